This is an optimization exercise on Yosys and OpenROAD, whose aim is small area and a short achievable clock period, not a production implementation.
Where RTL was checked, it was by simulation tests only, not by an equivalence proof against the original.
Runs are listed by start time; runs that overlapped did not see each other's results, and the first one shown may already differ from the original design.
The series may have gaps, and a smaller design here may also do less where the tests do not look.
No functional check of the RTL was part of runs 3 to 6, 8, 9, 12, 14, 22 and 25.

--- design/flow/design.v ---
`timescale 1ns / 1ps
module conv3x3 #(
    parameter int PIXEL_WIDTH = 8,   
    parameter int IMAGE_WIDTH = 8,   
    parameter int COEFF_WIDTH = 8,   
    parameter int OUTPUT_WIDTH = 8,   
    parameter logic signed [COEFF_WIDTH-1:0] K00 = 1,
    K01 = 1,
    K02 = 1,
    parameter logic signed [COEFF_WIDTH-1:0] K10 = 1,
    K11 = 1,
    K12 = 1,
    parameter logic signed [COEFF_WIDTH-1:0] K20 = 1,
    K21 = 1,
    K22 = 1,
    parameter int SCALE_SHIFT = 0   
) (
    input  logic                           clk,
    input  logic                           rst_n,
    input  logic        [ PIXEL_WIDTH-1:0] pixel_in,
    input  logic                           valid_in,
    output logic signed [OUTPUT_WIDTH-1:0] pixel_out,
    output logic                           valid_out
);
  logic [PIXEL_WIDTH-1:0] line_buf0[0:IMAGE_WIDTH-1];
  logic [PIXEL_WIDTH-1:0] line_buf1[0:IMAGE_WIDTH-1];
  int col_count;
  always_ff @(posedge clk or negedge rst_n) begin
    if (!rst_n) begin
      for (int i = 0; i <= IMAGE_WIDTH - 1; i++) begin
        line_buf0[i] <= '0;
        line_buf1[i] <= '0;
      end
      col_count <= 0;
    end else if (valid_in) begin
      for (int i = IMAGE_WIDTH - 1; i >= 0; i--) begin
        line_buf0[i] <= line_buf0[i-1];
        line_buf1[i] <= line_buf1[i-1];
      end
      line_buf0[0] <= pixel_in;
      line_buf1[0] <= line_buf0[IMAGE_WIDTH-1];
      if (col_count == IMAGE_WIDTH - 1) col_count <= 0;
      else col_count <= col_count + 1;
    end
  end
  localparam int WINDOW_SIZE = 3;
  logic [PIXEL_WIDTH-1:0] window_reg[WINDOW_SIZE-1:0][WINDOW_SIZE-1:0];
  always_ff @(posedge clk or negedge rst_n) begin
    if (!rst_n) begin
      for (int i = 0; i < WINDOW_SIZE; i++) begin
        for (int j = 0; j < WINDOW_SIZE; j++) begin
          window_reg[i][j] <= '0;
        end
      end
    end else if (valid_in) begin
      if (col_count == 0) begin
        window_reg[0][0] <= '0;
        window_reg[0][1] <= '0;
      end else if (col_count == 1) begin
        window_reg[0][0] <= '0;
        window_reg[0][1] <= window_reg[0][2];
      end else begin
        window_reg[0][0] <= window_reg[0][1];
        window_reg[0][1] <= window_reg[0][2];
      end
      window_reg[0][2] <= line_buf1[IMAGE_WIDTH-1];
      if (col_count == 0) begin
        window_reg[1][0] <= '0;
        window_reg[1][1] <= '0;
      end else if (col_count == 1) begin
        window_reg[1][0] <= '0;
        window_reg[1][1] <= window_reg[1][2];
      end else begin
        window_reg[1][0] <= window_reg[1][1];
        window_reg[1][1] <= window_reg[1][2];
      end
      window_reg[1][2] <= line_buf0[IMAGE_WIDTH-1];
      if (col_count == 0) begin
        window_reg[2][0] <= '0;
        window_reg[2][1] <= '0;
      end else if (col_count == 1) begin
        window_reg[2][0] <= '0;
        window_reg[2][1] <= window_reg[2][2];
      end else begin
        window_reg[2][0] <= window_reg[2][1];
        window_reg[2][1] <= window_reg[2][2];
      end
      window_reg[2][2] <= pixel_in;
    end
  end
  localparam int CONV_WIDTH = PIXEL_WIDTH + COEFF_WIDTH + 4;
  logic signed [CONV_WIDTH-1:0] sum;
  assign sum = $signed(
      {1'b0, window_reg[0][0]}
  ) * K00 + $signed(
      {1'b0, window_reg[0][1]}
  ) * K01 + $signed(
      {1'b0, window_reg[0][2]}
  ) * K02 + $signed(
      {1'b0, window_reg[1][0]}
  ) * K10 + $signed(
      {1'b0, window_reg[1][1]}
  ) * K11 + $signed(
      {1'b0, window_reg[1][2]}
  ) * K12 + $signed(
      {1'b0, window_reg[2][0]}
  ) * K20 + $signed(
      {1'b0, window_reg[2][1]}
  ) * K21 + $signed(
      {1'b0, window_reg[2][2]}
  ) * K22;
  logic signed [CONV_WIDTH-1:0] scaled;
  assign scaled = sum >>> SCALE_SHIFT;
  localparam int MAX_PIXEL = (1 << (OUTPUT_WIDTH - 1)) - 1;   
  localparam int MIN_PIXEL = -(1 << (OUTPUT_WIDTH - 1));   
  always_comb begin
    if (scaled > CONV_WIDTH'($signed(MAX_PIXEL))) pixel_out = MAX_PIXEL[OUTPUT_WIDTH-1:0];
    else if (scaled < CONV_WIDTH'($signed(MIN_PIXEL))) pixel_out = MIN_PIXEL[OUTPUT_WIDTH-1:0];
    else pixel_out = scaled[OUTPUT_WIDTH-1:0];
  end
  localparam int WARMUP_CYCLES = 2 * IMAGE_WIDTH + 3;
  int pixel_count;
  always_ff @(posedge clk or negedge rst_n) begin
    if (!rst_n) begin
      pixel_count <= '0;
    end else if (valid_in) begin
      if (pixel_count < WARMUP_CYCLES) pixel_count <= pixel_count + 1;
    end
  end
  assign valid_out = valid_in && (pixel_count >= WARMUP_CYCLES);
endmodule
`timescale 1ns / 1ps
module sobel_filter #(
    parameter int PIXEL_WIDTH = 8,
    parameter int IMAGE_WIDTH = 64
) (
    input  logic                   clk,
    input  logic                   rst_n,
    input  logic [PIXEL_WIDTH-1:0] pixel_in,
    input  logic                   valid_in,
    output logic [PIXEL_WIDTH-1:0] edge_out,
    output logic                   valid_out
);
  localparam int CONV_OUTPUT_WIDTH = 12;
  logic signed [CONV_OUTPUT_WIDTH-1:0] gx_out;
  logic valid_gx_out;
  conv3x3 #(
      .PIXEL_WIDTH(PIXEL_WIDTH),
      .IMAGE_WIDTH(IMAGE_WIDTH),
      .COEFF_WIDTH(8),
      .OUTPUT_WIDTH(CONV_OUTPUT_WIDTH),
      .K00(-8'sd1),
      .K01(8'sd0),
      .K02(8'sd1),
      .K10(-8'sd2),
      .K11(8'sd0),
      .K12(8'sd2),
      .K20(-8'sd1),
      .K21(8'sd0),
      .K22(8'sd1),
      .SCALE_SHIFT(0)
  ) gx (
      .clk(clk),
      .rst_n(rst_n),
      .pixel_in(pixel_in),
      .valid_in(valid_in),
      .pixel_out(gx_out),
      .valid_out(valid_gx_out)
  );
  logic signed [CONV_OUTPUT_WIDTH-1:0] gy_out;
  logic valid_gy_out;
  conv3x3 #(
      .PIXEL_WIDTH(PIXEL_WIDTH),
      .IMAGE_WIDTH(IMAGE_WIDTH),
      .COEFF_WIDTH(8),
      .OUTPUT_WIDTH(CONV_OUTPUT_WIDTH),
      .K00(-8'sd1),
      .K01(-8'sd2),
      .K02(-8'sd1),
      .K10(8'sd0),
      .K11(8'sd0),
      .K12(8'sd0),
      .K20(8'sd1),
      .K21(8'sd2),
      .K22(8'sd1),
      .SCALE_SHIFT(0)
  ) gy (
      .clk(clk),
      .rst_n(rst_n),
      .pixel_in(pixel_in),
      .valid_in(valid_in),
      .pixel_out(gy_out),
      .valid_out(valid_gy_out)
  );
  logic [  CONV_OUTPUT_WIDTH:0] gradient;
  logic [CONV_OUTPUT_WIDTH-1:0] gx_abs;
  logic [CONV_OUTPUT_WIDTH-1:0] gy_abs;
  always_comb begin
    gx_abs   = (gx_out < 0) ? -gx_out : gx_out;
    gy_abs   = (gy_out < 0) ? -gy_out : gy_out;
    gradient = gx_abs + gy_abs;
  end
  assign edge_out  = (gradient > 255) ? 8'd255 : gradient[PIXEL_WIDTH-1:0];
  assign valid_out = valid_gx_out & valid_gy_out;
endmodule
--- design/flow/run.sh ---
#!/bin/bash
# synth_recipe.tcl (not shown) runs the flow's synth.tcl, then flattens the netlist and writes it again
# the make line also repeats each setting of config.mk as NAME=value (left out here)
make -C /OpenROAD-flow-scripts/flow DESIGN_CONFIG=/design/flow/config.mk WORK_HOME=/design/flow/orfs CLKGATE_MAP_FILE= SYNTH_SCRIPT=/design/flow/synth_recipe.tcl finish
--- design/flow/config.mk ---
export PLATFORM = sky130hd
export DESIGN_NAME = sobel_filter
export DESIGN_NICKNAME = sobel_filter
export VERILOG_FILES = /design/flow/design.v
export SDC_FILE = /design/flow/constraint.sdc
export NUM_CORES = 4
export LEC_CHECK = 0
export CAP_MARGIN = 20
export CORE_MARGIN = 2
export CORE_UTILIZATION = 40
export SLEW_MARGIN = 20
--- design/flow/constraint.sdc ---
create_clock -name core_clock -period 12.0 [get_ports {clk}]
set_input_delay 2.4000 -clock core_clock [delete_from_list [all_inputs] [get_ports {clk}]]
set_output_delay 2.4000 -clock core_clock [all_outputs]
set_load 0.01 [all_outputs]
==> impl_metrics.yaml, run 1 <==
critical_path:
  end_kind: "primary output"
  crit_required_ps: 9600
  reg2reg_depth: 9
  max_stage_delay_ps: 650
  r2r_start: "gx.pixel_count[0]"
  r2r-end: "gx.pixel_count[30]"
  worstSetupPathType: "reg2out"
  crit_path_max_fanout: 11
  worstPathArrival_ps: 8960
  start_kind: "flop"
  crit_slowest_cell: "or4b_4"
  r2r_setup_slack_ps: 8700
timing:
  slew_violations: 0
  fin_crit_ps: 11360
  tightest_slew_ps: 1210
  timing.final.crit_share: 0.947
  maxSlewHeadroom: 0.192
  finalSetupViolCount: 0
  fmax_mhz: 88.0
  hold_viol_final: 0
  finClkSkew_ps: 25.0
  fin_tns_setup_ps: 0
  grt_setup_unrepaired: "false"
yosys:
  synth.distinct_cells: 92
  yosysWarnings: 9
  synth_common_cells: "1240 x dfrtp_1, 1004 x mux2_2, 192 x inv_1"
  syn_area_um2: 52300
  yosys_register_bits: 1240
  synthMostInstantiatedCell: "dfrtp_1"
  yosysTopAreaCellShare: 0.593
  yosysTopAreaCell: "dfrtp_1"
  netlist_instances: 3739
  synth_flop_cell: "dfrtp_1"
  ys_top_cells_by_area: "dfrtp_1 59%, mux2_2 22%, fa_1 2.4%, ha_1 2.1%, xnor2_1 1.9%"
  async_flop_share: 1.00
  avgSynthCellArea_um2: 14.0
  seq_area_frac_synth: 0.593
  synth_edf_count: 0
drt:
  dr.pass1.iters: 5
  drc: 0
  drt_iter0_markers: 1648
  dr_total_vias: 27600
  antenna_left: 0
  viasPerCell: 4.92
  routed_wl_um: 82100
  wl_per_cell_um: 14.6
status:
  status: "timing/DRC/antenna clean"
finish:
  multi_input_area_um2: 20100
  largest_reg_flops: 352
  reg_top3: "gy.line_buf1 (352), gx.line_buf0 (280), gy.line_buf0 (224)"
  fillCellCount: 11500
  area_growth_pct: 12.5
  regMostFlops: "gy.line_buf1"
  layout.nets: 3930
  drive_above_1_share: 0.332
  stdcell_count: 5608
  postLayoutCoreUtil: 0.454
  antenna_cells: 0
  seqCellArea_um2: 31000
grt:
  grt_pass1_vias: 28300
  grt_pass1_wl_um: 144000
  gr-total-overflow: 0
  grt_start_max_net_pins: 201
  antenna_found_initial: 0
  grt.total_usage: 0.128
floorplanning:
  num_io_pins: 20
  die_w_um: 366
  rows: 132
  die_area_um2: 134000
  die_h_um: 366
  start_util: 0.404
  placeableCoreArea_um2: 130000
placed_design:
  place_inst: 5370
  globalplace.congestion: 0.833
  portBuffers: 19
  dp_hpwl_um: 49900
min_path:
  hold_class: "reg2reg"
  hold_start: "gy.window_reg[1][3]"
  hold-path-cell-count: 2
  hold_end: "gy.window_reg[2][3]"
cts:
  clk_pin_slew_worst_paths_ps: 70
  clock_path_buffers: 3
  cts_max_level: 4
  cts_hold_buf: 0
  worstSkewPairLatency_ps: 740
  numCtsBuffers: 135
  cts_sinks: 1240
  cts_tree: "built"
  clock-root-buffer: "clkbuf_16"
job:
  cap_violations: 0
==> kinds of logic after synthesis <==
| kind of cell | Yosys count | synth area share |
|---|---|---|
| flops | 1240 | 0.593 |
| mux | 1011 | 0.218 |
| simple gates | 523 | 0.0517 |
| buf+inv | 350 | 0.0256 |
| compound gates | 307 | 0.0407 |
| xor+xnor | 159 | 0.0269 |
| fa+ha+maj | 149 | 0.0447 |
==> how the worst max path moves through the flow <==
| stage | start | to | slack (ps) | depth (start not counted) |
|---|---|---|---|---|
| final | gx.window_reg[5][0] | edge_out[1] | 640 | 32 |
| after global placement | gx.window_reg[5][0] | edge_out[0] | 940 | 32 |
| after global routing | gx.window_reg[5][0] | edge_out[1] | 20 | 32 |
| after detailed placement | gx.window_reg[5][0] | edge_out[1] | 700 | 32 |
| after floorplan | gx.window_reg[5][0] | edge_out[0] | 1900 | 33 |
| after CTS | gx.window_reg[5][0] | edge_out[1] | 70 | 31 |
==> cell type report <==
class,instances,area share
Clock buffer,205,0.0679
Clock inverter,28,0.00540
Inverter,193,0.0123
Multi-Input combinational cell,2149,0.341
Sequential cell,1240,0.527
Tap cell,1742,0.0370
Timing Repair Buffer,51,0.00903
==> repair_timing <==
action | CTS | global route
setup endpoints to repair | 3 | 8
setup buffers | 0 | 5
pin swaps | 0 | 8
cloned | 0 | 0
resized for setup | 1 | 24
==> worst max-delay path: cells and delay by family, from the launching register on <==
kind | cells | cell delay [ps]
AOI/OAI and AO/OA | 6 | 1120
adders and majority gates | 7 | 2890
buffers and inverters | 6 | 810
DFF | 1 | 430
muxes | 1 | 250
and+or+nand+nor | 12 | 2740
==> per-layer routing <==
| layer | GRT usage | up-vias | wire length [um] |
|---|---|---|---|
| met1 | 0.189 | 13900 | 41700 |
| met5 | 0 | - | 0 |
| met3 | 0.0269 | 149 | 2870 |
| li1 | - | 13300 | - |
| met2 | 0.185 | 301 | 35400 |
| met4 | 0.0454 | 0 | 2090 |
==> metrics by stage <==
step	hold slack (ps)	cell area, um^2	setup slack (ps)
after floorplan	443	52300	1900
final	471	58900	640
after global placement	458	54400	938
after detailed placement	464	54400	700
after global routing	494	58900	18.2
after CTS	470	58700	69.3
==> placed cells by master (no fill, tap or decap), types with 27 or more instances in the layout <==
cell type  instances
o21ai_0           69
o2bb2ai_1         35
mux2_2          1004
inv_1            190
nand2_1          163
a22o_1            27
nand3_1           60
clkbuf_16        141
nor3_1            30
nor4_1            31
dfrtp_1         1240
ha_1              82
xnor2_1          113
a21oi_1           57
and3_1            28
nand4_1           39
clkbuf_1          41
xor2_1            44
fa_1              63
nor2_1            69
Power of run 1 is not shown: the default activity estimate is doubtful for this run.
==> run 2, diff against run 1 <==
==> design/flow/design.v (replaced) <==
`timescale 1ns / 1ps
module conv3x3 #(
    parameter int PIXEL_WIDTH = 8,
    parameter int IMAGE_WIDTH = 64
) (
    input  logic                   clk,
    input  logic                   rst_n,
    input  logic [PIXEL_WIDTH-1:0] pixel_in,
    input  logic                   valid_in,
    output logic [PIXEL_WIDTH-1:0] edge_out,
    output logic                   valid_out
);
  localparam int W = IMAGE_WIDTH;
  localparam int PW = PIXEL_WIDTH;
  localparam int DEPTH = 2 * W + 2;   
  localparam int CW = 6;   
  logic [PW-1:0] lb[DEPTH];
  always_ff @(posedge clk) begin
    if (valid_in) begin
      lb[0] <= pixel_in;
      for (int i = 1; i < DEPTH; i++) lb[i] <= lb[i-1];
    end
  end
  logic [CW-1:0] col;
  logic [1:0] line;
  logic warm;
  always_ff @(posedge clk or negedge rst_n) begin
    if (!rst_n) begin
      col  <= '0;
      line <= '0;
      warm <= 1'b0;
    end else if (valid_in) begin
      col <= col + 1'b1;
      if (&col && !line[1]) line <= line + 1'b1;
      if (line[1] && col == CW'(2)) warm <= 1'b1;
    end
  end
  assign valid_out = valid_in & warm;
  logic m1, m0;   
  assign m1 = (col != '0);
  assign m0 = (col[CW-1:1] != '0);
  logic [PW-1:0] w02, w12, w21, w11, w01, w20, w10, w00;
  assign w12 = lb[W-1];
  assign w02 = lb[2*W-1];
  assign w21 = lb[0];
  assign w11 = lb[W];
  assign w01 = lb[2*W];
  assign w20 = lb[1];
  assign w10 = lb[W+1];
  assign w00 = lb[2*W+1];
  logic signed [11:0] e, f, g, u, z;
  assign e = m1 ? (12'(w21) - 12'(w01)) : '0;
  assign f = m0 ? (12'(w10) + 12'(w20)) : '0;
  assign g = m0 ? (12'(w00) + 12'(w10)) : '0;
  assign u = 12'(w02) + 12'(w12) - f - e;
  assign z = 12'(w12) - g + e;
  logic usat;
  logic [6:0] ua;
  assign usat = (u >= 12'sd128) || (u <= -12'sd128);
  assign ua = u[11] ? 7'(-u) : u[6:0];
  logic signed [11:0] v;
  logic vsat;
  logic [6:0] va;
  assign v = z + 12'(pixel_in);
  assign vsat = (v >= 12'sd128) || (v <= -12'sd128);
  assign va = v[11] ? 7'(-v) : v[6:0];
  logic [PW-1:0] edge_nxt;
  assign edge_nxt = (usat || vsat) ? 8'd255 : {(va > ua ? va : ua), 1'b0};
  always_ff @(posedge clk) begin
    if (valid_in) edge_out <= edge_nxt;
  end
endmodule
`timescale 1ns / 1ps
module sobel_filter #(
    parameter int PIXEL_WIDTH = 8,
    parameter int IMAGE_WIDTH = 64
) (
    input  logic                   clk,
    input  logic                   rst_n,
    input  logic [PIXEL_WIDTH-1:0] pixel_in,
    input  logic                   valid_in,
    output logic [PIXEL_WIDTH-1:0] edge_out,
    output logic                   valid_out
);
  conv3x3 #(
      .PIXEL_WIDTH(PIXEL_WIDTH),
      .IMAGE_WIDTH(IMAGE_WIDTH)
  ) u_core (
      .clk      (clk),
      .rst_n    (rst_n),
      .pixel_in (pixel_in),
      .valid_in (valid_in),
      .edge_out (edge_out),
      .valid_out(valid_out)
  );
endmodule
==> impl_metrics.yaml, run 2 <==
status:
  status: "timing/DRC/antenna clean"
grt:
  gr-total-overflow: 0
  grt_pass1_wl_um: 74600
  grt_pass1_vias: 13300
  antenna_found_initial: 1
  grt_start_max_net_pins: 229
  grt.total_usage: 0.105
job:
  cap_violations: 0
timing:
  slew_violations: 0
  timing.final.crit_share: 0.632
  tightest_slew_ps: 1010
  finClkSkew_ps: 50.4
  fin_crit_ps: 7590
  grt_setup_unrepaired: "false"
  fmax_mhz: 132
  maxSlewHeadroom: 0.324
  fin_tns_setup_ps: 0
  hold_viol_final: 0
  finalSetupViolCount: 0
yosys:
  async_flop_share: 0.00851
  yosysTopAreaCell: "edfxtp_1"
  seq_area_frac_synth: 0.895
  synth.distinct_cells: 63
  syn_area_um2: 35400
  synth_edf_count: 1048
  yosysWarnings: 2
  yosys_register_bits: 1057
  avgSynthCellArea_um2: 23.1
  yosysTopAreaCellShare: 0.889
  ys_top_cells_by_area: "edfxtp_1 89%, ha_1 2.4%, fa_1 1.6%, inv_1 0.86%, xnor2_1 0.72%"
  synth_flop_cell: "edfxtp_1"
  synth_common_cells: "1048 x edfxtp_1, 81 x inv_1, 67 x ha_1"
  synthMostInstantiatedCell: "edfxtp_1"
  netlist_instances: 1535
finish:
  reg_top3: "u_core.lb (1040), u_core.edge_out (8), u_core.col (6)"
  drive_above_1_share: 0.0985
  largest_reg_flops: 1040
  regMostFlops: "u_core.lb"
  final_cell_mix: "1048 x edfxtp_1, 99 x clkbuf_16, 81 x inv_1, 67 x ha_1, 34 x nand2_1"
  layout_commonest_cell: "edfxtp_1"
  layout.nets: 1769
  antenna_cells: 0
  area_growth_pct: 14.0
drt:
  dr_total_vias: 13500
  drt_iter0_markers: 1142
  routed_wl_um: 47300
  detail_route.wirelength.met1_um: 24700
  drc: 0
  antenna_left: 0
  wl_per_cell_um: 16.2
  top_layer: "met4"
  wl_met3_um: 2220
  viasPerCell: 4.63
  met2_length_um: 18800
  dr.pass1.iters: 5
floorplanning:
  rows: 109
  num_io_pins: 20
  die_area_um2: 90900
  start_util: 0.402
  die_w_um: 302
  placeableCoreArea_um2: 88100
  die_h_um: 302
min_path:
  hold_class: "reg2reg"
  hold_start: "u_core.lb[120][6]"
critical_path:
  r2r_start: "u_core.lb[65][1]"
  crit_start: "pixel_in[1]"
  worstSetupPathType: "in2reg"
  r2r_setup_slack_ps: 5040
  worstPathArrival_ps: 8080
  crit_required_ps: 12500
  crit_path_max_fanout: 7
  start_kind: "input port"
  end_kind: "flop"
placed_design:
  dp_hpwl_um: 25000
  portBuffers: 19
  globalplace.congestion: 0.789
cts:
  numCtsBuffers: 98
  clock_path_buffers: 3
  cts_setup_buffers: 0
  cts_max_level: 3
  cts_tree: "built"
  cts_hold_buf: 0
  worstSkewPairLatency_ps: 670
  cts-resized-gates: 0
  cts_sinks: 1057
  clock-root-buffer: "clkbuf_16"
  clk_pin_slew_worst_paths_ps: 60
run 2: worst paths after layout:
| check | end | cells after the start |
|---|---|---|
| worst max register to register | u_core.edge_out[6] | 29 |
| min in group asynchronous | u_core.col[1] | 1 |
| worst min-delay path | u_core.lb[121][6] | 0 |
| worst min register to register | u_core.lb[121][6] | 0 |
| max in group asynchronous | u_core.col[5] | 1 |
| worst max-delay path | u_core.edge_out[6] | 23 |
run 2: worst max-delay path: stages:
cell,delay [ps]
clkdlybuf4s50_1,500
fa_1,570
inv_1,60
fa_1,460
inv_1,60
ha_1,170
inv_1,70
fa_1,410
nor2b_1,200
o2111ai_2,140
a31oi_1,280
and2_1,310
nand2b_1,200
mux2_2,390
ha_1,330
nor2b_1,140
o21ai_0,140
nand2b_1,90
a221oi_1,470
a41oi_1,190
and3_1,260
a21o_1,160
nand3_2,70
run 2: metal layers:
layer / global-route usage / vias to the layer above
met2: 0.133 / 245
met3: 0.0256 / 113
met1: 0.167 / 6900
met5: 0 / -
li1: - / 6237
met4: 0.0471 / 0
run 2: stage by stage:
step / setup WS, ps / util / hold WS (ps) / instances / cell area [um^2]
after global routing: 4000 / 0.458 / 390 / 2912 / 40400
after detailed placement: 3790 / 0.422 / 405 / 2725 / 37100
after global placement: 3950 / 0.422 / 401 / 2725 / 37100
after CTS: 4490 / 0.458 / 384 / 2910 / 40300
after floorplan: 4890 / - / 400 / 1535 / 35400
final: 4410 / 0.458 / 390 / 2912 / 40400
run 2: cell type report:
type	instances	area, um^2
clock buffer	116	2540
clock inverter	69	631
fill	7351	47700
inverter	81	304
multi-input combinational	393	3390
sequential	1057	31700
tap	1165	1460
timing repair buffer	31	350
run 2: kinds of logic (layout without fill, tap and decap cells):
| group | after synthesis | after routing | synth area share |
|---|---|---|---|
| adder cells (fa/ha/maj) | 96 | 96 | 0.0401 |
| flip-flops | 1057 | 1057 | 0.895 |
| XOR/XNOR | 45 | 45 | 0.0111 |
| AO/OA/AOI/OAI | 118 | 118 | 0.0244 |
| multiplexers | 2 | 2 | 0.000601 |
| AND/OR/NAND/NOR | 132 | 132 | 0.0195 |
| buffers and inverters | 85 | 297 | 0.00905 |
Power of run 2 is not shown: the default activity estimate is doubtful for this run.
==> run 3, diff against run 2 <==
--- a/design/flow/design.v
+++ b/design/flow/design.v
@@ -41,31 +41,34 @@
   assign m0 = (col[CW-1:1] != '0);
-  logic [PW-1:0] w02, w12, w21, w11, w01, w20, w10, w00;
-  assign w12 = lb[W-1];
-  assign w02 = lb[2*W-1];
-  assign w21 = lb[0];
-  assign w11 = lb[W];
-  assign w01 = lb[2*W];
-  assign w20 = lb[1];
-  assign w10 = lb[W+1];
-  assign w00 = lb[2*W+1];
-  logic signed [11:0] e, f, g, u, z;
-  assign e = m1 ? (12'(w21) - 12'(w01)) : '0;
-  assign f = m0 ? (12'(w10) + 12'(w20)) : '0;
-  assign g = m0 ? (12'(w00) + 12'(w10)) : '0;
-  assign u = 12'(w02) + 12'(w12) - f - e;
-  assign z = 12'(w12) - g + e;
+  logic signed [11:0] w02, w12, w21, w01, w20, w10, w00;
+  assign w12 = 12'(lb[W-1]);
+  assign w02 = 12'(lb[2*W-1]);
+  assign w21 = m1 ? 12'(lb[0]) : '0;
+  assign w01 = m1 ? 12'(lb[2*W]) : '0;
+  assign w20 = m0 ? 12'(lb[1]) : '0;
+  assign w10 = m0 ? 12'(lb[W+1]) : '0;
+  assign w00 = m0 ? 12'(lb[2*W+1]) : '0;
+  logic signed [11:0] bx, ay, z, u, nu, k;
+  assign bx = 2 * w12 + w02 - w00 - 2 * w10 - w20;
+  assign ay = 2 * w21 - 2 * w01 - w02 + w20 - w00;
+  assign z  = w12 - w00 - w10 + w21 - w01;
+  assign u  = w12 + w02 - w10 - w20 - w21 + w01;
+  assign nu = w10 + w20 + w21 - w01 - w12 - w02;   
+  assign k  = 12'sd1 + w00 + w10 - w21 + w01 - w12;   
   logic usat;
-  logic [6:0] ua;
   assign usat = (u >= 12'sd128) || (u <= -12'sd128);
-  assign ua = u[11] ? 7'(-u) : u[6:0];
-  logic signed [11:0] v;
-  logic vsat;
-  logic [6:0] va;
-  assign v = z + 12'(pixel_in);
-  assign vsat = (v >= 12'sd128) || (v <= -12'sd128);
-  assign va = v[11] ? 7'(-v) : v[6:0];
-  logic [PW-1:0] edge_nxt;
-  assign edge_nxt = (usat || vsat) ? 8'd255 : {(va > ua ? va : ua), 1'b0};
+  logic signed [11:0] p, v, gx, gy;
+  logic [6:0] nv;
+  assign p  = 12'(pixel_in);
+  assign v  = p + z;
+  assign nv = 7'(~pixel_in) + k[6:0];   
+  assign gx = p + bx;
+  assign gy = p + ay;
+  logic sx, sy, sat;
+  logic [6:0] half;
+  assign sx  = gx[11];
+  assign sy  = gy[11];
+  assign sat = usat || (v >= 12'sd128) || (v <= -12'sd128);
+  assign half = (sx == sy) ? (sx ? nv : v[6:0]) : (sx ? nu[6:0] : u[6:0]);
   always_ff @(posedge clk) begin
-    if (valid_in) edge_out <= edge_nxt;
+    if (valid_in) edge_out <= sat ? 8'd255 : {half, 1'b0};
   end
--- a/design/flow/config.mk
+++ b/design/flow/config.mk
@@ -10,2 +10,5 @@
 export CORE_UTILIZATION = 40
+export CTS_BUF_LIST = sky130_fd_sc_hd__clkbuf_4 sky130_fd_sc_hd__clkbuf_8
+export CTS_CLUSTER_SIZE = 30
+export SETUP_SLACK_MARGIN = 5
 export SLEW_MARGIN = 20
==> impl_metrics.yaml, run 3 <==
yosys:
  yosysTopAreaCellShare: 0.808
  async_flop_share: 0.00851
  synth_compound_gate_area_share: 0.0236
  yosysWarnings: 2
  synth_adder_area_share: 0.105
  synth_flop_cell: "edfxtp_1"
  synth_edf_count: 1048
  avgSynthCellArea_um2: 20.7
  synth.distinct_cells: 57
  seq_area_frac_synth: 0.813
  netlist_instances: 1881
  synth-xor-area-share: 0.0144
  synth.area.mux_share: 0.00417
  synth_common_cells: "1048 x edfxtp_1, 229 x inv_1, 140 x fa_1"
  yosys.area_share.simple: 0.0163
  ys_top_cells_by_area: "edfxtp_1 81%, fa_1 7.2%, ha_1 3.3%, inv_1 2.2%, xnor2_1 0.94%"
  syn_area_um2: 39000
  yosysTopAreaCell: "edfxtp_1"
  synthMostInstantiatedCell: "edfxtp_1"
  yosys_register_bits: 1057
  synth_top_family_by_area: "adder cells"
drt:
  detail_route.wirelength.met1_um: 29800
  dr.pass1.iters: 4
  drt_iter0_markers: 1339
  drc: 0
  wl_met3_um: 2610
  top_layer: "met5"
  viasPerCell: 4.55
  routed_wl_um: 59200
  antenna_left: 0
  wl_per_cell_um: 17.0
  dr_total_vias: 15800
  met2_length_um: 25300
critical_path:
  crit_slowest_cell: "clkdlybuf4s50_1"
  end_kind: "flop"
  worstSetupPathType: "in2reg"
  worstPathArrival_ps: 7160
  max_stage_delay_ps: 630
  crit_family: "adder cells"
  path_common_cell: "fa_1"
  crit_path_max_fanout: 8
  cp.buffers_inverters: 4
  worstPathCellList: "clkdlybuf4s50_1, fa_1, inv_1, fa_1, inv_1, fa_1, inv_1, fa_1, nor2b_4, o21ai_0, a21oi_2, nor3_1, a2111o_1, nor4_1, a2bb2oi_4, o21ai_1"
  start_kind: "input port"
  crit_required_ps: 12510
cts:
  cts_tree: "built"
  clock-root-buffer: "clkbuf_8"
  worstSkewPairLatency_ps: 800
  cts_sinks: 1057
  cts_max_level: 4
  cts_hold_buf: 0
  clk_pin_slew_worst_paths_ps: 60
  numCtsBuffers: 157
  clock_path_buffers: 3
floorplanning:
  rows: 114
  die_w_um: 316
  die_h_um: 316
  num_io_pins: 20
  die_area_um2: 99900
  start_util: 0.404
  placeableCoreArea_um2: 96600
grt:
  grt_pass1_wl_um: 93500
  gr-total-overflow: 0
  grt_start_max_net_pins: 221
  antenna_found_initial: 6
  grt_pass1_vias: 16500
  grt.total_usage: 0.122
finish:
  regMostFlops: "u_core.lb"
  drive_above_1_share: 0.127
  fin_area_um2: 44100
  final_cell_mix: "1048 x edfxtp_1, 227 x inv_1, 159 x clkbuf_8, 140 x fa_1, 104 x ha_1"
  reg_top3: "u_core.lb (1040), u_core.edge_out (8), u_core.col (6)"
  layout.nets: 2322
  layout_commonest_cell: "edfxtp_1"
  largest_reg_flops: 1040
  area_growth_pct: 13.2
  postLayoutCoreUtil: 0.457
timing:
  fin_tns_setup_ps: 0
  maxSlewHeadroom: 0.307
  grt_setup_unrepaired: "false"
  timing.final.crit_share: 0.554
  slew_violations: 0
  finClkSkew_ps: 32.7
  fin_crit_ps: 6650
  fmax_mhz: 150
  hold_viol_final: 0
  finalSetupViolCount: 0
  tightest_slew_ps: 1040
placed_design:
  dp_hpwl_um: 34200
  portBuffers: 19
  globalplace.congestion: 0.836
  postPlaceCellArea_um2: 40900
min_path:
  hold_class: "reg2reg"
job:
  cap_violations: 0
status:
  status: "timing/DRC/antenna clean"
## run 3: cell types whose count changed after synthesis, sizes merged, moves of 6 or more
cell,before,now
a21o,15,21
a21oi,29,46
nor3,13,6
ha,67,104
fa,29,140
nand2,34,55
xnor2,29,42
mux2i,1,14
inv,81,229
## run 3: cells by family (layout without fill, tap and decap cells)
family,after synthesis,after routing
AOI/OAI and AO/OA,137,137
xor gates and xnor gates,61,61
adders and majority gates,244,244
buffers and inverters,236,551
DFF,1057,1057
muxes,16,16
other,0,3
and+or+nand+nor,130,130
## run 3: final cells by class
cell class,instances,area [um^2]
clock buffers,199,2490
well taps,1276,1600
flip-flops and latches,1057,31700
clock inverters,89,621
repair buffers,34,385
multi-input cells,588,6450
diodes,3,7.51
inverters,229,860
fillers,8163,52500
## run 3: worst paths after layout
kind | start | to | slack [ps] | cells past startpoint
max | pixel_in[2] | u_core.edge_out[1] | 5350 | 16
max in group asynchronous | rst_n | u_core.col[4] | 9780 | 1
max reg2reg | u_core.col[3] | u_core.edge_out[1] | 5370 | 27
min | u_core.lb[126][1] | u_core.lb[127][1] | 400 | 0
min reg2reg | u_core.lb[126][1] | u_core.lb[127][1] | 400 | 0
min in group asynchronous | rst_n | u_core.line[0] | 1910 | 1
## run 3: layer usage
metal / GRT usage / vias up
met3: 0.0334 / 122
met5: 0 / -
met4: 0.0514 / 6
met1: 0.184 / 8069
met2: 0.167 / 266
li1: - / 7336
## run 3: metrics by stage
stage / cells / setup WS, ps / hold WS, ps
6_report: 3475 / 5350 / 400
5_1_grt: 3474 / 4960 / 403
4_1_cts: 3467 / 5030 / 395
3_5_place_dp: 3179 / 4570 / 405
3_3_place_gp: 3179 / 4550 / 402
2_1_floorplan: 1881 / 5620 / 400
## run 3: what timing repair did
action,CTS,global route
resized for setup,7,17
setup buffers,0,4
pin swaps,2,6
endpoints found under the hold margin,0,0
setup endpoints to repair,8,8
## run 3: worst register-to-register path: stages, from the launching register on
cell       delay [ps]
dfrtp_1           450
nor4_4            370
nand2_1           130
buf_8             200
nand2_2           140
inv_2             100
fa_1              510
inv_1              50
ha_1              280
a21o_1            180
a21oi_2           170
o21ai_1           140
a21oi_2           210
nor2b_1            80
o21ai_1           130
nand2b_1          110
xnor2_1           200
fa_1              460
fa_1              510
inv_1              40
ha_1              210
or3_1             410
o32ai_4           260
and3b_1           210
o2111ai_1         160
o21bai_1          230
a2bb2oi_4         290
o21ai_1           110
Power of run 3 is not shown: the default activity estimate is doubtful for this run.
==> run 4, diff against run 3 <==
--- a/design/flow/config.mk
+++ b/design/flow/config.mk
@@ -10,5 +10,2 @@
 export CORE_UTILIZATION = 40
-export CTS_BUF_LIST = sky130_fd_sc_hd__clkbuf_4 sky130_fd_sc_hd__clkbuf_8
-export CTS_CLUSTER_SIZE = 30
-export SETUP_SLACK_MARGIN = 5
 export SLEW_MARGIN = 20
==> impl_metrics.yaml, run 4 <==
timing:
  finalSetupViolCount: 0
  grt_setup_unrepaired: "false"
  finClkSkew_ps: 14.3
  fin_tns_setup_ps: 0
  slew_violations: 0
  fmax_mhz: 136
  fin_crit_ps: 7330
  timing.final.crit_share: 0.611
  hold_viol_final: 0
  tightest_slew_ps: 1030
  maxSlewHeadroom: 0.312
yosys:
  ys_top_cells_by_area: "edfxtp_1 81%, fa_1 7.2%, ha_1 3.3%, inv_1 2.2%, xnor2_1 0.94%"
  avgSynthCellArea_um2: 20.7
  async_flop_share: 0.00851
  netlist_instances: 1881
  syn_area_um2: 39000
  synth_edf_count: 1048
  yosys_register_bits: 1057
  synth_common_cells: "1048 x edfxtp_1, 229 x inv_1, 140 x fa_1"
  synth_flop_cell: "edfxtp_1"
  synth.distinct_cells: 57
  yosysTopAreaCellShare: 0.808
  seq_area_frac_synth: 0.813
  synthMostInstantiatedCell: "edfxtp_1"
  yosysWarnings: 2
  yosysTopAreaCell: "edfxtp_1"
grt:
  use_met1: 0.181
  gr-total-overflow: 0
  grt_pass1_wl_um: 90700
  antenna_found_initial: 4
  met3_usage: 0.0245
  grt_pass1_vias: 15700
  grt_use_met2: 0.164
  grt.total_usage: 0.117
  grt-busiest-layer: "met1"
  grt_start_max_net_pins: 221
drt:
  dr.pass1.iters: 4
  viasPerCell: 4.57
  wl_per_cell_um: 17.2
  drt_iter0_markers: 1420
  dr_total_vias: 15400
  antenna_left: 0
  routed_wl_um: 57600
  drc: 0
status:
  status: "timing/DRC/antenna clean"
floorplanning:
  rows: 114
  die_area_um2: 99900
  placeableCoreArea_um2: 96600
  start_util: 0.404
  die_w_um: 316
  die_h_um: 316
  num_io_pins: 20
cts:
  cts_sinks: 1057
  clock-root-buffer: "clkbuf_16"
  cts-resized-gates: 0
  clock_path_buffers: 3
  cts_max_level: 3
  cts_setup_buffers: 0
  numCtsBuffers: 97
  cts_tree: "built"
  worstSkewPairLatency_ps: 640
  cts_hold_buf: 0
  clk_pin_slew_worst_paths_ps: 60
min_path:
  hold-path-cell-count: 0
  hold_class: "reg2reg"
  hold_start: "u_core.lb[126][7]"
critical_path:
  crit_required_ps: 12350
  reg2reg_depth: 27
  end_kind: "flop"
  crit_start: "u_core.col[2]"
  crit_path_max_fanout: 24
  worstSetupPathType: "reg2reg"
  start_kind: "flop"
  r2r_start: "u_core.col[2]"
  worstPathArrival_ps: 7680
placed_design:
  globalplace.congestion: 0.836
  portBuffers: 19
  dp_hpwl_um: 34200
finish:
  reg_top3: "u_core.lb (1040), u_core.edge_out (8), u_core.col (6)"
  regMostFlops: "u_core.lb"
  area_growth_pct: 12.8
  layout.nets: 2258
  layout_commonest_cell: "edfxtp_1"
  final_cell_mix: "1048 x edfxtp_1, 229 x inv_1, 140 x fa_1, 104 x ha_1, 99 x clkbuf_16"
  drive_above_1_share: 0.0793
  largest_reg_flops: 1040
job:
  cap_violations: 0
==> run 4: cell counts after synthesis <==
No cell type changed its count.
==> run 4: routing by layer <==
| layer | wire length, um | share of wire |
|---|---|---|
| met3 | 2240 | 0.039 |
| met5 | 42 | 0.00073 |
| met2 | 24600 | 0.43 |
| met1 | 29300 | 0.51 |
| met4 | 1460 | 0.025 |
==> run 4: path summary, 6_finish.rpt <==
path                                       to  slack, ps
min                         u_core.lb[127][7]        410
max in group asynchronous         u_core.warm       9660
max                        u_core.edge_out[3]       4670
min in group asynchronous       u_core.col[4]       2050
max reg2reg                u_core.edge_out[3]       4670
min reg2reg                 u_core.lb[127][7]        410
==> run 4: layout make-up <==
class / count / area (um^2)
well taps: 1276 / 1600
inverters: 229 / 860
diodes: 2 / 5.00
flip-flops and latches: 1057 / 31700
repair buffers: 30 / 348
multi-input cells: 588 / 6380
fillers: 8083 / 52600
clock inverters: 65 / 554
clock buffers: 111 / 2520
==> run 4: worst max-delay path, cell delays in order, from the launching register on <==
cell and delay, ps:
dfrtp_1 430, nor4_2 450, nand2_1 100, buf_4 260, nand2_1 160, inv_1 180
fa_1 630, inv_1 60, ha_1 280, a21o_1 160, a21oi_1 260, o21ai_0 190
a21oi_1 290, nor2b_1 90, o21ai_0 180, nand2b_1 130, xnor2_1 180, fa_1 460
fa_1 510, inv_1 40, ha_1 290, o21ai_0 110, a21boi_0 340, o32ai_4 160
mux2i_1 140, or3_1 410, a2bb2oi_2 390, o211ai_2 140
==> run 4: per-stage QoR <==
stage	hold slack, ps	setup WS, ps	std cells	area, um^2	util
2_1_floorplan	400	5620	1881	39000	-
3_3_place_gp	402	4550	3179	40900	0.423
3_5_place_dp	405	4570	3179	40900	0.423
4_1_cts	408	4640	3355	43900	0.455
5_1_grt	414	4120	3356	44000	0.455
6_report	410	4670	3358	44000	0.455
==> run 4: cells by family (layout without fill, tap and decap cells) <==
group                      count (synthesis)  count (layout)  share of synthesized area
muxes                                     16              16                    0.00417
DFF                                     1057            1057                      0.813
xor gates and xnor gates                  61              61                     0.0144
AOI/OAI and AO/OA                        137             137                     0.0236
buffers and inverters                    236             435                     0.0227
and+or+nand+nor                          130             130                     0.0163
other                                      0               2                          0
adders and majority gates                244             244                      0.105
Power of run 4 is not shown: the default activity estimate is doubtful for this run.
==> run 5, diff against run 4 <==
--- a/design/flow/design.v
+++ b/design/flow/design.v
@@ -41,35 +41,91 @@
   assign m0 = (col[CW-1:1] != '0);
-  logic signed [11:0] w02, w12, w21, w01, w20, w10, w00;
-  assign w12 = 12'(lb[W-1]);
-  assign w02 = 12'(lb[2*W-1]);
-  assign w21 = m1 ? 12'(lb[0]) : '0;
-  assign w01 = m1 ? 12'(lb[2*W]) : '0;
-  assign w20 = m0 ? 12'(lb[1]) : '0;
-  assign w10 = m0 ? 12'(lb[W+1]) : '0;
-  assign w00 = m0 ? 12'(lb[2*W+1]) : '0;
-  logic signed [11:0] bx, ay, z, u, nu, k;
-  assign bx = 2 * w12 + w02 - w00 - 2 * w10 - w20;
-  assign ay = 2 * w21 - 2 * w01 - w02 + w20 - w00;
-  assign z  = w12 - w00 - w10 + w21 - w01;
-  assign u  = w12 + w02 - w10 - w20 - w21 + w01;
-  assign nu = w10 + w20 + w21 - w01 - w12 - w02;   
-  assign k  = 12'sd1 + w00 + w10 - w21 + w01 - w12;   
+  logic signed [11:0] z, bx, ay;
+  logic [6:0] zm1, ua;
   logic usat;
+  sobel_pre u_pre (
+      .w02(lb[2*W-1]),
+      .w12(lb[W-1]),
+      .w21(lb[0]),
+      .w01(lb[2*W]),
+      .w20(lb[1]),
+      .w10(lb[W+1]),
+      .w00(lb[2*W+1]),
+      .m1 (m1),
+      .m0 (m0),
+      .z  (z),
+      .zm1(zm1),
+      .bx (bx),
+      .ay (ay),
+      .ua (ua),
+      .usat(usat)
+  );
+  logic [PW-1:0] edge_nxt;
+  sobel_mag u_mag (
+      .p   (pixel_in),
+      .z   (z),
+      .zm1 (zm1),
+      .bx  (bx),
+      .ay  (ay),
+      .ua  (ua),
+      .usat(usat),
+      .edge_nxt(edge_nxt)
+  );
+  always_ff @(posedge clk) begin
+    if (valid_in) edge_out <= edge_nxt;
+  end
+endmodule
+module sobel_pre (
+    input  logic        [7:0] w02,
+    input  logic        [7:0] w12,
+    input  logic        [7:0] w21,
+    input  logic        [7:0] w01,
+    input  logic        [7:0] w20,
+    input  logic        [7:0] w10,
+    input  logic        [7:0] w00,
+    input  logic              m1,
+    input  logic              m0,
+    output logic signed [11:0] z,
+    output logic        [6:0] zm1,
+    output logic signed [11:0] bx,
+    output logic signed [11:0] ay,
+    output logic        [6:0] ua,
+    output logic              usat
+);
+  logic signed [11:0] a, b, t1, s0, s1, u;
+  assign a  = 12'(w02);
+  assign b  = 12'(w12);
+  assign t1 = m1 ? 12'(w21) - 12'(w01) : '0;   
+  assign s0 = m0 ? 12'(w00) + 12'(w10) : '0;   
+  assign s1 = m0 ? 12'(w10) + 12'(w20) : '0;   
+  assign z  = b + t1 - s0;
+  assign u  = b + a - t1 - s1;
+  assign zm1 = 7'(z[6:0] - 7'd1);
+  assign bx = z + u;
+  assign ay = z - u;
+  assign ua = u[11] ? 7'(-u) : u[6:0];
   assign usat = (u >= 12'sd128) || (u <= -12'sd128);
-  logic signed [11:0] p, v, gx, gy;
-  logic [6:0] nv;
-  assign p  = 12'(pixel_in);
-  assign v  = p + z;
-  assign nv = 7'(~pixel_in) + k[6:0];   
-  assign gx = p + bx;
-  assign gy = p + ay;
+endmodule
+module sobel_mag (
+    input  logic        [7:0] p,
+    input  logic signed [11:0] z,
+    input  logic        [6:0] zm1,
+    input  logic signed [11:0] bx,
+    input  logic signed [11:0] ay,
+    input  logic        [6:0] ua,
+    input  logic              usat,
+    output logic        [7:0] edge_nxt
+);
+  logic signed [11:0] v, gx, gy;
+  logic [6:0] vm1;
+  assign v   = 12'(p) + z;
+  assign vm1 = p[6:0] + zm1;   
+  assign gx  = 12'(p) + bx;
+  assign gy  = 12'(p) + ay;
   logic sx, sy, sat;
   logic [6:0] half;
-  assign sx  = gx[11];
-  assign sy  = gy[11];
-  assign sat = usat || (v >= 12'sd128) || (v <= -12'sd128);
-  assign half = (sx == sy) ? (sx ? nv : v[6:0]) : (sx ? nu[6:0] : u[6:0]);
-  always_ff @(posedge clk) begin
-    if (valid_in) edge_out <= sat ? 8'd255 : {half, 1'b0};
-  end
+  assign sx   = gx[11];
+  assign sy   = gy[11];
+  assign sat  = usat || (v >= 12'sd128) || (v <= -12'sd128);
+  assign half = (sx == sy) ? (sx ? ~vm1 : v[6:0]) : ua;
+  assign edge_nxt = sat ? 8'd255 : {half, 1'b0};
 endmodule
--- a/design/flow/config.mk
+++ b/design/flow/config.mk
@@ -10,2 +10,7 @@
 export CORE_UTILIZATION = 40
+export CTS_BUF_LIST = sky130_fd_sc_hd__clkbuf_4 sky130_fd_sc_hd__clkbuf_8
+export CTS_CLUSTER_SIZE = 30
+export SETUP_SLACK_MARGIN = 5
 export SLEW_MARGIN = 20
+export SYNTH_HIERARCHICAL = 1
+export SYNTH_MINIMUM_KEEP_SIZE = 0
==> impl_metrics.yaml, run 5 <==
drt:
  wl_per_cell_um: 16.9
  dr.pass1.iters: 4
  routed_wl_um: 54400
  drc: 0
  viasPerCell: 4.70
  dr_total_vias: 15200
  antenna_left: 0
  drt_iter0_markers: 1122
finish:
  final_cell_mix: "1048 x edfxtp_1, 166 x clkbuf_8, 103 x ha_1, 88 x inv_1, 54 x clkbuf_4"
  reg_top3: "u_core.lb (1040), u_core.edge_out (8), u_core.col (6)"
  largest_reg_flops: 1040
  postLayoutCoreUtil: 0.459
  drive_above_1_share: 0.155
  layout_commonest_cell: "edfxtp_1"
  fillCellCount: 7601
  layout.nets: 2052
  area_growth_pct: 13.9
  regMostFlops: "u_core.lb"
yosys:
  yosysTopAreaCellShare: 0.855
  synth_edf_count: 1048
  yosysTopAreaCell: "edfxtp_1"
  yosys_register_bits: 1057
  synth.distinct_cells: 71
  netlist_instances: 1718
  seq_area_frac_synth: 0.861
  avgSynthCellArea_um2: 21.4
  ys_top_cells_by_area: "edfxtp_1 85%, ha_1 3.6%, fa_1 1.4%, xnor2_1 1.3%, inv_1 0.90%"
  synth_common_cells: "1048 x edfxtp_1, 107 x ha_1, 88 x inv_1"
  synth_flop_cell: "edfxtp_1"
  syn_area_um2: 36800
  async_flop_share: 0.00851
  synthMostInstantiatedCell: "edfxtp_1"
  yosysWarnings: 9
timing:
  fin_crit_ps: 6640
  hold_viol_final: 0
  grt_setup_unrepaired: "false"
  fmax_mhz: 151
  timing.final.crit_share: 0.553
  finClkSkew_ps: 29.5
  slew_violations: 0
  fin_ws_ps: 5360
  finalSetupViolCount: 0
  hold_ws_ps: 386
  tightest_slew_ps: 1040
  fin_tns_setup_ps: 0
  maxSlewHeadroom: 0.305
critical_path:
  r2r_start: "u_core.lb[127][0]"
  r2r-end: "u_core.edge_out[7]"
  start_kind: "flop"
  crit_path_max_fanout: 6
  reg2reg_depth: 24
  r2r_setup_slack_ps: 5360
  worstPathArrival_ps: 7140
  end_kind: "flop"
  worstSetupPathType: "reg2reg"
  crit_required_ps: 12500
min_path:
  hold_class: "reg2reg"
  hold-path-cell-count: 0
  hold_start: "u_core.lb[44][5]"
  hold_end: "u_core.lb[45][5]"
cts:
  worstSkewPairLatency_ps: 770
  clk_pin_slew_worst_paths_ps: 60
  cts_tree: "built"
  cts_max_level: 4
  cts_sinks: 1057
  clock_path_buffers: 3
  clock-root-buffer: "clkbuf_8"
  numCtsBuffers: 163
  cts_hold_buf: 0
floorplanning:
  num_io_pins: 20
  placeableCoreArea_um2: 91400
  die_area_um2: 94500
  die_h_um: 307
  rows: 111
  die_w_um: 307
  start_util: 0.403
grt:
  grt.total_usage: 0.116
  grt_start_max_net_pins: 187
  grt_pass1_vias: 15500
  gr-total-overflow: 0
  antenna_found_initial: 1
  grt_pass1_wl_um: 86400
placed_design:
  portBuffers: 19
  place_ws_ps: 4590
  globalplace.congestion: 0.847
  dp_hpwl_um: 28300
status:
  status: "timing/DRC/antenna clean"
job:
  cap_violations: 0
-- run 5: layer usage --
metal / routed length [um] / share of wire / vias to the layer above / global-route usage
li1: - / - / 7074 / -
met1: 28000 / 0.52 / 7730 / 0.176
met2: 22800 / 0.42 / 276 / 0.157
met3: 2270 / 0.042 / 103 / 0.0325
met4: 1280 / 0.024 / 0 / 0.0482
met5: 0 / 0 / - / 0
-- run 5: area by class of cell --
| class | instances | area (um^2) | area share |
|---|---|---|---|
| antenna | 1 | 2.50 | 0.0000597 |
| clock inverter | 76 | 463 | 0.0110 |
| timing repair buffer | 35 | 348 | 0.00829 |
| multi-input combinational | 563 | 4920 | 0.117 |
| sequential | 1057 | 31700 | 0.756 |
| tap | 1186 | 1480 | 0.0354 |
| inverter | 89 | 334 | 0.00797 |
| clock buffer | 220 | 2690 | 0.0641 |
-- run 5: metrics by stage --
step,instance area (um^2),cells
after floorplan,36800,1718
after global placement,38500,2925
after detailed placement,38500,2925
after CTS,41700,3222
after global routing,41900,3227
final,41900,3227
-- run 5: worst max path at each step --
stage,startpoint,endpoint,slack (ps),depth (start not counted)
floorplan,u_core.lb[0][0],u_core.edge_out[4],5780,28
global placement,u_core.lb[1][0],u_core.edge_out[5],4770,25
detailed placement,u_core.lb[1][0],u_core.edge_out[6],4590,25
CTS,u_core.lb[65][0],u_core.edge_out[5],5030,27
global route,u_core.lb[0][0],u_core.edge_out[3],4990,28
finish,u_core.lb[127][0],u_core.edge_out[7],5360,24
-- run 5: worst max-delay path: stages (launching register included) --
cell,delay (ps)
edfxtp_1,400
ha_1,270
fa_1,420
a21o_1,180
a21oi_1,240
o21bai_1,110
a21oi_1,230
xnor2_1,200
fa_1,480
ha_2,350
a21o_1,210
o221a_2,280
o31a_1,350
a31oi_4,230
inv_1,70
ha_1,370
inv_1,100
a21o_1,210
a221o_1,350
a311o_1,310
o2111ai_1,160
xor2_2,180
or2_2,370
o22ai_1,190
o21ai_1,100
-- run 5: repair_timing --
item / 4_1_cts / 5_1_grt
setup buffers: 1 / 3
pin swaps: 2 / 9
endpoints found under the setup margin: 7 / 7
gates resized for setup: 7 / 29
-- run 5: kinds of logic after synthesis --
kind of cell,count (synthesis),synth area share
simple gates,152,0.0208
buf+inv,98,0.0103
fa+ha+maj,135,0.0508
mux,3,0.000850
compound gates,185,0.0351
xor+xnor,88,0.0211
flops,1057,0.861
-- run 5: modules after synthesis (local to each module, per instance), excerpt --
module,flops+latches,times used
sobel_mag,0,1
sobel_pre,0,1
Power of run 5 is left out: the tool's default activity adds up to more than one toggle a clock period on the data nets, which glitch-free logic cannot reach.
==> run 6, diff against run 5 <==
==> design/flow/flow/run.sh (new file) <==
#!/bin/bash
set -euo pipefail
bash standard.sh SETUP_SLACK_MARGIN=7 finish > standard_flow.log 2>&1
==> design/flow/standard.sh (new file) <==
#!/bin/bash
# synth_recipe.tcl (not shown) runs the flow's synth.tcl, then flattens the netlist and writes it again
# the make line also repeats each setting of config.mk as NAME=value (left out here)
make -C /OpenROAD-flow-scripts/flow DESIGN_CONFIG=/design/flow/config.mk WORK_HOME=/design/flow/orfs CLKGATE_MAP_FILE= SYNTH_SCRIPT=/design/flow/synth_recipe.tcl "${@:-finish}"
removed: design/flow/run.sh
==> impl_metrics.yaml, run 6 <==
finish:
  layout_commonest_cell: "edfxtp_1"
  drive_above_1_share: 0.214
  reg_top3: "u_core.lb (1040), u_core.edge_out (8), u_core.col (6)"
  fillCellCount: 7454
  layout.nets: 2097
  largest_reg_flops: 1040
  area_growth_pct: 17.1
  regMostFlops: "u_core.lb"
  final_cell_mix: "1048 x edfxtp_1, 167 x clkbuf_8, 87 x ha_1, 80 x inv_1, 47 x buf_4"
timing:
  maxSlewHeadroom: 0.317
  fin_crit_ps: 6180
  finClkSkew_ps: 34.5
  grt_setup_unrepaired: "true"
  timing.final.crit_share: 0.515
  finalSetupViolCount: 0
  fin_tns_setup_ps: 0
  slew_violations: 0
  tightest_slew_ps: 1020
  hold_viol_final: 0
  fmax_mhz: 162
critical_path:
  crit_path_max_fanout: 6
  start_kind: "flop"
  worstPathArrival_ps: 6720
  crit_required_ps: 12530
  r2r_setup_slack_ps: 5820
  end_kind: "flop"
  crit_start: "u_core.lb[0][0]"
  worstSetupPathType: "reg2reg"
  r2r_start: "u_core.lb[0][0]"
  crit_slowest_cell: "fa_1"
  max_stage_delay_ps: 560
cts:
  cts_hold_buf: 0
  cts_sinks: 1057
  clk_pin_slew_worst_paths_ps: 60
  worstSkewPairLatency_ps: 800
  clock_path_buffers: 3
  numCtsBuffers: 162
  clock-root-buffer: "clkbuf_8"
  cts_max_level: 4
  cts_tree: "built"
placed_design:
  portBuffers: 19
  globalplace.congestion: 0.805
  dp_hpwl_um: 30700
grt:
  gr-total-overflow: 0
  grt_pass1_wl_um: 89300
  antenna_found_initial: 2
  grt_start_max_net_pins: 200
  grt_use_met2: 0.170
  use_met1: 0.185
  grt_pass1_vias: 15800
  grt-busiest-layer: "met1"
  met3_usage: 0.0328
  grt.total_usage: 0.122
yosys:
  synth_common_cells: "1048 x edfxtp_1, 107 x ha_1, 88 x inv_1"
  synth.distinct_cells: 71
  ys_top_cells_by_area: "edfxtp_1 85%, ha_1 3.6%, fa_1 1.4%, xnor2_1 1.3%, inv_1 0.90%"
  synth_flop_cell: "edfxtp_1"
  seq_area_frac_synth: 0.861
  synth_edf_count: 1048
  async_flop_share: 0.00851
  netlist_instances: 1718
  yosysWarnings: 9
  yosys_register_bits: 1057
  yosysTopAreaCellShare: 0.855
  avgSynthCellArea_um2: 21.4
  synthMostInstantiatedCell: "edfxtp_1"
  syn_area_um2: 36800
  yosysTopAreaCell: "edfxtp_1"
drt:
  drc: 0
  routed_wl_um: 57100
  dr.pass1.iters: 4
  drt_iter0_markers: 1314
  viasPerCell: 4.73
  dr_total_vias: 15500
  antenna_left: 0
  wl_per_cell_um: 17.5
status:
  status: "timing/DRC/antenna clean"
floorplanning:
  num_io_pins: 20
  die_h_um: 307
  placeableCoreArea_um2: 91400
  rows: 111
  die_w_um: 307
  die_area_um2: 94500
  start_util: 0.403
min_path:
  hold_class: "reg2reg"
  hold_start: "u_core.lb[108][2]"
job:
  cap_violations: 0
[run 6: cell counts after synthesis]
Identical to the previous run, type by type.
[run 6: critical path, delay by kind of cell (launching register included)]
family                     cells  cell delay (ps)
AOI/OAI and AO/OA             10             1500
xor gates and xnor gates       4              790
adders and majority gates      6             1940
buffers and inverters          5              410
DFF                            1              380
and+or+nand+nor                3              920
[run 6: final cells by class]
cell class,count,area [um^2],area share
inverters,89,337,0.00781
multi-input cells,563,5610,0.130
repair buffers,81,817,0.0190
flip-flops and latches,1057,31700,0.735
well taps,1186,1480,0.0344
diodes,1,2.50,0.0000581
clock inverters,83,536,0.0124
clock buffers,210,2620,0.0608
[run 6: routing by layer]
layer,vias up,wire [um]
li1,7170,-
met1,7914,29100
met2,287,24500
met3,94,2390
met4,0,1140
met5,-,0
[run 6: worst paths after layout]
check,endpoint,cells after the start
worst min-delay path,u_core.lb[109][2],0
min in group asynchronous,u_core.col[1],1
worst max-delay path,u_core.edge_out[6],28
worst min register to register,u_core.lb[109][2],0
worst max register to register,u_core.edge_out[6],28
max in group asynchronous,u_core.col[0],1
[run 6: stage by stage]
| step | util | instance area, um^2 | cells | hold WS [ps] | setup WS (ps) |
|---|---|---|---|---|---|
| after global routing | 0.472 | 43100 | 3270 | 406 | 5500 |
| after global placement | 0.425 | 38800 | 2927 | 402 | 5050 |
| after CTS | 0.469 | 42800 | 3259 | 401 | 5770 |
| final | 0.472 | 43100 | 3270 | 400 | 5820 |
| after floorplan | - | 37100 | 1718 | 400 | 6270 |
| after detailed placement | 0.425 | 38800 | 2927 | 405 | 4980 |
[run 6: kinds of logic after synthesis]
family          synth area share
mux                     0.000850
compound gates            0.0351
xor+xnor                  0.0211
fa+ha+maj                 0.0508
flops                      0.861
simple gates              0.0208
buf+inv                   0.0103
[run 6: Yosys stat by module, one instance, submodules excluded, excerpt]
module | cells inside | flip-flops and latches | cell area [um^2]
sobel_pre | 479 | 0 | 3710
sobel_mag | 153 | 0 | 1200
[run 6: timing repair]
action / 4_1_cts / 5_1_grt
gates resized for setup: 91 / 33
pin swaps: 58 / 25
gates cloned: 2 / 0
setup endpoints to repair: 9 / 9
setup buffers: 37 / 9
Power of run 6 is left out for the same reason.
==> run 7, diff against run 6 <==
--- a/design/flow/design.v
+++ b/design/flow/design.v
@@ -14,3 +14,3 @@
   localparam int PW = PIXEL_WIDTH;
-  localparam int DEPTH = 2 * W + 2;   
+  localparam int DEPTH = 2 * W + 1;   
   localparam int CW = 6;   
@@ -38,23 +38,41 @@
   assign valid_out = valid_in & warm;
-  logic m1, m0;   
-  assign m1 = (col != '0);
-  assign m0 = (col[CW-1:1] != '0);
-  logic signed [11:0] z, bx, ay;
+  logic n1, n0;
+  assign n1 = ~&col;
+  assign n0 = n1 & (col != '0);
+  logic signed [10:0] bx, ay;   
+  logic signed [10:0] bx_nxt, ayq, ay_nxt;
+  sobel_bx u_bx (
+      .w12(lb[W-2]),
+      .w02(lb[2*W-2]),
+      .w00(lb[2*W]),
+      .w10(lb[W]),
+      .w20(lb[0]),
+      .n0 (n0),
+      .bx (bx_nxt)
+  );
+  sobel_ayq u_ayq (
+      .w01(lb[2*W-1]),
+      .w02(lb[2*W-2]),
+      .w20(lb[0]),
+      .w00(lb[2*W]),
+      .n1 (n1),
+      .n0 (n0),
+      .ayq(ayq)
+  );
+  assign ay_nxt = ayq + (n1 ? {2'b00, pixel_in, 1'b0} : 11'sd0);
+  always_ff @(posedge clk) begin
+    if (valid_in) begin
+      bx <= bx_nxt;
+      ay <= ay_nxt;
+    end
+  end
+  logic signed [10:0] z;
   logic [6:0] zm1, ua;
   logic usat;
-  sobel_pre u_pre (
-      .w02(lb[2*W-1]),
-      .w12(lb[W-1]),
-      .w21(lb[0]),
-      .w01(lb[2*W]),
-      .w20(lb[1]),
-      .w10(lb[W+1]),
-      .w00(lb[2*W+1]),
-      .m1 (m1),
-      .m0 (m0),
-      .z  (z),
-      .zm1(zm1),
-      .bx (bx),
-      .ay (ay),
-      .ua (ua),
+  sobel_zu u_zu (
+      .bx  (bx),
+      .ay  (ay),
+      .z   (z),
+      .zm1 (zm1),
+      .ua  (ua),
       .usat(usat)
@@ -63,9 +81,9 @@
   sobel_mag u_mag (
-      .p   (pixel_in),
-      .z   (z),
-      .zm1 (zm1),
-      .bx  (bx),
-      .ay  (ay),
-      .ua  (ua),
-      .usat(usat),
+      .p       (pixel_in),
+      .z       (z),
+      .zm1     (zm1),
+      .bx      (bx),
+      .ay      (ay),
+      .ua      (ua),
+      .usat    (usat),
       .edge_nxt(edge_nxt)
@@ -76,16 +94,34 @@
 endmodule
-module sobel_pre (
+module sobel_bx (
+    input  logic        [7:0] w12,
     input  logic        [7:0] w02,
-    input  logic        [7:0] w12,
-    input  logic        [7:0] w21,
+    input  logic        [7:0] w00,
+    input  logic        [7:0] w10,
+    input  logic        [7:0] w20,
+    input  logic              n0,
+    output logic signed [10:0] bx
+);
+  logic signed [10:0] s0;
+  assign s0 = n0 ? 11'(w00) + 11'(2 * w10) + 11'(w20) : 11'sd0;
+  assign bx = 11'(2 * w12) + 11'(w02) - s0;
+endmodule
+module sobel_ayq (
     input  logic        [7:0] w01,
+    input  logic        [7:0] w02,
     input  logic        [7:0] w20,
-    input  logic        [7:0] w10,
     input  logic        [7:0] w00,
-    input  logic              m1,
-    input  logic              m0,
-    output logic signed [11:0] z,
+    input  logic              n1,
+    input  logic              n0,
+    output logic signed [10:0] ayq
+);
+  logic signed [10:0] t1, d0;
+  assign t1  = n1 ? 11'(2 * w01) : 11'sd0;
+  assign d0  = n0 ? 11'(w20) - 11'(w00) : 11'sd0;
+  assign ayq = d0 - t1 - 11'(w02);
+endmodule
+module sobel_zu (
+    input  logic signed [10:0] bx,
+    input  logic signed [10:0] ay,
+    output logic signed [10:0] z,
     output logic        [6:0] zm1,
-    output logic signed [11:0] bx,
-    output logic signed [11:0] ay,
     output logic        [6:0] ua,
@@ -93,15 +129,11 @@
 );
-  logic signed [11:0] a, b, t1, s0, s1, u;
-  assign a  = 12'(w02);
-  assign b  = 12'(w12);
-  assign t1 = m1 ? 12'(w21) - 12'(w01) : '0;   
-  assign s0 = m0 ? 12'(w00) + 12'(w10) : '0;   
-  assign s1 = m0 ? 12'(w10) + 12'(w20) : '0;   
-  assign z  = b + t1 - s0;
-  assign u  = b + a - t1 - s1;
+  logic signed [11:0] s, d;
+  logic signed [10:0] u;
+  assign s = 12'(bx) + 12'(ay);
+  assign d = 12'(bx) - 12'(ay);
+  assign z = s[11:1];
+  assign u = d[11:1];
   assign zm1 = 7'(z[6:0] - 7'd1);
-  assign bx = z + u;
-  assign ay = z - u;
-  assign ua = u[11] ? 7'(-u) : u[6:0];
-  assign usat = (u >= 12'sd128) || (u <= -12'sd128);
+  assign ua = u[10] ? 7'(-u) : u[6:0];
+  assign usat = (u >= 11'sd128) || (u <= -11'sd128);
 endmodule
@@ -109,6 +141,6 @@
     input  logic        [7:0] p,
-    input  logic signed [11:0] z,
+    input  logic signed [10:0] z,
     input  logic        [6:0] zm1,
-    input  logic signed [11:0] bx,
-    input  logic signed [11:0] ay,
+    input  logic signed [10:0] bx,
+    input  logic signed [10:0] ay,
     input  logic        [6:0] ua,
@@ -119,6 +151,6 @@
   logic [6:0] vm1;
-  assign v   = 12'(p) + z;
+  assign v   = 12'(p) + 12'(z);
   assign vm1 = p[6:0] + zm1;   
-  assign gx  = 12'(p) + bx;
-  assign gy  = 12'(p) + ay;
+  assign gx  = 12'(p) + 12'(bx);
+  assign gy  = 12'(p) + 12'(ay);
   logic sx, sy, sat;
==> design/flow/run.sh (new file) <==
#!/bin/bash
# synth_recipe.tcl (not shown) runs the flow's synth.tcl, then flattens the netlist and writes it again
# the make line also repeats each setting of config.mk as NAME=value (left out here)
make -C /OpenROAD-flow-scripts/flow DESIGN_CONFIG=/design/flow/config.mk WORK_HOME=/design/flow/orfs CLKGATE_MAP_FILE= SYNTH_SCRIPT=/design/flow/synth_recipe.tcl finish
removed: design/flow/flow/run.sh
removed: design/flow/standard.sh
==> impl_metrics.yaml, run 7 <==
status:
  status: "timing/DRC/antenna clean"
floorplanning:
  die_area_um2: 96200
  die_w_um: 310
  start_util: 0.403
  placeableCoreArea_um2: 93000
  die_h_um: 310
  rows: 112
  num_io_pins: 20
critical_path:
  crit_path_max_fanout: 48
  reg2reg_depth: 21
  worstSetupPathType: "in2out"
  cp.buffers_inverters: 2
  end_kind: "primary output"
  worstPathCellList: "buf_8, and2_1, clkdlybuf4s50_1"
  start_kind: "input port"
  worstPathArrival_ps: 3550
  crit_family: "buffers and inverters"
  r2r_start: "u_core.col[0]"
  max_stage_delay_ps: 550
  r2r_setup_slack_ps: 6900
  crit_required_ps: 9600
  crit_cells: 3
  r2r-end: "u_core.ay[10]"
  crit_slowest_cell: "clkdlybuf4s50_1"
timing:
  fin_tns_setup_ps: 0
  finClkSkew_ps: 37.6
  tightest_slew_ps: 1020
  fin_crit_ps: 5950
  slew_violations: 0
  grt_setup_unrepaired: "false"
  maxSlewHeadroom: 0.320
  timing.final.crit_share: 0.496
  finalSetupViolCount: 0
  hold_viol_final: 0
  fmax_mhz: 168
drt:
  dr_total_vias: 15800
  routed_wl_um: 55800
  antenna_left: 0
  viasPerCell: 4.73
  drc: 0
  wl_per_cell_um: 16.7
  drt_iter0_markers: 1301
  dr.pass1.iters: 5
cts:
  cts-resized-gates: 0
  clk_pin_slew_worst_paths_ps: 60
  cts_hold_buf: 0
  worstSkewPairLatency_ps: 800
  cts_tree: "built"
  numCtsBuffers: 163
  clock-root-buffer: "clkbuf_8"
  clock_path_buffers: 3
  cts_setup_buffers: 0
  cts_sinks: 1071
  cts_max_level: 4
yosys:
  synth_flop_cell: "edfxtp_1"
  synth_edf_count: 1062
  yosysWarnings: 9
  synth_common_cells: "1062 x edfxtp_1, 106 x ha_1, 75 x inv_1"
  avgSynthCellArea_um2: 21.1
  yosys_register_bits: 1071
  yosysTopAreaCell: "edfxtp_1"
  ys_top_cells_by_area: "edfxtp_1 85%, ha_1 3.5%, fa_1 1.2%, xnor2_1 1.1%, inv_1 0.75%"
  async_flop_share: 0.00840
  netlist_instances: 1779
  synth.distinct_cells: 75
  syn_area_um2: 37500
  seq_area_frac_synth: 0.857
  synthMostInstantiatedCell: "edfxtp_1"
  yosysTopAreaCellShare: 0.851
finish:
  regMostFlops: "u_core.lb"
  layout_commonest_cell: "edfxtp_1"
  area_growth_pct: 13.1
  layout.nets: 2101
  final_cell_mix: "1062 x edfxtp_1, 163 x clkbuf_8, 106 x ha_1, 75 x inv_1, 53 x nand2_1"
  drive_above_1_share: 0.142
  reg_top3: "u_core.lb (1032), u_core.ay (11), u_core.bx (11)"
  largest_reg_flops: 1032
grt:
  gr-total-overflow: 0
  grt_pass1_wl_um: 86700
  grt_start_max_net_pins: 191
  grt_pass1_vias: 15800
  antenna_found_initial: 1
  grt.total_usage: 0.117
placed_design:
  globalplace.congestion: 0.888
  portBuffers: 19
  dp_hpwl_um: 30600
job:
  cap_violations: 0
min_path:
  hold_start: "u_core.lb[108][0]"
  hold_end: "u_core.lb[109][0]"
  hold_class: "reg2reg"
  hold-path-cell-count: 0
[run 7: cell count changes after synthesis, sizes merged, moves of 7 or more]
cell / delta
inv: -14
nand2: +23
o21ai: +7
nand3: +14
o211ai: +10
nor2: -12
a21oi: +11
edfxtp: +14
a21o: -8
[run 7: per-module statistics from Yosys, one instance, submodules excluded, a selection]
| module | flip-flops and latches | cells | area [um^2] |
|---|---|---|---|
| sobel_ayq | 0 | 129 | 978 |
| sobel_bx | 0 | 147 | 1190 |
| sobel_mag | 0 | 169 | 1300 |
| sobel_zu | 0 | 178 | 1270 |
[run 7: cell families after synthesis]
logic type / after synthesis / share of synthesized area
XOR/XNOR: 77 / 0.0182
flip-flops: 1071 / 0.857
adder cells (fa/ha/maj): 129 / 0.0477
buffers and inverters: 89 / 0.00978
multiplexers: 4 / 0.00107
AND/OR/NAND/NOR: 212 / 0.0299
AO/OA/AOI/OAI: 197 / 0.0367
[run 7: area by class of cell]
cell class | instances | area (um^2)
flip-flops and latches | 1071 | 32100
multi-input cells | 619 | 5010
clock inverters | 70 | 474
diodes | 1 | 2.50
well taps | 1254 | 1570
inverters | 75 | 282
fillers | 7894 | 50600
clock buffers | 214 | 2630
repair buffers | 31 | 335
[run 7: how the worst max path moves through the flow]
stage | from | endpoint | slack [ps]
2_1_floorplan | valid_in | valid_out | 6870
3_3_place_gp | valid_in | u_core.lb[45][7] | 5960
3_5_place_dp | valid_in | u_core.lb[45][7] | 5800
4_1_cts | valid_in | valid_out | 6010
5_1_grt | valid_in | valid_out | 5990
6_report | valid_in | valid_out | 6050
[run 7: stage by stage]
stage / hold WS [ps] / util / setup slack, ps / instance area, um^2 / cells
4_1_cts: 398 / 0.456 / 6010 / 42400 / 3333
3_5_place_dp: 405 / 0.422 / 5800 / 39300 / 3049
3_3_place_gp: 400 / 0.422 / 5960 / 39300 / 3049
5_1_grt: 397 / 0.456 / 5990 / 42400 / 3334
2_1_floorplan: 400 / - / 6870 / 37500 / 1779
6_report: 400 / 0.456 / 6050 / 42400 / 3335
[run 7: layer usage]
layer	track usage	vias up	share of wire
met1	0.174	7981	0.50
met5	0	-	0
met4	0.0645	0	0.037
met3	0.0283	120	0.044
li1	-	7333	-
met2	0.158	328	0.41
Power of run 7 is not shown: the default activity estimate is doubtful for this run.
==> run 8, diff against run 7 <==
==> design/flow/design.v (replaced) <==
`timescale 1ns / 1ps
module conv3x3 #(
    parameter int PIXEL_WIDTH = 8,
    parameter int IMAGE_WIDTH = 64
) (
    input  logic                   clk,
    input  logic                   rst_n,
    input  logic [PIXEL_WIDTH-1:0] pixel_in,
    input  logic                   valid_in,
    output logic [PIXEL_WIDTH-1:0] edge_out,
    output logic                   valid_out
);
  localparam int W = IMAGE_WIDTH;
  localparam int PW = PIXEL_WIDTH;
  localparam int DEPTH = 2 * W + 1;   
  localparam int CW = 6;   
  logic [DEPTH*PW-1:0] lb;
  always_ff @(posedge clk) begin
    if (valid_in) lb <= {lb[(DEPTH-1)*PW-1:0], pixel_in};
  end
  logic [CW-1:0] col;
  logic [1:0] line;
  logic warm;
  always_ff @(posedge clk or negedge rst_n) begin
    if (!rst_n) begin
      col  <= '0;
      line <= '0;
      warm <= 1'b0;
    end else if (valid_in) begin
      col <= col + 1'b1;
      if (&col && !line[1]) line <= line + 1'b1;
      if (line[1] && col == CW'(2)) warm <= 1'b1;
    end
  end
  assign valid_out = valid_in & warm;
  logic n1, n0;
  assign n1 = ~&col;
  assign n0 = n1 & (col != '0);
  logic [7:0] w12, w02, w01, w20, w10, w00, w21;
  assign w12 = lb[(W-2)*PW+:PW];
  assign w02 = lb[(2*W-2)*PW+:PW];
  assign w01 = n1 ? lb[(2*W-1)*PW+:PW] : '0;
  assign w20 = n0 ? lb[(0)*PW+:PW] : '0;
  assign w10 = n0 ? lb[(W)*PW+:PW] : '0;
  assign w00 = n0 ? lb[(2*W)*PW+:PW] : '0;
  assign w21 = n1 ? pixel_in : '0;
  logic [7:0] zs1, zc1;
  logic [8:0] zs2, zc2, zs3, zc3;
  assign zs1 = w12 ^ ~w00 ^ ~w10;
  assign zc1 = (w12 & ~w00) | (w12 & ~w10) | (~w00 & ~w10);
  sobel_csa #(9) u_z2 (
      .a({1'b0, zs1}),
      .b({zc1, 1'b1}),
      .c({1'b0, ~w01}),
      .s(zs2),
      .co(zc2)
  );
  sobel_csa #(9) u_z3 (
      .a(zs2),
      .b({zc2[7:0], 1'b1}),
      .c({1'b0, w21}),
      .s(zs3),
      .co(zc3)
  );
  logic [10:0] z_nxt;
  assign z_nxt = 11'(zs3) + {1'b0, zc3, 1'b1};
  logic [7:0] us1, uc1, us2, uc2;
  logic [8:0] us3, uc3;
  logic [9:0] us4, uc4;
  assign us1 = w12 ^ w02 ^ w01;
  assign uc1 = (w12 & w02) | (w12 & w01) | (w02 & w01);
  assign us2 = ~w10 ^ ~w20 ^ us1;
  assign uc2 = (~w10 & ~w20) | (~w10 & us1) | (~w20 & us1);
  sobel_csa #(9) u_u3 (
      .a({1'b0, us2}),
      .b({uc1, 1'b1}),
      .c({uc2, 1'b1}),
      .s(us3),
      .co(uc3)
  );
  sobel_csa #(10) u_u4 (
      .a({1'b0, us3}),
      .b({uc3, 1'b0}),
      .c({2'b00, ~w21}),
      .s(us4),
      .co(uc4)
  );
  logic [10:0] u_nxt;
  assign u_nxt = 11'(us4) + {uc4, 1'b1};
  logic [6:0] ua_nxt;
  logic usat_nxt;
  sobel_abs u_abs (
      .x   (u_nxt),
      .xa  (ua_nxt),
      .xsat(usat_nxt)
  );
  logic [10:0] z;   
  logic [6:0] ua;
  logic usat;
  always_ff @(posedge clk) begin
    if (valid_in) begin
      z    <= z_nxt;
      ua   <= ua_nxt;
      usat <= usat_nxt;
    end
  end
  logic [10:0] v;
  logic [6:0] va;
  logic vsat;
  assign v = 11'(pixel_in) + z;
  sobel_abs u_vabs (
      .x   (v),
      .xa  (va),
      .xsat(vsat)
  );
  always_ff @(posedge clk) begin
    if (valid_in) edge_out <= (usat || vsat) ? 8'd255 : {(va > ua ? va : ua), 1'b0};
  end
endmodule
module sobel_csa #(
    parameter int N = 8
) (
    input  logic [N-1:0] a,
    input  logic [N-1:0] b,
    input  logic [N-1:0] c,
    output logic [N-1:0] s,
    output logic [N-1:0] co
);
  assign s  = a ^ b ^ c;
  assign co = (a & b) | (a & c) | (b & c);
endmodule
module sobel_abs (
    input  logic [10:0] x,
    output logic [ 6:0] xa,
    output logic        xsat
);
  assign xa   = (x >= 11'd768) ? x[6:0] : 7'(-x[6:0]);
  assign xsat = (x >= 11'd896) || (x <= 11'd640);
endmodule
`timescale 1ns / 1ps
module sobel_filter #(
    parameter int PIXEL_WIDTH = 8,
    parameter int IMAGE_WIDTH = 64
) (
    input  logic                   clk,
    input  logic                   rst_n,
    input  logic [PIXEL_WIDTH-1:0] pixel_in,
    input  logic                   valid_in,
    output logic [PIXEL_WIDTH-1:0] edge_out,
    output logic                   valid_out
);
  conv3x3 #(
      .PIXEL_WIDTH(PIXEL_WIDTH),
      .IMAGE_WIDTH(IMAGE_WIDTH)
  ) u_core (
      .clk      (clk),
      .rst_n    (rst_n),
      .pixel_in (pixel_in),
      .valid_in (valid_in),
      .edge_out (edge_out),
      .valid_out(valid_out)
  );
endmodule
==> design/flow/flow/run.sh (new file) <==
#!/bin/bash
set -euo pipefail
bash standard.sh SETUP_SLACK_MARGIN=7 finish > standard_flow.log 2>&1
==> design/flow/standard.sh (new file) <==
#!/bin/bash
# synth_recipe.tcl (not shown) runs the flow's synth.tcl, then flattens the netlist and writes it again
# the make line also repeats each setting of config.mk as NAME=value (left out here)
make -C /OpenROAD-flow-scripts/flow DESIGN_CONFIG=/design/flow/config.mk WORK_HOME=/design/flow/orfs CLKGATE_MAP_FILE= SYNTH_SCRIPT=/design/flow/synth_recipe.tcl "${@:-finish}"
--- a/design/flow/config.mk
+++ b/design/flow/config.mk
@@ -10,7 +10,5 @@
 export CORE_UTILIZATION = 40
-export CTS_BUF_LIST = sky130_fd_sc_hd__clkbuf_4 sky130_fd_sc_hd__clkbuf_8
+export CTS_BUF_LIST = sky130_fd_sc_hd__clkbuf_16
+export CTS_CLUSTER_DIAMETER = 80
 export CTS_CLUSTER_SIZE = 30
-export SETUP_SLACK_MARGIN = 5
 export SLEW_MARGIN = 20
-export SYNTH_HIERARCHICAL = 1
-export SYNTH_MINIMUM_KEEP_SIZE = 0
removed: design/flow/run.sh
==> impl_metrics.yaml, run 8 <==
timing:
  timing.final.crit_share: 0.459
  grt_setup_unrepaired: "true"
  tightest_slew_ps: 1000
  finClkSkew_ps: 24.8
  fmax_mhz: 182
  finalSetupViolCount: 0
  fin_tns_setup_ps: 0
  hold_viol_final: 0
  maxSlewHeadroom: 0.332
  slew_violations: 0
  fin_crit_ps: 5510
yosys:
  synth_common_cells: "1059 x edfxtp_1, 62 x nand2_1, 58 x ha_1"
  yosys_register_bits: 1068
  ys_top_cells_by_area: "edfxtp_1 89%, ha_1 2.0%, fa_1 2.0%, xor2_1 0.88%, nand2_1 0.65%"
  synth_flop_cell: "edfxtp_1"
  yosysWarnings: 1
  async_flop_share: 0.00843
  synthMostInstantiatedCell: "edfxtp_1"
  syn_area_um2: 35800
  avgSynthCellArea_um2: 22.9
  yosysTopAreaCellShare: 0.888
  netlist_instances: 1563
  seq_area_frac_synth: 0.894
  yosysTopAreaCell: "edfxtp_1"
  synth_edf_count: 1059
  synth.distinct_cells: 55
finish:
  fillCellCount: 7245
  reg_top3: "u_core.lb (1032), u_core.z (11), u_core.edge_out (8)"
  layout_commonest_cell: "edfxtp_1"
  final_cell_mix: "1059 x edfxtp_1, 56 x inv_1, 55 x nand2_1, 47 x clkbuf_16, 45 x ha_1"
  layout.nets: 1786
  largest_reg_flops: 1032
  area_growth_pct: 11.7
  regMostFlops: "u_core.lb"
  drive_above_1_share: 0.124
  antenna_cells: 0
grt:
  grt.total_usage: 0.101
  gr-total-overflow: 0
  grt_start_max_net_pins: 195
  grt_pass1_wl_um: 73800
  grt_pass1_vias: 13200
  antenna_found_initial: 3
critical_path:
  end_kind: "flop"
  worstSetupPathType: "in2reg"
  reg2reg_depth: 18
  start_kind: "input port"
  r2r_setup_slack_ps: 7070
  r2r_start: "u_core.col[0]"
  worstPathArrival_ps: 5820
  r2r-end: "u_core.ua[4]"
  crit_required_ps: 12310
  crit_path_max_fanout: 8
cts:
  clk_pin_slew_worst_paths_ps: 100
  cts_max_level: 2
  clock_path_buffers: 3
  cts_sinks: 1068
  numCtsBuffers: 45
  clock-root-buffer: "clkbuf_16"
  cts_tree: "built"
  cts_hold_buf: 0
  worstSkewPairLatency_ps: 620
floorplanning:
  num_io_pins: 20
  die_w_um: 303
  placeableCoreArea_um2: 88500
  die_h_um: 303
  die_area_um2: 92000
  rows: 109
  start_util: 0.405
min_path:
  hold_start: "u_core.lb[340]"
  hold_class: "reg2reg"
  hold-path-cell-count: 0
  hold_end: "u_core.lb[348]"
placed_design:
  dp_hpwl_um: 23500
  globalplace.congestion: 0.785
  portBuffers: 19
drt:
  dr_total_vias: 13500
  drt_iter0_markers: 1228
  routed_wl_um: 47700
  drc: 0
  dr.pass1.iters: 5
  wl_per_cell_um: 16.6
  viasPerCell: 4.72
  antenna_left: 0
job:
  cap_violations: 0
status:
  status: "timing/DRC/antenna clean"
run 8: worst max path at each step:
stage,start,end,slack [ps],cells after the start
2_1_floorplan,pixel_in[0],u_core.edge_out[3],6110,15
3_3_place_gp,pixel_in[0],u_core.edge_out[7],5010,17
3_5_place_dp,valid_in,u_core.lb[133],4800,5
4_1_cts,pixel_in[0],u_core.edge_out[4],6520,19
5_1_grt,pixel_in[0],u_core.edge_out[4],6360,19
6_report,pixel_in[0],u_core.edge_out[4],6490,17
run 8: layout make-up:
type                            instances  area, um^2  area share
Clock inverter                         18         259     0.00648
Sequential cell                      1068       32000       0.801
Multi-Input combinational cell        431        4040       0.101
Inverter                               56         210     0.00526
Timing Repair Buffer                   79         850      0.0212
Clock buffer                           46        1150      0.0288
Tap cell                             1165        1460      0.0364
run 8: routing by layer:
layer  up-vias  part of all wire  global-route usage
met1      7030              0.52               0.161
li1       6260                 -                   -
met2       151              0.41               0.139
met4         4             0.025              0.0331
met5         -           0.00057                   0
met3        72             0.037              0.0206
run 8: timing repair:
action / in CTS / in global routing
gates cloned: 4 / 1
gates resized for setup: 82 / 60
pin swaps: 30 / 56
buffers inserted: 23 / 23
setup endpoints to repair: 276 / 192
run 8: logic make-up (layout without fill, tap and decap cells):
group                      count (synthesis)  in the layout  synth area share
DFF                                     1068           1068             0.894
xor gates and xnor gates                  61             61            0.0149
AOI/OAI and AO/OA                         98             98            0.0190
muxes                                      5              5           0.00143
adders and majority gates                 98             98            0.0415
and+or+nand+nor                          168            169            0.0224
buffers and inverters                     65            199           0.00681
run 8: critical path, cell delays in order:
cell and delay, ps:
buf_8 100, ha_4 150, fa_2 370, a211oi_4 290
o21ai_2 120, a2111oi_4 330, mux2i_2 140, and2_4 220
mux2_4 320, ha_4 220, nor2b_4 120, o21a_1 160
o21a_1 210, o21ai_4 310, nor2_2 80, mux2i_1 140
o2111ai_1 130
run 8: through the flow:
step	cell area, um^2	std cells	hold slack [ps]	worst slack [ps]	utilization
floorplan	36000	1563	400	6110	-
global placement	37600	2748	402	5010	0.425
detailed placement	37600	2748	405	4800	0.425
CTS	39600	2839	394	6520	0.447
global route	40000	2863	416	6360	0.452
finish	40000	2863	411	6490	0.452
Power of run 8 is not shown: the default activity estimate is doubtful for this run.
==> run 9, diff against run 8 <==
--- a/design/flow/config.mk
+++ b/design/flow/config.mk
@@ -10,5 +10,5 @@
 export CORE_UTILIZATION = 40
-export CTS_BUF_LIST = sky130_fd_sc_hd__clkbuf_16
-export CTS_CLUSTER_DIAMETER = 80
-export CTS_CLUSTER_SIZE = 30
+export CTS_BUF_LIST = sky130_fd_sc_hd__clkbuf_8
+export CTS_CLUSTER_DIAMETER = 60
+export CTS_CLUSTER_SIZE = 16
 export SLEW_MARGIN = 20
==> impl_metrics.yaml, run 9 <==
status:
  status: "timing/DRC/antenna clean"
drt:
  wl_per_cell_um: 16.6
  antenna_left: 0
  routed_wl_um: 48200
  drt_iter0_markers: 1111
  drc: 0
  viasPerCell: 4.72
  dr_total_vias: 13700
  dr.pass1.iters: 5
floorplanning:
  start_util: 0.405
  die_h_um: 303
  die_area_um2: 92000
  num_io_pins: 20
  placeableCoreArea_um2: 88500
  rows: 109
  die_w_um: 303
critical_path:
  worstPathArrival_ps: 5830
  crit_path_max_fanout: 8
  crit_required_ps: 12410
  worstSetupPathType: "in2reg"
  end_kind: "flop"
  crit_start: "pixel_in[4]"
  r2r_setup_slack_ps: 7030
  reg2reg_depth: 17
  start_kind: "input port"
  r2r_start: "u_core.col[1]"
finish:
  layout.nets: 1810
  drive_above_1_share: 0.136
  reg_top3: "u_core.lb (1032), u_core.z (11), u_core.edge_out (8)"
  regMostFlops: "u_core.lb"
  largest_reg_flops: 1032
  layout_commonest_cell: "edfxtp_1"
  area_growth_pct: 11.3
  final_cell_mix: "1059 x edfxtp_1, 82 x clkbuf_8, 58 x nand2_1, 58 x inv_1, 46 x ha_1"
cts:
  cts_sinks: 1068
  numCtsBuffers: 81
  cts_max_level: 3
  clk_pin_slew_worst_paths_ps: 90
  clock_path_buffers: 3
  worstSkewPairLatency_ps: 690
  cts_tree: "built"
  clock-root-buffer: "clkbuf_8"
yosys:
  synth_common_cells: "1059 x edfxtp_1, 62 x nand2_1, 58 x ha_1"
  synth_flop_cell: "edfxtp_1"
  syn_area_um2: 35800
  yosysTopAreaCellShare: 0.888
  yosys_register_bits: 1068
  netlist_instances: 1563
  async_flop_share: 0.00843
  yosysWarnings: 1
  synth.distinct_cells: 55
  yosysTopAreaCell: "edfxtp_1"
  avgSynthCellArea_um2: 22.9
  synthMostInstantiatedCell: "edfxtp_1"
  seq_area_frac_synth: 0.894
  ys_top_cells_by_area: "edfxtp_1 89%, ha_1 2.0%, fa_1 2.0%, xor2_1 0.88%, nand2_1 0.65%"
  synth_edf_count: 1059
timing:
  maxSlewHeadroom: 0.321
  tightest_slew_ps: 1020
  fin_crit_ps: 5430
  fin_tns_setup_ps: 0
  hold_viol_final: 0
  timing.final.crit_share: 0.452
  grt_setup_unrepaired: "true"
  finalSetupViolCount: 0
  fmax_mhz: 184
  finClkSkew_ps: 31.3
  slew_violations: 0
job:
  cap_violations: 0
grt:
  grt.total_usage: 0.104
  grt_start_max_net_pins: 195
  antenna_found_initial: 5
  grt_pass1_vias: 13500
  gr-total-overflow: 0
  grt_pass1_wl_um: 75100
min_path:
  hold_start: "u_core.lb[340]"
  hold_class: "reg2reg"
  hold-path-cell-count: 0
placed_design:
  portBuffers: 19
  dp_hpwl_um: 23500
  globalplace.congestion: 0.785
==> run 9: cell counts after synthesis <==
No cell type changed its count.
==> run 9: metal layers <==
layer | part of all wire | global-route usage | vias to the layer above
met2 | 0.41 | 0.139 | 194
li1 | - | - | 6299
met1 | 0.52 | 0.162 | 7101
met3 | 0.042 | 0.0232 | 93
met5 | 0.00056 | 0 | -
met4 | 0.026 | 0.0427 | 4
==> run 9: final cells by class <==
class / count / area (um^2)
fillers: 7247 / 48600
flip-flops and latches: 1068 / 32000
multi-input cells: 431 / 4040
well taps: 1165 / 1460
clock buffers: 82 / 1130
repair buffers: 67 / 748
clock inverters: 28 / 277
inverters: 56 / 210
diodes: 2 / 5.00
==> run 9: cells by family after synthesis <==
group / count (synthesis) / share of synthesized area
flip-flops: 1068 / 0.894
AND/OR/NAND/NOR: 168 / 0.0224
AO/OA/AOI/OAI: 98 / 0.0190
adder cells (fa/ha/maj): 98 / 0.0415
buffers and inverters: 65 / 0.00681
XOR/XNOR: 61 / 0.0149
multiplexers: 5 / 0.00143
==> run 9: critical path, stage by stage <==
cell and delay [ps]:
dlygate4sd2_1 310, ha_2 370, nor4_2 300, a21oi_1 110, nand3_1 150, mux2i_2 240, and2_4 240, mux2_4 330
ha_4 220, nor2b_4 120, o21a_1 160, o21a_1 210, o21ai_4 310, nor2_1 90, mux2i_1 150, o2111ai_1 120
==> run 9: through the flow <==
stage	util	cells	worst slack [ps]	area [um^2]	hold WS, ps
after floorplan	-	1563	6110	36000	400
after global placement	0.425	2748	5010	37600	402
after detailed placement	0.425	2748	4800	37600	405
after CTS	0.447	2882	6640	39600	384
after global routing	0.451	2899	6460	39900	413
final	0.451	2899	6570	39900	393
==> run 9: final timing paths <==
kind,endpoint
max in group asynchronous,u_core.line[1]
worst max-delay path,u_core.edge_out[7]
min in group asynchronous,u_core.line[0]
worst max register to register,u_core.ua[4]
worst min register to register,u_core.lb[348]
worst min-delay path,u_core.lb[348]
==> run 9: what timing repair did <==
action                                  in CTS  in global routing
hold buffers                                 0                  0
cloned                                       4                  1
resized for setup                           78                 60
endpoints found under the setup margin     276                187
pin swaps                                   24                 43
setup buffers                               20                 14
Power of run 9 is not shown: the default activity estimate is doubtful for this run.
==> run 10, diff against run 9 <==
==> design/flow/design.v: back to that of run 7 <==
--- a/design/flow/config.mk
+++ b/design/flow/config.mk
@@ -14 +14,3 @@
 export SLEW_MARGIN = 20
+export SYNTH_HIERARCHICAL = 1
+export SYNTH_MINIMUM_KEEP_SIZE = 0
==> impl_metrics.yaml, run 10 <==
status:
  status: "timing/DRC/antenna clean"
timing:
  finClkSkew_ps: 28.1
  hold_viol_final: 0
  fin_tns_setup_ps: 0
  maxSlewHeadroom: 0.241
  fin_crit_ps: 5190
  timing.final.crit_share: 0.433
  slew_violations: 0
  finalSetupViolCount: 0
  grt_setup_unrepaired: "true"
  tightest_slew_ps: 1140
  fmax_mhz: 193
critical_path:
  start_kind: "input port"
  worstSetupPathType: "in2out"
  crit_required_ps: 9600
  crit_path_max_fanout: 4
  end_kind: "primary output"
  worstPathArrival_ps: 2790
placed_design:
  dp_hpwl_um: 31000
  globalplace.congestion: 0.850
  portBuffers: 19
yosys:
  synth.distinct_cells: 75
  ys_top_cells_by_area: "edfxtp_1 85%, ha_1 3.5%, fa_1 1.2%, xnor2_1 1.1%, inv_1 0.75%"
  netlist_instances: 1779
  async_flop_share: 0.00840
  synth_flop_cell: "edfxtp_1"
  yosysTopAreaCellShare: 0.851
  avgSynthCellArea_um2: 21.1
  synthMostInstantiatedCell: "edfxtp_1"
  yosys_register_bits: 1071
  yosysTopAreaCell: "edfxtp_1"
  seq_area_frac_synth: 0.857
  yosysWarnings: 9
  synth_edf_count: 1062
  syn_area_um2: 37500
  synth_common_cells: "1062 x edfxtp_1, 106 x ha_1, 75 x inv_1"
drt:
  antenna_left: 0
  routed_wl_um: 55700
  dr_total_vias: 15200
  drc: 0
  viasPerCell: 4.78
  dr.pass1.iters: 7
  wl_per_cell_um: 17.5
  drt_iter0_markers: 1230
floorplanning:
  die_w_um: 310
  die_h_um: 310
  die_area_um2: 96200
  num_io_pins: 20
  start_util: 0.403
  rows: 112
  placeableCoreArea_um2: 93000
grt:
  grt_pass1_wl_um: 86100
  grt_pass1_vias: 15000
  gr-total-overflow: 0
  grt_start_max_net_pins: 195
  grt.total_usage: 0.116
  antenna_found_initial: 1
cts:
  worstSkewPairLatency_ps: 710
  cts_max_level: 3
  numCtsBuffers: 83
  clk_pin_slew_worst_paths_ps: 100
  clock_path_buffers: 3
  clock-root-buffer: "clkbuf_8"
  cts_hold_buf: 0
  cts_sinks: 1071
  cts_tree: "built"
finish:
  drive_above_1_share: 0.0865
  reg_top3: "u_core.lb (1032), u_core.ay (11), u_core.bx (11)"
  fillCellCount: 7966
  largest_reg_flops: 1032
  layout.nets: 2029
  area_growth_pct: 9.25
  final_cell_mix: "1062 x edfxtp_1, 106 x ha_1, 85 x inv_1, 85 x clkbuf_8, 53 x nand2_1"
  layout_commonest_cell: "edfxtp_1"
  regMostFlops: "u_core.lb"
min_path:
  hold_class: "reg2reg"
job:
  cap_violations: 0
==> run 10: what timing repair did <==
item,CTS,global route
pin swaps,1,4
gates resized for setup,14,11
setup buffers,1,5
cloned,3,0
setup endpoints to repair,145,28
==> run 10: area by class of cell <==
cell class,count,area [um^2],area share
Tap cell,1254,1570,0.0383
Sequential cell,1071,32100,0.784
Clock buffer,85,1170,0.0286
Antenna cell,1,2.50,0.0000611
Timing Repair Buffer,39,502,0.0123
Inverter,75,285,0.00697
Clock inverter,30,267,0.00651
Multi-Input combinational cell,619,5050,0.123
==> run 10: Yosys stat by module (local to each module, per instance), a selection <==
module | cell area, um^2 | flops+latches
sobel_mag | 1300 | 0
sobel_zu | 1270 | 0
sobel_bx | 1190 | 0
sobel_ayq | 978 | 0
==> run 10: worst paths after layout <==
| check | endpoint | start | slack, ps | cells after the start |
|---|---|---|---|---|
| max | valid_out | valid_in | 6810 | 3 |
| min | u_core.lb[115][7] | u_core.lb[114][7] | 410 | 0 |
| max reg2reg | u_core.ay[10] | u_core.col[0] | 7170 | 21 |
| min reg2reg | u_core.lb[115][7] | u_core.lb[114][7] | 410 | 0 |
| max in group asynchronous | u_core.col[4] | rst_n | 9740 | 1 |
| min in group asynchronous | u_core.col[5] | rst_n | 1970 | 1 |
==> run 10: logic make-up (layout without fill, tap and decap cells) <==
kind of cell,count (synthesis),after routing,share of synthesized area
AOI/OAI and AO/OA,197,197,0.0367
and+or+nand+nor,212,212,0.0299
muxes,4,4,0.00107
DFF,1071,1071,0.857
xor gates and xnor gates,77,77,0.0182
buffers and inverters,89,229,0.00978
other,0,1,0
adders and majority gates,129,129,0.0477
==> run 10: worst max-delay path, stage by stage <==
cell,delay [ps]
buf_16,120
and2_4,150
buf_6,110
==> run 10: stage by stage <==
| stage | setup slack [ps] | instance area [um^2] | std cells | hold WS (ps) | util |
|---|---|---|---|---|---|
| after global routing | 6800 | 41000 | 3173 | 411 | 0.440 |
| after CTS | 6770 | 40900 | 3168 | 411 | 0.439 |
| after global placement | 5670 | 39300 | 3049 | 401 | 0.422 |
| after floorplan | 6960 | 37500 | 1779 | 400 | - |
| final | 6810 | 41000 | 3174 | 411 | 0.440 |
| after detailed placement | 5640 | 39300 | 3049 | 405 | 0.422 |
==> run 10: metal layers <==
metal / track usage / wire length [um] / vias up
met1: 0.176 / 28000 / 7756
met5: 0 / 0 / -
met3: 0.0235 / 1900 / 103
met4: 0.0381 / 1630 / 0
li1: - / - / 7087
met2: 0.167 / 24100 / 217
Power of run 10 is not shown: the default activity estimate is doubtful for this run.
==> run 11, diff against run 10 <==
--- a/design/flow/config.mk
+++ b/design/flow/config.mk
@@ -9,3 +9,3 @@
 export CORE_MARGIN = 2
-export CORE_UTILIZATION = 40
+export CORE_UTILIZATION = 60
 export CTS_BUF_LIST = sky130_fd_sc_hd__clkbuf_8
@@ -13,2 +13,3 @@
 export CTS_CLUSTER_SIZE = 16
+export PLACE_DENSITY = 0.7
 export SLEW_MARGIN = 20
==> impl_metrics.yaml, run 11 <==
critical_path:
  worstPathCellList: "buf_16, and2_4, buf_6"
  crit_slowest_cell: "and2_4"
  crit_required_ps: 9600
  r2r_start: "u_core.lb[0][0]"
  cp.buffers_inverters: 2
  worstSetupPathType: "in2out"
  max_stage_delay_ps: 140
  worstPathArrival_ps: 2780
  end_kind: "primary output"
  start_kind: "input port"
  crit_family: "buffers and inverters"
  crit_path_max_fanout: 3
  crit_start: "valid_in"
yosys:
  async_flop_share: 0.00840
  synth.distinct_cells: 75
  seq_area_frac_synth: 0.857
  synthMostInstantiatedCell: "edfxtp_1"
  synth_edf_count: 1062
  netlist_instances: 1779
  avgSynthCellArea_um2: 21.1
  yosysTopAreaCellShare: 0.851
  synth_common_cells: "1062 x edfxtp_1, 106 x ha_1, 75 x inv_1"
  yosysWarnings: 9
  yosysTopAreaCell: "edfxtp_1"
  yosys_register_bits: 1071
  ys_top_cells_by_area: "edfxtp_1 85%, ha_1 3.5%, fa_1 1.2%, xnor2_1 1.1%, inv_1 0.75%"
  synth_flop_cell: "edfxtp_1"
  syn_area_um2: 37500
cts:
  numCtsBuffers: 79
  worstSkewPairLatency_ps: 700
  cts_sinks: 1071
  cts_hold_buf: 0
  clock_path_buffers: 3
  cts_max_level: 3
  cts_tree: "built"
  clk_pin_slew_worst_paths_ps: 100
  clock-root-buffer: "clkbuf_8"
finish:
  final_cell_mix: "1062 x edfxtp_1, 106 x ha_1, 81 x inv_1, 81 x clkbuf_8, 53 x nand2_1"
  largest_reg_flops: 1032
  reg_top3: "u_core.lb (1032), u_core.ay (11), u_core.bx (11)"
  antenna_cells: 0
  drive_above_1_share: 0.0764
  regMostFlops: "u_core.lb"
  layout.nets: 2023
  layout_commonest_cell: "edfxtp_1"
  area_growth_pct: 7.01
timing:
  finalSetupViolCount: 0
  fin_crit_ps: 5180
  finClkSkew_ps: 40.9
  tightest_slew_ps: 1100
  fmax_mhz: 193
  slew_violations: 0
  maxSlewHeadroom: 0.267
  hold_viol_final: 0
  timing.final.crit_share: 0.432
  grt_setup_unrepaired: "true"
  fin_tns_setup_ps: 0
  fin_ws_ps: 6820
floorplanning:
  rows: 91
  die_w_um: 254
  die_area_um2: 64500
  num_io_pins: 20
  placeableCoreArea_um2: 61700
  die_h_um: 254
  start_util: 0.607
drt:
  drc: 0
  antenna_left: 0
  detail_route.wirelength.met1_um: 25900
  dr_total_vias: 15000
  wl_per_cell_um: 18.7
  viasPerCell: 5.48
  wl_met3_um: 2390
  drt_iter0_markers: 1148
  dr.pass1.iters: 6
  top_layer: "met4"
  met2_length_um: 21400
  routed_wl_um: 51200
grt:
  gr-total-overflow: 0
  grt_start_max_net_pins: 211
  grt_pass1_wl_um: 79300
  grt.total_usage: 0.162
  grt_pass1_vias: 14600
  antenna_found_initial: 0
min_path:
  hold_class: "reg2reg"
  hold_start: "u_core.lb[50][4]"
job:
  cap_violations: 0
placed_design:
  globalplace.congestion: 0.871
  place_ws_ps: 6020
  dp_hpwl_um: 28700
  portBuffers: 19
status:
  status: "timing/DRC/antenna clean"
-- run 11: cell counts after synthesis --
Identical to the previous run, type by type.
-- run 11: cell families (layout without fill, tap and decap cells) --
logic type | Yosys count | count (layout) | share of synthesized area
AOI/OAI and AO/OA | 197 | 197 | 0.0367
xor gates and xnor gates | 77 | 77 | 0.0182
adders and majority gates | 129 | 129 | 0.0477
buffers and inverters | 89 | 209 | 0.00978
DFF | 1071 | 1071 | 0.857
muxes | 4 | 4 | 0.00107
and+or+nand+nor | 212 | 212 | 0.0299
-- run 11: worst paths after layout --
check,to,slack (ps),cells after the start
max in group asynchronous,u_core.line[0],9740,1
max reg2reg,u_core.ay[10],7270,20
min reg2reg,u_core.lb[51][4],390,0
min in group asynchronous,u_core.col[4],1980,1
min,u_core.lb[51][4],390,0
max,valid_out,6820,3
-- run 11: cell type report --
class	instances	area (um^2)
fill	4051	21600
clock inverter	16	109
inverter	75	282
tap	837	1050
clock buffer	81	1110
sequential	1071	32100
timing repair buffer	37	425
multi-input combinational	619	5020
-- run 11: worst register-to-register path: cells and delay by family (launching register included) --
kind	cells	cell delay (ps)
xor gates and xnor gates	2	270
DFF	1	450
adders and majority gates	5	1790
and+or+nand+nor	4	570
AOI/OAI and AO/OA	8	1430
buffers and inverters	1	70
-- run 11: metrics by stage --
step,hold WS [ps],std cells,cell area [um^2],utilization
detailed placement,405,2633,38800,0.628
finish,385,2736,40100,0.650
global placement,401,2633,38800,0.628
CTS,378,2734,40100,0.650
floorplan,400,1779,37500,-
global route,408,2736,40100,0.650
-- run 11: repair_timing --
action	in CTS	in global routing
setup buffers	2	2
gates resized for setup	9	5
pin swaps	0	0
setup endpoints to repair	186	232
gates cloned	2	0
-- run 11: modules after synthesis, one instance, submodules excluded, excerpt --
module | cell area (um^2) | cells inside
sobel_ayq | 978 | 129
sobel_bx | 1190 | 147
sobel_zu | 1270 | 178
sobel_mag | 1300 | 169
-- run 11: routing by layer --
layer / GRT usage / up-vias
li1: - / 7049
met1: 0.263 / 7577
met2: 0.221 / 270
met3: 0.0304 / 89
met4: 0.0607 / 0
met5: 0 / -
Power of run 11 is not shown: the default activity estimate is doubtful for this run.
==> run 12, diff against run 11 <==
==> design/flow/design.v (replaced) <==
`timescale 1ns / 1ps
module conv3x3 #(
    parameter int PIXEL_WIDTH = 8,
    parameter int IMAGE_WIDTH = 64
) (
    input  logic                   clk,
    input  logic                   rst_n,
    input  logic [PIXEL_WIDTH-1:0] pixel_in,
    input  logic                   valid_in,
    output logic [PIXEL_WIDTH-1:0] edge_out,
    output logic                   valid_out
);
  localparam int W = IMAGE_WIDTH;
  localparam int PW = PIXEL_WIDTH;
  localparam int DEPTH = 2 * W + 1;   
  localparam int CW = 6;   
  logic [DEPTH*PW-1:0] lb;
  always_ff @(posedge clk) begin
    if (valid_in) lb <= {lb[(DEPTH-1)*PW-1:0], pixel_in};
  end
  logic [CW-1:0] col;
  logic [1:0] line;
  logic warm;
  always_ff @(posedge clk or negedge rst_n) begin
    if (!rst_n) begin
      col  <= '0;
      line <= '0;
      warm <= 1'b0;
    end else if (valid_in) begin
      col <= col + 1'b1;
      if (&col && !line[1]) line <= line + 1'b1;
      if (line[1] && col == CW'(2)) warm <= 1'b1;
    end
  end
  assign valid_out = valid_in & warm;
  logic n1, n0;
  assign n1 = ~&col;
  assign n0 = n1 & (col != '0);
  logic [7:0] w12, w02, w01, w20, w10, w00, w21;
  assign w12 = lb[(W-2)*PW+:PW];
  assign w02 = lb[(2*W-2)*PW+:PW];
  assign w01 = n1 ? lb[(2*W-1)*PW+:PW] : '0;
  assign w20 = n0 ? lb[(0)*PW+:PW] : '0;
  assign w10 = n0 ? lb[(W)*PW+:PW] : '0;
  assign w00 = n0 ? lb[(2*W)*PW+:PW] : '0;
  assign w21 = n1 ? pixel_in : '0;
  logic [7:0] zs1, zc1;
  logic [8:0] zs2, zc2, zs3, zc3;
  assign zs1 = w12 ^ ~w00 ^ ~w10;
  assign zc1 = (w12 & ~w00) | (w12 & ~w10) | (~w00 & ~w10);
  sobel_csa #(9) u_z2 (
      .a({1'b0, zs1}),
      .b({zc1, 1'b1}),
      .c({1'b0, ~w01}),
      .s(zs2),
      .co(zc2)
  );
  sobel_csa #(9) u_z3 (
      .a(zs2),
      .b({zc2[7:0], 1'b1}),
      .c({1'b0, w21}),
      .s(zs3),
      .co(zc3)
  );
  logic [10:0] z_nxt;
  assign z_nxt = 11'(zs3) + {1'b0, zc3, 1'b1};
  logic [7:0] us1, uc1, us2, uc2;
  logic [8:0] us3, uc3;
  logic [9:0] us4, uc4;
  assign us1 = w12 ^ w02 ^ w01;
  assign uc1 = (w12 & w02) | (w12 & w01) | (w02 & w01);
  assign us2 = ~w10 ^ ~w20 ^ us1;
  assign uc2 = (~w10 & ~w20) | (~w10 & us1) | (~w20 & us1);
  sobel_csa #(9) u_u3 (
      .a({1'b0, us2}),
      .b({uc1, 1'b1}),
      .c({uc2, 1'b1}),
      .s(us3),
      .co(uc3)
  );
  sobel_csa #(10) u_u4 (
      .a({1'b0, us3}),
      .b({uc3, 1'b0}),
      .c({2'b00, ~w21}),
      .s(us4),
      .co(uc4)
  );
  logic [10:0] u_nxt;
  assign u_nxt = 11'(us4) + {uc4, 1'b1};
  logic [10:0] z, u;   
  always_ff @(posedge clk) begin
    if (valid_in) begin
      z <= z_nxt;
      u <= u_nxt;
    end
  end
  logic signed [11:0] tx, ty;
  logic [6:0] zm1, ua;
  logic usat;
  sobel_pre u_pre (
      .z   (z),
      .u   (u),
      .tx  (tx),
      .ty  (ty),
      .zm1 (zm1),
      .ua  (ua),
      .usat(usat)
  );
  logic [10:0] v;
  logic [6:0] vm1;
  logic sx, sy, vsat;
  logic [6:0] half;
  assign v    = 11'(pixel_in) + z;
  assign vm1  = pixel_in[6:0] + zm1;
  assign sx   = $signed({4'b0000, pixel_in}) < tx;
  assign sy   = $signed({4'b0000, pixel_in}) < ty;
  assign vsat = (v >= 11'd896) || (v <= 11'd640);
  assign half = (sx == sy) ? (sx ? ~vm1 : v[6:0]) : ua;
  always_ff @(posedge clk) begin
    if (valid_in) edge_out <= (usat || vsat) ? 8'd255 : {half, 1'b0};
  end
endmodule
module sobel_csa #(
    parameter int N = 8
) (
    input  logic [N-1:0] a,
    input  logic [N-1:0] b,
    input  logic [N-1:0] c,
    output logic [N-1:0] s,
    output logic [N-1:0] co
);
  assign s  = a ^ b ^ c;
  assign co = (a & b) | (a & c) | (b & c);
endmodule
module sobel_pre (
    input  logic        [10:0] z,
    input  logic        [10:0] u,
    output logic signed [11:0] tx,
    output logic signed [11:0] ty,
    output logic        [ 6:0] zm1,
    output logic        [ 6:0] ua,
    output logic               usat
);
  assign tx  = 12'sd1536 - 12'(z) - 12'(u);
  assign ty  = 12'(u) - 12'(z);
  assign zm1 = 7'(z[6:0] - 7'd1);
  sobel_abs u_abs (
      .x   (u),
      .xa  (ua),
      .xsat(usat)
  );
endmodule
module sobel_abs (
    input  logic [10:0] x,
    output logic [ 6:0] xa,
    output logic        xsat
);
  assign xa   = (x >= 11'd768) ? x[6:0] : 7'(-x[6:0]);
  assign xsat = (x >= 11'd896) || (x <= 11'd640);
endmodule
`timescale 1ns / 1ps
module sobel_filter #(
    parameter int PIXEL_WIDTH = 8,
    parameter int IMAGE_WIDTH = 64
) (
    input  logic                   clk,
    input  logic                   rst_n,
    input  logic [PIXEL_WIDTH-1:0] pixel_in,
    input  logic                   valid_in,
    output logic [PIXEL_WIDTH-1:0] edge_out,
    output logic                   valid_out
);
  conv3x3 #(
      .PIXEL_WIDTH(PIXEL_WIDTH),
      .IMAGE_WIDTH(IMAGE_WIDTH)
  ) u_core (
      .clk      (clk),
      .rst_n    (rst_n),
      .pixel_in (pixel_in),
      .valid_in (valid_in),
      .edge_out (edge_out),
      .valid_out(valid_out)
  );
endmodule
--- a/design/flow/config.mk
+++ b/design/flow/config.mk
@@ -9,3 +9,3 @@
 export CORE_MARGIN = 2
-export CORE_UTILIZATION = 60
+export CORE_UTILIZATION = 40
 export CTS_BUF_LIST = sky130_fd_sc_hd__clkbuf_8
@@ -13,3 +13,2 @@
 export CTS_CLUSTER_SIZE = 16
-export PLACE_DENSITY = 0.7
 export SLEW_MARGIN = 20
==> impl_metrics.yaml, run 12 <==
status:
  status: "timing/DRC/antenna clean"
grt:
  grt.total_usage: 0.108
  grt_pass1_wl_um: 80800
  gr-total-overflow: 0
  grt_start_max_net_pins: 192
  antenna_found_initial: 1
  grt_pass1_vias: 14600
yosys:
  synth.distinct_cells: 63
  avgSynthCellArea_um2: 21.7
  yosys_register_bits: 1071
  seq_area_frac_synth: 0.863
  async_flop_share: 0.00840
  yosysTopAreaCellShare: 0.857
  synth_edf_count: 1062
  yosysTopAreaCell: "edfxtp_1"
  synth_flop_cell: "edfxtp_1"
  ys_top_cells_by_area: "edfxtp_1 86%, fa_1 3.6%, ha_1 2.8%, inv_1 1.3%, xnor2_1 0.87%"
  synthMostInstantiatedCell: "edfxtp_1"
  netlist_instances: 1712
  syn_area_um2: 37200
  synth_common_cells: "1062 x edfxtp_1, 126 x inv_1, 82 x ha_1"
  yosysWarnings: 7
finish:
  layout_commonest_cell: "edfxtp_1"
  drive_above_1_share: 0.101
  fillCellCount: 7796
  layout.nets: 2014
  largest_reg_flops: 1032
  final_cell_mix: "1062 x edfxtp_1, 130 x inv_1, 90 x clkbuf_8, 79 x ha_1, 65 x fa_1"
  reg_top3: "u_core.lb (1032), u_core.u (11), u_core.z (11)"
  regMostFlops: "u_core.lb"
  area_growth_pct: 10.2
cts:
  clock_path_buffers: 3
  cts_max_level: 3
  cts_tree: "built"
  clock-root-buffer: "clkbuf_8"
  clk_pin_slew_worst_paths_ps: 90
  cts_hold_buf: 0
  worstSkewPairLatency_ps: 690
  numCtsBuffers: 87
  cts_sinks: 1071
placed_design:
  dp_hpwl_um: 27200
  globalplace.congestion: 0.838
  portBuffers: 19
  place_ws_ps: 5070
critical_path:
  r2r_setup_slack_ps: 7040
  end_kind: "primary output"
  worstSetupPathType: "in2out"
  start_kind: "input port"
  worstPathArrival_ps: 2790
  crit_required_ps: 9600
  crit_path_max_fanout: 4
job:
  cap_violations: 0
timing:
  finalSetupViolCount: 0
  maxSlewHeadroom: 0.239
  grt_setup_unrepaired: "true"
  timing.final.crit_share: 0.433
  fin_ws_ps: 6810
  finClkSkew_ps: 31.7
  slew_violations: 0
  fin_tns_setup_ps: 0
  fin_crit_ps: 5190
  hold_viol_final: 0
  fmax_mhz: 193
  tightest_slew_ps: 1140
floorplanning:
  rows: 111
  die_h_um: 309
  die_w_um: 309
  num_io_pins: 20
  start_util: 0.405
  die_area_um2: 95500
  placeableCoreArea_um2: 91900
drt:
  dr.pass1.iters: 5
  routed_wl_um: 51600
  wl_per_cell_um: 16.5
  drt_iter0_markers: 1279
  antenna_left: 0
  drc: 0
  dr_total_vias: 14500
  viasPerCell: 4.64
min_path:
  hold_class: "reg2reg"
[run 12: cell count changes after synthesis, sizes merged, moves of 9 or more]
cell	change
fa	+44
inv	+51
a21oi	-20
o21ai	-12
ha	-24
o21a	-9
xnor2	-13
nand3	-13
[run 12: logic make-up after synthesis]
| family | after synthesis | share of synthesized area |
|---|---|---|
| AOI/OAI and AO/OA | 125 | 0.0220 |
| buffers and inverters | 134 | 0.0137 |
| muxes | 4 | 0.00111 |
| and+or+nand+nor | 165 | 0.0221 |
| xor gates and xnor gates | 62 | 0.0146 |
| other | 2 | 0.000202 |
| adders and majority gates | 149 | 0.0636 |
| DFF | 1071 | 0.863 |
[run 12: repair_timing]
| action | in CTS | in global routing |
|---|---|---|
| hold endpoints to repair | 0 | 0 |
| gates cloned | 3 | 1 |
| pin swaps | 9 | 17 |
| setup endpoints to repair | 375 | 211 |
| setup buffers | 10 | 6 |
| gates resized for setup | 27 | 30 |
[run 12: cell type report]
cell class	instances	area, um^2	area share
tap	1243	1560	0.0379
clock inverter	33	289	0.00705
clock buffer	89	1220	0.0299
sequential	1071	32100	0.783
inverter	126	473	0.0115
timing repair buffer	51	583	0.0142
multi-input combinational	517	4770	0.116
antenna	2	5.00	0.000122
[run 12: path summary, 6_finish.rpt]
path / from / endpoint / cells after the start
worst min register to register: u_core.lb[879] / u_core.lb[887] / 0
worst min-delay path: u_core.lb[879] / u_core.lb[887] / 0
worst max-delay path: valid_in / valid_out / 3
worst max register to register: u_core.col[1] / u_core.u[9] / 17
min in group asynchronous: rst_n / u_core.col[4] / 1
max in group asynchronous: rst_n / u_core.col[3] / 1
[run 12: Yosys stat by module (local to each module, per instance), excerpt]
| module | area (um^2) | copies in the design |
|---|---|---|
| sobel_abs | 179 | 1 |
| sobel_pre | 1220 | 1 |
[run 12: metrics by stage]
stage	std cells	area (um^2)	hold slack (ps)	util
2_1_floorplan	1722	37300	400	-
3_3_place_gp	2988	39100	401	0.425
3_5_place_dp	2988	39100	405	0.425
4_1_cts	3123	40900	400	0.444
5_1_grt	3132	41000	407	0.446
6_report	3132	41000	409	0.446
[run 12: metal layers]
metal / track usage / up-vias / routed length, um
met3: 0.0199 / 109 / 2020
met2: 0.151 / 269 / 21600
li1: - / 6716 / -
met5: 0 / - / 0
met4: 0.0414 / 0 / 1400
met1: 0.167 / 7441 / 26600
[run 12: critical path, stage by stage]
cell and delay [ps]:
buf_16 120, and2_4 150, buf_6 110
Power of run 12 is not shown: the default activity estimate is doubtful for this run.
==> run 13, diff against run 12 <==
==> design/flow/design.v: back to that of run 7 <==
--- a/design/flow/config.mk
+++ b/design/flow/config.mk
@@ -9,6 +9,7 @@
 export CORE_MARGIN = 2
-export CORE_UTILIZATION = 40
-export CTS_BUF_LIST = sky130_fd_sc_hd__clkbuf_8
-export CTS_CLUSTER_DIAMETER = 60
-export CTS_CLUSTER_SIZE = 16
+export CORE_UTILIZATION = 60
+export CTS_BUF_LIST = sky130_fd_sc_hd__clkbuf_16
+export CTS_CLUSTER_DIAMETER = 50
+export CTS_CLUSTER_SIZE = 32
+export PLACE_DENSITY = 0.7
 export SLEW_MARGIN = 20
==> impl_metrics.yaml, run 13 <==
yosys:
  synth_edf_count: 1062
  avgSynthCellArea_um2: 21.1
  synth_common_cells: "1062 x edfxtp_1, 106 x ha_1, 75 x inv_1"
  ys_top_cells_by_area: "edfxtp_1 85%, ha_1 3.5%, fa_1 1.2%, xnor2_1 1.1%, inv_1 0.75%"
  yosysTopAreaCell: "edfxtp_1"
  yosysTopAreaCellShare: 0.851
  async_flop_share: 0.00840
  yosysWarnings: 9
  synth.distinct_cells: 75
  synth_flop_cell: "edfxtp_1"
  syn_area_um2: 37500
  synthMostInstantiatedCell: "edfxtp_1"
  netlist_instances: 1779
  seq_area_frac_synth: 0.857
  yosys_register_bits: 1071
timing:
  fmax_mhz: 193
  timing.final.crit_share: 0.432
  finalSetupViolCount: 0
  fin_ws_ps: 6810
  maxSlewHeadroom: 0.266
  fin_tns_setup_ps: 0
  fin_crit_ps: 5190
  finClkSkew_ps: 26.9
  grt_setup_unrepaired: "true"
  slew_violations: 0
  hold_ws_ps: 399
  hold_viol_final: 0
  tightest_slew_ps: 1100
drt:
  dr_total_vias: 15200
  drt_iter0_markers: 1149
  viasPerCell: 5.47
  drc: 0
  routed_wl_um: 52600
  antenna_left: 0
  wl_per_cell_um: 18.9
  dr.pass1.iters: 5
finish:
  layout_commonest_cell: "edfxtp_1"
  drive_above_1_share: 0.0980
  fin_area_um2: 41700
  final_cell_mix: "1062 x edfxtp_1, 106 x ha_1, 79 x clkbuf_16, 78 x inv_1, 53 x nand2_1"
  layout.nets: 2023
  reg_top3: "u_core.lb (1032), u_core.ay (11), u_core.bx (11)"
  regMostFlops: "u_core.lb"
  largest_reg_flops: 1032
  fillCellCount: 3888
  area_growth_pct: 11.2
  seqCellArea_um2: 32100
  multi_input_area_um2: 5020
  antenna_cells: 0
critical_path:
  r2r-end: "u_core.ay[10]"
  worstPathArrival_ps: 2790
  crit_slowest_cell: "and2_4"
  start_kind: "input port"
  worstPathCellList: "buf_16, and2_4, buf_6"
  max_stage_delay_ps: 140
  crit_family: "buffers and inverters"
  crit_path_max_fanout: 3
  cp.buffers_inverters: 2
  r2r_start: "u_core.col[0]"
  r2r_setup_slack_ps: 7260
  end_kind: "primary output"
  worstSetupPathType: "in2out"
  reg2reg_depth: 20
  crit_required_ps: 9600
cts:
  cts_tree: "built"
  clk_pin_slew_worst_paths_ps: 80
  worstSkewPairLatency_ps: 640
  clock-root-buffer: "clkbuf_16"
  cts_sinks: 1071
  numCtsBuffers: 79
  cts_max_level: 3
  clock_path_buffers: 3
grt:
  grt.total_usage: 0.166
  grt_start_max_net_pins: 211
  gr-total-overflow: 0
  grt_pass1_vias: 14700
  antenna_found_initial: 0
  grt_pass1_wl_um: 80900
placed_design:
  dp_hpwl_um: 28700
  portBuffers: 19
  place_ws_ps: 6020
  globalplace.congestion: 0.871
  postPlaceCellArea_um2: 38800
floorplanning:
  die_h_um: 254
  die_w_um: 254
  num_io_pins: 20
  rows: 91
  placeableCoreArea_um2: 61700
  die_area_um2: 64500
  start_util: 0.607
job:
  cap_violations: 0
min_path:
  hold_start: "u_core.lb[2][3]"
  hold_end: "u_core.lb[3][3]"
  hold_class: "reg2reg"
  hold-path-cell-count: 0
status:
  status: "timing/DRC/antenna clean"
## run 13: cell count changes in the layout (fill, tap and decap cells not counted), sizes merged, moves of 13 or more
cell    previous run  this run
a21oi             37        57
clkbuf            92        79
ha                82       106
inv              141       110
xnor2             37        50
nand3             11        24
fa                67        23
clkinv            13        28
## run 13: Yosys stat by module, one instance, submodules excluded, excerpt
module / cell area, um^2 / cells inside
sobel_zu: 1270 / 178
sobel_mag: 1300 / 169
sobel_ayq: 978 / 129
sobel_bx: 1190 / 147
## run 13: cell type report
| cell class | count | share of cell area |
|---|---|---|
| inverter | 75 | 0.00675 |
| tap | 837 | 0.0251 |
| timing repair buffer | 37 | 0.0104 |
| clock inverter | 68 | 0.0195 |
| sequential | 1071 | 0.770 |
| clock buffer | 79 | 0.0474 |
| multi-input combinational | 619 | 0.121 |
## run 13: repair_timing
item | CTS | global route
pin swaps | 0 | 1
hold buffers | 0 | 0
cloned | 2 | 0
endpoints found under the hold margin | 0 | 0
endpoints found under the setup margin | 269 | 257
gates resized for setup | 11 | 6
setup buffers | 2 | 2
## run 13: through the flow
| step | std cells | utilization |
|---|---|---|
| after CTS | 2784 | 0.675 |
| after detailed placement | 2633 | 0.628 |
| final | 2786 | 0.676 |
| after global routing | 2786 | 0.676 |
| after global placement | 2633 | 0.628 |
| after floorplan | 1779 | - |
## run 13: worst max-delay path by stage
| stage | start | depth (start not counted) | slack [ps] | to |
|---|---|---|---|---|
| after floorplan | valid_in | 2 | 6960 | valid_out |
| after global placement | valid_in | 3 | 6020 | valid_out |
| after global routing | valid_in | 3 | 6810 | valid_out |
| final | valid_in | 3 | 6810 | valid_out |
| after CTS | valid_in | 3 | 6810 | valid_out |
| after detailed placement | valid_in | 3 | 6020 | valid_out |
## run 13: logic make-up (layout without fill, tap and decap cells)
family	after synthesis	in the layout	synth area share
AOI/OAI and AO/OA	197	197	0.0367
DFF	1071	1071	0.857
xor gates and xnor gates	77	77	0.0182
adders and majority gates	129	129	0.0477
muxes	4	4	0.00107
and+or+nand+nor	212	212	0.0299
buffers and inverters	89	259	0.00978
## run 13: worst reg2reg max path, delay by kind of cell, from the launching register on
family	cells	cell delay [ps]
xor gates and xnor gates	1	150
adders and majority gates	4	1400
and+or+nand+nor	4	700
DFF	1	420
buffers and inverters	3	420
AOI/OAI and AO/OA	8	1480
## run 13: layer usage
metal,GRT usage,routed length (um),up-vias
met5,0,0,-
li1,-,-,7145
met2,0.232,22300,276
met3,0.0310,2050,119
met1,0.264,26500,7688
met4,0.0613,1820,0
Power of run 13 is not shown: the default activity estimate is doubtful for this run.
==> run 14, diff against run 13 <==
==> design/flow/design.v: back to that of run 8 <==
==> design/flow/flow/run.sh (replaced) <==
#!/bin/bash
set -euo pipefail
bash standard.sh SETUP_SLACK_MARGIN=7 MATCH_CELL_FOOTPRINT=0 \
  'BUFFER_PORTS_ARGS=-buffer_cell sky130_fd_sc_hd__buf_2' finish > standard_flow.log 2>&1
--- a/design/flow/config.mk
+++ b/design/flow/config.mk
@@ -10,8 +10,6 @@
 export CORE_UTILIZATION = 60
-export CTS_BUF_LIST = sky130_fd_sc_hd__clkbuf_16
-export CTS_CLUSTER_DIAMETER = 50
-export CTS_CLUSTER_SIZE = 32
+export CTS_BUF_LIST = sky130_fd_sc_hd__clkbuf_8
+export CTS_CLUSTER_DIAMETER = 60
+export CTS_CLUSTER_SIZE = 16
 export PLACE_DENSITY = 0.7
 export SLEW_MARGIN = 20
-export SYNTH_HIERARCHICAL = 1
-export SYNTH_MINIMUM_KEEP_SIZE = 0
==> impl_metrics.yaml, run 14 <==
status:
  status: "timing/DRC/antenna clean"
yosys:
  synth_edf_count: 1059
  syn_area_um2: 35800
  ys_top_cells_by_area: "edfxtp_1 89%, ha_1 2.0%, fa_1 2.0%, xor2_1 0.88%, nand2_1 0.65%"
  avgSynthCellArea_um2: 22.9
  yosys.area_share.simple: 0.0224
  synth-xor-area-share: 0.0149
  yosysTopAreaCell: "edfxtp_1"
  synth_adder_area_share: 0.0415
  synth.area.mux_share: 0.00143
  yosys_register_bits: 1068
  yosysTopAreaCellShare: 0.888
  synth_common_cells: "1059 x edfxtp_1, 62 x nand2_1, 58 x ha_1"
  yosysWarnings: 1
  synth.distinct_cells: 55
  async_flop_share: 0.00843
  synth_compound_gate_area_share: 0.0190
  netlist_instances: 1563
  synthMostInstantiatedCell: "edfxtp_1"
  synth_top_family_by_area: "adder cells"
  synth_flop_cell: "edfxtp_1"
  seq_area_frac_synth: 0.894
floorplanning:
  start_util: 0.607
  die_area_um2: 61700
  placeableCoreArea_um2: 59000
  die_w_um: 248
  die_h_um: 248
  num_io_pins: 20
  rows: 89
finish:
  drive_above_1_share: 0.125
  layout.nets: 1810
  final_cell_mix: "1059 x edfxtp_1, 80 x clkbuf_8, 59 x nand2_1, 58 x inv_1, 52 x ha_1"
  area_growth_pct: 8.92
  reg_top3: "u_core.lb (1032), u_core.z (11), u_core.edge_out (8)"
  largest_reg_flops: 1032
  seqCellArea_um2: 32000
  fillCellCount: 3704
  multi_input_area_um2: 3850
  regMostFlops: "u_core.lb"
  layout_commonest_cell: "edfxtp_1"
placed_design:
  globalplace.congestion: 0.800
  dp_hpwl_um: 24100
  portBuffers: 19
grt:
  gr-total-overflow: 0
  grt_pass1_wl_um: 73300
  antenna_found_initial: 2
  grt_pass1_vias: 13200
  grt.total_usage: 0.156
  grt_start_max_net_pins: 97
critical_path:
  worstSetupPathType: "in2reg"
  worstPathArrival_ps: 5960
  crit_path_max_fanout: 8
  crit_family: "compound AO/OA/AOI/OAI gates"
  path_common_cell: "buf_6"
  r2r_setup_slack_ps: 7030
  crit_slowest_cell: "fa_2"
  cp.buffers_inverters: 5
  start_kind: "input port"
  end_kind: "flop"
  worstPathCellList: "buf_8, ha_4, fa_2, a211oi_4, o21ai_2, a2111oi_2, mux2i_1, and2_4, buf_12, nor2_4, xor2_1, ha_1, nand2_1, nor2_1, a211o_1, o21ai_4, buf_4, buf_6, buf_6, o211ai_1"
  crit_required_ps: 12400
  max_stage_delay_ps: 370
timing:
  tightest_slew_ps: 1040
  hold_viol_final: 0
  fin_tns_setup_ps: 0
  finClkSkew_ps: 33.2
  grt_setup_unrepaired: "true"
  fmax_mhz: 180
  slew_violations: 0
  timing.final.crit_share: 0.463
  finalSetupViolCount: 0
  maxSlewHeadroom: 0.307
  fin_crit_ps: 5560
cts:
  worstSkewPairLatency_ps: 690
  numCtsBuffers: 80
  cts_max_level: 3
  clk_pin_slew_worst_paths_ps: 90
  cts_tree: "built"
  clock-root-buffer: "clkbuf_8"
  cts_sinks: 1068
  clock_path_buffers: 3
drt:
  dr.pass1.iters: 4
  antenna_left: 0
  dr_total_vias: 13600
  drt_iter0_markers: 1139
  wl_per_cell_um: 18.9
  drc: 0
  viasPerCell: 5.45
  routed_wl_um: 47200
min_path:
  hold_class: "reg2reg"
job:
  cap_violations: 0
[run 14: logic make-up (layout without fill, tap and decap cells)]
family                   count (synthesis)  after routing
multiplexers                             5              5
AND/OR/NAND/NOR                        168            168
other                                    0              1
flip-flops                            1068           1068
buffers and inverters                   65            224
AO/OA/AOI/OAI                           98             99
adder cells (fa/ha/maj)                 98             98
XOR/XNOR                                61             61
[run 14: final timing paths]
path	start	to	cells past startpoint
max in group asynchronous	rst_n	u_core.col[5]	1
min in group asynchronous	rst_n	u_core.line[0]	1
hold / removal	u_core.lb[484]	u_core.lb[492]	0
setup / recovery	pixel_in[0]	u_core.edge_out[1]	20
setup reg to reg	u_core.col[1]	u_core.ua[2]	18
hold reg to reg	u_core.lb[484]	u_core.lb[492]	0
[run 14: layer usage]
layer | GRT usage | vias up | part of all wire
met5 | 0 | - | 0
met4 | 0.0588 | 0 | 0.025
met3 | 0.0307 | 89 | 0.044
met2 | 0.206 | 264 | 0.41
met1 | 0.261 | 6975 | 0.52
li1 | - | 6290 | -
[run 14: what timing repair did]
item	4_1_cts	5_1_grt
endpoints found under the setup margin	332	177
buffers inserted	24	8
hold buffers	0	0
gates resized for setup	41	27
gates cloned	4	0
pin swaps	25	18
[run 14: area by class of cell]
type | count | area share
flip-flops and latches | 1068 | 0.821
inverters | 56 | 0.00539
well taps | 773 | 0.0248
diodes | 1 | 0.0000641
repair buffers | 68 | 0.0160
clock inverters | 20 | 0.00603
multi-input cells | 431 | 0.0987
clock buffers | 80 | 0.0282
[run 14: worst reg2reg max path, cell delays in order, from the launching register on]
cell       delay (ps)
dfrtp_1           380
ha_2              190
and3_4            240
nand2_8           110
nand2_4           100
inv_1              50
fa_1              470
inv_1              60
fa_1              480
inv_1              50
fa_1              470
fa_1              500
ha_2              220
or3_4             410
o21bai_1          190
and2_4            190
o2111ai_4         320
nand3b_1          140
xor2_1            160
[run 14: metrics by stage]
stage / util / hold slack, ps / setup slack, ps / instances / area (um^2)
floorplan: - / 400 / 6110 / 1563 / 36000
global placement: 0.628 / 401 / 5540 / 2360 / 37100
detailed placement: 0.628 / 405 / 5360 / 2360 / 37100
CTS: 0.658 / 405 / 6610 / 2488 / 38900
global route: 0.661 / 412 / 6330 / 2497 / 39000
finish: 0.661 / 399 / 6440 / 2497 / 39000
Power of run 14 is not shown: the default activity estimate is doubtful for this run.
==> run 15, diff against run 14 <==
==> design/flow/design.v: back to that of run 7 <==
--- a/design/flow/config.mk
+++ b/design/flow/config.mk
@@ -15 +15,3 @@
 export SLEW_MARGIN = 20
+export SYNTH_HIERARCHICAL = 1
+export SYNTH_MINIMUM_KEEP_SIZE = 0
==> impl_metrics.yaml, run 15 <==
critical_path:
  r2r_start: "u_core.col[0]"
  cp.buffers_inverters: 2
  max_stage_delay_ps: 140
  start_kind: "input port"
  crit_family: "buffers and inverters"
  worstPathCellList: "buf_16, and2_4, buf_6"
  worstPathArrival_ps: 2780
  crit_start: "valid_in"
  crit_path_max_fanout: 4
  worstSetupPathType: "in2out"
  end_kind: "primary output"
  crit_required_ps: 9600
  crit_slowest_cell: "and2_4"
cts:
  clock-root-buffer: "clkbuf_8"
  cts_max_level: 3
  cts_hold_buf: 0
  clk_pin_slew_worst_paths_ps: 90
  cts_tree: "built"
  worstSkewPairLatency_ps: 680
  clock_path_buffers: 3
  cts_sinks: 1071
  numCtsBuffers: 78
status:
  status: "timing/DRC/antenna clean"
grt:
  gr-total-overflow: 0
  grt_pass1_vias: 14600
  grt_start_max_net_pins: 210
  met3_usage: 0.0304
  grt-busiest-layer: "met1"
  grt.total_usage: 0.165
  antenna_found_initial: 0
  use_met1: 0.262
  grt_use_met2: 0.235
  grt_pass1_wl_um: 80800
floorplanning:
  rows: 91
  num_io_pins: 20
  start_util: 0.607
  die_h_um: 254
  die_w_um: 254
  placeableCoreArea_um2: 61700
  die_area_um2: 64500
yosys:
  yosysTopAreaCellShare: 0.851
  avgSynthCellArea_um2: 21.1
  async_flop_share: 0.00840
  synthMostInstantiatedCell: "edfxtp_1"
  synth.distinct_cells: 75
  netlist_instances: 1779
  synth_common_cells: "1062 x edfxtp_1, 106 x ha_1, 75 x inv_1"
  yosys_register_bits: 1071
  synth_flop_cell: "edfxtp_1"
  syn_area_um2: 37500
  yosysWarnings: 9
  yosysTopAreaCell: "edfxtp_1"
  seq_area_frac_synth: 0.857
  synth_edf_count: 1062
  ys_top_cells_by_area: "edfxtp_1 85%, ha_1 3.5%, fa_1 1.2%, xnor2_1 1.1%, inv_1 0.75%"
drt:
  drt_iter0_markers: 1253
  routed_wl_um: 52000
  drc: 0
  wl_per_cell_um: 19.0
  antenna_left: 0
  dr.pass1.iters: 6
  dr_total_vias: 15000
  viasPerCell: 5.46
timing:
  hold_viol_final: 0
  maxSlewHeadroom: 0.267
  finClkSkew_ps: 33.0
  grt_setup_unrepaired: "true"
  finalSetupViolCount: 0
  slew_violations: 0
  fin_crit_ps: 5180
  tightest_slew_ps: 1100
  fmax_mhz: 193
  timing.final.crit_share: 0.432
  fin_tns_setup_ps: 0
finish:
  final_cell_mix: "1062 x edfxtp_1, 106 x ha_1, 88 x inv_1, 81 x clkbuf_8, 53 x nand2_1"
  antenna_cells: 0
  reg_top3: "u_core.lb (1032), u_core.ay (11), u_core.bx (11)"
  largest_reg_flops: 1032
  postLayoutCoreUtil: 0.649
  layout_commonest_cell: "edfxtp_1"
  regMostFlops: "u_core.lb"
  layout.nets: 2020
  drive_above_1_share: 0.0831
  fillCellCount: 4037
  area_growth_pct: 6.87
placed_design:
  dp_hpwl_um: 29400
  globalplace.congestion: 0.850
  portBuffers: 19
min_path:
  hold_start: "u_core.lb[99][4]"
  hold_class: "reg2reg"
job:
  cap_violations: 0
[run 15: cell types whose count changed after synthesis, moves of 7 or more]
cell / previous run / this run
a21oi_1: 21 / 48
o21a_1: 5 / 12
fa_1: 36 / 23
nor2b_1: 4 / 11
nand3_1: 15 / 24
ha_1: 58 / 106
a21oi_2: 0 / 9
nor3_1: 8 / 19
xnor2_1: 25 / 49
inv_1: 55 / 75
nand2_1: 62 / 53
a21o_1: 7 / 17
o21ai_0: 16 / 35
xor2_1: 36 / 27
[run 15: layout make-up]
cell class / instances / area (um^2) / area share
sequential: 1071 / 32100 / 0.802
multi-input combinational: 619 / 5020 / 0.125
clock buffer: 81 / 1110 / 0.0278
tap: 837 / 1050 / 0.0261
timing repair buffer: 35 / 344 / 0.00859
inverter: 75 / 282 / 0.00703
clock inverter: 20 / 135 / 0.00337
[run 15: cell families (layout without fill, tap and decap cells)]
group | after synthesis | in the layout | synth area share
mux | 4 | 4 | 0.00107
xor+xnor | 77 | 77 | 0.0182
simple gates | 212 | 212 | 0.0299
fa+ha+maj | 129 | 129 | 0.0477
compound gates | 197 | 197 | 0.0367
buf+inv | 89 | 211 | 0.00978
flops | 1071 | 1071 | 0.857
[run 15: worst paths after layout]
path                                     end  slack (ps)  depth (start not counted)
min in group asynchronous      u_core.col[2]        1550                          1
hold / removal             u_core.lb[100][4]         410                          0
max in group asynchronous      u_core.col[5]       10260                          1
setup reg to reg               u_core.ay[10]        7230                         20
setup / recovery                   valid_out        6820                          3
hold reg to reg            u_core.lb[100][4]         410                          0
[run 15: repair_timing]
| item | 4_1_cts | 5_1_grt |
|---|---|---|
| endpoints found under the hold margin | 0 | 0 |
| pin swaps | 1 | 1 |
| resized for setup | 6 | 6 |
| gates cloned | 3 | 0 |
| setup buffers | 2 | 0 |
| endpoints found under the setup margin | 417 | 160 |
[run 15: through the flow]
stage	cell area (um^2)	hold slack, ps	setup WS (ps)	cells
after floorplan	37500	400	6960	1779
after global placement	38700	401	5540	2632
after detailed placement	38700	405	5390	2632
after CTS	40000	408	6790	2738
after global routing	40100	410	6810	2738
final	40100	405	6820	2738
[run 15: modules after synthesis, one instance, submodules excluded, excerpt]
module,copies in the design,cells,flip-flops and latches
sobel_zu,1,178,0
sobel_ayq,1,129,0
sobel_bx,1,147,0
sobel_mag,1,169,0
[run 15: per-layer routing]
metal  wire length, um  vias to the layer above
met5                 0                        -
met4              1270                        0
met3              2020                       91
met2             22700                      227
met1             26000                     7585
li1                  -                     7050
Power of run 15 is not shown: the default activity estimate is doubtful for this run.
==> run 16, diff against run 15 <==
==> design/flow/design.v (replaced) <==
`timescale 1ns / 1ps
module conv3x3 #(
    parameter int PIXEL_WIDTH = 8,
    parameter int IMAGE_WIDTH = 64
) (
    input  logic                   clk,
    input  logic                   rst_n,
    input  logic [PIXEL_WIDTH-1:0] pixel_in,
    input  logic                   valid_in,
    output logic [PIXEL_WIDTH-1:0] edge_out,
    output logic                   valid_out
);
  localparam int W = IMAGE_WIDTH;
  localparam int PW = PIXEL_WIDTH;
  localparam int DEPTH = 2 * W + 1;   
  localparam int CW = 6;   
  logic [DEPTH*PW-1:0] lb;
  always_ff @(posedge clk) begin
    if (valid_in) lb <= {lb[(DEPTH-1)*PW-1:0], pixel_in};
  end
  logic [CW-1:0] col;
  logic [1:0] line;
  logic warm;
  always_ff @(posedge clk or negedge rst_n) begin
    if (!rst_n) begin
      col  <= '0;
      line <= '0;
      warm <= 1'b0;
    end else if (valid_in) begin
      col <= col + 1'b1;
      if (&col && !line[1]) line <= line + 1'b1;
      if (line[1] && col == CW'(2)) warm <= 1'b1;
    end
  end
  assign valid_out = valid_in & warm;
  logic n1, n0;
  assign n1 = ~&col;
  assign n0 = n1 & (col != '0);
  logic [7:0] w12, w02, w01, w20, w10, w00, w21;
  assign w12 = lb[(W-2)*PW+:PW];
  assign w02 = lb[(2*W-2)*PW+:PW];
  assign w01 = n1 ? lb[(2*W-1)*PW+:PW] : '0;
  assign w20 = n0 ? lb[(0)*PW+:PW] : '0;
  assign w10 = n0 ? lb[(W)*PW+:PW] : '0;
  assign w00 = n0 ? lb[(2*W)*PW+:PW] : '0;
  assign w21 = n1 ? pixel_in : '0;
  logic [7:0] zs1, zc1;
  logic [8:0] zs2, zc2, zs3, zc3;
  assign zs1 = w12 ^ ~w00 ^ ~w10;
  assign zc1 = (w12 & ~w00) | (w12 & ~w10) | (~w00 & ~w10);
  sobel_csa #(9) u_z2 (
      .a({1'b0, zs1}),
      .b({zc1, 1'b1}),
      .c({1'b0, ~w01}),
      .s(zs2),
      .co(zc2)
  );
  sobel_csa #(9) u_z3 (
      .a(zs2),
      .b({zc2[7:0], 1'b1}),
      .c({1'b0, w21}),
      .s(zs3),
      .co(zc3)
  );
  logic [10:0] z_nxt;
  assign z_nxt = 11'(zs3) + {1'b0, zc3, 1'b1};
  logic [7:0] us1, uc1, us2, uc2;
  logic [8:0] us3, uc3;
  logic [9:0] us4, uc4;
  assign us1 = w12 ^ w02 ^ w01;
  assign uc1 = (w12 & w02) | (w12 & w01) | (w02 & w01);
  assign us2 = ~w10 ^ ~w20 ^ us1;
  assign uc2 = (~w10 & ~w20) | (~w10 & us1) | (~w20 & us1);
  sobel_csa #(9) u_u3 (
      .a({1'b0, us2}),
      .b({uc1, 1'b1}),
      .c({uc2, 1'b1}),
      .s(us3),
      .co(uc3)
  );
  sobel_csa #(10) u_u4 (
      .a({1'b0, us3}),
      .b({uc3, 1'b0}),
      .c({2'b00, ~w21}),
      .s(us4),
      .co(uc4)
  );
  logic [10:0] u_nxt;
  assign u_nxt = 11'(us4) + {uc4, 1'b1};
  logic [10:0] z, u;   
  always_ff @(posedge clk) begin
    if (valid_in) begin
      z <= z_nxt;
      u <= u_nxt;
    end
  end
  logic [10:0] xs, xc, ys, yc;
  sobel_csa #(11) u_gx (
      .a ({3'b010, pixel_in}),
      .b (z),
      .c (u),
      .s (xs),
      .co(xc)
  );
  sobel_csa #(11) u_gy (
      .a ({3'b000, pixel_in}),
      .b (z),
      .c (~u),
      .s (ys),
      .co(yc)
  );
  logic xco, yco;
  sobel_co #(11) u_sx (
      .a  (xs),
      .b  ({xc[9:0], 1'b0}),
      .co (xco)
  );
  sobel_co #(11) u_sy (
      .a  (ys),
      .b  ({yc[9:0], 1'b1}),
      .co (yco)
  );
  logic sx, sy;
  assign sx = ~xc[10] & ~xco;
  assign sy = ~yc[10] & ~yco;
  logic [6:0] zm1, ua;
  logic usat;
  assign zm1 = 7'(z[6:0] - 7'd1);
  sobel_abs u_abs (
      .x   (u),
      .xa  (ua),
      .xsat(usat)
  );
  logic [10:0] v;
  logic [6:0] vm1;
  logic vsat;
  logic [6:0] half;
  assign v    = 11'(pixel_in) + z;
  assign vm1  = pixel_in[6:0] + zm1;
  assign vsat = (v >= 11'd896) || (v <= 11'd640);
  assign half = (sx == sy) ? (sx ? ~vm1 : v[6:0]) : ua;
  always_ff @(posedge clk) begin
    if (valid_in) edge_out <= (usat || vsat) ? 8'd255 : {half, 1'b0};
  end
endmodule
module sobel_csa #(
    parameter int N = 8
) (
    input  logic [N-1:0] a,
    input  logic [N-1:0] b,
    input  logic [N-1:0] c,
    output logic [N-1:0] s,
    output logic [N-1:0] co
);
  assign s  = a ^ b ^ c;
  assign co = (a & b) | (a & c) | (b & c);
endmodule
module sobel_co #(
    parameter int N = 11
) (
    input  logic [N-1:0] a,
    input  logic [N-1:0] b,
    output logic         co
);
  logic [N:0] sum;
  assign sum = (N + 1)'(a) + (N + 1)'(b);
  assign co  = sum[N];
endmodule
module sobel_abs (
    input  logic [10:0] x,
    output logic [ 6:0] xa,
    output logic        xsat
);
  assign xa   = (x >= 11'd768) ? x[6:0] : 7'(-x[6:0]);
  assign xsat = (x >= 11'd896) || (x <= 11'd640);
endmodule
`timescale 1ns / 1ps
module sobel_filter #(
    parameter int PIXEL_WIDTH = 8,
    parameter int IMAGE_WIDTH = 64
) (
    input  logic                   clk,
    input  logic                   rst_n,
    input  logic [PIXEL_WIDTH-1:0] pixel_in,
    input  logic                   valid_in,
    output logic [PIXEL_WIDTH-1:0] edge_out,
    output logic                   valid_out
);
  conv3x3 #(
      .PIXEL_WIDTH(PIXEL_WIDTH),
      .IMAGE_WIDTH(IMAGE_WIDTH)
  ) u_core (
      .clk      (clk),
      .rst_n    (rst_n),
      .pixel_in (pixel_in),
      .valid_in (valid_in),
      .edge_out (edge_out),
      .valid_out(valid_out)
  );
endmodule
==> impl_metrics.yaml, run 16 <==
critical_path:
  worstPathArrival_ps: 2760
  worstSetupPathType: "in2out"
  r2r_start: "u_core.col[1]"
  crit_start: "valid_in"
  crit_required_ps: 9600
  crit_path_max_fanout: 4
  r2r-end: "u_core.u[9]"
  r2r_setup_slack_ps: 7070
  end_kind: "primary output"
  cp-endpoint: "valid_out"
  reg2reg_depth: 18
  start_kind: "input port"
grt:
  grt.total_usage: 0.152
  grt_pass1_wl_um: 73900
  gr-total-overflow: 0
  grt_start_max_net_pins: 205
  grt_pass1_vias: 13800
  antenna_found_initial: 1
cts:
  cts_sinks: 1071
  cts_tree: "built"
  clock-root-buffer: "clkbuf_8"
  clk_pin_slew_worst_paths_ps: 100
  clock_path_buffers: 3
  numCtsBuffers: 80
  cts_max_level: 3
  worstSkewPairLatency_ps: 700
drt:
  drc: 0
  wl_per_cell_um: 18.2
  viasPerCell: 5.35
  antenna_left: 0
  drt_iter0_markers: 1135
  dr_total_vias: 13700
  routed_wl_um: 46700
  dr.pass1.iters: 5
finish:
  fin_area_um2: 39700
  postLayoutCoreUtil: 0.656
  layout_commonest_cell: "edfxtp_1"
  reg_top3: "u_core.lb (1032), u_core.u (11), u_core.z (11)"
  regMostFlops: "u_core.lb"
  area_growth_pct: 7.92
  final_cell_mix: "1062 x edfxtp_1, 125 x inv_1, 86 x fa_1, 81 x clkbuf_8, 57 x ha_1"
  drive_above_1_share: 0.0981
  largest_reg_flops: 1032
  layout.nets: 1920
yosys:
  synth_flop_cell: "edfxtp_1"
  synth.distinct_cells: 58
  synth_common_cells: "1062 x edfxtp_1, 117 x inv_1, 87 x fa_1"
  yosysWarnings: 7
  yosys_register_bits: 1071
  syn_area_um2: 36800
  ys_top_cells_by_area: "edfxtp_1 87%, fa_1 4.7%, ha_1 2.0%, inv_1 1.2%, dfrtp_1 0.61%"
  yosysTopAreaCellShare: 0.868
  netlist_instances: 1620
  synthMostInstantiatedCell: "edfxtp_1"
  seq_area_frac_synth: 0.874
  yosysTopAreaCell: "edfxtp_1"
  synth_edf_count: 1062
  avgSynthCellArea_um2: 22.7
  async_flop_share: 0.00840
timing:
  fin_crit_ps: 5160
  maxSlewHeadroom: 0.270
  finalSetupViolCount: 0
  tightest_slew_ps: 1100
  fin_tns_setup_ps: 0
  timing.final.crit_share: 0.430
  slew_violations: 0
  grt_setup_unrepaired: "true"
  hold_viol_final: 0
  fmax_mhz: 194
  finClkSkew_ps: 31.7
floorplanning:
  placeableCoreArea_um2: 60500
  die_area_um2: 63200
  num_io_pins: 20
  rows: 90
  start_util: 0.608
  die_h_um: 251
  die_w_um: 251
placed_design:
  dp_hpwl_um: 24300
  globalplace.congestion: 0.792
  portBuffers: 19
  postPlaceCellArea_um2: 38000
status:
  status: "timing/DRC/antenna clean"
job:
  cap_violations: 0
min_path:
  hold_class: "reg2reg"
## run 16: cells by family (layout without fill, tap and decap cells)
group / after synthesis / count (layout) / synth area share
flip-flops: 1071 / 1071 / 0.874
adder cells (fa/ha/maj): 148 / 148 / 0.0681
AND/OR/NAND/NOR: 139 / 139 / 0.0186
buffers and inverters: 123 / 268 / 0.0129
AO/OA/AOI/OAI: 101 / 101 / 0.0176
XOR/XNOR: 33 / 33 / 0.00786
multiplexers: 3 / 3 / 0.000851
other: 2 / 21 / 0.000204
## run 16: routing by layer
metal	wire, um	vias to the layer above	GRT usage
met5	0	-	0
met4	1160	0	0.0505
met3	1890	82	0.0306
met2	19400	212	0.206
met1	24200	7092	0.251
li1	-	6350	-
## run 16: cell type report
| cell class | instances | area [um^2] |
|---|---|---|
| diodes | 1 | 2.50 |
| clock buffers | 81 | 1110 |
| clock inverters | 22 | 195 |
| fillers | 3771 | 20800 |
| inverters | 117 | 442 |
| multi-input cells | 444 | 4360 |
| flip-flops and latches | 1071 | 32100 |
| well taps | 782 | 978 |
| repair buffers | 48 | 454 |
## run 16: worst min-delay path by stage
stage | end | start | slack [ps] | cells after the start
after CTS | u_core.lb[46] | u_core.lb[38] | 380 | 0
final | u_core.lb[46] | u_core.lb[38] | 390 | 0
after floorplan | u_core.lb[1000] | u_core.lb[992] | 400 | 0
after global routing | u_core.lb[46] | u_core.lb[38] | 410 | 0
after detailed placement | u_core.lb[104] | u_core.lb[96] | 400 | 0
after global placement | u_core.lb[519] | u_core.lb[511] | 400 | 0
## run 16: stage by stage
stage | worst slack (ps) | hold slack [ps] | cells
detailed placement | 5110 | 405 | 2446
floorplan | 6950 | 400 | 1638
CTS | 6830 | 384 | 2561
global route | 6830 | 409 | 2566
global placement | 5330 | 401 | 2445
finish | 6840 | 389 | 2566
## run 16: what timing repair did
item,4_1_cts,5_1_grt
endpoints found under the hold margin,0,0
setup buffers,8,4
setup endpoints to repair,204,162
cloned,4,0
pin swaps,7,4
hold buffers,0,0
gates resized for setup,26,20
## run 16: worst max-delay path: stages
cell and delay [ps]:
buf_16 110, and2_4 130, buf_6 120
Power of run 16 is not shown: the default activity estimate is doubtful for this run.
==> run 17, diff against run 16 <==
==> design/flow/flow/run.sh (replaced) <==
#!/bin/bash
set -euo pipefail
bash standard.sh SETUP_SLACK_MARGIN=7 MATCH_CELL_FOOTPRINT=0 \
  'BUFFER_PORTS_ARGS=-buffer_cell sky130_fd_sc_hd__buf_2' \
  'CTS_ARGS=-sink_clustering_enable -repair_clock_nets -sink_clustering_size 16 -sink_clustering_max_diameter 60 -buf_list sky130_fd_sc_hd__clkbuf_8 -dont_use_dummy_load' \
  finish > standard_flow.log 2>&1
--- a/design/flow/config.mk
+++ b/design/flow/config.mk
@@ -10,5 +10,2 @@
 export CORE_UTILIZATION = 60
-export CTS_BUF_LIST = sky130_fd_sc_hd__clkbuf_8
-export CTS_CLUSTER_DIAMETER = 60
-export CTS_CLUSTER_SIZE = 16
 export PLACE_DENSITY = 0.7
==> impl_metrics.yaml, run 17 <==
status:
  status: "timing/DRC/antenna clean"
yosys:
  netlist_instances: 1620
  yosys_register_bits: 1071
  seq_area_frac_synth: 0.874
  synth_edf_count: 1062
  synth.distinct_cells: 58
  synth_common_cells: "1062 x edfxtp_1, 117 x inv_1, 87 x fa_1"
  synthMostInstantiatedCell: "edfxtp_1"
  yosysTopAreaCellShare: 0.868
  yosysWarnings: 7
  ys_top_cells_by_area: "edfxtp_1 87%, fa_1 4.7%, ha_1 2.0%, inv_1 1.2%, dfrtp_1 0.61%"
  synth_flop_cell: "edfxtp_1"
  avgSynthCellArea_um2: 22.7
  syn_area_um2: 36800
  yosysTopAreaCell: "edfxtp_1"
  async_flop_share: 0.00840
critical_path:
  crit_path_max_fanout: 4
  start_kind: "input port"
  max_stage_delay_ps: 130
  worstPathCellList: "buf_16, and2_4, buf_6"
  crit_slowest_cell: "and2_4"
  crit_cells: 3
  r2r_setup_slack_ps: 7090
  worstPathArrival_ps: 2760
  reg2reg_depth: 17
  crit_required_ps: 9600
  crit_family: "buffers and inverters"
  end_kind: "primary output"
  cp.buffers_inverters: 2
  r2r-end: "u_core.u[9]"
  r2r_start: "u_core.col[1]"
  worstSetupPathType: "in2out"
timing:
  slew_violations: 0
  timing.final.crit_share: 0.430
  grt_setup_unrepaired: "true"
  fin_crit_ps: 5160
  tightest_slew_ps: 1100
  fmax_mhz: 194
  hold_viol_final: 0
  finalSetupViolCount: 0
  maxSlewHeadroom: 0.264
  fin_tns_setup_ps: 0
  finClkSkew_ps: 57.1
finish:
  layout_commonest_cell: "edfxtp_1"
  stdcell_count: 2546
  largest_reg_flops: 1032
  area_growth_pct: 7.57
  drive_above_1_share: 0.0964
  multi_input_area_um2: 4390
  fillCellCount: 3785
  reg_top3: "u_core.lb (1032), u_core.u (11), u_core.z (11)"
  postLayoutCoreUtil: 0.654
  seqCellArea_um2: 32100
  regMostFlops: "u_core.lb"
  layout.nets: 1923
  final_cell_mix: "1062 x edfxtp_1, 115 x inv_1, 86 x fa_1, 80 x clkbuf_8, 57 x ha_1"
grt:
  grt.total_usage: 0.152
  antenna_found_initial: 1
  grt_pass1_vias: 13700
  grt-busiest-layer: "met1"
  grt_pass1_wl_um: 73800
  use_met1: 0.252
  gr-total-overflow: 0
  grt_start_max_net_pins: 205
  grt_use_met2: 0.206
  met3_usage: 0.0296
cts:
  cts_max_level: 3
  worstSkewPairLatency_ps: 670
  cts_sinks: 1071
  clock_path_buffers: 3
  numCtsBuffers: 80
  clock-root-buffer: "clkbuf_8"
  clk_pin_slew_worst_paths_ps: 100
  cts_tree: "built"
  cts_hold_buf: 0
floorplanning:
  placeableCoreArea_um2: 60500
  die_w_um: 251
  die_area_um2: 63200
  rows: 90
  start_util: 0.608
  die_h_um: 251
  num_io_pins: 20
min_path:
  hold-path-cell-count: 0
  hold_start: "u_core.lb[38]"
  hold_end: "u_core.lb[46]"
  hold_class: "reg2reg"
placed_design:
  portBuffers: 19
  dp_hpwl_um: 24300
  globalplace.congestion: 0.792
  place_inst: 2446
drt:
  routed_wl_um: 46800
  antenna_left: 0
  dr_total_vias: 13700
  wl_per_cell_um: 18.4
  drt_iter0_markers: 1154
  dr.pass1.iters: 5
  viasPerCell: 5.37
  drc: 0
job:
  cap_violations: 0
## run 17: cell counts after synthesis
Identical to the previous run, type by type.
## run 17: worst reg2reg max path: cells and delay by family, from the launching register on
family	cells	cell delay, ps
adders and majority gates	6	2420
buffers and inverters	1	50
and+or+nand+nor	3	410
AOI/OAI and AO/OA	6	1270
DFF	1	430
xor gates and xnor gates	1	80
## run 17: metal layers
layer	share of wire	vias to the layer above
li1	-	6338
met4	0.026	0
met5	0	-
met2	0.42	219
met3	0.038	84
met1	0.52	7038
## run 17: how the worst max path moves through the flow
stage | start | slack [ps] | to
after floorplan | valid_in | 6950 | valid_out
after global placement | valid_in | 5330 | u_core.lb[780]
after detailed placement | valid_in | 5110 | u_core.lb[772]
after CTS | valid_in | 6830 | valid_out
after global routing | valid_in | 6830 | valid_out
final | valid_in | 6840 | valid_out
## run 17: cell families (layout without fill, tap and decap cells)
kind of cell | Yosys count | in the layout | share of synthesized area
AO/OA/AOI/OAI | 101 | 101 | 0.0176
AND/OR/NAND/NOR | 139 | 139 | 0.0186
buffers and inverters | 123 | 248 | 0.0129
other | 2 | 21 | 0.000204
flip-flops | 1071 | 1071 | 0.874
multiplexers | 3 | 3 | 0.000851
adder cells (fa/ha/maj) | 148 | 148 | 0.0681
XOR/XNOR | 33 | 33 | 0.00786
## run 17: area by class of cell
class                           instances  share of cell area
Timing Repair Buffer                   51              0.0126
Antenna cell                            1           0.0000633
Tap cell                              782              0.0248
Multi-Input combinational cell        444               0.111
Clock buffer                           80              0.0279
Inverter                              117              0.0112
Sequential cell                      1071               0.812
## run 17: timing repair
| item | in CTS | in global routing |
|---|---|---|
| endpoints found under the hold margin | 0 | 0 |
| endpoints found under the setup margin | 204 | 161 |
| resized for setup | 28 | 28 |
| pin swaps | 4 | 19 |
| buffers inserted | 8 | 6 |
| gates cloned | 4 | 1 |
## run 17: stage by stage
step / cell area, um^2 / hold WS [ps] / setup slack [ps]
finish: 39500 / 348 / 6840
global placement: 38000 / 401 / 5330
CTS: 39400 / 341 / 6830
detailed placement: 38000 / 405 / 5110
global route: 39500 / 366 / 6830
floorplan: 36800 / 400 / 6950
Power of run 17 is not shown: the default activity estimate is doubtful for this run.
==> run 18, diff against run 17 <==
--- a/design/flow/config.mk
+++ b/design/flow/config.mk
@@ -12,3 +12 @@
 export SLEW_MARGIN = 20
-export SYNTH_HIERARCHICAL = 1
-export SYNTH_MINIMUM_KEEP_SIZE = 0
==> impl_metrics.yaml, run 18 <==
status:
  status: "timing/DRC/antenna clean"
cts:
  clock-root-buffer: "clkbuf_8"
  numCtsBuffers: 79
  clock_path_buffers: 3
  cts_sinks: 1071
  clk_pin_slew_worst_paths_ps: 90
  cts_tree: "built"
  worstSkewPairLatency_ps: 670
  cts_max_level: 3
yosys:
  synth_flop_cell: "edfxtp_1"
  netlist_instances: 1641
  synth-xor-area-share: 0.0134
  synth_common_cells: "1062 x edfxtp_1, 128 x inv_1, 78 x ha_1"
  yosysTopAreaCellShare: 0.870
  ys_top_cells_by_area: "edfxtp_1 87%, fa_1 3.3%, ha_1 2.7%, inv_1 1.3%, xnor2_1 0.98%"
  yosysTopAreaCell: "edfxtp_1"
  synthMostInstantiatedCell: "edfxtp_1"
  async_flop_share: 0.00840
  synth_compound_gate_area_share: 0.0185
  synth.area.mux_share: 0.000854
  yosys.area_share.simple: 0.0173
  yosys_register_bits: 1071
  avgSynthCellArea_um2: 22.3
  syn_area_um2: 36600
  synth_adder_area_share: 0.0600
  synth_top_family_by_area: "adder cells"
  synth.distinct_cells: 56
  yosysWarnings: 1
  seq_area_frac_synth: 0.876
  synth_edf_count: 1062
finish:
  final_cell_mix: "1062 x edfxtp_1, 127 x inv_1, 79 x clkbuf_8, 74 x ha_1, 59 x fa_1"
  layout.nets: 1914
  largest_reg_flops: 1032
  area_growth_pct: 7.22
  layout_commonest_cell: "edfxtp_1"
  drive_above_1_share: 0.0908
  regMostFlops: "u_core.lb"
  reg_top3: "u_core.lb (1032), u_core.u (11), u_core.z (11)"
floorplanning:
  num_io_pins: 20
  die_w_um: 251
  rows: 90
  die_area_um2: 63100
  start_util: 0.607
  die_h_um: 251
  placeableCoreArea_um2: 60400
critical_path:
  crit_start: "valid_in"
  r2r-end: "u_core.u[9]"
  crit_required_ps: 9600
  worstPathArrival_ps: 2790
  reg2reg_depth: 18
  crit_path_max_fanout: 4
  r2r_setup_slack_ps: 7170
  worstSetupPathType: "in2out"
  end_kind: "primary output"
  start_kind: "input port"
  r2r_start: "u_core.col[1]"
drt:
  routed_wl_um: 47200
  viasPerCell: 5.40
  antenna_left: 0
  dr.pass1.iters: 5
  drc: 0
  dr_total_vias: 13700
  drt_iter0_markers: 1087
  wl_per_cell_um: 18.5
grt:
  grt_start_max_net_pins: 227
  grt.total_usage: 0.149
  gr-total-overflow: 0
  grt_pass1_wl_um: 72200
  antenna_found_initial: 1
  grt_pass1_vias: 13400
placed_design:
  dp_hpwl_um: 25100
  globalplace.congestion: 0.852
  portBuffers: 19
timing:
  fmax_mhz: 193
  fin_crit_ps: 5190
  fin_tns_setup_ps: 0
  maxSlewHeadroom: 0.332
  finalSetupViolCount: 0
  tightest_slew_ps: 1000
  timing.final.crit_share: 0.432
  grt_setup_unrepaired: "true"
  finClkSkew_ps: 51.3
  hold_viol_final: 0
  slew_violations: 0
job:
  cap_violations: 0
min_path:
  hold_start: "u_core.lb[817]"
  hold_end: "u_core.lb[825]"
  hold_class: "reg2reg"
  hold-path-cell-count: 0
## run 18: cell types whose count changed in the layout (fill, tap and decap cells not counted), sizes merged, moves of 10 or more
cell	previous run	this run
ha	60	78
fa	87	60
conb	20	0
nor2	22	32
xnor2	19	41
inv	117	127
## run 18: layout make-up
type	instances	area (um^2)
flip-flops and latches	1071	32100
fillers	3887	21100
multi-input cells	436	4160
clock buffers	79	1090
well taps	782	978
inverters	128	484
repair buffers	49	470
diodes	1	2.50
## run 18: cells by family (layout without fill, tap and decap cells)
logic type / Yosys count / in the layout
muxes: 3 / 3
other: 0 / 1
and+or+nand+nor: 134 / 134
buffers and inverters: 134 / 256
AOI/OAI and AO/OA: 103 / 103
DFF: 1071 / 1071
adders and majority gates: 140 / 140
xor gates and xnor gates: 56 / 56
## run 18: routing by layer
layer  wire length, um  track usage  share of wire  vias to the layer above
met5                 0            0              0                        -
met4               966       0.0537          0.020                        0
met3              2050       0.0280          0.043                       71
met2             19800        0.203           0.42                      243
met1             24400        0.245           0.52                     7056
li1                  -            -              -                     6379
## run 18: timing repair
item,in CTS,in global routing
setup endpoints to repair,404,335
hold buffers,0,0
resized for setup,9,29
setup buffers,6,8
cloned,3,1
pin swaps,1,8
## run 18: critical path, cell delays in order
cell	delay [ps]
buf_16	120
and2_4	140
buf_6	120
## run 18: worst max-delay path by stage
stage                     end  slack (ps)  depth (start not counted)
4_1_cts             valid_out        6800                          3
6_report            valid_out        6810                          3
5_1_grt             valid_out        6800                          3
3_3_place_gp   u_core.lb[194]        5840                          4
3_5_place_dp   u_core.lb[761]        5690                          4
2_1_floorplan       valid_out        6940                          2
## run 18: stage by stage
stage | instances | utilization | hold slack [ps] | cell area [um^2] | worst slack (ps)
after floorplan | 1641 | - | 400 | 36700 | 6940
after global placement | 2447 | 0.626 | 400 | 37800 | 5840
after detailed placement | 2447 | 0.626 | 405 | 37800 | 5690
after CTS | 2535 | 0.647 | 408 | 39100 | 6800
after global routing | 2546 | 0.651 | 410 | 39300 | 6800
final | 2546 | 0.651 | 409 | 39300 | 6810
Power of run 18 is not shown: the default activity estimate is doubtful for this run.
==> run 19, diff against run 18 <==
--- a/design/flow/config.mk
+++ b/design/flow/config.mk
@@ -9,4 +9,6 @@
 export CORE_MARGIN = 2
-export CORE_UTILIZATION = 60
-export PLACE_DENSITY = 0.7
+export CORE_UTILIZATION = 70
+export PLACE_DENSITY = 0.8
 export SLEW_MARGIN = 20
+export SYNTH_HIERARCHICAL = 1
+export SYNTH_MINIMUM_KEEP_SIZE = 0
==> impl_metrics.yaml, run 19 <==
min_path:
  hold-path-cell-count: 0
  hold_class: "reg2reg"
  hold_start: "u_core.lb[361]"
  hold_end: "u_core.lb[369]"
timing:
  slew_violations: 0
  finalSetupViolCount: 0
  finClkSkew_ps: 96.8
  tightest_slew_ps: 1060
  fin_crit_ps: 5160
  maxSlewHeadroom: 0.293
  fmax_mhz: 194
  fin_tns_setup_ps: 0
  grt_setup_unrepaired: "true"
  hold_viol_final: 0
  timing.final.crit_share: 0.430
finish:
  reg_top3: "u_core.lb (1032), u_core.u (11), u_core.z (11)"
  drive_above_1_share: 0.0972
  antenna_cells: 0
  largest_reg_flops: 1032
  area_growth_pct: 7.12
  regMostFlops: "u_core.lb"
  final_cell_mix: "1062 x edfxtp_1, 116 x inv_1, 85 x fa_1, 78 x clkbuf_8, 53 x ha_1"
  layout_commonest_cell: "edfxtp_1"
  layout.nets: 1919
floorplanning:
  die_h_um: 233
  die_area_um2: 54300
  die_w_um: 233
  num_io_pins: 20
  start_util: 0.712
  placeableCoreArea_um2: 51600
  rows: 83
critical_path:
  start_kind: "input port"
  crit_required_ps: 9600
  worstPathArrival_ps: 2760
  worstPathCellList: "buf_16, and2_4, buf_6"
  r2r_start: "u_core.col[1]"
  max_stage_delay_ps: 140
  reg2reg_depth: 18
  cp.buffers_inverters: 2
  worstSetupPathType: "in2out"
  crit_path_max_fanout: 4
  end_kind: "primary output"
  crit_family: "buffers and inverters"
  r2r-end: "u_core.u[9]"
  crit_slowest_cell: "and2_4"
  r2r_setup_slack_ps: 7040
cts:
  cts_max_level: 3
  clock-root-buffer: "clkbuf_8"
  cts_tree: "built"
  numCtsBuffers: 78
  cts_sinks: 1071
  clk_pin_slew_worst_paths_ps: 90
  worstSkewPairLatency_ps: 710
  clock_path_buffers: 3
grt:
  grt_pass1_vias: 14100
  grt_start_max_net_pins: 204
  grt_pass1_wl_um: 77300
  antenna_found_initial: 0
  gr-total-overflow: 0
  grt.total_usage: 0.192
drt:
  dr_total_vias: 14000
  drc: 0
  antenna_left: 0
  viasPerCell: 5.74
  dr.pass1.iters: 5
  drt_iter0_markers: 1136
  routed_wl_um: 50900
  wl_per_cell_um: 20.9
placed_design:
  dp_hpwl_um: 27400
  globalplace.congestion: 0.836
  portBuffers: 19
yosys:
  yosysTopAreaCell: "edfxtp_1"
  synth_flop_cell: "edfxtp_1"
  synth_edf_count: 1062
  synth_common_cells: "1062 x edfxtp_1, 117 x inv_1, 87 x fa_1"
  syn_area_um2: 36800
  seq_area_frac_synth: 0.874
  yosys_register_bits: 1071
  avgSynthCellArea_um2: 22.7
  synthMostInstantiatedCell: "edfxtp_1"
  async_flop_share: 0.00840
  ys_top_cells_by_area: "edfxtp_1 87%, fa_1 4.7%, ha_1 2.0%, inv_1 1.2%, dfrtp_1 0.61%"
  yosysWarnings: 7
  synth.distinct_cells: 58
  yosysTopAreaCellShare: 0.868
  netlist_instances: 1620
status:
  status: "timing/DRC/antenna clean"
job:
  cap_violations: 0
==> run 19: cell count changes after synthesis, moves of 4 or more <==
cell	before	now
xnor2_1	41	19
and2_1	2	9
nor2_1	32	22
fa_1	60	87
nand2_1	53	58
inv_1	128	117
ha_1	78	60
or3_1	7	3
a21oi_1	31	38
a211oi_1	5	0
o211ai_1	6	2
==> run 19: kinds of logic after synthesis <==
family,synth area share
other,0.000204
multiplexers,0.000851
buffers and inverters,0.0129
flip-flops,0.874
adder cells (fa/ha/maj),0.0681
AO/OA/AOI/OAI,0.0176
XOR/XNOR,0.00786
AND/OR/NAND/NOR,0.0186
==> run 19: final cells by class <==
class,instances,area (um^2)
inverter,117,442
timing repair buffer,49,465
sequential,1071,32100
tap,680,851
clock buffer,78,1070
fill,2503,12200
multi-input combinational,444,4420
==> run 19: worst max path at each step <==
stage | slack [ps] | cells past startpoint | endpoint | start
3_3_place_gp | 5860 | 4 | u_core.lb[823] | valid_in
2_1_floorplan | 6950 | 2 | valid_out | valid_in
4_1_cts | 6850 | 3 | valid_out | valid_in
3_5_place_dp | 5680 | 4 | u_core.lb[847] | valid_in
5_1_grt | 6840 | 3 | valid_out | valid_in
6_report | 6840 | 3 | valid_out | valid_in
==> run 19: worst reg2reg max path, stage by stage (launching register included) <==
cell and delay, ps:
dfrtp_1 430, ha_4 180, and3_4 190, nand3_4 160, buf_6 140, buf_8 140
nand2_4 70, fa_1 490, fa_1 510, inv_1 60, fa_1 560, fa_1 470
ha_4 250, inv_1 80, o21ai_2 70, a2111o_1 380, a31o_2 270, a21oi_2 130
xnor2_1 80
==> run 19: metrics by stage <==
stage	area (um^2)	util	cells	hold slack, ps	setup slack [ps]
after detailed placement	37800	0.733	2341	405	5680
after global placement	37800	0.733	2341	401	5860
after global routing	39400	0.763	2439	387	6840
after CTS	39200	0.760	2433	377	6850
final	39400	0.763	2439	375	6840
after floorplan	36800	-	1638	400	6950
==> run 19: what timing repair did <==
item                                   4_1_cts  5_1_grt
cloned                                       4        0
endpoints found under the hold margin        0        0
hold buffers                                 0        0
setup buffers                               10        6
setup endpoints to repair                  266       91
resized for setup                           29       27
pin swaps                                   13       26
==> run 19: routing by layer <==
metal,GRT usage,wire [um]
met3,0.0334,2340
met2,0.286,23800
met4,0.0707,1180
met1,0.296,23600
met5,0,0
Power of run 19 is not shown: the default activity estimate is doubtful for this run.
==> run 20, diff against run 19 <==
--- a/design/flow/config.mk
+++ b/design/flow/config.mk
@@ -12,3 +12 @@
 export SLEW_MARGIN = 20
-export SYNTH_HIERARCHICAL = 1
-export SYNTH_MINIMUM_KEEP_SIZE = 0
==> impl_metrics.yaml, run 20 <==
status:
  status: "timing/DRC/antenna clean"
finish:
  regMostFlops: "u_core.lb"
  layout.nets: 1906
  layout_commonest_cell: "edfxtp_1"
  antenna_cells: 0
  reg_top3: "u_core.lb (1032), u_core.u (11), u_core.z (11)"
  drive_above_1_share: 0.0826
  area_growth_pct: 6.58
  largest_reg_flops: 1032
  final_cell_mix: "1062 x edfxtp_1, 128 x inv_1, 79 x clkbuf_8, 77 x ha_1, 60 x fa_1"
placed_design:
  dp_hpwl_um: 27000
  globalplace.congestion: 0.803
  place_ws_ps: 5940
  portBuffers: 19
critical_path:
  start_kind: "input port"
  end_kind: "primary output"
  reg2reg_depth: 19
  worstPathCellList: "buf_16, and2_4, buf_6"
  crit_slowest_cell: "and2_4"
  r2r_setup_slack_ps: 7180
  cp.buffers_inverters: 2
  r2r_start: "u_core.col[0]"
  worstSetupPathType: "in2out"
  worstPathArrival_ps: 2800
  max_stage_delay_ps: 150
  r2r-end: "u_core.z[9]"
  crit_path_max_fanout: 3
  crit_required_ps: 9600
  crit_family: "buffers and inverters"
timing:
  hold_viol_final: 0
  tightest_slew_ps: 1060
  fin_tns_setup_ps: 0
  timing.final.crit_share: 0.433
  fin_crit_ps: 5200
  slew_violations: 0
  fin_ws_ps: 6800
  maxSlewHeadroom: 0.291
  grt_setup_unrepaired: "true"
  finClkSkew_ps: 59.6
  finalSetupViolCount: 0
  fmax_mhz: 192
yosys:
  yosysTopAreaCell: "edfxtp_1"
  syn_area_um2: 36600
  synth_edf_count: 1062
  synthMostInstantiatedCell: "edfxtp_1"
  ys_top_cells_by_area: "edfxtp_1 87%, fa_1 3.3%, ha_1 2.7%, inv_1 1.3%, xnor2_1 0.98%"
  async_flop_share: 0.00840
  yosysWarnings: 1
  avgSynthCellArea_um2: 22.3
  synth_common_cells: "1062 x edfxtp_1, 128 x inv_1, 78 x ha_1"
  seq_area_frac_synth: 0.876
  yosysTopAreaCellShare: 0.870
  synth_flop_cell: "edfxtp_1"
  yosys_register_bits: 1071
  synth.distinct_cells: 56
  netlist_instances: 1641
grt:
  grt.total_usage: 0.187
  grt_pass1_wl_um: 75900
  gr-total-overflow: 0
  antenna_found_initial: 0
  grt_pass1_vias: 13900
  grt_start_max_net_pins: 226
cts:
  cts_tree: "built"
  numCtsBuffers: 79
  cts_sinks: 1071
  clock_path_buffers: 3
  clk_pin_slew_worst_paths_ps: 90
  worstSkewPairLatency_ps: 670
  cts_hold_buf: 0
  clock-root-buffer: "clkbuf_8"
  cts_max_level: 3
min_path:
  hold_start: "u_core.lb[984]"
  hold-path-cell-count: 0
  hold_end: "u_core.lb[992]"
  hold_class: "reg2reg"
floorplanning:
  die_w_um: 233
  num_io_pins: 20
  placeableCoreArea_um2: 51500
  die_area_um2: 54200
  start_util: 0.711
  die_h_um: 233
  rows: 83
job:
  cap_violations: 0
drt:
  viasPerCell: 5.70
  drc: 0
  routed_wl_um: 49500
  wl_per_cell_um: 20.3
  antenna_left: 0
  dr_total_vias: 13900
  dr.pass1.iters: 5
  drt_iter0_markers: 1249
## run 20: worst max-delay path by stage
| stage | startpoint | endpoint | slack (ps) | depth (start not counted) |
|---|---|---|---|---|
| finish | valid_in | valid_out | 6800 | 3 |
| global route | valid_in | valid_out | 6800 | 3 |
| CTS | valid_in | valid_out | 6800 | 3 |
| detailed placement | valid_in | u_core.lb[657] | 5940 | 4 |
| global placement | valid_in | u_core.lb[377] | 6130 | 4 |
| floorplan | valid_in | valid_out | 6940 | 2 |
## run 20: layer usage
metal	routed length [um]	vias to the layer above	GRT usage
li1	-	6376	-
met1	23900	7074	0.298
met4	1100	0	0.0629
met5	0	-	0
met2	22100	332	0.271
met3	2420	89	0.0335
## run 20: what timing repair did
item	CTS	global route
buffers inserted	7	3
pin swaps	0	2
resized for setup	14	17
gates cloned	3	0
endpoints found under the hold margin	0	0
setup endpoints to repair	239	281
## run 20: through the flow
stage / hold WS [ps] / std cells / cell area [um^2] / utilization
global route: 390 / 2435 / 39100 / 0.758
finish: 393 / 2435 / 39100 / 0.758
CTS: 391 / 2432 / 39000 / 0.756
global placement: 402 / 2343 / 37700 / 0.732
floorplan: 400 / 1641 / 36700 / -
detailed placement: 405 / 2343 / 37700 / 0.732
## run 20: cells by family (layout without fill, tap and decap cells)
logic type / after synthesis / count (layout) / synth area share
XOR/XNOR: 56 / 56 / 0.0134
buffers and inverters: 134 / 248 / 0.0137
AND/OR/NAND/NOR: 134 / 134 / 0.0173
multiplexers: 3 / 3 / 0.000854
AO/OA/AOI/OAI: 103 / 103 / 0.0185
adder cells (fa/ha/maj): 140 / 140 / 0.0600
flip-flops: 1071 / 1071 / 0.876
## run 20: cell type report
class	count	area, um^2
Sequential cell	1071	32100
Fill cell	2653	12400
Multi-Input combinational cell	436	4120
Clock buffer	79	1090
Tap cell	680	851
Inverter	128	480
Timing Repair Buffer	41	402
Power of run 20 is not shown: the default activity estimate is doubtful for this run.
==> run 21, diff against run 20 <==
--- a/design/flow/config.mk
+++ b/design/flow/config.mk
@@ -7,3 +7,3 @@
 export LEC_CHECK = 0
-export CAP_MARGIN = 20
+export CAP_MARGIN = 5
 export CORE_MARGIN = 2
@@ -11,2 +11,4 @@
 export PLACE_DENSITY = 0.8
-export SLEW_MARGIN = 20
+export SLEW_MARGIN = 5
+export SYNTH_HIERARCHICAL = 1
+export SYNTH_MINIMUM_KEEP_SIZE = 0
==> impl_metrics.yaml, run 21 <==
floorplanning:
  die_w_um: 233
  start_util: 0.712
  placeableCoreArea_um2: 51600
  rows: 83
  die_h_um: 233
  num_io_pins: 20
  die_area_um2: 54300
yosys:
  synth_flop_cell: "edfxtp_1"
  avgSynthCellArea_um2: 22.7
  synth.distinct_cells: 58
  syn_area_um2: 36800
  synth_edf_count: 1062
  async_flop_share: 0.00840
  netlist_instances: 1620
  yosysWarnings: 7
  synth_common_cells: "1062 x edfxtp_1, 117 x inv_1, 87 x fa_1"
  yosysTopAreaCellShare: 0.868
  yosysTopAreaCell: "edfxtp_1"
  yosys_register_bits: 1071
  synthMostInstantiatedCell: "edfxtp_1"
  ys_top_cells_by_area: "edfxtp_1 87%, fa_1 4.7%, ha_1 2.0%, inv_1 1.2%, dfrtp_1 0.61%"
  seq_area_frac_synth: 0.874
critical_path:
  crit_required_ps: 9600
  start_kind: "input port"
  crit_path_max_fanout: 4
  worstPathArrival_ps: 2760
  end_kind: "primary output"
  worstSetupPathType: "in2out"
timing:
  fin_crit_ps: 5160
  hold_viol_final: 0
  maxSlewHeadroom: 0.293
  fin_tns_setup_ps: 0
  finalSetupViolCount: 0
  timing.final.crit_share: 0.430
  slew_violations: 0
  tightest_slew_ps: 1060
  fmax_mhz: 194
  grt_setup_unrepaired: "true"
  finClkSkew_ps: 96.8
finish:
  antenna_cells: 0
  final_cell_mix: "1062 x edfxtp_1, 116 x inv_1, 85 x fa_1, 78 x clkbuf_8, 53 x ha_1"
  area_growth_pct: 7.12
  drive_above_1_share: 0.0972
  fin_area_um2: 39400
  regMostFlops: "u_core.lb"
  fillCellCount: 2503
  largest_reg_flops: 1032
  layout_commonest_cell: "edfxtp_1"
  reg_top3: "u_core.lb (1032), u_core.u (11), u_core.z (11)"
  layout.nets: 1919
grt:
  grt_start_max_net_pins: 204
  grt_pass1_vias: 14100
  antenna_found_initial: 0
  gr-total-overflow: 0
  grt.total_usage: 0.192
  grt_pass1_wl_um: 77300
cts:
  clk_pin_slew_worst_paths_ps: 90
  cts_sinks: 1071
  numCtsBuffers: 78
  cts_max_level: 3
  clock_path_buffers: 3
  clock-root-buffer: "clkbuf_8"
  worstSkewPairLatency_ps: 710
  cts_tree: "built"
drt:
  routed_wl_um: 50900
  wl_per_cell_um: 20.9
  drc: 0
  dr_total_vias: 14000
  drt_iter0_markers: 1136
  viasPerCell: 5.74
  antenna_left: 0
  dr.pass1.iters: 5
job:
  cap_violations: 0
placed_design:
  portBuffers: 19
  globalplace.congestion: 0.836
  postPlaceCellArea_um2: 37800
  dp_hpwl_um: 27400
status:
  status: "timing/DRC/antenna clean"
min_path:
  hold_class: "reg2reg"
[run 21: timing repair]
| item | 4_1_cts | 5_1_grt |
|---|---|---|
| hold buffers | 0 | 0 |
| pin swaps | 13 | 26 |
| cloned | 4 | 0 |
| resized for setup | 29 | 28 |
| endpoints found under the setup margin | 266 | 262 |
| setup buffers | 10 | 6 |
[run 21: critical path: stages]
cell and delay [ps]:
buf_16 100, and2_4 140, buf_6 110
[run 21: through the flow]
stage                     cells   util  setup WS [ps]  hold slack (ps)
after global routing       2439  0.763           6840              387
after global placement     2341  0.733           5860              401
after floorplan            1638      -           6950              400
final                      2439  0.763           6840              375
after CTS                  2433  0.760           6850              377
after detailed placement   2341  0.733           5680              405
[run 21: area by class of cell]
type	count	area [um^2]	area share
well taps	680	851	0.0216
repair buffers	49	465	0.0118
clock buffers	78	1070	0.0273
flip-flops and latches	1071	32100	0.816
inverters	117	442	0.0112
multi-input cells	444	4420	0.112
[run 21: per-layer routing]
layer | GRT usage | routed length (um)
met1 | 0.296 | 23600
met2 | 0.286 | 23800
met3 | 0.0334 | 2340
met4 | 0.0707 | 1180
met5 | 0 | 0
[run 21: logic make-up (layout without fill, tap and decap cells)]
family | Yosys count | after routing | share of synthesized area
buffers and inverters | 123 | 244 | 0.0129
multiplexers | 3 | 3 | 0.000851
adder cells (fa/ha/maj) | 148 | 148 | 0.0681
AND/OR/NAND/NOR | 139 | 139 | 0.0186
AO/OA/AOI/OAI | 101 | 101 | 0.0176
other | 2 | 20 | 0.000204
flip-flops | 1071 | 1071 | 0.874
XOR/XNOR | 33 | 33 | 0.00786
[run 21: worst paths after layout]
path / startpoint / endpoint / slack (ps) / cells after the start
max in group asynchronous: rst_n / u_core.col[0] / 10290 / 1
min in group asynchronous: rst_n / u_core.col[1] / 1530 / 1
hold / removal: u_core.lb[361] / u_core.lb[369] / 370 / 0
setup reg to reg: u_core.col[1] / u_core.u[9] / 7040 / 18
hold reg to reg: u_core.lb[361] / u_core.lb[369] / 370 / 0
setup / recovery: valid_in / valid_out / 6840 / 3
Power of run 21 is not shown: the default activity estimate is doubtful for this run.
==> run 22, diff against run 21 <==
--- a/design/flow/design.v
+++ b/design/flow/design.v
@@ -65,3 +65,8 @@
   logic [10:0] z_nxt;
-  assign z_nxt = 11'(zs3) + {1'b0, zc3, 1'b1};
+  sobel_add #(11) u_zadd (
+      .a  (11'(zs3)),
+      .b  ({1'b0, zc3[8:0], 1'b0}),
+      .ci (1'b1),
+      .s  (z_nxt)
+  );
   logic [7:0] us1, uc1, us2, uc2;
@@ -88,3 +93,8 @@
   logic [10:0] u_nxt;
-  assign u_nxt = 11'(us4) + {uc4, 1'b1};
+  sobel_add #(11) u_uadd (
+      .a  (11'(us4)),
+      .b  ({uc4, 1'b0}),
+      .ci (1'b1),
+      .s  (u_nxt)
+  );
   logic [10:0] z, u;   
@@ -137,4 +147,14 @@
   logic [6:0] half;
-  assign v    = 11'(pixel_in) + z;
-  assign vm1  = pixel_in[6:0] + zm1;
+  sobel_add #(11) u_vadd (
+      .a  (11'(pixel_in)),
+      .b  (z),
+      .ci (1'b0),
+      .s  (v)
+  );
+  sobel_add #(7) u_vm1add (
+      .a  (pixel_in[6:0]),
+      .b  (zm1),
+      .ci (1'b0),
+      .s  (vm1)
+  );
   assign vsat = (v >= 11'd896) || (v <= 11'd640);
@@ -156,2 +176,31 @@
   assign co = (a & b) | (a & c) | (b & c);
+endmodule
+module sobel_add #(
+    parameter int N = 11
+) (
+    input  logic [N-1:0] a,
+    input  logic [N-1:0] b,
+    input  logic         ci,
+    output logic [N-1:0] s
+);
+  localparam int L = (N > 8) ? 4 : (N > 4) ? 3 : (N > 2) ? 2 : 1;   
+  logic [N-1:0] g[L+1];
+  logic [N-1:0] p[L+1];
+  logic [N-1:0] h;
+  assign h = a ^ b;
+  assign g[0] = (a & b) | {{(N - 1) {1'b0}}, h[0] & ci};
+  assign p[0] = h;
+  for (genvar l = 0; l < L; l++) begin : g_lvl
+    for (genvar i = 0; i < N; i++) begin : g_bit
+      if ((i >> l) & 1) begin : g_cmb
+        localparam int J = ((i >> l) << l) - 1;
+        assign g[l+1][i] = g[l][i] | (p[l][i] & g[l][J]);
+        assign p[l+1][i] = p[l][i] & p[l][J];
+      end else begin : g_pass
+        assign g[l+1][i] = g[l][i];
+        assign p[l+1][i] = p[l][i];
+      end
+    end
+  end
+  assign s = h ^ {g[L][N-2:0], ci};
 endmodule
--- a/design/flow/config.mk
+++ b/design/flow/config.mk
@@ -7,3 +7,3 @@
 export LEC_CHECK = 0
-export CAP_MARGIN = 5
+export CAP_MARGIN = 20
 export CORE_MARGIN = 2
@@ -11,4 +11,2 @@
 export PLACE_DENSITY = 0.8
-export SLEW_MARGIN = 5
-export SYNTH_HIERARCHICAL = 1
-export SYNTH_MINIMUM_KEEP_SIZE = 0
+export SLEW_MARGIN = 20
==> impl_metrics.yaml, run 22 <==
yosys:
  synth.distinct_cells: 48
  yosysTopAreaCellShare: 0.875
  seq_area_frac_synth: 0.881
  yosysTopAreaCell: "edfxtp_1"
  syn_area_um2: 36500
  synthMostInstantiatedCell: "edfxtp_1"
  yosys_register_bits: 1071
  netlist_instances: 1579
  synth_common_cells: "1062 x edfxtp_1, 123 x inv_1, 72 x fa_1"
  yosysWarnings: 7
  async_flop_share: 0.00840
  synth_edf_count: 1062
  avgSynthCellArea_um2: 23.1
  synth_flop_cell: "edfxtp_1"
  ys_top_cells_by_area: "edfxtp_1 87%, fa_1 4.0%, ha_1 2.4%, inv_1 1.3%, xnor2_1 0.74%"
critical_path:
  crit_required_ps: 9600
  end_kind: "primary output"
  max_stage_delay_ps: 140
  crit_path_max_fanout: 3
  worstSetupPathType: "in2out"
  worstPathArrival_ps: 2780
  worstPathCellList: "buf_16, and2_4, buf_6"
  crit_slowest_cell: "and2_4"
  start_kind: "input port"
timing:
  tightest_slew_ps: 1160
  slew_violations: 0
  maxSlewHeadroom: 0.230
  fin_tns_setup_ps: 0
  timing.final.crit_share: 0.432
  hold_viol_final: 0
  fin_crit_ps: 5180
  grt_setup_unrepaired: "true"
  finClkSkew_ps: 65.1
  finalSetupViolCount: 0
  fmax_mhz: 193
floorplanning:
  die_w_um: 232
  placeableCoreArea_um2: 51400
  start_util: 0.709
  die_area_um2: 53900
  die_h_um: 232
  rows: 83
  num_io_pins: 20
drt:
  dr_total_vias: 13800
  wl_per_cell_um: 22.7
  drt_iter0_markers: 1256
  antenna_left: 0
  dr.pass1.iters: 6
  viasPerCell: 5.76
  routed_wl_um: 54500
  drc: 0
job:
  cap_violations: 0
finish:
  stdcell_count: 2402
  area_growth_pct: 7.92
  fin_area_um2: 39300
  postLayoutCoreUtil: 0.765
  reg_top3: "u_core.lb (1032), u_core.u (11), u_core.z (11)"
  final_cell_mix: "1062 x edfxtp_1, 119 x inv_1, 79 x clkbuf_8, 66 x fa_1, 62 x ha_1"
  layout_commonest_cell: "edfxtp_1"
  antenna_cells: 0
  layout.nets: 1878
  fillCellCount: 2474
  regMostFlops: "u_core.lb"
  largest_reg_flops: 1032
  drive_above_1_share: 0.118
cts:
  clk_pin_slew_worst_paths_ps: 90
  worstSkewPairLatency_ps: 670
  cts_hold_buf: 0
  numCtsBuffers: 79
  cts_sinks: 1071
  cts_tree: "built"
  clock-root-buffer: "clkbuf_8"
  cts_max_level: 3
  clock_path_buffers: 3
placed_design:
  globalplace.congestion: 0.846
  place_inst: 2280
  portBuffers: 19
  dp_hpwl_um: 29500
  postPlaceCellArea_um2: 37500
grt:
  grt_pass1_wl_um: 79500
  gr-total-overflow: 0
  grt_start_max_net_pins: 222
  grt.total_usage: 0.201
  grt_pass1_vias: 13800
  antenna_found_initial: 1
min_path:
  hold_class: "reg2reg"
status:
  status: "timing/DRC/antenna clean"
run 22: changes by cell type after synthesis, moves of 5 or more:
cell	delta
a21o_1	+5
a21oi_1	-24
fa_1	-15
ha_1	+11
inv_1	+6
nand2_1	-8
nor2_1	-8
o21ai_0	-12
o21bai_1	+8
xnor2_1	+12
run 22: critical path, delay by kind of cell:
kind	cells	cell delay, ps
buffers and inverters	2	230
AND/OR/NAND/NOR	1	140
run 22: per-stage QoR:
step | setup slack [ps] | hold WS (ps)
after detailed placement | 6110 | 405
after floorplan | 6570 | 400
after global placement | 6230 | 402
after global routing | 6730 | 367
after CTS | 6810 | 364
final | 6820 | 363
run 22: cells by family (layout without fill, tap and decap cells):
group	after synthesis	count (layout)	share of synthesized area
flip-flops	1071	1071	0.881
adder cells (fa/ha/maj)	147	147	0.0650
buffers and inverters	131	274	0.0135
AND/OR/NAND/NOR	101	101	0.0126
AO/OA/AOI/OAI	78	78	0.0155
XOR/XNOR	49	49	0.0118
multiplexers	2	2	0.000549
run 22: layout make-up:
class                           instances  area [um^2]  share of cell area
Sequential cell                      1071        32100               0.816
Timing Repair Buffer                   71          683              0.0174
Tap cell                              680          851              0.0216
Multi-Input combinational cell        377         4130               0.105
Clock buffer                           79         1090              0.0276
Inverter                              124          473              0.0120
run 22: worst paths after layout:
path,start,end,slack (ps),cells past startpoint
min in group asynchronous,rst_n,u_core.col[2],1580,1
setup / recovery,valid_in,valid_out,6820,3
setup reg to reg,u_core.col[0],u_core.z[9],6890,21
hold reg to reg,u_core.lb[575],u_core.lb[583],360,0
hold / removal,u_core.lb[575],u_core.lb[583],360,0
max in group asynchronous,rst_n,u_core.line[0],10210,1
run 22: layer usage:
metal	global-route usage	share of wire
met1	0.294	0.44
met2	0.318	0.49
met3	0.0403	0.046
met4	0.0609	0.025
met5	0	0.00024
run 22: repair_timing:
item,in CTS,in global routing
setup buffers,21,17
gates cloned,3,1
endpoints found under the setup margin,21,13
pin swaps,26,40
resized for setup,24,37
Power of run 22 is not shown: the default activity estimate is doubtful for this run.
==> run 23, diff against run 22 <==
--- a/design/flow/design.v
+++ b/design/flow/design.v
@@ -65,8 +65,3 @@
   logic [10:0] z_nxt;
-  sobel_add #(11) u_zadd (
-      .a  (11'(zs3)),
-      .b  ({1'b0, zc3[8:0], 1'b0}),
-      .ci (1'b1),
-      .s  (z_nxt)
-  );
+  assign z_nxt = 11'(zs3) + {1'b0, zc3, 1'b1};
   logic [7:0] us1, uc1, us2, uc2;
@@ -93,8 +88,3 @@
   logic [10:0] u_nxt;
-  sobel_add #(11) u_uadd (
-      .a  (11'(us4)),
-      .b  ({uc4, 1'b0}),
-      .ci (1'b1),
-      .s  (u_nxt)
-  );
+  assign u_nxt = 11'(us4) + {uc4, 1'b1};
   logic [10:0] z, u;   
@@ -147,14 +137,4 @@
   logic [6:0] half;
-  sobel_add #(11) u_vadd (
-      .a  (11'(pixel_in)),
-      .b  (z),
-      .ci (1'b0),
-      .s  (v)
-  );
-  sobel_add #(7) u_vm1add (
-      .a  (pixel_in[6:0]),
-      .b  (zm1),
-      .ci (1'b0),
-      .s  (vm1)
-  );
+  assign v    = 11'(pixel_in) + z;
+  assign vm1  = pixel_in[6:0] + zm1;
   assign vsat = (v >= 11'd896) || (v <= 11'd640);
@@ -176,31 +156,2 @@
   assign co = (a & b) | (a & c) | (b & c);
-endmodule
-module sobel_add #(
-    parameter int N = 11
-) (
-    input  logic [N-1:0] a,
-    input  logic [N-1:0] b,
-    input  logic         ci,
-    output logic [N-1:0] s
-);
-  localparam int L = (N > 8) ? 4 : (N > 4) ? 3 : (N > 2) ? 2 : 1;   
-  logic [N-1:0] g[L+1];
-  logic [N-1:0] p[L+1];
-  logic [N-1:0] h;
-  assign h = a ^ b;
-  assign g[0] = (a & b) | {{(N - 1) {1'b0}}, h[0] & ci};
-  assign p[0] = h;
-  for (genvar l = 0; l < L; l++) begin : g_lvl
-    for (genvar i = 0; i < N; i++) begin : g_bit
-      if ((i >> l) & 1) begin : g_cmb
-        localparam int J = ((i >> l) << l) - 1;
-        assign g[l+1][i] = g[l][i] | (p[l][i] & g[l][J]);
-        assign p[l+1][i] = p[l][i] & p[l][J];
-      end else begin : g_pass
-        assign g[l+1][i] = g[l][i];
-        assign p[l+1][i] = p[l][i];
-      end
-    end
-  end
-  assign s = h ^ {g[L][N-2:0], ci};
 endmodule
==> design/flow/flow/run.sh (replaced) <==
#!/bin/bash
set -euo pipefail
bash standard.sh SETUP_SLACK_MARGIN=7 MATCH_CELL_FOOTPRINT=0 \
  'BUFFER_PORTS_ARGS=-buffer_cell sky130_fd_sc_hd__buf_2' \
  'CTS_ARGS=-sink_clustering_enable -repair_clock_nets -sink_clustering_size 18 -sink_clustering_max_diameter 55 -buf_list sky130_fd_sc_hd__clkbuf_8 -dont_use_dummy_load' \
  finish > standard_flow.log 2>&1
==> impl_metrics.yaml, run 23 <==
drt:
  routed_wl_um: 49200
  viasPerCell: 5.65
  drt_iter0_markers: 1249
  antenna_left: 0
  dr_total_vias: 13700
  wl_per_cell_um: 20.3
  drc: 0
  dr.pass1.iters: 5
timing:
  finalSetupViolCount: 0
  fin_crit_ps: 5200
  timing.final.crit_share: 0.433
  grt_setup_unrepaired: "true"
  tightest_slew_ps: 1060
  hold_viol_final: 0
  slew_violations: 0
  fin_tns_setup_ps: 0
  fin_ws_ps: 6800
  finClkSkew_ps: 49.9
  maxSlewHeadroom: 0.291
  hold_ws_ps: 386
  fmax_mhz: 192
cts:
  clock-root-buffer: "clkbuf_8"
  cts_sinks: 1071
  cts_tree: "built"
  clk_pin_slew_worst_paths_ps: 100
  clock_path_buffers: 3
  numCtsBuffers: 71
  cts_hold_buf: 0
  cts_max_level: 3
  worstSkewPairLatency_ps: 650
critical_path:
  crit_path_max_fanout: 3
  crit_family: "buffers and inverters"
  r2r-end: "u_core.u[9]"
  worstPathArrival_ps: 2800
  r2r_setup_slack_ps: 7160
  cp.buffers_inverters: 2
  r2r_start: "u_core.col[1]"
  worstPathCellList: "buf_16, and2_4, buf_6"
  max_stage_delay_ps: 150
  crit_required_ps: 9600
  start_kind: "input port"
  reg2reg_depth: 18
  crit_slowest_cell: "and2_4"
  end_kind: "primary output"
  worstSetupPathType: "in2out"
yosys:
  syn_area_um2: 36600
  netlist_instances: 1641
  ys_top_cells_by_area: "edfxtp_1 87%, fa_1 3.3%, ha_1 2.7%, inv_1 1.3%, xnor2_1 0.98%"
  avgSynthCellArea_um2: 22.3
  synthMostInstantiatedCell: "edfxtp_1"
  seq_area_frac_synth: 0.876
  synth_edf_count: 1062
  synth_flop_cell: "edfxtp_1"
  yosysTopAreaCell: "edfxtp_1"
  yosysTopAreaCellShare: 0.870
  yosys_register_bits: 1071
  yosysWarnings: 1
  async_flop_share: 0.00840
  synth_common_cells: "1062 x edfxtp_1, 128 x inv_1, 78 x ha_1"
  synth.distinct_cells: 56
grt:
  antenna_found_initial: 1
  grt.total_usage: 0.186
  gr-total-overflow: 0
  grt_pass1_wl_um: 75200
  grt_start_max_net_pins: 226
  grt_pass1_vias: 13700
min_path:
  hold_class: "reg2reg"
  hold-path-cell-count: 0
  hold_end: "u_core.lb[992]"
  hold_start: "u_core.lb[984]"
placed_design:
  dp_hpwl_um: 27000
  globalplace.congestion: 0.803
  place_ws_ps: 5940
  portBuffers: 19
  postPlaceCellArea_um2: 37700
floorplanning:
  die_area_um2: 54200
  start_util: 0.711
  num_io_pins: 20
  die_h_um: 233
  die_w_um: 233
  placeableCoreArea_um2: 51500
  rows: 83
finish:
  drive_above_1_share: 0.0790
  fin_area_um2: 38900
  reg_top3: "u_core.lb (1032), u_core.u (11), u_core.z (11)"
  largest_reg_flops: 1032
  area_growth_pct: 6.21
  final_cell_mix: "1062 x edfxtp_1, 128 x inv_1, 76 x ha_1, 71 x clkbuf_8, 60 x fa_1"
  layout_commonest_cell: "edfxtp_1"
  layout.nets: 1897
  regMostFlops: "u_core.lb"
job:
  cap_violations: 0
status:
  status: "timing/DRC/antenna clean"
-- run 23: cell types whose count changed after synthesis, sizes merged, moves of 7 or more --
cell and change:
fa -12, or3 +8, xnor2 +10, a21oi +18
o21ai +15, ha +7, nor2 +18
-- run 23: cells by family (layout without fill, tap and decap cells) --
logic type	Yosys count	after routing	synth area share
AOI/OAI and AO/OA	103	103	0.0185
and+or+nand+nor	134	134	0.0173
adders and majority gates	140	140	0.0600
xor gates and xnor gates	56	56	0.0134
DFF	1071	1071	0.876
buffers and inverters	134	239	0.0137
muxes	3	3	0.000854
other	0	1	0
-- run 23: what timing repair did --
item,in CTS,in global routing
endpoints found under the setup margin,239,329
gates resized for setup,14,18
pin swaps,0,5
cloned,3,0
hold endpoints to repair,0,0
buffers inserted,6,3
-- run 23: through the flow --
| stage | utilization | std cells |
|---|---|---|
| floorplan | - | 1641 |
| global placement | 0.732 | 2343 |
| detailed placement | 0.732 | 2343 |
| CTS | 0.754 | 2423 |
| global route | 0.756 | 2427 |
| finish | 0.756 | 2427 |
-- run 23: area by class of cell --
cell class | count | area, um^2
antenna | 1 | 2.50
clock buffer | 71 | 977
fill | 2674 | 12600
inverter | 128 | 480
multi-input combinational | 436 | 4120
sequential | 1071 | 32100
tap | 680 | 851
timing repair buffer | 40 | 382
-- run 23: worst max-delay path by stage --
stage | cells after the start | start | slack, ps | end
detailed placement | 4 | valid_in | 5940 | u_core.lb[657]
global placement | 4 | valid_in | 6130 | u_core.lb[377]
floorplan | 2 | valid_in | 6940 | valid_out
global route | 3 | valid_in | 6800 | valid_out
CTS | 3 | valid_in | 6800 | valid_out
finish | 3 | valid_in | 6800 | valid_out
-- run 23: metal layers --
layer  vias to the layer above  GRT usage  share of wire
li1                       6358          -              -
met1                      6965      0.295           0.48
met2                       297      0.271           0.45
met3                        85     0.0363          0.045
met4                         0     0.0561          0.020
met5                         -          0              0
Power of run 23 is not shown: the default activity estimate is doubtful for this run.
==> run 24, diff against run 23 <==
--- a/design/flow/flow/run.sh
+++ b/design/flow/flow/run.sh
@@ -5,2 +5,3 @@
   'CTS_ARGS=-sink_clustering_enable -repair_clock_nets -sink_clustering_size 18 -sink_clustering_max_diameter 55 -buf_list sky130_fd_sc_hd__clkbuf_8 -dont_use_dummy_load' \
+  "IO_CONSTRAINTS=$PWD/flow/io.tcl" \
   finish > standard_flow.log 2>&1
==> design/flow/flow/io.tcl (new file) <==
# Keep valid_in and valid_out next to each other on the die edge: the only
# path between them is the combinational valid_in -> valid_out one.
set_io_pin_constraint -group -order -pin_names {valid_in valid_out}
==> impl_metrics.yaml, run 24 <==
status:
  status: "timing/DRC/antenna clean"
timing:
  fin_crit_ps: 5150
  fin_tns_setup_ps: 0
  tightest_slew_ps: 1010
  fmax_mhz: 194
  maxSlewHeadroom: 0.325
  finalSetupViolCount: 0
  hold_viol_final: 0
  grt_setup_unrepaired: "true"
  timing.final.crit_share: 0.429
  slew_violations: 0
  finClkSkew_ps: 52.3
cts:
  clk_pin_slew_worst_paths_ps: 100
  cts_sinks: 1071
  clock_path_buffers: 3
  clock-root-buffer: "clkbuf_8"
  worstSkewPairLatency_ps: 680
  numCtsBuffers: 72
  cts_max_level: 3
  cts_hold_buf: 0
  cts_tree: "built"
grt:
  grt.total_usage: 0.181
  gr-total-overflow: 0
  grt_pass1_wl_um: 73400
  antenna_found_initial: 2
  grt_pass1_vias: 13500
  grt_start_max_net_pins: 207
floorplanning:
  die_h_um: 233
  die_area_um2: 54200
  start_util: 0.711
  placeableCoreArea_um2: 51500
  num_io_pins: 20
  rows: 83
  die_w_um: 233
placed_design:
  globalplace.congestion: 0.850
  portBuffers: 19
  place_inst: 2345
  postPlaceCellArea_um2: 37700
  dp_hpwl_um: 26500
yosys:
  avgSynthCellArea_um2: 22.3
  yosysWarnings: 1
  synth_flop_cell: "edfxtp_1"
  synth_edf_count: 1062
  synth_common_cells: "1062 x edfxtp_1, 128 x inv_1, 78 x ha_1"
  synth.distinct_cells: 56
  yosysTopAreaCellShare: 0.870
  seq_area_frac_synth: 0.876
  netlist_instances: 1641
  yosysTopAreaCell: "edfxtp_1"
  async_flop_share: 0.00840
  ys_top_cells_by_area: "edfxtp_1 87%, fa_1 3.3%, ha_1 2.7%, inv_1 1.3%, xnor2_1 0.98%"
  synthMostInstantiatedCell: "edfxtp_1"
  yosys_register_bits: 1071
  syn_area_um2: 36600
drt:
  dr_total_vias: 13800
  routed_wl_um: 48200
  antenna_left: 0
  viasPerCell: 5.69
  wl_per_cell_um: 19.8
  dr.pass1.iters: 7
  drc: 0
  drt_iter0_markers: 1202
finish:
  stdcell_count: 2432
  antenna_cells: 0
  layout_commonest_cell: "edfxtp_1"
  largest_reg_flops: 1032
  area_growth_pct: 6.30
  layout.nets: 1903
  fin_area_um2: 39000
  final_cell_mix: "1062 x edfxtp_1, 128 x inv_1, 76 x ha_1, 72 x clkbuf_8, 60 x fa_1"
  drive_above_1_share: 0.0816
  regMostFlops: "u_core.lb"
  reg_top3: "u_core.lb (1032), u_core.u (11), u_core.z (11)"
  fillCellCount: 2715
critical_path:
  crit_required_ps: 9600
  end_kind: "primary output"
  worstSetupPathType: "in2out"
  start_kind: "input port"
  crit_path_max_fanout: 4
  worstPathArrival_ps: 2750
min_path:
  hold_class: "reg2reg"
job:
  cap_violations: 0
[run 24: cell counts after synthesis]
No cell type changed its count.
[run 24: path summary, 6_finish.rpt]
| path | startpoint | end | slack (ps) | cells after the start |
|---|---|---|---|---|
| min in group asynchronous | rst_n | u_core.warm | 1580 | 1 |
| setup / recovery | valid_in | valid_out | 6850 | 3 |
| hold / removal | u_core.lb[661] | u_core.lb[669] | 390 | 0 |
| setup reg to reg | u_core.col[0] | u_core.z[10] | 7140 | 19 |
| max in group asynchronous | rst_n | u_core.col[2] | 10210 | 1 |
| hold reg to reg | u_core.lb[661] | u_core.lb[669] | 390 | 0 |
[run 24: logic make-up (layout without fill, tap and decap cells)]
| logic type | count (synthesis) | count (layout) | synth area share |
|---|---|---|---|
| AOI/OAI and AO/OA | 103 | 103 | 0.0185 |
| xor gates and xnor gates | 56 | 56 | 0.0134 |
| adders and majority gates | 140 | 140 | 0.0600 |
| buffers and inverters | 134 | 245 | 0.0137 |
| DFF | 1071 | 1071 | 0.876 |
| muxes | 3 | 3 | 0.000854 |
| and+or+nand+nor | 134 | 134 | 0.0173 |
[run 24: critical path: stages]
cell	delay, ps
buf_16	100
and2_4	130
buf_6	110
[run 24: routing by layer]
metal  up-vias  part of all wire  track usage
met3       107             0.042       0.0355
met5         -                 0            0
met2       294              0.44        0.265
li1       6352                 -            -
met4         0             0.027       0.0553
met1      7093              0.49        0.287
[run 24: area by class of cell]
cell class,instances,area [um^2],share of cell area
inverter,128,480,0.0123
clock buffer,72,991,0.0254
sequential,1071,32100,0.824
multi-input combinational,436,4110,0.105
tap,680,851,0.0218
timing repair buffer,45,409,0.0105
[run 24: timing repair]
action | in CTS | in global routing
gates cloned | 4 | 0
gates resized for setup | 14 | 15
pin swaps | 1 | 4
setup buffers | 6 | 5
setup endpoints to repair | 109 | 33
[run 24: per-stage QoR]
step                      hold slack [ps]  setup slack [ps]   util
after detailed placement              405              5500  0.732
after global placement                402              5650  0.732
final                                 390              6850  0.756
after floorplan                       400              6940      -
after global routing                  388              6840  0.756
after CTS                             391              6850  0.755
Power of run 24 is not shown: the default activity estimate is doubtful for this run.
==> run 25, diff against run 24 <==
--- a/design/flow/design.v
+++ b/design/flow/design.v
@@ -65,3 +65,8 @@
   logic [10:0] z_nxt;
-  assign z_nxt = 11'(zs3) + {1'b0, zc3, 1'b1};
+  sobel_add #(11) u_zadd (
+      .a  (11'(zs3)),
+      .b  ({1'b0, zc3[8:0], 1'b0}),
+      .ci (1'b1),
+      .s  (z_nxt)
+  );
   logic [7:0] us1, uc1, us2, uc2;
@@ -88,3 +93,8 @@
   logic [10:0] u_nxt;
-  assign u_nxt = 11'(us4) + {uc4, 1'b1};
+  sobel_add #(11) u_uadd (
+      .a  (11'(us4)),
+      .b  ({uc4, 1'b0}),
+      .ci (1'b1),
+      .s  (u_nxt)
+  );
   logic [10:0] z, u;   
@@ -137,4 +147,14 @@
   logic [6:0] half;
-  assign v    = 11'(pixel_in) + z;
-  assign vm1  = pixel_in[6:0] + zm1;
+  sobel_add #(11) u_vadd (
+      .a  (11'(pixel_in)),
+      .b  (z),
+      .ci (1'b0),
+      .s  (v)
+  );
+  sobel_add #(7) u_vm1add (
+      .a  (pixel_in[6:0]),
+      .b  (zm1),
+      .ci (1'b0),
+      .s  (vm1)
+  );
   assign vsat = (v >= 11'd896) || (v <= 11'd640);
@@ -156,2 +176,31 @@
   assign co = (a & b) | (a & c) | (b & c);
+endmodule
+module sobel_add #(
+    parameter int N = 11
+) (
+    input  logic [N-1:0] a,
+    input  logic [N-1:0] b,
+    input  logic         ci,
+    output logic [N-1:0] s
+);
+  localparam int L = (N > 8) ? 4 : (N > 4) ? 3 : (N > 2) ? 2 : 1;   
+  logic [N-1:0] g[L+1];
+  logic [N-1:0] p[L+1];
+  logic [N-1:0] h;
+  assign h = a ^ b;
+  assign g[0] = (a & b) | {{(N - 1) {1'b0}}, h[0] & ci};
+  assign p[0] = h;
+  for (genvar l = 0; l < L; l++) begin : g_lvl
+    for (genvar i = 0; i < N; i++) begin : g_bit
+      if ((i >> l) & 1) begin : g_cmb
+        localparam int J = ((i >> l) << l) - 1;
+        assign g[l+1][i] = g[l][i] | (p[l][i] & g[l][J]);
+        assign p[l+1][i] = p[l][i] & p[l][J];
+      end else begin : g_pass
+        assign g[l+1][i] = g[l][i];
+        assign p[l+1][i] = p[l][i];
+      end
+    end
+  end
+  assign s = h ^ {g[L][N-2:0], ci};
 endmodule
==> impl_metrics.yaml, run 25 <==
timing:
  tightest_slew_ps: 997
  timing.final.crit_share: 0.429
  fin_tns_setup_ps: 0
  finalSetupViolCount: 0
  fmax_mhz: 194
  finClkSkew_ps: 70.4
  slew_violations: 0
  fin_crit_ps: 5150
  maxSlewHeadroom: 0.335
  grt_setup_unrepaired: "true"
  hold_viol_final: 0
critical_path:
  crit_start: "valid_in"
  r2r_setup_slack_ps: 6910
  worstPathArrival_ps: 2750
  worstSetupPathType: "in2out"
  reg2reg_depth: 24
  crit_required_ps: 9600
  r2r-end: "u_core.z[9]"
  crit_path_max_fanout: 5
  cp-endpoint: "valid_out"
  end_kind: "primary output"
  start_kind: "input port"
  r2r_start: "u_core.col[1]"
yosys:
  synth_edf_count: 1062
  yosys_register_bits: 1071
  synth_common_cells: "1062 x edfxtp_1, 123 x inv_1, 72 x fa_1"
  async_flop_share: 0.00840
  synth_flop_cell: "edfxtp_1"
  avgSynthCellArea_um2: 23.1
  netlist_instances: 1579
  synth.distinct_cells: 48
  yosysWarnings: 7
  yosysTopAreaCellShare: 0.875
  ys_top_cells_by_area: "edfxtp_1 87%, fa_1 4.0%, ha_1 2.4%, inv_1 1.3%, xnor2_1 0.74%"
  synthMostInstantiatedCell: "edfxtp_1"
  syn_area_um2: 36500
  seq_area_frac_synth: 0.881
  yosysTopAreaCell: "edfxtp_1"
grt:
  gr-total-overflow: 0
  grt.total_usage: 0.204
  grt_pass1_wl_um: 80200
  grt_pass1_vias: 13800
  antenna_found_initial: 1
  grt_start_max_net_pins: 238
floorplanning:
  start_util: 0.709
  die_h_um: 232
  num_io_pins: 20
  placeableCoreArea_um2: 51400
  rows: 83
  die_w_um: 232
  die_area_um2: 53900
finish:
  layout.nets: 1874
  antenna_cells: 0
  stdcell_count: 2398
  largest_reg_flops: 1032
  area_growth_pct: 7.77
  drive_above_1_share: 0.118
  layout_commonest_cell: "edfxtp_1"
  final_cell_mix: "1062 x edfxtp_1, 118 x inv_1, 74 x clkbuf_8, 65 x ha_1, 64 x fa_1"
  regMostFlops: "u_core.lb"
  reg_top3: "u_core.lb (1032), u_core.u (11), u_core.z (11)"
  fillCellCount: 2530
drt:
  wl_per_cell_um: 23.0
  dr_total_vias: 13900
  drt_iter0_markers: 1238
  dr.pass1.iters: 6
  drc: 0
  antenna_left: 0
  viasPerCell: 5.78
  routed_wl_um: 55100
placed_design:
  place_inst: 2281
  portBuffers: 19
  globalplace.congestion: 0.882
  dp_hpwl_um: 28600
cts:
  clock-root-buffer: "clkbuf_8"
  cts_hold_buf: 0
  cts_max_level: 3
  worstSkewPairLatency_ps: 680
  clk_pin_slew_worst_paths_ps: 100
  cts_tree: "built"
  numCtsBuffers: 74
  clock_path_buffers: 3
  cts_sinks: 1071
min_path:
  hold_class: "reg2reg"
status:
  status: "timing/DRC/antenna clean"
job:
  cap_violations: 0
## run 25: cell count changes after synthesis, sizes merged, moves of 5 or more
cell,change
or2,+5
a21oi,-18
xnor2,-10
nor2,-18
or3,-8
ha,-7
fa,+12
o21bai,+6
and2,+6
o211ai,-5
o21ai,-15
## run 25: cell type report
class	count	area, um^2	share of cell area
Sequential cell	1071	32100	0.817
Multi-Input combinational cell	377	4100	0.104
Clock buffer	74	1020	0.0259
Tap cell	680	851	0.0217
Timing Repair Buffer	72	728	0.0185
Inverter	124	473	0.0120
## run 25: routing by layer
layer / global-route usage / vias to the layer above / share of wire
met3: 0.0349 / 118 / 0.050
met5: 0 / - / 0
met1: 0.307 / 7139 / 0.44
met2: 0.316 / 416 / 0.48
li1: - / 6191 / -
met4: 0.0617 / 0 / 0.028
## run 25: kinds of logic after synthesis
family / count (synthesis) / share of synthesized area
flops: 1071 / 0.881
fa+ha+maj: 147 / 0.0650
buf+inv: 131 / 0.0135
simple gates: 101 / 0.0126
compound gates: 78 / 0.0155
xor+xnor: 49 / 0.0118
mux: 2 / 0.000549
## run 25: what timing repair did
action,CTS,global route
gates resized for setup,28,39
gates cloned,5,0
pin swaps,34,43
setup endpoints to repair,462,288
buffers inserted,21,15
## run 25: worst min path at each step
stage,cells past startpoint,slack [ps],from,end
floorplan,0,400,u_core.lb[992],u_core.lb[1000]
global placement,0,400,u_core.lb[941],u_core.lb[949]
detailed placement,0,400,u_core.lb[231],u_core.lb[239]
CTS,0,380,u_core.lb[735],u_core.lb[743]
global route,0,370,u_core.lb[215],u_core.lb[223]
finish,0,370,u_core.lb[735],u_core.lb[743]
## run 25: critical path, cell delays in order
cell	delay (ps)
buf_16	100
and2_4	130
buf_6	110
## run 25: stage by stage
step                       util  worst slack, ps  hold WS, ps  area (um^2)
after floorplan               -             6570          400        36500
after global placement    0.730             5570          401        37500
after detailed placement  0.730             5360          405        37500
after CTS                 0.758             6870          375        39000
after global routing      0.764             6710          372        39300
final                     0.764             6850          373        39300
Power of run 25 is not shown: the default activity estimate is doubtful for this run.
==> run 26, diff against run 25 <==
--- a/design/flow/design.v
+++ b/design/flow/design.v
@@ -65,8 +65,3 @@
   logic [10:0] z_nxt;
-  sobel_add #(11) u_zadd (
-      .a  (11'(zs3)),
-      .b  ({1'b0, zc3[8:0], 1'b0}),
-      .ci (1'b1),
-      .s  (z_nxt)
-  );
+  assign z_nxt = 11'(zs3) + {1'b0, zc3, 1'b1};
   logic [7:0] us1, uc1, us2, uc2;
@@ -93,8 +88,3 @@
   logic [10:0] u_nxt;
-  sobel_add #(11) u_uadd (
-      .a  (11'(us4)),
-      .b  ({uc4, 1'b0}),
-      .ci (1'b1),
-      .s  (u_nxt)
-  );
+  assign u_nxt = 11'(us4) + {uc4, 1'b1};
   logic [10:0] z, u;   
@@ -147,14 +137,4 @@
   logic [6:0] half;
-  sobel_add #(11) u_vadd (
-      .a  (11'(pixel_in)),
-      .b  (z),
-      .ci (1'b0),
-      .s  (v)
-  );
-  sobel_add #(7) u_vm1add (
-      .a  (pixel_in[6:0]),
-      .b  (zm1),
-      .ci (1'b0),
-      .s  (vm1)
-  );
+  assign v    = 11'(pixel_in) + z;
+  assign vm1  = pixel_in[6:0] + zm1;
   assign vsat = (v >= 11'd896) || (v <= 11'd640);
@@ -176,31 +156,2 @@
   assign co = (a & b) | (a & c) | (b & c);
-endmodule
-module sobel_add #(
-    parameter int N = 11
-) (
-    input  logic [N-1:0] a,
-    input  logic [N-1:0] b,
-    input  logic         ci,
-    output logic [N-1:0] s
-);
-  localparam int L = (N > 8) ? 4 : (N > 4) ? 3 : (N > 2) ? 2 : 1;   
-  logic [N-1:0] g[L+1];
-  logic [N-1:0] p[L+1];
-  logic [N-1:0] h;
-  assign h = a ^ b;
-  assign g[0] = (a & b) | {{(N - 1) {1'b0}}, h[0] & ci};
-  assign p[0] = h;
-  for (genvar l = 0; l < L; l++) begin : g_lvl
-    for (genvar i = 0; i < N; i++) begin : g_bit
-      if ((i >> l) & 1) begin : g_cmb
-        localparam int J = ((i >> l) << l) - 1;
-        assign g[l+1][i] = g[l][i] | (p[l][i] & g[l][J]);
-        assign p[l+1][i] = p[l][i] & p[l][J];
-      end else begin : g_pass
-        assign g[l+1][i] = g[l][i];
-        assign p[l+1][i] = p[l][i];
-      end
-    end
-  end
-  assign s = h ^ {g[L][N-2:0], ci};
 endmodule
--- a/design/flow/config.mk
+++ b/design/flow/config.mk
@@ -12 +12,3 @@
 export SLEW_MARGIN = 20
+export SYNTH_HIERARCHICAL = 1
+export SYNTH_MINIMUM_KEEP_SIZE = 0
==> impl_metrics.yaml, run 26 <==
yosys:
  ys_top_cells_by_area: "edfxtp_1 87%, fa_1 4.7%, ha_1 2.0%, inv_1 1.2%, dfrtp_1 0.61%"
  synth_flop_cell: "edfxtp_1"
  yosysTopAreaCellShare: 0.868
  syn_area_um2: 36800
  synth.distinct_cells: 58
  yosys_register_bits: 1071
  synth_common_cells: "1062 x edfxtp_1, 117 x inv_1, 87 x fa_1"
  seq_area_frac_synth: 0.874
  yosysWarnings: 7
  synth_edf_count: 1062
  avgSynthCellArea_um2: 22.7
  netlist_instances: 1620
  yosysTopAreaCell: "edfxtp_1"
  async_flop_share: 0.00840
  synthMostInstantiatedCell: "edfxtp_1"
finish:
  reg_top3: "u_core.lb (1032), u_core.u (11), u_core.z (11)"
  largest_reg_flops: 1032
  fillCellCount: 2576
  layout.nets: 1903
  regMostFlops: "u_core.lb"
  area_growth_pct: 6.57
  final_cell_mix: "1062 x edfxtp_1, 116 x inv_1, 84 x fa_1, 72 x clkbuf_8, 57 x ha_1"
  layout_commonest_cell: "edfxtp_1"
  antenna_cells: 0
  drive_above_1_share: 0.0889
timing:
  fmax_mhz: 194
  hold_viol_final: 0
  tightest_slew_ps: 1130
  maxSlewHeadroom: 0.246
  finalSetupViolCount: 0
  timing.final.crit_share: 0.429
  fin_crit_ps: 5150
  fin_tns_setup_ps: 0
  grt_setup_unrepaired: "true"
  finClkSkew_ps: 84.5
  slew_violations: 0
cts:
  cts_sinks: 1071
  cts_max_level: 3
  numCtsBuffers: 72
  clock_path_buffers: 3
  cts_tree: "built"
  clock-root-buffer: "clkbuf_8"
  worstSkewPairLatency_ps: 680
  cts_hold_buf: 0
  clk_pin_slew_worst_paths_ps: 100
drt:
  antenna_left: 0
  dr_total_vias: 13700
  drt_iter0_markers: 1192
  drc: 0
  viasPerCell: 5.64
  routed_wl_um: 49600
  dr.pass1.iters: 5
  wl_per_cell_um: 20.5
min_path:
  hold_class: "reg2reg"
  hold_start: "u_core.lb[483]"
placed_design:
  dp_hpwl_um: 27900
  portBuffers: 19
  globalplace.congestion: 0.830
job:
  cap_violations: 0
critical_path:
  worstSetupPathType: "in2out"
  max_stage_delay_ps: 130
  crit_required_ps: 9600
  worstPathArrival_ps: 2750
  crit_family: "buffers and inverters"
  crit_start: "valid_in"
  cp.buffers_inverters: 2
  start_kind: "input port"
  crit_slowest_cell: "and2_4"
  crit_path_max_fanout: 4
  worstPathCellList: "buf_16, and2_4, buf_6"
  end_kind: "primary output"
  r2r_start: "u_core.col[1]"
floorplanning:
  die_h_um: 233
  rows: 83
  die_area_um2: 54300
  die_w_um: 233
  start_util: 0.712
  num_io_pins: 20
  placeableCoreArea_um2: 51600
grt:
  grt_pass1_wl_um: 76500
  grt_start_max_net_pins: 207
  grt.total_usage: 0.189
  gr-total-overflow: 0
  antenna_found_initial: 0
  grt_pass1_vias: 13900
status:
  status: "timing/DRC/antenna clean"
## run 26: changes by cell type in the layout (fill, tap and decap cells not counted), sizes merged, moves of 8 or more
cell	delta
o21ai	+12
nand2	+8
o21bai	-8
buf	-31
a21oi	+24
fa	+15
xnor2	-12
ha	-11
conb	+20
nor2	+8
## run 26: metrics by stage
stage	hold slack [ps]	utilization	std cells	instance area (um^2)	setup slack [ps]
CTS	354	0.757	2423	39100	6850
global placement	401	0.733	2339	37800	5750
finish	368	0.759	2423	39200	6850
floorplan	400	-	1638	36800	6950
detailed placement	405	0.733	2339	37800	5560
global route	381	0.759	2423	39200	6850
## run 26: cells by family after synthesis
group / count (synthesis) / share of synthesized area
fa+ha+maj: 148 / 0.0681
xor+xnor: 33 / 0.00786
flops: 1071 / 0.874
mux: 3 / 0.000851
buf+inv: 123 / 0.0129
other cells: 2 / 0.000204
simple gates: 139 / 0.0186
compound gates: 101 / 0.0176
## run 26: layout make-up
class / count / area (um^2) / share of cell area
well taps: 680 / 851 / 0.0217
flip-flops and latches: 1071 / 32100 / 0.820
inverters: 117 / 439 / 0.0112
clock buffers: 72 / 991 / 0.0253
repair buffers: 39 / 388 / 0.00990
multi-input cells: 444 / 4380 / 0.112
## run 26: layer usage
layer  share of wire  routed length, um  track usage  vias to the layer above
li1                -                  -            -                     6294
met1            0.47              23300        0.289                     7053
met2            0.47              23400        0.287                      248
met3           0.038               1890       0.0311                       80
met4           0.021               1050       0.0647                        0
met5               0                  0            0                        -
## run 26: path summary, 6_finish.rpt
kind | to | slack [ps] | cells after the start
setup / recovery | valid_out | 6850 | 3
max in group asynchronous | u_core.col[2] | 10190 | 1
min in group asynchronous | u_core.line[1] | 1550 | 1
hold / removal | u_core.lb[491] | 370 | 0
hold reg to reg | u_core.lb[491] | 370 | 0
setup reg to reg | u_core.u[9] | 7030 | 17
## run 26: repair_timing
item | CTS | global route
resized for setup | 26 | 21
gates cloned | 4 | 0
endpoints found under the setup margin | 110 | 106
setup buffers | 8 | 0
pin swaps | 14 | 13
Power of run 26 is not shown: the default activity estimate is doubtful for this run.

[re-timing with driven ports]
How much do the figures lean on ideal ports? The routed layouts below were timed once more, with nothing changed but the port constraints.
Step 1: set_driving_cell puts a clkbuf_16 on clk and a buf_2 on each other input, an assumption about the parent block.
Step 2 adds t to the input delays and takes it off the output delays; t is the mean of the earliest and latest rising clock arrival at the registers after step 1. Input paths then give back, and output paths get back, about the clock's delay inside the block.
Slacks: ideal ports / drivers / drivers and shift; pairs: ideal ports / drivers.
run | t, ns | slack for setup (ns) | slew at the worst register clock pin (ns)
run 1 | 0.786 | 0.640 / 0.574 / 1.360 | 0.07 / 0.07
run 2 | 0.705 | 4.415 / 4.453 / 3.749 | 0.07 / 0.07
run 3 | 0.847 | 5.354 / 5.362 / 4.515 | 0.08 / 0.08
run 4 | 0.690 | 4.669 / 4.669 / 4.501 | 0.07 / 0.07
run 5 | 0.825 | 5.359 / 5.359 / 5.292 | 0.06 / 0.06
run 6 | 0.843 | 5.816 / 5.816 / 5.816 | 0.07 / 0.07
run 7 | 0.834 | 6.051 / 6.001 / 5.974 | 0.07 / 0.07
run 8 | 0.667 | 6.495 / 6.488 / 5.821 | 0.11 / 0.11
run 9 | 0.732 | 6.573 / 6.582 / 5.859 | 0.11 / 0.11
run 10 | 0.749 | 6.808 / 6.589 / 6.388 | 0.10 / 0.10
run 11 | 0.720 | 6.818 / 6.606 / 6.327 | 0.10 / 0.10
run 12 | 0.735 | 6.805 / 6.667 / 6.441 | 0.10 / 0.10
run 13 | 0.681 | 6.813 / 6.573 / 6.387 | 0.09 / 0.09
run 14 | 0.730 | 6.443 / 6.450 / 5.721 | 0.10 / 0.10
run 15 | 0.720 | 6.819 / 6.546 / 6.221 | 0.10 / 0.10
run 16 | 0.736 | 6.842 / 6.636 / 6.345 | 0.10 / 0.10
run 17 | 0.702 | 6.841 / 6.641 / 6.359 | 0.10 / 0.10
run 18 | 0.708 | 6.814 / 6.542 / 6.303 | 0.10 / 0.10
run 19 | 0.715 | 6.841 / 6.651 / 6.423 | 0.11 / 0.11
run 20 | 0.693 | 6.805 / 6.617 / 6.337 | 0.10 / 0.10
run 21 | 0.715 | 6.841 / 6.651 / 6.423 | 0.11 / 0.11
run 22 | 0.688 | 6.818 / 6.578 / 6.285 | 0.11 / 0.11
run 23 | 0.701 | 6.800 / 6.627 / 6.360 | 0.11 / 0.11
run 24 | 0.695 | 6.849 / 6.639 / 6.518 | 0.11 / 0.11
run 25 | 0.701 | 6.855 / 6.598 / 6.265 | 0.12 / 0.12
run 26 | 0.685 | 6.854 / 6.651 / 6.444 | 0.11 / 0.11
After both steps setup and hold are still met in every run listed. The setup slack of run 3, which loses most, moves by +0.008 ns with the drivers and by -0.839 ns with both steps.
